This design comes from an exercise in tuning for small area and a short achievable clock period on the open sky130 flow, not from production work.
Where RTL was checked, it was by simulation tests only, not by an equivalence proof against the original.
Runs are listed by start time; runs that overlapped did not see each other's results, and the first one shown may already differ from the original design.
Not every run is shown, and edits may drop behaviour that the tests do not exercise.
For runs 6 to 8, 10 and 17, only the layout was checked, not whether the RTL still works.

[constraint.sdc]
create_clock -name core_clock -period 5.0 [get_ports {clk_in}]
set_input_delay 1.0000 -clock core_clock [delete_from_list [all_inputs] [get_ports {clk_in}]]
set_output_delay 1.0000 -clock core_clock [all_outputs]
set_load 0.01 [all_outputs]
[run.sh]
#!/bin/bash
# synth_recipe.tcl (not shown) runs the flow's synth.tcl, then flattens the netlist and writes it again
# the make line also repeats each setting of config.mk as NAME=value (left out here)
make -C /OpenROAD-flow-scripts/flow DESIGN_CONFIG=/design/flow/config.mk WORK_HOME=/design/flow/orfs CLKGATE_MAP_FILE= SYNTH_SCRIPT=/design/flow/synth_recipe.tcl finish
[design.v]
module fifo_queue
#(
        parameter QUEUE_SIZE = 16,
        parameter QUEUE_PTR_WIDTH_IN_BITS = 4,
        parameter SINGLE_ENTRY_WIDTH_IN_BITS = 32,
        parameter STORAGE_TYPE = "LUTRAM"
)
(  
        input                                                                   reset_in,
        input                                                                   clk_in,
        output                                                                  is_empty_out,
        output                                                                  is_full_out,
        input           [SINGLE_ENTRY_WIDTH_IN_BITS - 1 : 0]                    request_in,
        input                                                                   request_valid_in,
        output  reg                                                             issue_ack_out,
        output  reg     [SINGLE_ENTRY_WIDTH_IN_BITS - 1 : 0]                    request_out,
        output  reg                                                             request_valid_out,
        input                                                                   issue_ack_in,
        output          [SINGLE_ENTRY_WIDTH_IN_BITS * QUEUE_SIZE - 1 : 0]       fifo_entry_packed_out,
        output          [QUEUE_SIZE - 1 : 0]                                    fifo_entry_valid_packed_out
);
wire [SINGLE_ENTRY_WIDTH_IN_BITS  - 1 : 0] fifo_entry_packed [QUEUE_SIZE - 1 : 0];
wire [QUEUE_SIZE                  - 1 : 0] fifo_entry_valid_packed;
genvar gen;
for(gen = 0; gen < QUEUE_SIZE; gen = gen + 1)
begin
        assign fifo_entry_packed_out[(gen+1) * SINGLE_ENTRY_WIDTH_IN_BITS - 1 : gen * SINGLE_ENTRY_WIDTH_IN_BITS] = fifo_entry_packed[gen];
end
assign fifo_entry_valid_packed_out = fifo_entry_valid_packed;
reg  [QUEUE_PTR_WIDTH_IN_BITS     - 1 : 0] write_ptr;
reg  [QUEUE_PTR_WIDTH_IN_BITS     - 1 : 0] read_ptr;
assign is_full_out  = &fifo_entry_valid_packed;
assign is_empty_out = &(~fifo_entry_valid_packed);
always@(posedge clk_in, posedge reset_in)
begin
        if(reset_in)
        begin
                write_ptr     <= {(QUEUE_PTR_WIDTH_IN_BITS){1'b0}};
                issue_ack_out <= 1'b0;
                read_ptr      <= {(QUEUE_PTR_WIDTH_IN_BITS){1'b0}};
                request_out   <= {(SINGLE_ENTRY_WIDTH_IN_BITS){1'b0}};
                request_valid_out <= 1'b0;
        end
        else
        begin
                if((~is_full_out | (issue_ack_in & is_full_out)) & request_valid_in)
                begin
                        write_ptr     <= write_ptr == {(QUEUE_PTR_WIDTH_IN_BITS){1'b1}} ? {(QUEUE_PTR_WIDTH_IN_BITS){1'b0}} : write_ptr + 1'b1;
                        issue_ack_out <= 1'b1;
                end
                else 
                begin
                        write_ptr     <= write_ptr;
                        issue_ack_out <= 1'b0;
                end
                if(issue_ack_in & fifo_entry_valid_packed[read_ptr])
                begin
                        read_ptr    <= read_ptr == {(QUEUE_PTR_WIDTH_IN_BITS){1'b1}} ? {(QUEUE_PTR_WIDTH_IN_BITS){1'b0}} : read_ptr + 1'b1;
                        request_out <= fifo_entry_packed[read_ptr];
                        request_valid_out <= 1'b1;
                end
                else if(fifo_entry_valid_packed[read_ptr])
                begin
                        read_ptr    <= read_ptr;
                        request_out <= fifo_entry_packed[read_ptr];   
                        request_valid_out <= 1'b1;    
                end
                else
                begin
                        read_ptr    <= read_ptr;
                        request_out <= {(SINGLE_ENTRY_WIDTH_IN_BITS){1'b0}};
                        request_valid_out <= 1'b0;
                end
        end
end
generate
if(STORAGE_TYPE == "LUTRAM")
        for(gen = 0; gen < QUEUE_SIZE; gen = gen + 1)
        begin
                reg [SINGLE_ENTRY_WIDTH_IN_BITS  - 1 : 0] entry;
                reg                                       entry_valid;
                assign fifo_entry_packed[gen]        =    entry;
                assign fifo_entry_valid_packed[gen]  =    entry_valid;
                wire write_qualified = (~is_full_out | (issue_ack_in & is_full_out)) & request_valid_in & gen == write_ptr;
                wire read_qualified  = ~is_empty_out & issue_ack_in & entry_valid & gen == read_ptr;
                always @(posedge clk_in, posedge reset_in)
                begin
                        if (reset_in)
                        begin
                                entry       <= {(SINGLE_ENTRY_WIDTH_IN_BITS){1'b0}};
                                entry_valid <= 1'b0;
                        end
                        else
                        begin
                                if(write_qualified & read_qualified)
                                begin
                                        entry       <= request_in;
                                        entry_valid <= 1'b1;
                                end
                                else
                                begin
                                        if(read_qualified)
                                        begin
                                                entry       <= {(SINGLE_ENTRY_WIDTH_IN_BITS){1'b0}};
                                                entry_valid <= 1'b0;
                                        end
                                        else if(write_qualified)
                                        begin
                                                entry       <= request_in;
                                                entry_valid <= 1'b1;
                                        end
                                        else
                                        begin
                                                entry       <= entry;
                                                entry_valid <= entry_valid;   
                                        end
                                end
                        end
                end
        end
endgenerate
endmodule
[config.mk]
export PLATFORM = sky130hd
export DESIGN_NAME = fifo_queue
export DESIGN_NICKNAME = fifo_queue
export VERILOG_FILES = /design/flow/design.v
export SDC_FILE = /design/flow/constraint.sdc
export NUM_CORES = 4
export LEC_CHECK = 0
export CAP_MARGIN = 20
export CORE_MARGIN = 2
export CORE_UTILIZATION = 40
export SLEW_MARGIN = 20
==> impl_metrics.json, run 1 <==
{
  "hold_viol": 0,
  "period_needed_ps": 3920,
  "synthSimpleGateAreaFrac": 0.149,
  "r2r-start": "read_ptr[0]",
  "cts_max_level": 2,
  "drcViolationCount": 0,
  "worstPathRequired_ps": 5570,
  "holdPathStages": 2,
  "setup_tns_ps": 0,
  "synth.distinct_cells": 67,
  "r2r_cells": 6,
  "fmax_ghz": 0.255,
  "final_cell_mix": "clkdlybuf4s50_1, dfrtp_1, o21ai_0",
  "setup.worst_path.end_class": "flip-flop",
  "maxSlewViolCount": 0,
  "regArea_um2": 14300,
  "clock-sinks": 570,
  "synthXorXnorAreaFrac": 0.000337,
  "tritoncts": "done",
  "synth_top_family_by_area": "compound AO/OA/AOI/OAI gates",
  "r2r_end": "request_out[24]",
  "tightestPinTransition_ps": 1050,
  "finalCritPeriodShare": 0.784,
  "synth.area.mux_share": 0.0206,
  "synth_seq_cells": 570,
  "reg2reg_slack_ps": 1080,
  "synth_warnings": 1,
  "syn2layout_area_growth_pct": 32.8,
  "rsz0062_at_grt": "no",
  "n_fill_cell": 5649,
  "dp_cells": 3941,
  "min_from": "genblk2.genblk1[6].entry[18]",
  "status": "no timing/DRC/antenna violations",
  "cts_resized": 0,
  "grt_max_degree": 116,
  "fin_skew_ps": 25.5,
  "hpwl_um": 90400,
  "grt_pass1_wl_um": 188000,
  "detail-route-antenna-nets": 0,
  "synth_compound_area_frac": 0.208,
  "met2_usage": 0.595,
  "criticalPathCategory": "flip-flop to flip-flop",
  "clkLatencyLatePin_ps": 650,
  "antenna_found_initial": 2,
  "drt_wl_total_um": 133000,
  "final_common_cell": "clkdlybuf4s50_1",
  "fp.dieW_um": 259,
  "synthCells": 2710,
  "fin_nets": 3193,
  "post_cts_buffers": 0,
  "synth_ff_type": "dfrtp_1",
  "initial_core_util": 0.404,
  "synth-async-reset-ratio": 1.00,
  "crit_arrival_ps": 4500,
  "syn_area_um2": 26000,
  "first_pass_iters": 9,
  "multi_input_area_um2": 10300,
  "synthAdderAreaFrac": 0.00385,
  "die-area_um2": 67000,
  "drtIter0Drc": 4196,
  "die_y_um": 259,
  "setup_viol": 0,
  "setup_ws_ps": 1080,
  "cts_root_buf": "clkbuf_16",
  "avgSynthCellArea_um2": 9.59,
  "place_congestion": 0.917,
  "drv_cap": 0,
  "worstPathMaxFanout": 60,
  "hp-class": "flip-flop to flip-flop",
  "grtUsageTotal": 0.389,
  "hold_ws_ps": 530,
  "synth_nets": 2754,
  "maxSlewHeadroom": 0.297,
  "cts_hold_buf": 0,
  "synth_edf_count": 0,
  "vias": 26308,
  "via_per_inst": 6.49,
  "wl_per_cell_um": 32.9,
  "start_kind": "flip-flop",
  "cts.path.max_buffers": 3,
  "use_met1": 0.484,
  "numPortBuffers": 599,
  "rows": 93,
  "use_met3": 0.118,
  "preCtsSetupSlack_ps": 1110,
  "grt_pass1_vias": 24848,
  "cts_buffers": 60,
  "overflow": 0,
  "instances_no_fill": 4053,
  "core_area_um2": 64300,
  "top_usage_layer": "met2",
  "clkTransAtPathRegs_ps": 60,
  "io_pins": 600,
  "yosysSeqAreaShare": 0.549,
  "layout-drive-gt1-share": 0.0789,
  "worstHoldEndpoint": "genblk2.genblk1[6].entry[18]"
}
## routing by layer
| layer | up-vias | wire length [um] |
|---|---|---|
| met1 | 12960 | 47500 |
| li1 | 10666 | - |
| met5 | - | 0 |
| met3 | 496 | 16700 |
| met4 | 0 | 9410 |
| met2 | 2186 | 59800 |
## worst max-delay path by stage
stage	cells past startpoint	to	slack, ps	from
6_report	6	request_out[24]	1080	read_ptr[0]
3_3_place_gp	6	genblk2.genblk1[10].entry[15]	900	read_ptr[0]
5_1_grt	6	genblk2.genblk1[2].entry[18]	950	read_ptr[0]
3_5_place_dp	6	genblk2.genblk1[2].entry[2]	1110	read_ptr[0]
4_1_cts	6	genblk2.genblk1[2].entry[2]	1090	read_ptr[0]
2_1_floorplan	1	genblk2.genblk1[0].entry[0]	-3760	reset_in
## worst max-delay path, stage by stage (launching register included)
cell and delay, ps:
dfrtp_1 840, ha_4 540, buf_4 750, nor2b_1 860, a32oi_1 150, a31oi_1 470, o21a_1 180
## cell families after synthesis
family | Yosys count
AOI/OAI and AO/OA | 868
xor gates and xnor gates | 1
adders and majority gates | 8
buffers and inverters | 348
DFF | 570
muxes | 44
and+or+nand+nor | 871
## registers in the layout, summed over array words and instances, names as in the netlist
name	count
genblk2.genblk1.entry	512
issue_ack_out	1
request_out	32
read_ptr	4
genblk2.genblk1.entry_valid	16
write_ptr	4
request_valid_out	1
## synthesized netlist by cell type, types with 33 or more instances
cell | number | area share
nor2_1 | 37 | 0.0053
o21ai_0 | 513 | 0.099
a22oi_1 | 62 | 0.018
dfrtp_1 | 570 | 0.55
inv_1 | 41 | 0.0059
clkbuf_1 | 117 | 0.017
nand2_1 | 397 | 0.057
a21oi_1 | 43 | 0.0083
a221oi_1 | 37 | 0.012
a222oi_1 | 48 | 0.018
buf_6 | 33 | 0.014
buf_2 | 100 | 0.019
nand3_1 | 378 | 0.073
## layout make-up
class                           count  area share
Sequential cell                   570       0.413
Multi-Input combinational cell   1792       0.297
Timing Repair Buffer              683       0.196
Clock buffer                       92      0.0519
Tap cell                          855      0.0310
Clock inverter                     15     0.00602
Inverter                           42     0.00467
Antenna cell                        4    0.000290
## per-stage QoR
stage                     utilization  cell area [um2]
after global placement          0.505            32500
after CTS                       0.536            34500
after global routing            0.536            34500
final                           0.537            34500
after detailed placement        0.505            32500
after floorplan                     -            26000
Power of run 1 is not shown: the default activity estimate is doubtful for this run.
==> run 2, diff against run 1 <==
==> design.v (replaced) <==
module fifo_queue
#(
        parameter QUEUE_SIZE = 16,
        parameter QUEUE_PTR_WIDTH_IN_BITS = 4,
        parameter SINGLE_ENTRY_WIDTH_IN_BITS = 32,
        parameter STORAGE_TYPE = "LUTRAM"
)
(
        input                                                                   reset_in,
        input                                                                   clk_in,
        output                                                                  is_empty_out,
        output                                                                  is_full_out,
        input           [SINGLE_ENTRY_WIDTH_IN_BITS - 1 : 0]                    request_in,
        input                                                                   request_valid_in,
        output  reg                                                             issue_ack_out,
        output  reg     [SINGLE_ENTRY_WIDTH_IN_BITS - 1 : 0]                    request_out,
        output  reg                                                             request_valid_out,
        input                                                                   issue_ack_in,
        output          [SINGLE_ENTRY_WIDTH_IN_BITS * QUEUE_SIZE - 1 : 0]       fifo_entry_packed_out,
        output          [QUEUE_SIZE - 1 : 0]                                    fifo_entry_valid_packed_out
);
localparam W = SINGLE_ENTRY_WIDTH_IN_BITS;
localparam N = QUEUE_SIZE;
reg  [QUEUE_PTR_WIDTH_IN_BITS - 1 : 0] write_ptr;
reg  [QUEUE_PTR_WIDTH_IN_BITS - 1 : 0] read_ptr;
reg                                    full_r;
reg                                    empty_r;
reg  [N - 1 : 0]                       valid_r;
reg  [W * N - 1 : 0]                   data_r;
assign is_full_out                 = full_r;
assign is_empty_out                = empty_r;
assign fifo_entry_valid_packed_out = valid_r;
assign fifo_entry_packed_out       = data_r;
wire write = request_valid_in & (~full_r | issue_ack_in);
wire read  = issue_ack_in & ~empty_r;
wire [N - 1 : 0] write_sel = {{(N - 1){1'b0}}, 1'b1} << write_ptr;
wire [N - 1 : 0] read_sel  = {{(N - 1){1'b0}}, 1'b1} << read_ptr;
wire after_read_valid  = valid_r[read_ptr + 1'b1];
wire after_write_valid = valid_r[write_ptr + 1'b1];
reg  [W - 1 : 0] head;
integer k;
always @(*)
begin
        head = {W{1'b0}};
        for (k = 0; k < N; k = k + 1)
                head = head | (data_r[k * W +: W] & {W{read_sel[k]}});
end
always @(posedge clk_in, posedge reset_in)
begin
        if (reset_in)
        begin
                write_ptr         <= {(QUEUE_PTR_WIDTH_IN_BITS){1'b0}};
                read_ptr          <= {(QUEUE_PTR_WIDTH_IN_BITS){1'b0}};
                issue_ack_out     <= 1'b0;
                request_out       <= {W{1'b0}};
                request_valid_out <= 1'b0;
                full_r            <= 1'b0;
                empty_r           <= 1'b1;
        end
        else
        begin
                write_ptr         <= write_ptr + write;
                read_ptr          <= read_ptr + read;
                issue_ack_out     <= write;
                request_out       <= head;
                request_valid_out <= ~empty_r;
                full_r            <= full_r ? (~issue_ack_in | request_valid_in)
                                            : (request_valid_in & ~read & after_write_valid);
                empty_r           <= ~full_r & ~request_valid_in & (empty_r | (issue_ack_in & ~after_read_valid));
        end
end
genvar gen;
generate
        for (gen = 0; gen < N; gen = gen + 1)
        begin : slot
                wire we   = write & write_sel[gen];
                wire rd   = read  & read_sel[gen];
                wire keep = ~(we | rd);
                always @(posedge clk_in, posedge reset_in)
                begin
                        if (reset_in)
                        begin
                                data_r[gen * W +: W] <= {W{1'b0}};
                                valid_r[gen]         <= 1'b0;
                        end
                        else
                        begin
                                data_r[gen * W +: W] <= (request_in & {W{we}}) | (data_r[gen * W +: W] & {W{keep}});
                                valid_r[gen]         <= we | (valid_r[gen] & ~rd);
                        end
                end
        end
endgenerate
endmodule
==> run 2 against run 1 <==
Against the previous run:
- still clean
- flip-flop and latch count rose by 2
- cell count fell by 21%
- global-route usage up 0.27 points
- synthesized area down 5.4%
- die area fell by 5.3%
- non-clock buffer count shrank 18
- highest routed layer is now met5
==> impl_metrics.json, run 2 <==
{
  "status": "no timing/DRC/antenna violations",
  "path_delay_family": "simple AND/OR/NAND/NOR gates",
  "maxSlewHeadroom": 0.207,
  "synth-async-reset-ratio": 1.00,
  "synth_compound_area_frac": 0.287,
  "worst-path-stages": 7,
  "drv_cap": 0,
  "synthAdderAreaFrac": 0.00814,
  "reg_top3": "data_r: 512 flops, request_out: 32 flops, valid_r: 16 flops",
  "fin_skew_ps": 21.0,
  "rsz0062_at_grt": "no",
  "syn2layout_area_growth_pct": 36.0,
  "setup_viol": 0,
  "cts.path.max_buffers": 3,
  "io_pins": 600,
  "worstPathMaxFanout": 34,
  "reg2reg_slack_ps": 1510,
  "final_cell_mix": "clkdlybuf4s50_1, dfrtp_1, a22o_1",
  "worstPathRequired_ps": 5570,
  "detail-route-antenna-nets": 0,
  "r2r_end": "data_r[281]",
  "via_per_inst": 6.91,
  "fp.dieW_um": 252,
  "path_buf_inv": 3,
  "synth_seq_cells": 572,
  "drcViolationCount": 0,
  "grt_max_degree": 126,
  "synthTopCellsByCount": "dfrtp_1, a22o_1, clkbuf_1",
  "layout-drive-gt1-share": 0.106,
  "final_common_cell": "clkdlybuf4s50_1",
  "slowest_delay_ps": 860,
  "numPortBuffers": 599,
  "crit_arrival_ps": 4260,
  "grt_pass1_vias": 22054,
  "syn_area_um2": 24600,
  "r2r-start": "read_ptr[0]",
  "tightestPinTransition_ps": 1190,
  "worstPathCellList": "clkdlybuf4s50_1 > nor2b_2 > nor3_4 > buf_4 > nor2b_4 > buf_4 > a22o_1",
  "hpwl_um": 80900,
  "maxSlewViolCount": 0,
  "min_from": "empty_r",
  "n_fill_cell": 5121,
  "tritoncts": "done",
  "yosys.area.top_type": "dfrtp_1",
  "regMostFlops": "data_r",
  "wl_per_cell_um": 39.2,
  "synth_top_area_share": 0.581,
  "post_cts_buffers": 0,
  "overflow": 0,
  "hp-class": "flip-flop to flip-flop",
  "setup_tns_ps": 0,
  "finalCritPeriodShare": 0.738,
  "setup_ws_ps": 1310,
  "initial_core_util": 0.406,
  "clkLatencyLatePin_ps": 650,
  "yosysMostFrequentCell": "dfrtp_1",
  "vias": 22278,
  "synth_edf_count": 0,
  "synthXorXnorAreaFrac": 0.00178,
  "multi_input_area_um2": 9400,
  "place_congestion": 0.924,
  "grtUsageTotal": 0.392,
  "fin_nets": 2443,
  "synth_warnings": 1,
  "synth_nets": 1976,
  "criticalPathCategory": "input port to flip-flop",
  "start_kind": "input port",
  "core_area_um2": 60600,
  "holdPathStages": 1,
  "cts_resized": 0,
  "yosysSeqAreaShare": 0.582,
  "fmax_ghz": 0.271,
  "period_needed_ps": 3690,
  "setup.worst_path.end_class": "flip-flop",
  "regArea_um2": 14300,
  "first_pass_iters": 7,
  "preCtsSetupSlack_ps": 726,
  "worstHoldEndpoint": "request_valid_out",
  "synth_ff_type": "dfrtp_1",
  "cts_root_buf": "clkbuf_16",
  "rows": 90,
  "grt_pass1_wl_um": 177000,
  "r2r_cells": 8,
  "avgSynthCellArea_um2": 12.8,
  "synth.distinct_cells": 67,
  "synthSimpleGateAreaFrac": 0.0372,
  "crit_path_frequent_cell": "buf_4",
  "die-area_um2": 63500,
  "cts_buffers": 60,
  "ys_top_cells_by_area": "dfrtp_1, a22o_1, a22oi_1",
  "antenna_found_initial": 3,
  "clock-sinks": 572,
  "drtIter0Drc": 2883,
  "clkTransAtPathRegs_ps": 60,
  "hold_viol": 0,
  "synth_top_family_by_area": "compound AO/OA/AOI/OAI gates",
  "synth.area.mux_share": 0.0367,
  "cts_hold_buf": 0,
  "synthCells": 1924,
  "die_y_um": 252,
  "largest_reg_flops": 512,
  "drt_wl_total_um": 126000,
  "cts_max_level": 2,
  "critical-path-slowest-cell": "nor2b_2"
}
-- run 2: worst max path at each step --
stage / from / end / slack [ps]
finish: issue_ack_in / data_r[281] / 1310
detailed placement: issue_ack_in / data_r[284] / 730
global placement: issue_ack_in / data_r[278] / 810
global route: issue_ack_in / data_r[377] / 1260
CTS: issue_ack_in / data_r[281] / 1400
floorplan: reset_in / data_r[0] / -3790
-- run 2: per-layer routing --
| layer | track usage | wire length [um] | vias to the layer above |
|---|---|---|---|
| met5 | 0 | 32 | - |
| met4 | 0.191 | 6730 | 6 |
| met3 | 0.125 | 16100 | 399 |
| met2 | 0.605 | 57500 | 1907 |
| met1 | 0.500 | 45800 | 11472 |
| li1 | - | - | 8494 |
-- run 2: metrics by stage --
| stage | hold slack, ps | cell area [um2] | cells | utilization |
|---|---|---|---|---|
| final | 464 | 33400 | 3222 | 0.552 |
| after global routing | 484 | 33400 | 3221 | 0.552 |
| after CTS | 465 | 33400 | 3221 | 0.552 |
| after detailed placement | 451 | 31400 | 3111 | 0.518 |
| after global placement | 443 | 31300 | 3109 | 0.517 |
| after floorplan | 450 | 24600 | 1924 | - |
-- run 2: final cells by class --
type,count,area share
sequential,572,0.428
inverter,11,0.00135
clock buffer,91,0.0544
multi-input combinational,1081,0.281
timing repair buffer,665,0.199
antenna,1,0.0000748
tap,782,0.0293
clock inverter,19,0.00666
-- run 2: worst reg2reg max path: cells and delay by family, from the launching register on --
family	cells	cell delay [ps]
DFF	1	490
AOI/OAI and AO/OA	1	240
buffers and inverters	3	1030
and+or+nand+nor	3	810
adders and majority gates	1	820
-- run 2: logic make-up (layout without fill, tap and decap cells) --
group | after synthesis | count (layout)
multiplexers | 67 | 67
XOR/XNOR | 5 | 5
AO/OA/AOI/OAI | 838 | 838
other | 0 | 1
flip-flops | 572 | 572
adder cells (fa/ha/maj) | 16 | 16
buffers and inverters | 271 | 786
AND/OR/NAND/NOR | 155 | 155
Power of run 2 is not shown: the default activity estimate is doubtful for this run.
==> run 3, diff against run 2 <==
--- a/config.mk
+++ b/config.mk
@@ -10,2 +10,3 @@
 export CORE_UTILIZATION = 40
+export SETUP_SLACK_MARGIN = 3.0
 export SLEW_MARGIN = 20
==> run 3 against run 2 <==
Against the previous run:
- cell area increased by 27%
- die area unchanged
- maximum frequency increased by 53%
- core utilization increased by 15 points
- clock skew decreased by 2.7 ps
- flip-flop and latch count unchanged
- still clean
- first-iteration DRC count increased by 84%
- cell count increased by 28%
==> impl_metrics.json, run 3 <==
{
  "fin_nets": 3330,
  "antenna_found_initial": 10,
  "reg_top3": "data_r: 512 flops, request_out: 32 flops, valid_r: 16 flops",
  "synth_seq_cells": 572,
  "yosys.area.top_type": "dfrtp_1",
  "cts_buffers": 60,
  "synthCells": 1924,
  "hpwl_um": 82500,
  "worstPathCellList": "inv_4 > ha_4 > buf_12 > buf_6 > nor2b_4 > buf_4 > nand3_2 > nor2b_4 > buf_12 > a22o_1",
  "period_needed_ps": 2410,
  "grtUsageTotal": 0.469,
  "regArea_um2": 14500,
  "ys_top_cells_by_area": "dfrtp_1, a22o_1, a22oi_1",
  "detail-route-antenna-nets": 0,
  "drcViolationCount": 0,
  "critical-path-slowest-cell": "dfrtp_2",
  "status": "no timing/DRC/antenna violations",
  "via_per_inst": 7.04,
  "avgSynthCellArea_um2": 12.8,
  "yosysMostFrequentCell": "dfrtp_1",
  "synthTopCellsByCount": "dfrtp_1, a22o_1, clkbuf_1",
  "synth_ff_type": "dfrtp_1",
  "regMostFlops": "data_r",
  "first_pass_iters": 7,
  "synth_warnings": 1,
  "slowest_delay_ps": 500,
  "clock-sinks": 572,
  "die_y_um": 252,
  "maxSlewViolCount": 0,
  "final_cell_mix": "buf_4, a22o_1, dfrtp_1",
  "grt_pass1_wl_um": 209000,
  "rsz0062_at_grt": "yes",
  "start_kind": "flip-flop",
  "worstPathRequired_ps": 5540,
  "setup_ws_ps": 2590,
  "drv_cap": 0,
  "path_buf_inv": 5,
  "tightestPinTransition_ps": 1060,
  "vias": 28975,
  "worstPathMaxFanout": 17,
  "n_fill_cell": 4141,
  "synth.distinct_cells": 67,
  "drt_wl_total_um": 167000,
  "cts_max_level": 2,
  "drtIter0Drc": 5304,
  "preCtsSetupSlack_ps": 1370,
  "synth-async-reset-ratio": 1.00,
  "hp-class": "flip-flop to flip-flop",
  "setup.worst_path.end_class": "flip-flop",
  "initial_core_util": 0.406,
  "setup_viol": 0,
  "tritoncts": "done",
  "fin_skew_ps": 18.3,
  "fmax_ghz": 0.414,
  "finalCritPeriodShare": 0.483,
  "layout-drive-gt1-share": 0.578,
  "final_common_cell": "buf_4",
  "numPortBuffers": 599,
  "grt_pass1_vias": 26642,
  "place_congestion": 0.905,
  "synth_nets": 1976,
  "syn_area_um2": 24600,
  "crit_arrival_ps": 2950,
  "synth_top_area_share": 0.581,
  "die-area_um2": 63500,
  "yosysSeqAreaShare": 0.582,
  "fp.dieW_um": 252,
  "reg2reg_slack_ps": 2590,
  "grt_max_degree": 112,
  "largest_reg_flops": 512,
  "clkLatencyLatePin_ps": 670,
  "wl_per_cell_um": 40.7,
  "maxSlewHeadroom": 0.291,
  "cts.path.max_buffers": 3,
  "hold_viol": 0,
  "criticalPathCategory": "flip-flop to flip-flop",
  "cts_hold_buf": 0,
  "clkTransAtPathRegs_ps": 80,
  "synth_edf_count": 0,
  "core_area_um2": 60600,
  "path_delay_family": "buffers and inverters",
  "cts_root_buf": "clkbuf_16",
  "syn2layout_area_growth_pct": 72.4,
  "rows": 90,
  "multi_input_area_um2": 10000,
  "io_pins": 600,
  "overflow": 0
}
==> run 3: cell types whose count changed in the layout (fill, tap and decap cells not counted), sizes merged, moves of 5 or more <==
cell / delta
bufbuf: +5
clkbuf: +14
buf: +1419
diode: +6
clkdlybuf4s50: -566
bufinv: +7
==> run 3: worst reg2reg max path, stage by stage, from the launching register on <==
cell and delay [ps]:
dfrtp_2 500, inv_4 140, ha_4 230, buf_12 130, buf_6 100, nor2b_4 340, buf_4 190, nand3_2 80
nor2b_4 160, buf_12 190, a22o_1 220
==> run 3: through the flow <==
step                utilization  std cells  TNS (ps)  hold WS (ps)  area, um2
floorplan                     -       1924  -2166130           450      25000
global placement          0.518       3104         0           460      31400
detailed placement        0.519       3106         0           464      31400
CTS                       0.649       3911         0           533      39300
global route              0.700       4110         0           561      42400
finish                    0.700       4117         0           543      42400
==> run 3: metal layers <==
layer | up-vias | share of wire | track usage
li1 | 10301 | - | -
met1 | 14041 | 0.32 | 0.562
met2 | 3462 | 0.40 | 0.670
met4 | 10 | 0.11 | 0.350
met5 | - | 0.00042 | 0
met3 | 1161 | 0.17 | 0.200
==> run 3: area by class of cell <==
class,count,area share
multi-input combinational,1085,0.236
timing repair inverter,2,0.000383
clock inverter,30,0.0106
timing repair buffer,1546,0.344
clock buffer,82,0.0419
sequential,572,0.341
inverter,11,0.00189
antenna,7,0.000413
tap,782,0.0231
==> run 3: what timing repair did <==
action,in CTS,in global routing
gates resized for setup,2912,232
buffers inserted,670,175
setup endpoints to repair,1437,1077
pin swaps,69,88
gates cloned,23,24
==> run 3: path summary, 6_finish.rpt <==
path / to / startpoint / cells past startpoint
setup / recovery: data_r[257] / read_ptr[0] / 10
hold / removal: data_r[384] / data_r[384] / 1
setup reg to reg: data_r[257] / read_ptr[0] / 10
hold reg to reg: data_r[384] / data_r[384] / 1
max in group asynchronous: data_r[184] / reset_in / 4
min in group asynchronous: data_r[295] / reset_in / 3
==> run 3: logic make-up (layout without fill, tap and decap cells) <==
| family | after synthesis | in the layout | synth area share |
|---|---|---|---|
| AOI/OAI and AO/OA | 838 | 839 | 0.287 |
| xor gates and xnor gates | 5 | 5 | 0.00178 |
| other | 0 | 7 | 0 |
| and+or+nand+nor | 155 | 158 | 0.0372 |
| muxes | 67 | 67 | 0.0367 |
| buffers and inverters | 271 | 1671 | 0.0476 |
| adders and majority gates | 16 | 16 | 0.00814 |
| DFF | 572 | 572 | 0.582 |
Power of run 3 is not shown: the default activity estimate is doubtful for this run.
==> run 4, diff against run 3 <==
--- a/config.mk
+++ b/config.mk
@@ -10,3 +10,3 @@
 export CORE_UTILIZATION = 40
-export SETUP_SLACK_MARGIN = 3.0
+export SETUP_SLACK_MARGIN = 2.5
 export SLEW_MARGIN = 20
==> run 4 against run 3 <==
Against the previous run:
- still clean on timing, DRC and antenna
- critical path depth down 4
- flip-flop and latch count stayed put
- register-to-register slack worse by 60 ps
- hold slack lost 89 ps
- clock skew increased by 0.50 ps
- routed wire length is 21% lower
- via count down 20%
==> impl_metrics.json, run 4 <==
{
  "grt_max_degree": 133,
  "antenna_found_initial": 5,
  "drv_cap": 0,
  "r2r_cells": 8,
  "reg2reg_slack_ps": 2530,
  "final_cell_mix": "dlygate4sd2_1, a22o_1, dfrtp_1",
  "maxSlewViolCount": 0,
  "hold_viol": 0,
  "synth_ff_type": "dfrtp_1",
  "ys_top_cells_by_area": "dfrtp_1, a22o_1, a22oi_1",
  "drtIter0Drc": 3313,
  "holdPathStages": 1,
  "critical-path-slowest-cell": "and4b_4",
  "overflow": 0,
  "die-area_um2": 63500,
  "reg_top3": "data_r: 512 flops, request_out: 32 flops, valid_r: 16 flops",
  "final_common_cell": "dlygate4sd2_1",
  "finalCritPeriodShare": 0.500,
  "hpwl_um": 80000,
  "via_per_inst": 6.89,
  "period_needed_ps": 2500,
  "synthTopCellsByCount": "dfrtp_1, a22o_1, clkbuf_1",
  "synth_edf_count": 0,
  "synthCells": 1924,
  "clock-sinks": 572,
  "worstPathCellList": "clkdlybuf4s50_1 > nor2b_4 > and4b_4 > nor2b_4 > buf_4 > a22o_1",
  "syn2layout_area_growth_pct": 39.9,
  "grt_pass1_vias": 23022,
  "slowest_delay_ps": 800,
  "cts_root_buf": "clkbuf_16",
  "yosysMostFrequentCell": "dfrtp_1",
  "regMostFlops": "data_r",
  "vias": 23324,
  "worstHoldEndpoint": "request_valid_out",
  "hp-class": "flip-flop to flip-flop",
  "drt_wl_total_um": 133000,
  "syn_area_um2": 24600,
  "maxSlewHeadroom": 0.387,
  "final_core_util": 0.568,
  "numPortBuffers": 599,
  "place_congestion": 0.928,
  "clkTransAtPathRegs_ps": 60,
  "fin_skew_ps": 18.8,
  "fin_nets": 2610,
  "rows": 90,
  "synth_top_area_share": 0.581,
  "setup_viol": 0,
  "fmax_ghz": 0.400,
  "cts.path.max_buffers": 3,
  "yosysSeqAreaShare": 0.582,
  "crit_arrival_ps": 3020,
  "drcViolationCount": 0,
  "layout-drive-gt1-share": 0.192,
  "start_kind": "input port",
  "r2r_end": "data_r[273]",
  "grt_pass1_wl_um": 184000,
  "setup.worst_path.end_class": "flip-flop",
  "yosys.area.top_type": "dfrtp_1",
  "cts_max_level": 2,
  "synth_nets": 1976,
  "synth_seq_cells": 572,
  "grtUsageTotal": 0.412,
  "die_y_um": 252,
  "criticalPathCategory": "input port to flip-flop",
  "synth_warnings": 1,
  "worstPathMaxFanout": 35,
  "avgSynthCellArea_um2": 12.8,
  "cts_buffers": 60,
  "initial_core_util": 0.406,
  "r2r-start": "read_ptr[0]",
  "worstPathRequired_ps": 5520,
  "crit_path_frequent_cell": "nor2b_4",
  "detail-route-antenna-nets": 0,
  "fp.dieW_um": 252,
  "rsz0062_at_grt": "yes",
  "min_from": "empty_r",
  "clkLatencyLatePin_ps": 640,
  "hold_ws_ps": 453,
  "status": "no timing/DRC/antenna violations",
  "io_pins": 600,
  "largest_reg_flops": 512,
  "synth.distinct_cells": 67,
  "first_pass_iters": 6,
  "wl_per_cell_um": 39.3,
  "tightestPinTransition_ps": 916,
  "core_area_um2": 60600,
  "synth-async-reset-ratio": 1.00,
  "tritoncts": "done"
}
-- run 4: cell types whose count changed in the layout (fill, tap and decap cells not counted), sizes merged, moves of 3 or more --
cell / before / now
diode: 7 / 4
clkinv: 15 / 10
buf: 1485 / 231
bufbuf: 5 / 0
bufinv: 11 / 0
clkbuf: 105 / 92
dlygate4sd2: 0 / 563
-- run 4: cell families (layout without fill, tap and decap cells) --
group | after synthesis | count (layout) | share of synthesized area
other cells | 0 | 4 | 0
flops | 572 | 572 | 0.582
buf+inv | 271 | 945 | 0.0476
mux | 67 | 67 | 0.0367
xor+xnor | 5 | 5 | 0.00178
compound gates | 838 | 838 | 0.287
fa+ha+maj | 16 | 16 | 0.00814
simple gates | 155 | 157 | 0.0372
-- run 4: critical path: cells and delay by family --
family / cells / cell delay [ps]
compound gates: 1 / 190
buf+inv: 2 / 780
simple gates: 3 / 1000
-- run 4: how the worst max path moves through the flow --
stage                 startpoint          end  slack, ps  cells after the start
finish              issue_ack_in  data_r[376]       2500                      6
global route        issue_ack_in  data_r[378]       2490                      6
CTS                 issue_ack_in  data_r[342]       2500                      6
detailed placement  issue_ack_in  data_r[357]       1040                      5
global placement    issue_ack_in  data_r[268]       1010                      6
floorplan               reset_in    data_r[0]      -3790                      1
-- run 4: routing by layer --
layer	vias to the layer above	track usage	part of all wire
li1	8827	-	-
met1	11936	0.517	0.35
met2	2109	0.631	0.45
met3	450	0.127	0.13
met4	2	0.240	0.065
met5	-	0	0.000083
-- run 4: cell type report --
cell class                      instances  area (um2)
Fill cell                            5279       26200
Clock buffer                           92        1830
Inverter                               11        55.1
Antenna cell                            4        10.0
Tap cell                              782         978
Timing Repair Buffer                  830        7540
Multi-Input combinational cell       1083        9500
Sequential cell                       572       14400
Clock inverter                         12        80.1
-- run 4: metrics by stage --
step / instance area [um2] / TNS, ps / std cells / setup WS (ps)
2_1_floorplan: 24600 / -2166130 / 1924 / -3790
3_3_place_gp: 31400 / 0 / 3114 / 1010
3_5_place_dp: 31400 / 0 / 3115 / 1040
4_1_cts: 34200 / 0 / 3371 / 2500
5_1_grt: 34400 / 0 / 3382 / 2490
6_report: 34400 / 0 / 3386 / 2500
-- run 4: repair_timing --
item | 4_1_cts | 5_1_grt
pin swaps | 4 | 3
setup buffers | 150 | 11
cloned | 2 | 0
hold buffers | 0 | 0
setup endpoints to repair | 1107 | 240
resized for setup | 671 | 21
Power of run 4 is not shown: the default activity estimate is doubtful for this run.
==> run 5, diff against run 4 <==
--- a/design.v
+++ b/design.v
@@ -23,8 +23,8 @@
 localparam N = QUEUE_SIZE;
-reg  [QUEUE_PTR_WIDTH_IN_BITS - 1 : 0] write_ptr;
-reg  [QUEUE_PTR_WIDTH_IN_BITS - 1 : 0] read_ptr;
-reg                                    full_r;
-reg                                    empty_r;
-reg  [N - 1 : 0]                       valid_r;
-reg  [W * N - 1 : 0]                   data_r;
+reg  [N - 1 : 0]     write_sel;
+reg  [N - 1 : 0]     read_sel;
+reg                  full_r;
+reg                  empty_r;
+reg  [N - 1 : 0]     valid_r;
+reg  [W * N - 1 : 0] data_r;
 assign is_full_out                 = full_r;
@@ -35,6 +35,5 @@
 wire read  = issue_ack_in & ~empty_r;
-wire [N - 1 : 0] write_sel = {{(N - 1){1'b0}}, 1'b1} << write_ptr;
-wire [N - 1 : 0] read_sel  = {{(N - 1){1'b0}}, 1'b1} << read_ptr;
-wire after_read_valid  = valid_r[read_ptr + 1'b1];
-wire after_write_valid = valid_r[write_ptr + 1'b1];
+wire [N - 1 : 0] valid_next_slot = {valid_r[0], valid_r[N - 1 : 1]};
+wire after_read_valid  = |(read_sel  & valid_next_slot);
+wire after_write_valid = |(write_sel & valid_next_slot);
 reg  [W - 1 : 0] head;
@@ -51,4 +50,4 @@
         begin
-                write_ptr         <= {(QUEUE_PTR_WIDTH_IN_BITS){1'b0}};
-                read_ptr          <= {(QUEUE_PTR_WIDTH_IN_BITS){1'b0}};
+                write_sel         <= {{(N - 1){1'b0}}, 1'b1};
+                read_sel          <= {{(N - 1){1'b0}}, 1'b1};
                 issue_ack_out     <= 1'b0;
@@ -61,4 +60,6 @@
         begin
-                write_ptr         <= write_ptr + write;
-                read_ptr          <= read_ptr + read;
+                if (write)
+                        write_sel <= {write_sel[N - 2 : 0], write_sel[N - 1]};
+                if (read)
+                        read_sel  <= {read_sel[N - 2 : 0], read_sel[N - 1]};
                 issue_ack_out     <= write;
==> flow/run.sh (new file) <==
#!/bin/bash
export BUFFER_PORTS_ARGS="-buffer_cell sky130_fd_sc_hd__buf_1"
export SETUP_MOVE_SEQUENCE="unbuffer,sizeup,swap"
bash standard.sh > standard.log 2>&1
==> standard.sh (new file) <==
#!/bin/bash
# synth_recipe.tcl (not shown) runs the flow's synth.tcl, then flattens the netlist and writes it again
# the make line also repeats each setting of config.mk as NAME=value (left out here)
make -C /OpenROAD-flow-scripts/flow DESIGN_CONFIG=/design/flow/config.mk WORK_HOME=/design/flow/orfs CLKGATE_MAP_FILE= SYNTH_SCRIPT=/design/flow/synth_recipe.tcl "${@:-finish}"
--- a/config.mk
+++ b/config.mk
@@ -10,3 +10,3 @@
 export CORE_UTILIZATION = 40
-export SETUP_SLACK_MARGIN = 2.5
+export SETUP_SLACK_MARGIN = 2.8
 export SLEW_MARGIN = 20
removed: run.sh
==> run 5 against run 4 <==
Against the previous run:
- maximum frequency grew 8.1%
- register-to-register slack gained 200 ps
- setup slack gained 190 ps
- routed wire length shrank 15%
- die area shrank 1.7%
- first-iteration DRC count shrank 9.6%
==> impl_metrics.json, run 5 <==
{
  "avgSynthCellArea_um2": 13.5,
  "hold_viol": 0,
  "clock-sinks": 596,
  "synth_top_area_share": 0.614,
  "criticalPathCategory": "input port to flip-flop",
  "synth_edf_count": 0,
  "synth_warnings": 1,
  "initial_core_util": 0.403,
  "drt_wl_total_um": 114000,
  "maxSlewViolCount": 0,
  "layout-drive-gt1-share": 0.275,
  "critical-path-slowest-cell": "nor2_4",
  "synth_seq_cells": 596,
  "reg_top3": "data_r: 512 flops, request_out: 32 flops",
  "tritoncts": "done",
  "hp-class": "flip-flop to flip-flop",
  "synth-async-reset-ratio": 1.00,
  "via_per_inst": 6.98,
  "overflow": 0,
  "worstPathMaxFanout": 20,
  "yosysSeqAreaShare": 0.617,
  "antenna_found_initial": 2,
  "cts_buffers": 66,
  "numPortBuffers": 599,
  "syn2layout_area_growth_pct": 24.5,
  "yosysMostFrequentCell": "a22o_1",
  "reg2reg_slack_ps": 2730,
  "cts_max_level": 3,
  "status": "no timing/DRC/antenna violations",
  "fmax_ghz": 0.432,
  "crit_arrival_ps": 2790,
  "cts.path.max_buffers": 3,
  "synth_nets": 1827,
  "synthCells": 1791,
  "die-area_um2": 62400,
  "first_pass_iters": 9,
  "core_area_um2": 60000,
  "drtIter0Drc": 2995,
  "syn_area_um2": 24200,
  "finalCritPeriodShare": 0.463,
  "hpwl_um": 69400,
  "path_buf_inv": 4,
  "final_cell_mix": "a22o_1, dfrtp_1, buf_2",
  "grtUsageTotal": 0.356,
  "rsz0062_at_grt": "yes",
  "setup_viol": 0,
  "detail-route-antenna-nets": 0,
  "slowest_delay_ps": 570,
  "n_fill_cell": 5314,
  "largest_reg_flops": 512,
  "synth_ff_type": "dfrtp_1",
  "vias": 21615,
  "clkLatencyLatePin_ps": 610,
  "synthTopCellsByCount": "a22o_1, dfrtp_1, a221oi_1",
  "wl_per_cell_um": 36.7,
  "regMostFlops": "data_r",
  "tightestPinTransition_ps": 1110,
  "period_needed_ps": 2310,
  "path_delay_family": "compound AO/OA/AOI/OAI gates",
  "fin_skew_ps": 23.7,
  "post_cts_buffers": 0,
  "place_congestion": 0.911,
  "synth.distinct_cells": 27,
  "start_kind": "input port",
  "io_pins": 600,
  "final_common_cell": "a22o_1",
  "worstPathCellList": "buf_6 > buf_12 > inv_8 > nor2_4 > a21oi_4 > buf_12 > a22o_1",
  "drv_cap": 0,
  "final_core_util": 0.501,
  "cts_root_buf": "clkbuf_16",
  "fin_nets": 2307,
  "die_y_um": 250,
  "drcViolationCount": 0,
  "ys_top_cells_by_area": "dfrtp_1, a22o_1, a221oi_1",
  "yosys.area.top_type": "dfrtp_1",
  "maxSlewHeadroom": 0.262,
  "crit_path_frequent_cell": "buf_12",
  "rows": 90,
  "grt_pass1_wl_um": 160000,
  "grt_pass1_vias": 21080,
  "clkTransAtPathRegs_ps": 60,
  "setup.worst_path.end_class": "flip-flop",
  "fp.dieW_um": 250,
  "grt_max_degree": 118,
  "worstPathRequired_ps": 5470
}
run 5: changes by cell type in the layout (fill, tap and decap cells not counted), sizes merged, moves of 27 or more:
| cell | delta |
|---|---|
| clkbuf | +82 |
| nand3 | -27 |
| dlygate4sd2 | -563 |
| a222oi | -27 |
| clkdlybuf4s50 | -34 |
| mux2 | -34 |
| buf | +352 |
| a22oi | -59 |
| nand4 | +32 |
| a221oi | +85 |
| a22o | +97 |
run 5: final cells by class:
class,count,area [um2],share of cell area
sequential,596,15000,0.499
clock inverter,14,130,0.00433
multi-input combinational,940,8000,0.266
timing repair buffer,662,4010,0.133
antenna,2,5.00,0.000166
tap,782,978,0.0325
clock buffer,95,1930,0.0643
inverter,5,32.5,0.00108
run 5: worst paths after layout:
| check | startpoint | cells after the start | endpoint |
|---|---|---|---|
| worst min register to register | data_r[163] | 1 | data_r[163] |
| max in group asynchronous | reset_in | 4 | data_r[303] |
| worst min-delay path | data_r[163] | 1 | data_r[163] |
| worst max-delay path | issue_ack_in | 7 | data_r[301] |
| min in group asynchronous | reset_in | 2 | data_r[450] |
| worst max register to register | read_sel[2] | 4 | data_r[82] |
run 5: routing by layer:
metal  vias to the layer above  GRT usage  routed length [um]
met5                         -          0                   0
met4                         0      0.186                6050
met3                       422     0.0938               13100
met2                      2020      0.546               52100
met1                     11099      0.464               42200
li1                       8074          -                   -
run 5: per-stage QoR:
stage / setup TNS [ps] / hold WS (ps) / worst slack, ps / instances / area (um2)
after floorplan: -2451540 / 468 / -4120 / 1791 / 24200
after global placement: 0 / 486 / 1530 / 2983 / 26700
after detailed placement: 0 / 498 / 1520 / 2983 / 26700
after CTS: 0 / 515 / 2590 / 3092 / 29700
after global routing: 0 / 533 / 2650 / 3095 / 30100
final: 0 / 522 / 2690 / 3096 / 30100
run 5: kinds of logic after synthesis:
family	Yosys count	synth area share
buf+inv	255	0.0550
simple gates	88	0.0177
flops	596	0.617
compound gates	852	0.310
run 5: repair_timing:
action,in CTS,in global routing
setup endpoints to repair,833,641
resized for setup,446,157
endpoints found under the hold margin,0,0
hold buffers,0,0
pin swaps,20,12
run 5: worst reg2reg max path, cell delays in order (launching register included):
cell and delay [ps]:
dfrtp_2 760, buf_4 570, a21oi_4 310, buf_12 290, a22o_1 220
Power of run 5 is not shown: the default activity estimate is doubtful for this run.
==> run 6, diff against run 5 <==
--- a/design.v
+++ b/design.v
@@ -23,4 +23,4 @@
 localparam N = QUEUE_SIZE;
-reg  [N - 1 : 0]     write_sel;
-reg  [N - 1 : 0]     read_sel;
+reg  [N - 1 : 0]     wr_nf;
+reg  [N - 1 : 0]     rd_ne;
 reg                  full_r;
@@ -35,5 +35,12 @@
 wire read  = issue_ack_in & ~empty_r;
+wire [N - 1 : 0] write_sel = wr_nf | (rd_ne & {N{full_r}});
+wire [N - 1 : 0] read_sel  = rd_ne | (wr_nf & {N{empty_r}});
 wire [N - 1 : 0] valid_next_slot = {valid_r[0], valid_r[N - 1 : 1]};
-wire after_read_valid  = |(read_sel  & valid_next_slot);
-wire after_write_valid = |(write_sel & valid_next_slot);
+wire after_read_valid  = |(rd_ne & valid_next_slot);
+wire after_write_valid = |(wr_nf & valid_next_slot);
+wire full_next  = full_r ? (~issue_ack_in | request_valid_in)
+                         : (request_valid_in & ~read & after_write_valid);
+wire empty_next = ~full_r & ~request_valid_in & (empty_r | (issue_ack_in & ~after_read_valid));
+wire [N - 1 : 0] write_sel_next = write ? {write_sel[N - 2 : 0], write_sel[N - 1]} : write_sel;
+wire [N - 1 : 0] read_sel_next  = read  ? {read_sel[N - 2 : 0],  read_sel[N - 1]}  : read_sel;
 reg  [W - 1 : 0] head;
@@ -44,3 +51,3 @@
         for (k = 0; k < N; k = k + 1)
-                head = head | (data_r[k * W +: W] & {W{read_sel[k]}});
+                head = head | (data_r[k * W +: W] & {W{rd_ne[k]}});
 end
@@ -50,4 +57,4 @@
         begin
-                write_sel         <= {{(N - 1){1'b0}}, 1'b1};
-                read_sel          <= {{(N - 1){1'b0}}, 1'b1};
+                wr_nf             <= {{(N - 1){1'b0}}, 1'b1};
+                rd_ne             <= {N{1'b0}};
                 issue_ack_out     <= 1'b0;
@@ -60,6 +67,4 @@
         begin
-                if (write)
-                        write_sel <= {write_sel[N - 2 : 0], write_sel[N - 1]};
-                if (read)
-                        read_sel  <= {read_sel[N - 2 : 0], read_sel[N - 1]};
+                wr_nf             <= write_sel_next & {N{~full_next}};
+                rd_ne             <= read_sel_next  & {N{~empty_next}};
                 issue_ack_out     <= write;
@@ -67,7 +72,7 @@
                 request_valid_out <= ~empty_r;
-                full_r            <= full_r ? (~issue_ack_in | request_valid_in)
-                                            : (request_valid_in & ~read & after_write_valid);
-                empty_r           <= ~full_r & ~request_valid_in & (empty_r | (issue_ack_in & ~after_read_valid));
+                full_r            <= full_next;
+                empty_r           <= empty_next;
         end
 end
+wire write_full = request_valid_in & issue_ack_in & full_r;
 genvar gen;
@@ -76,5 +81,4 @@
         begin : slot
-                wire we   = write & write_sel[gen];
-                wire rd   = read  & read_sel[gen];
-                wire keep = ~(we | rd);
+                wire we   = (request_valid_in & wr_nf[gen]) | (write_full & rd_ne[gen]);
+                wire keep = ~((request_valid_in & wr_nf[gen]) | (issue_ack_in & rd_ne[gen]));
                 always @(posedge clk_in, posedge reset_in)
@@ -89,3 +93,3 @@
                                 data_r[gen * W +: W] <= (request_in & {W{we}}) | (data_r[gen * W +: W] & {W{keep}});
-                                valid_r[gen]         <= we | (valid_r[gen] & ~rd);
+                                valid_r[gen]         <= we | (valid_r[gen] & keep);
                         end
==> run 6 against run 5 <==
Against the previous run:
- via count increased by 1.9%
- maximum frequency decreased by 9.5%
- die area increased by 0.46%
- synthesized cell count increased by 5.1%
- synthesized area increased by 0.46%
- critical endpoint is now is_empty_out
==> impl_metrics.json, run 6 <==
{
  "criticalPathCategory": "flip-flop to output pin",
  "synth_compound_area_frac": 0.317,
  "grt_pass1_vias": 21477,
  "cts_buffers": 61,
  "antenna_found_initial": 2,
  "clkTransAtPathRegs_ps": 60,
  "worstPathMaxFanout": 21,
  "fp.dieW_um": 250,
  "place_congestion": 0.901,
  "synthSimpleGateAreaFrac": 0.0230,
  "reg_top3": "data_r: 512 flops, request_out: 32 flops",
  "synth_edf_count": 0,
  "worstPathCellList": "buf_6",
  "drv_cap": 0,
  "tightestPinTransition_ps": 1070,
  "layout-drive-gt1-share": 0.337,
  "path_buf_inv": 1,
  "slowest_delay_ps": 760,
  "drcViolationCount": 0,
  "yosysSeqAreaShare": 0.614,
  "final_cell_mix": "a22o_1, dfrtp_1, buf_2",
  "worstPathRequired_ps": 4000,
  "synth_top_family_by_area": "compound AO/OA/AOI/OAI gates",
  "first_pass_iters": 6,
  "rsz0062_at_grt": "yes",
  "drtIter0Drc": 2826,
  "regMostFlops": "data_r",
  "avgSynthCellArea_um2": 12.9,
  "initial_core_util": 0.404,
  "core_area_um2": 60100,
  "r2r_end": "rd_ne[13]",
  "hp-class": "flip-flop to flip-flop",
  "overflow": 0,
  "antennaDiodeCount": 0,
  "synth_seq_cells": 596,
  "synth_nets": 1918,
  "crit_arrival_ps": 1560,
  "n_fill_cell": 5216,
  "synth.distinct_cells": 29,
  "clkLatencyLatePin_ps": 640,
  "drt_wl_total_um": 117000,
  "setup_ws_ps": 2440,
  "tritoncts": "done",
  "grt_max_degree": 145,
  "via_per_inst": 6.89,
  "maxSlewViolCount": 0,
  "hold_viol": 0,
  "cp-startpoint": "empty_r",
  "clock-sinks": 596,
  "setup_viol": 0,
  "maxSlewHeadroom": 0.285,
  "fin_nets": 2404,
  "r2r_cells": 6,
  "synthAdderAreaFrac": 0,
  "vias": 22016,
  "fmax_ghz": 0.391,
  "largest_reg_flops": 512,
  "start_kind": "flip-flop",
  "cts_max_level": 2,
  "final_common_cell": "a22o_1",
  "synthXorXnorAreaFrac": 0,
  "critical-path-slowest-cell": "dfstp_4",
  "endpoint": "is_empty_out",
  "instances_no_fill": 3197,
  "yosys.area.top_type": "dfrtp_1",
  "setup.worst_path.end_class": "output pin",
  "ys_top_cells_by_area": "dfrtp_1, a22o_1, a221oi_1",
  "synthCells": 1882,
  "die-area_um2": 62700,
  "r2r-start": "rd_ne[10]",
  "die_y_um": 250,
  "numPortBuffers": 599,
  "reg2reg_slack_ps": 2650,
  "status": "no timing/DRC/antenna violations",
  "grtUsageTotal": 0.361,
  "dp_cells": 3087,
  "path_delay_family": "flip-flops",
  "synth-async-reset-ratio": 1.00,
  "syn_area_um2": 24300,
  "synth_ff_type": "dfrtp_1",
  "grt_pass1_wl_um": 163000,
  "synth.area.mux_share": 0,
  "synth_warnings": 1,
  "hpwl_um": 71500,
  "fin_skew_ps": 19.3,
  "post_cts_buffers": 0,
  "synth_top_area_share": 0.612,
  "wl_per_cell_um": 36.5,
  "preCtsSetupSlack_ps": 1590,
  "worst-path-stages": 1,
  "syn2layout_area_growth_pct": 29.1,
  "cts.path.max_buffers": 3,
  "synthTopCellsByCount": "a22o_1, dfrtp_1, a221oi_1",
  "rows": 90,
  "period_needed_ps": 2560,
  "io_pins": 600,
  "cts_root_buf": "clkbuf_16",
  "yosysMostFrequentCell": "a22o_1",
  "finalCritPeriodShare": 0.511,
  "detail-route-antenna-nets": 0
}
run 6: layout make-up:
type	count	area, um2	area share
sequential	596	15000	0.479
tap	782	978	0.0312
clock inverter	18	226	0.00722
multi-input combinational	1022	8400	0.268
inverter	21	82.6	0.00263
timing repair buffer	666	4810	0.153
clock buffer	92	1820	0.0582
run 6: worst min path at each step:
stage / endpoint / start / slack [ps] / cells after the start
finish: data_r[101] / data_r[101] / 530 / 1
global route: data_r[141] / data_r[141] / 550 / 1
CTS: data_r[398] / data_r[398] / 540 / 1
detailed placement: data_r[186] / data_r[186] / 510 / 1
global placement: data_r[432] / data_r[432] / 520 / 1
floorplan: valid_r[15] / valid_r[15] / 560 / 1
run 6: layer usage:
layer  GRT usage  wire length (um)  up-vias
li1            -                 -     8438
met1       0.474             44600    11227
met2       0.548             52500     1915
met3       0.101             13000      434
met4       0.185              6510        2
met5           0                 9        -
run 6: repair_timing:
| item | in CTS | in global routing |
|---|---|---|
| pin swaps | 20 | 7 |
| resized for setup | 672 | 218 |
| setup endpoints to repair | 1043 | 666 |
| cloned | 0 | 0 |
| hold buffers | 0 | 0 |
run 6: kinds of logic after synthesis:
kind of cell | count (synthesis)
AOI/OAI and AO/OA | 917
DFF | 596
buffers and inverters | 264
and+or+nand+nor | 105
run 6: per-stage QoR:
| stage | setup TNS [ps] | cell area (um2) | hold slack (ps) | util |
|---|---|---|---|---|
| after floorplan | -2454310 | 24300 | 556 | - |
| after global placement | 0 | 27100 | 517 | 0.451 |
| after detailed placement | 0 | 27400 | 514 | 0.455 |
| after CTS | 0 | 30800 | 540 | 0.512 |
| after global routing | 0 | 31300 | 552 | 0.521 |
| final | 0 | 31300 | 533 | 0.521 |
Power of run 6 is not shown: the default activity estimate is doubtful for this run.
==> run 7, diff against run 6 <==
--- a/design.v
+++ b/design.v
@@ -23,6 +23,8 @@
 localparam N = QUEUE_SIZE;
-reg  [N - 1 : 0]     wr_nf;
-reg  [N - 1 : 0]     rd_ne;
+reg  [N - 1 : 0]     write_sel;
+reg  [N - 1 : 0]     read_sel;
 reg                  full_r;
 reg                  empty_r;
+reg                  not_full_r;
+reg                  not_empty_r;
 reg  [N - 1 : 0]     valid_r;
@@ -33,14 +35,10 @@
 assign fifo_entry_packed_out       = data_r;
-wire write = request_valid_in & (~full_r | issue_ack_in);
-wire read  = issue_ack_in & ~empty_r;
-wire [N - 1 : 0] write_sel = wr_nf | (rd_ne & {N{full_r}});
-wire [N - 1 : 0] read_sel  = rd_ne | (wr_nf & {N{empty_r}});
 wire [N - 1 : 0] valid_next_slot = {valid_r[0], valid_r[N - 1 : 1]};
-wire after_read_valid  = |(rd_ne & valid_next_slot);
-wire after_write_valid = |(wr_nf & valid_next_slot);
-wire full_next  = full_r ? (~issue_ack_in | request_valid_in)
-                         : (request_valid_in & ~read & after_write_valid);
-wire empty_next = ~full_r & ~request_valid_in & (empty_r | (issue_ack_in & ~after_read_valid));
-wire [N - 1 : 0] write_sel_next = write ? {write_sel[N - 2 : 0], write_sel[N - 1]} : write_sel;
-wire [N - 1 : 0] read_sel_next  = read  ? {read_sel[N - 2 : 0],  read_sel[N - 1]}  : read_sel;
+wire after_read_valid  = |(read_sel  & valid_next_slot);
+wire after_write_valid = |(write_sel & valid_next_slot);
+wire write = request_valid_in & (not_full_r | issue_ack_in);
+wire read  = issue_ack_in & not_empty_r;
+wire full_next  = not_full_r ? (request_valid_in & ~read & after_write_valid)
+                             : (~issue_ack_in | request_valid_in);
+wire empty_next = not_full_r & ~request_valid_in & (~not_empty_r | (issue_ack_in & ~after_read_valid));
 reg  [W - 1 : 0] head;
@@ -51,3 +49,3 @@
         for (k = 0; k < N; k = k + 1)
-                head = head | (data_r[k * W +: W] & {W{rd_ne[k]}});
+                head = head | (data_r[k * W +: W] & {W{read_sel[k]}});
 end
@@ -57,4 +55,4 @@
         begin
-                wr_nf             <= {{(N - 1){1'b0}}, 1'b1};
-                rd_ne             <= {N{1'b0}};
+                write_sel         <= {{(N - 1){1'b0}}, 1'b1};
+                read_sel          <= {{(N - 1){1'b0}}, 1'b1};
                 issue_ack_out     <= 1'b0;
@@ -64,2 +62,4 @@
                 empty_r           <= 1'b1;
+                not_full_r        <= 1'b1;
+                not_empty_r       <= 1'b0;
         end
@@ -67,12 +67,15 @@
         begin
-                wr_nf             <= write_sel_next & {N{~full_next}};
-                rd_ne             <= read_sel_next  & {N{~empty_next}};
+                if (write)
+                        write_sel <= {write_sel[N - 2 : 0], write_sel[N - 1]};
+                if (read)
+                        read_sel  <= {read_sel[N - 2 : 0], read_sel[N - 1]};
                 issue_ack_out     <= write;
                 request_out       <= head;
-                request_valid_out <= ~empty_r;
+                request_valid_out <= not_empty_r;
                 full_r            <= full_next;
                 empty_r           <= empty_next;
+                not_full_r        <= ~full_next;
+                not_empty_r       <= ~empty_next;
         end
 end
-wire write_full = request_valid_in & issue_ack_in & full_r;
 genvar gen;
@@ -81,4 +84,5 @@
         begin : slot
-                wire we   = (request_valid_in & wr_nf[gen]) | (write_full & rd_ne[gen]);
-                wire keep = ~((request_valid_in & wr_nf[gen]) | (issue_ack_in & rd_ne[gen]));
+                wire we   = write & write_sel[gen];
+                wire rd   = read  & read_sel[gen];
+                wire keep = ~(we | rd);
                 always @(posedge clk_in, posedge reset_in)
@@ -93,3 +97,3 @@
                                 data_r[gen * W +: W] <= (request_in & {W{we}}) | (data_r[gen * W +: W] & {W{keep}});
-                                valid_r[gen]         <= we | (valid_r[gen] & keep);
+                                valid_r[gen]         <= we | (valid_r[gen] & ~rd);
                         end
==> run 7 against run 6 <==
Against the previous run:
- via count fell by 0.64%
- hold slack lost 110 ps
- critical path depth rose by 7
- synthesized cell count decreased by 4.9%
- cell count shrank 2.8%
- cell area shrank 0.97%
- critical endpoint is now data_r[370]
==> impl_metrics.json, run 7 <==
{
  "status": "no timing/DRC/antenna violations",
  "synthTopCellsByCount": "a22o_1, dfrtp_1, a221oi_1",
  "clkTransAtPathRegs_ps": 60,
  "setup_viol": 0,
  "ys_top_cells_by_area": "dfrtp_1, a22o_1, a221oi_1",
  "preCtsSetupSlack_ps": 1390,
  "synth_seq_cells": 598,
  "rows": 90,
  "overflow": 0,
  "setup_ws_ps": 2210,
  "final_common_cell": "a22o_1",
  "syn_area_um2": 24200,
  "regMostFlops": "data_r",
  "die-area_um2": 62400,
  "yosysSeqAreaShare": 0.619,
  "fin_nets": 2307,
  "largest_reg_flops": 512,
  "synthCells": 1790,
  "hp-class": "input port to asynchronous set/reset pin",
  "cts_root_buf": "clkbuf_16",
  "io_pins": 600,
  "finalCritPeriodShare": 0.558,
  "hold_viol": 0,
  "synth.distinct_cells": 28,
  "detail-route-antenna-nets": 0,
  "antenna_found_initial": 1,
  "dp_cells": 2983,
  "reg_top3": "data_r: 512 flops, request_out: 32 flops",
  "core_area_um2": 60000,
  "worstPathRequired_ps": 5540,
  "wl_per_cell_um": 37.9,
  "grt_pass1_vias": 21290,
  "vias": 21874,
  "die_y_um": 250,
  "final_core_util": 0.517,
  "final_cell_mix": "a22o_1, dfrtp_1, buf_2",
  "drtIter0Drc": 3278,
  "yosysMostFrequentCell": "a22o_1",
  "synth_ff_type": "dfrtp_1",
  "first_pass_iters": 6,
  "place_congestion": 0.937,
  "cts_max_level": 3,
  "period_needed_ps": 2790,
  "start_kind": "input port",
  "cts.path.max_buffers": 3,
  "syn2layout_area_growth_pct": 28.4,
  "drt_wl_total_um": 118000,
  "cts_buffers": 67,
  "initial_core_util": 0.403,
  "hpwl_um": 72400,
  "via_per_inst": 7.04,
  "synth_nets": 1826,
  "r2r_cells": 7,
  "crit_arrival_ps": 3330,
  "yosys.area.top_type": "dfrtp_1",
  "synth_warnings": 1,
  "n_fill_cell": 5139,
  "regArea_um2": 15100,
  "instances_no_fill": 3106,
  "cp-startpoint": "issue_ack_in",
  "numPortBuffers": 599,
  "fmax_ghz": 0.358,
  "worstPathMaxFanout": 35,
  "criticalPathCategory": "input port to flip-flop",
  "reg2reg_slack_ps": 2290,
  "setup.worst_path.end_class": "flip-flop",
  "avgSynthCellArea_um2": 13.5,
  "drv_cap": 0,
  "clock-sinks": 598,
  "maxSlewViolCount": 0,
  "cts_hold_buf": 0,
  "multi_input_area_um2": 7980,
  "rsz0062_at_grt": "yes",
  "fp.dieW_um": 250,
  "grtUsageTotal": 0.367,
  "tritoncts": "done",
  "r2r-start": "not_full_r",
  "synth_top_area_share": 0.615,
  "tightestPinTransition_ps": 1140,
  "fin_skew_ps": 33.5,
  "grt_max_degree": 148,
  "drcViolationCount": 0,
  "grt_pass1_wl_um": 164000,
  "layout-drive-gt1-share": 0.332,
  "clkLatencyLatePin_ps": 630,
  "synth_edf_count": 0,
  "synth-async-reset-ratio": 1.00,
  "maxSlewHeadroom": 0.240
}
## run 7: changes by cell type in the layout (fill, tap and decap cells not counted), moves of 17 or more
| cell | before | now |
|---|---|---|
| buf_1 | 64 | 147 |
| buf_2 | 267 | 208 |
| dfrtp_2 | 61 | 111 |
| o21ai_0 | 48 | 0 |
| dfrtp_1 | 525 | 483 |
| clkbuf_2 | 119 | 84 |
| nand2_1 | 19 | 52 |
| a21oi_1 | 33 | 2 |
| inv_1 | 20 | 0 |
| nor2_4 | 17 | 0 |
## run 7: cell families after synthesis
family                 synth area share
AOI/OAI and AO/OA                 0.304
and+or+nand+nor                  0.0229
buffers and inverters            0.0539
DFF                               0.619
## run 7: routing by layer
| metal | track usage | wire [um] | share of wire | vias to the layer above |
|---|---|---|---|---|
| li1 | - | - | - | 8071 |
| met1 | 0.473 | 43300 | 0.37 | 11204 |
| met2 | 0.548 | 52300 | 0.44 | 2094 |
| met3 | 0.122 | 15100 | 0.13 | 503 |
| met4 | 0.196 | 6950 | 0.059 | 2 |
| met5 | 0.00386 | 36 | 0.00031 | - |
## run 7: final timing paths
path / endpoint
hold / removal: data_r[258]
hold reg to reg: request_valid_out
min in group core_clock: request_valid_out
max in group asynchronous: data_r[467]
setup reg to reg: data_r[370]
setup / recovery: data_r[370]
## run 7: layout make-up
| cell class | count | share of cell area |
|---|---|---|
| Inverter | 2 | 0.000443 |
| Clock buffer | 99 | 0.0651 |
| Antenna cell | 1 | 0.0000806 |
| Multi-Input combinational cell | 943 | 0.257 |
| Timing Repair Buffer | 659 | 0.152 |
| Clock inverter | 22 | 0.00754 |
| Tap cell | 782 | 0.0315 |
| Sequential cell | 598 | 0.487 |
## run 7: repair_timing
action                                  4_1_cts  5_1_grt
endpoints found under the setup margin      899      902
pin swaps                                    87       28
setup buffers                                 0        0
resized for setup                           613      201
## run 7: metrics by stage
step | setup TNS, ps | hold WS [ps] | area [um2]
final | 0 | 421 | 31000
after global routing | 0 | 450 | 31000
after detailed placement | 0 | 428 | 27000
after floorplan | -2473710 | 387 | 24200
after CTS | 0 | 443 | 30500
after global placement | 0 | 408 | 26600
## run 7: critical path: stages
cell and delay [ps]:
buf_8 110, o21ai_4 420, inv_4 170, and2_4 410
a21oi_4 620, buf_16 240, buf_16 180, a22o_1 150
Power of run 7 is not shown: the default activity estimate is doubtful for this run.
==> run 8, diff against run 7 <==
--- a/flow/run.sh
+++ b/flow/run.sh
@@ -3,2 +3,3 @@
 export SETUP_MOVE_SEQUENCE="unbuffer,sizeup,swap"
+export PRE_RESIZE_TCL="$PWD/flow/pre_resize.tcl"
 bash standard.sh > standard.log 2>&1
==> flow/pre_resize.tcl (new file) <==
# buffer high-fanout nets by gain before the standard repair_design
estimate_parasitics -placement
repair_design -buffer_gain 4.0 -verbose
==> run 8 against run 7 <==
Against the previous run:
- the run now fails in 3_4_place_resized
- synthesized area is the same
- synthesized cell count is the same
==> impl_metrics.json, run 8 <==
{
  "status": "stopped before the end",
  "stop_stage": "3_4_place_resized",
  "stop_error": "[ERROR EST-0104] inconsistent parasitics state",
  "synthCells": 1790,
  "synth-async-reset-ratio": 1.00,
  "synthTopCellsByCount": "a22o_1, dfrtp_1, a221oi_1",
  "place_congestion": 0.937,
  "synth_edf_count": 0,
  "synth.distinct_cells": 28,
  "syn_area_um2": 24200,
  "initial_core_util": 0.403,
  "synth_seq_cells": 598,
  "ys_top_cells_by_area": "dfrtp_1, a22o_1, a221oi_1",
  "yosysSeqAreaShare": 0.619,
  "synth_nets": 1826,
  "synth_warnings": 1,
  "die_y_um": 250,
  "rows": 90,
  "synth_ff_type": "dfrtp_1",
  "io_pins": 600,
  "yosys.area.top_type": "dfrtp_1",
  "fp.dieW_um": 250,
  "synth_top_area_share": 0.615,
  "numPortBuffers": 599,
  "avgSynthCellArea_um2": 13.5,
  "yosysMostFrequentCell": "a22o_1"
}
==> run 8: worst min path at each step <==
stage                      endpoint  depth (start not counted)        start  slack (ps)
floorplan         request_valid_out                          0  not_empty_r         390
global placement  request_valid_out                          0  not_empty_r         410
==> run 8: cell families after synthesis <==
kind of cell    count (synthesis)  synth area share
simple gates                  106            0.0229
flops                         598             0.619
compound gates                837             0.304
buf+inv                       249            0.0539
==> run 8: metrics by stage <==
step / setup slack [ps] / hold slack, ps / TNS, ps / instances / cell area [um2]
2_1_floorplan: -4150 / 387 / -2473710 / 1790 / 24200
3_3_place_gp: 1100 / 408 / 0 / 2970 / 26600
==> run 9, diff against run 8 <==
--- a/design.v
+++ b/design.v
@@ -27,4 +27,2 @@
 reg                  empty_r;
-reg                  not_full_r;
-reg                  not_empty_r;
 reg  [N - 1 : 0]     valid_r;
@@ -35,2 +33,4 @@
 assign fifo_entry_packed_out       = data_r;
+wire write = request_valid_in & (~full_r | issue_ack_in);
+wire read  = issue_ack_in & ~empty_r;
 wire [N - 1 : 0] valid_next_slot = {valid_r[0], valid_r[N - 1 : 1]};
@@ -38,7 +38,2 @@
 wire after_write_valid = |(write_sel & valid_next_slot);
-wire write = request_valid_in & (not_full_r | issue_ack_in);
-wire read  = issue_ack_in & not_empty_r;
-wire full_next  = not_full_r ? (request_valid_in & ~read & after_write_valid)
-                             : (~issue_ack_in | request_valid_in);
-wire empty_next = not_full_r & ~request_valid_in & (~not_empty_r | (issue_ack_in & ~after_read_valid));
 reg  [W - 1 : 0] head;
@@ -62,4 +57,2 @@
                 empty_r           <= 1'b1;
-                not_full_r        <= 1'b1;
-                not_empty_r       <= 1'b0;
         end
@@ -73,7 +66,6 @@
                 request_out       <= head;
-                request_valid_out <= not_empty_r;
-                full_r            <= full_next;
-                empty_r           <= empty_next;
-                not_full_r        <= ~full_next;
-                not_empty_r       <= ~empty_next;
+                request_valid_out <= ~empty_r;
+                full_r            <= full_r ? (~issue_ack_in | request_valid_in)
+                                            : (request_valid_in & ~read & after_write_valid);
+                empty_r           <= ~full_r & ~request_valid_in & (empty_r | (issue_ack_in & ~after_read_valid));
         end
==> flow/run.sh (replaced) <==
#!/bin/bash
export BUFFER_PORTS_ARGS="-buffer_cell sky130_fd_sc_hd__buf_1"
export SETUP_MOVE_SEQUENCE="unbuffer,sizeup,swap"
bash standard.sh > standard.log 2>&1
--- a/config.mk
+++ b/config.mk
@@ -7,2 +7,3 @@
 export LEC_CHECK = 0
+export ABC_CLOCK_PERIOD_IN_PS = 1500
 export CAP_MARGIN = 20
removed: flow/pre_resize.tcl
==> run 9 against run 8 <==
Against the previous run:
- now clean on timing, DRC and antenna
- synthesized cell count barely moved
- synthesized area barely moved
==> impl_metrics.json, run 9 <==
{
  "reg_top3": "data_r: 512 flops, request_out: 32 flops",
  "cts_buffers": 66,
  "initial_core_util": 0.403,
  "ys_top_cells_by_area": "dfrtp_1, a22o_1, a221oi_1",
  "start_kind": "input port",
  "detail-route-antenna-nets": 0,
  "status": "no timing/DRC/antenna violations",
  "criticalPathCategory": "input port to flip-flop",
  "final_common_cell": "a22o_1",
  "maxSlewViolCount": 0,
  "instances_no_fill": 3096,
  "maxSlewHeadroom": 0.262,
  "drcViolationCount": 0,
  "synth_nets": 1827,
  "place_congestion": 0.911,
  "final_cell_mix": "a22o_1, dfrtp_1, buf_2",
  "cts_max_level": 3,
  "synth_ff_type": "dfrtp_1",
  "drtIter0Drc": 2995,
  "tightestPinTransition_ps": 1110,
  "clock-sinks": 596,
  "clkTransAtPathRegs_ps": 60,
  "syn2layout_area_growth_pct": 24.5,
  "synth_top_area_share": 0.614,
  "dp_cells": 2983,
  "tritoncts": "done",
  "syn_area_um2": 24200,
  "synth_warnings": 1,
  "setup_viol": 0,
  "grt_pass1_vias": 21080,
  "fin_skew_ps": 23.7,
  "synth_seq_cells": 596,
  "yosysSeqAreaShare": 0.617,
  "cts.path.max_buffers": 3,
  "synth_edf_count": 0,
  "clkLatencyLatePin_ps": 610,
  "fmax_ghz": 0.432,
  "hp-class": "flip-flop to flip-flop",
  "layout-drive-gt1-share": 0.275,
  "final_core_util": 0.501,
  "fin_nets": 2307,
  "hold_viol": 0,
  "core_area_um2": 60000,
  "post_cts_buffers": 0,
  "grt_max_degree": 118,
  "synthTopCellsByCount": "a22o_1, dfrtp_1, a221oi_1",
  "via_per_inst": 6.98,
  "first_pass_iters": 9,
  "rows": 90,
  "synth-async-reset-ratio": 1.00,
  "cts_root_buf": "clkbuf_16",
  "io_pins": 600,
  "numPortBuffers": 599,
  "largest_reg_flops": 512,
  "fp.dieW_um": 250,
  "grtUsageTotal": 0.356,
  "period_needed_ps": 2310,
  "vias": 21615,
  "crit_arrival_ps": 2790,
  "worstPathMaxFanout": 20,
  "drv_cap": 0,
  "die-area_um2": 62400,
  "grt_pass1_wl_um": 160000,
  "setup.worst_path.end_class": "flip-flop",
  "worstPathRequired_ps": 5470,
  "finalCritPeriodShare": 0.463,
  "die_y_um": 250,
  "drt_wl_total_um": 114000,
  "avgSynthCellArea_um2": 13.5,
  "overflow": 0,
  "regMostFlops": "data_r",
  "antenna_found_initial": 2,
  "n_fill_cell": 5314,
  "hpwl_um": 69400,
  "cts_hold_buf": 0,
  "yosysMostFrequentCell": "a22o_1",
  "synthCells": 1791,
  "synth.distinct_cells": 27,
  "yosys.area.top_type": "dfrtp_1",
  "wl_per_cell_um": 36.7,
  "rsz0062_at_grt": "yes"
}
run 9: what timing repair did:
action / 4_1_cts / 5_1_grt
setup endpoints to repair: 833 / 641
gates cloned: 0 / 0
gates resized for setup: 446 / 157
pin swaps: 20 / 12
run 9: cell type report:
cell class | instances | area (um2) | share of cell area
repair buffers | 662 | 4010 | 0.133
well taps | 782 | 978 | 0.0325
flip-flops and latches | 596 | 15000 | 0.499
clock inverters | 14 | 130 | 0.00433
inverters | 5 | 32.5 | 0.00108
multi-input cells | 940 | 8000 | 0.266
clock buffers | 95 | 1930 | 0.0643
diodes | 2 | 5.00 | 0.000166
run 9: logic make-up (layout without fill, tap and decap cells):
| family | after synthesis | count (layout) | share of synthesized area |
|---|---|---|---|
| compound gates | 852 | 852 | 0.310 |
| buf+inv | 255 | 776 | 0.0550 |
| flops | 596 | 596 | 0.617 |
| other cells | 0 | 2 | 0 |
| simple gates | 88 | 88 | 0.0177 |
run 9: worst paths after layout:
check | end | slack (ps) | cells after the start | start
min in group asynchronous | data_r[450] | 580 | 2 | reset_in
worst max register to register | data_r[82] | 2730 | 4 | read_sel[2]
worst min register to register | data_r[163] | 520 | 1 | data_r[163]
worst min-delay path | data_r[163] | 520 | 1 | data_r[163]
max in group asynchronous | data_r[303] | 3200 | 4 | reset_in
worst max-delay path | data_r[301] | 2690 | 7 | issue_ack_in
run 9: worst max-delay path: stages:
cell,delay [ps]
buf_6,80
buf_12,160
inv_8,40
nor2_4,570
a21oi_4,420
buf_12,300
a22o_1,180
run 9: routing by layer:
layer | GRT usage | part of all wire | routed length (um) | vias up
met3 | 0.0938 | 0.12 | 13100 | 422
li1 | - | - | - | 8074
met4 | 0.186 | 0.053 | 6050 | 0
met2 | 0.546 | 0.46 | 52100 | 2020
met5 | 0 | 0 | 0 | -
met1 | 0.464 | 0.37 | 42200 | 11099
run 9: per-stage QoR:
stage | setup WS (ps) | hold slack (ps) | cell area (um2) | setup TNS (ps)
3_3_place_gp | 1530 | 486 | 26700 | 0
6_report | 2690 | 522 | 30100 | 0
5_1_grt | 2650 | 533 | 30100 | 0
4_1_cts | 2590 | 515 | 29700 | 0
2_1_floorplan | -4120 | 468 | 24200 | -2451540
3_5_place_dp | 1520 | 498 | 26700 | 0
Power of run 9 is not shown: the default activity estimate is doubtful for this run.
==> run 10, diff against run 9 <==
--- a/design.v
+++ b/design.v
@@ -24,5 +24,7 @@
 reg  [N - 1 : 0]     write_sel;
-reg  [N - 1 : 0]     read_sel;
+reg  [N - 1 : 0]     head_sel;
 reg                  full_r;
 reg                  empty_r;
+reg                  not_full_r;
+reg                  not_empty_r;
 reg  [N - 1 : 0]     valid_r;
@@ -33,7 +35,13 @@
 assign fifo_entry_packed_out       = data_r;
-wire write = request_valid_in & (~full_r | issue_ack_in);
-wire read  = issue_ack_in & ~empty_r;
+wire write = request_valid_in & (not_full_r | issue_ack_in);
+wire read  = issue_ack_in & not_empty_r;
 wire [N - 1 : 0] valid_next_slot = {valid_r[0], valid_r[N - 1 : 1]};
-wire after_read_valid  = |(read_sel  & valid_next_slot);
+wire after_read_valid  = |(head_sel  & valid_next_slot);
 wire after_write_valid = |(write_sel & valid_next_slot);
+wire full_next  = not_full_r ? (request_valid_in & ~read & after_write_valid)
+                             : (~issue_ack_in | request_valid_in);
+wire empty_next = not_full_r & ~request_valid_in & (~not_empty_r | (issue_ack_in & ~after_read_valid));
+wire [N - 1 : 0] read_sel       = head_sel | (write_sel & {N{~not_empty_r}});
+wire [N - 1 : 0] write_sel_next = write ? {write_sel[N - 2 : 0], write_sel[N - 1]} : write_sel;
+wire [N - 1 : 0] read_sel_next  = read  ? {read_sel[N - 2 : 0],  read_sel[N - 1]}  : read_sel;
 reg  [W - 1 : 0] head;
@@ -44,3 +52,3 @@
         for (k = 0; k < N; k = k + 1)
-                head = head | (data_r[k * W +: W] & {W{read_sel[k]}});
+                head = head | (data_r[k * W +: W] & {W{head_sel[k]}});
 end
@@ -51,3 +59,3 @@
                 write_sel         <= {{(N - 1){1'b0}}, 1'b1};
-                read_sel          <= {{(N - 1){1'b0}}, 1'b1};
+                head_sel          <= {N{1'b0}};
                 issue_ack_out     <= 1'b0;
@@ -57,2 +65,4 @@
                 empty_r           <= 1'b1;
+                not_full_r        <= 1'b1;
+                not_empty_r       <= 1'b0;
         end
@@ -60,12 +70,11 @@
         begin
-                if (write)
-                        write_sel <= {write_sel[N - 2 : 0], write_sel[N - 1]};
-                if (read)
-                        read_sel  <= {read_sel[N - 2 : 0], read_sel[N - 1]};
+                write_sel         <= write_sel_next;
+                head_sel          <= read_sel_next & {N{~empty_next}};
                 issue_ack_out     <= write;
                 request_out       <= head;
-                request_valid_out <= ~empty_r;
-                full_r            <= full_r ? (~issue_ack_in | request_valid_in)
-                                            : (request_valid_in & ~read & after_write_valid);
-                empty_r           <= ~full_r & ~request_valid_in & (empty_r | (issue_ack_in & ~after_read_valid));
+                request_valid_out <= not_empty_r;
+                full_r            <= full_next;
+                empty_r           <= empty_next;
+                not_full_r        <= ~full_next;
+                not_empty_r       <= ~empty_next;
         end
@@ -77,4 +86,3 @@
                 wire we   = write & write_sel[gen];
-                wire rd   = read  & read_sel[gen];
-                wire keep = ~(we | rd);
+                wire keep = ~(issue_ack_in & head_sel[gen]);
                 always @(posedge clk_in, posedge reset_in)
@@ -89,3 +97,3 @@
                                 data_r[gen * W +: W] <= (request_in & {W{we}}) | (data_r[gen * W +: W] & {W{keep}});
-                                valid_r[gen]         <= we | (valid_r[gen] & ~rd);
+                                valid_r[gen]         <= we | (valid_r[gen] & keep);
                         end
--- a/config.mk
+++ b/config.mk
@@ -7,3 +7,2 @@
 export LEC_CHECK = 0
-export ABC_CLOCK_PERIOD_IN_PS = 1500
 export CAP_MARGIN = 20
==> run 10 against run 9 <==
Against the previous run:
- still clean on timing, DRC and antenna
- global-route usage increased by 1.3 points
- maximum frequency down 6.1%
- clock skew is 9.0 ps higher
- via count grew 0.18%
- routed wire length up 4.2%
- register-to-register slack got worse by 190 ps
- non-clock buffer count fell by 22
- first-iteration DRC count shrank 6.3%
- synthesized cell count increased by 1.1%
- flip-flop and latch count grew 2
- core utilization up 1.1 points
- die area about the same
- critical path type is now flip-flop to flip-flop
- largest cell class unchanged
==> impl_metrics.json, run 10 <==
{
  "status": "no timing/DRC/antenna violations",
  "worstPathMaxFanout": 21,
  "syn_area_um2": 24200,
  "vias": 21654,
  "initial_core_util": 0.403,
  "yosysMostFrequentCell": "a22o_1",
  "syn2layout_area_growth_pct": 27.1,
  "maxSlewHeadroom": 0.276,
  "overflow": 0,
  "cts_buffers": 67,
  "criticalPathCategory": "flip-flop to flip-flop",
  "layout-drive-gt1-share": 0.328,
  "synth_nets": 1847,
  "rsz0062_at_grt": "yes",
  "r2r-start": "head_sel[6]",
  "rows": 90,
  "final_common_cell": "a22o_1",
  "hpwl_um": 70700,
  "post_cts_buffers": 0,
  "drv_cap": 0,
  "detail-route-antenna-nets": 0,
  "path_buf_inv": 1,
  "n_fill_cell": 5284,
  "setup_viol": 0,
  "period_needed_ps": 2460,
  "multi_input_area_um2": 8030,
  "met2_usage": 0.541,
  "regArea_um2": 15100,
  "largest_reg_flops": 512,
  "reg_top3": "data_r: 512 flops, request_out: 32 flops",
  "synth-async-reset-ratio": 1.00,
  "io_pins": 600,
  "synth_ff_type": "dfrtp_1",
  "hp-class": "input port to asynchronous set/reset pin",
  "drtIter0Drc": 2807,
  "die_y_um": 250,
  "tritoncts": "done",
  "wl_per_cell_um": 38.2,
  "maxSlewViolCount": 0,
  "worst-path-stages": 5,
  "crit_arrival_ps": 2930,
  "grt_pass1_vias": 21281,
  "final_core_util": 0.512,
  "final_cell_mix": "a22o_1, dfrtp_1, buf_2",
  "die-area_um2": 62400,
  "clkTransAtPathRegs_ps": 70,
  "cts_max_level": 3,
  "cts.path.max_buffers": 3,
  "fp.dieW_um": 250,
  "top_usage_layer": "met2",
  "worstPathRequired_ps": 5460,
  "fin_nets": 2306,
  "fin_skew_ps": 32.7,
  "grt_max_degree": 129,
  "synthTopCellsByCount": "a22o_1, dfrtp_1, a221oi_1",
  "avgSynthCellArea_um2": 13.3,
  "antenna_found_initial": 0,
  "yosysSeqAreaShare": 0.619,
  "hold_viol": 0,
  "place_area_um2": 26600,
  "yosys.area.top_type": "dfrtp_1",
  "r2r_cells": 5,
  "synth.distinct_cells": 31,
  "reg2reg_slack_ps": 2540,
  "worstPathCellList": "buf_6 > nand2_1 > nand4_1 > o31ai_4 > nor2_1",
  "first_pass_iters": 9,
  "finalCritPeriodShare": 0.493,
  "cp-startpoint": "head_sel[6]",
  "use_met1": 0.480,
  "setup.worst_path.end_class": "flip-flop",
  "critical-path-slowest-cell": "o31ai_4",
  "endpoint": "head_sel[6]",
  "cts_root_buf": "clkbuf_16",
  "numPortBuffers": 599,
  "grt_pass1_wl_um": 165000,
  "synth_warnings": 1,
  "drcViolationCount": 0,
  "ys_top_cells_by_area": "dfrtp_1, a22o_1, a221oi_1",
  "drt_wl_total_um": 118000,
  "path_delay_family": "compound AO/OA/AOI/OAI gates",
  "use_met3": 0.133,
  "fmax_ghz": 0.406,
  "r2r_end": "head_sel[6]",
  "dp_cells": 2983,
  "clkLatencyLatePin_ps": 640,
  "place_congestion": 0.940,
  "start_kind": "flip-flop",
  "synth_top_area_share": 0.616,
  "instances_no_fill": 3098,
  "synth_edf_count": 0,
  "grtUsageTotal": 0.369,
  "slowest_delay_ps": 940,
  "via_per_inst": 6.99,
  "core_area_um2": 60000,
  "synthCells": 1811,
  "synth_seq_cells": 598,
  "tightestPinTransition_ps": 1090,
  "regMostFlops": "data_r",
  "clock-sinks": 598,
  "final_area_um2": 30700
}
[run 10: cell types whose count changed after synthesis, sizes merged, moves of 2 or more]
cell,delta
nor2,+47
a22oi,-2
buf,-14
nand2,-32
a21oi,-16
and2,+16
clkbuf,+14
o22ai,+17
o211a,-16
dfrtp,+2
[run 10: final cells by class]
| cell class | count | share of cell area |
|---|---|---|
| sequential | 598 | 0.490 |
| multi-input combinational | 958 | 0.261 |
| timing repair buffer | 640 | 0.143 |
| clock buffer | 98 | 0.0636 |
| tap | 782 | 0.0318 |
| clock inverter | 16 | 0.00863 |
| inverter | 5 | 0.000896 |
| antenna | 1 | 0.0000814 |
[run 10: per-layer routing]
metal	vias to the layer above	part of all wire
met4	0	0.055
met2	1914	0.44
li1	8084	-
met5	-	0
met1	11176	0.38
met3	480	0.13
[run 10: worst register-to-register path: cells and delay by family (launching register included)]
| family | cells | cell delay [ps] |
|---|---|---|
| compound gates | 1 | 940 |
| flops | 1 | 690 |
| simple gates | 3 | 370 |
| buf+inv | 1 | 310 |
[run 10: cells by family (layout without fill, tap and decap cells)]
family	Yosys count	count (layout)	share of synthesized area
AOI/OAI and AO/OA	837	837	0.301
buffers and inverters	255	759	0.0549
DFF	598	598	0.619
other	0	1	0
and+or+nand+nor	121	121	0.0253
[run 10: metrics by stage]
step                worst slack [ps]   TNS, ps  hold WS, ps
floorplan                      -4150  -2476490          365
global placement                1700         0          515
detailed placement              1610         0          515
CTS                             2570         0          528
global route                    2450         0          549
finish                          2540         0          532
[run 10: what timing repair did]
action / 4_1_cts / 5_1_grt
pin swaps: 16 / 11
gates resized for setup: 616 / 252
hold buffers: 0 / 0
endpoints found under the setup margin: 950 / 732
[run 10: how the worst min path moves through the flow]
stage                start                end  slack, ps  cells past startpoint
3_3_place_gp   data_r[288]        data_r[288]        520                      1
6_report          reset_in        head_sel[3]        530                      2
5_1_grt        data_r[237]        data_r[237]        550                      1
4_1_cts           reset_in        head_sel[3]        530                      2
2_1_floorplan  not_empty_r  request_valid_out        360                      0
3_5_place_dp   data_r[246]        data_r[246]        520                      1
Power of run 10 is not shown: the default activity estimate is doubtful for this run.
==> run 11, diff against run 10 <==
--- a/design.v
+++ b/design.v
@@ -24,3 +24,3 @@
 reg  [N - 1 : 0]     write_sel;
-reg  [N - 1 : 0]     head_sel;
+reg  [N - 1 : 0]     read_sel;
 reg                  full_r;
@@ -38,3 +38,3 @@
 wire [N - 1 : 0] valid_next_slot = {valid_r[0], valid_r[N - 1 : 1]};
-wire after_read_valid  = |(head_sel  & valid_next_slot);
+wire after_read_valid  = |(read_sel  & valid_next_slot);
 wire after_write_valid = |(write_sel & valid_next_slot);
@@ -43,3 +43,2 @@
 wire empty_next = not_full_r & ~request_valid_in & (~not_empty_r | (issue_ack_in & ~after_read_valid));
-wire [N - 1 : 0] read_sel       = head_sel | (write_sel & {N{~not_empty_r}});
 wire [N - 1 : 0] write_sel_next = write ? {write_sel[N - 2 : 0], write_sel[N - 1]} : write_sel;
@@ -52,3 +51,3 @@
         for (k = 0; k < N; k = k + 1)
-                head = head | (data_r[k * W +: W] & {W{head_sel[k]}});
+                head = head | (data_r[k * W +: W] & {W{read_sel[k]}});
 end
@@ -59,3 +58,3 @@
                 write_sel         <= {{(N - 1){1'b0}}, 1'b1};
-                head_sel          <= {N{1'b0}};
+                read_sel          <= {{(N - 1){1'b0}}, 1'b1};
                 issue_ack_out     <= 1'b0;
@@ -71,3 +70,3 @@
                 write_sel         <= write_sel_next;
-                head_sel          <= read_sel_next & {N{~empty_next}};
+                read_sel          <= read_sel_next;
                 issue_ack_out     <= write;
@@ -86,3 +85,3 @@
                 wire we   = write & write_sel[gen];
-                wire keep = ~(issue_ack_in & head_sel[gen]);
+                wire keep = ~(issue_ack_in & (read_sel[gen] & not_empty_r));
                 always @(posedge clk_in, posedge reset_in)
==> flow/run.sh (replaced) <==
#!/bin/bash
export BUFFER_PORTS_ARGS="-buffer_cell sky130_fd_sc_hd__buf_1"
bash standard.sh MATCH_CELL_FOOTPRINT=0 finish > standard.log 2>&1
--- a/config.mk
+++ b/config.mk
@@ -12 +12,2 @@
 export SLEW_MARGIN = 20
+export TNS_END_PERCENT = 5
==> run 11 against run 10 <==
Against the previous run:
- synthesized cell count decreased by 2.2%
- core utilization fell by 3.0 points
- setup slack improved by 44 ps
- hold slack worse by 47 ps
- via count decreased by 2.6%
- cell area is 7.3% lower
- count of clock-buffer cells in the layout down 2
- maximum frequency rose by 1.8%
- register-to-register slack better by 150 ps
- synthesized area decreased by 0.90%
- highest routed layer is now met5
==> impl_metrics.json, run 11 <==
{
  "cts_root_buf": "clkbuf_16",
  "finalCritPeriodShare": 0.484,
  "criticalPathCategory": "input port to flip-flop",
  "min_from": "not_empty_r",
  "holdPathStages": 0,
  "synthCells": 1772,
  "period_needed_ps": 2420,
  "grt_max_degree": 150,
  "via_per_inst": 6.88,
  "grt_pass1_vias": 20473,
  "clock-sinks": 598,
  "cts.path.max_buffers": 3,
  "maxSlewViolCount": 0,
  "worstPathMaxFanout": 26,
  "fp.dieW_um": 249,
  "worstPathRequired_ps": 5510,
  "synth_top_area_share": 0.621,
  "rows": 89,
  "clkLatencyLatePin_ps": 650,
  "synth_seq_cells": 598,
  "clkTransAtPathRegs_ps": 60,
  "tritoncts": "done",
  "r2r-start": "read_sel[2]",
  "initial_core_util": 0.405,
  "final_cell_mix": "a22o_1, buf_1, dfrtp_1",
  "cp-startpoint": "issue_ack_in",
  "vias": 21083,
  "crit_arrival_ps": 2930,
  "avgSynthCellArea_um2": 13.5,
  "drtIter0Drc": 2577,
  "ys_top_cells_by_area": "dfrtp_1, a22o_1, a221oi_1",
  "fmax_ghz": 0.413,
  "hold_viol": 0,
  "die-area_um2": 61900,
  "setup_viol": 0,
  "core_area_um2": 59100,
  "die_y_um": 249,
  "cts_buffers": 61,
  "maxSlewHeadroom": 0.308,
  "syn_area_um2": 24000,
  "layout-drive-gt1-share": 0.0882,
  "place_area_um2": 26400,
  "r2r_cells": 3,
  "grt_pass1_wl_um": 159000,
  "drcViolationCount": 0,
  "start_kind": "input port",
  "overflow": 0,
  "wl_per_cell_um": 37.1,
  "final_core_util": 0.482,
  "synth_warnings": 1,
  "drv_cap": 0,
  "synth_nets": 1808,
  "rsz0062_at_grt": "yes",
  "yosysMostFrequentCell": "a22o_1",
  "dp_cells": 2948,
  "largest_reg_flops": 512,
  "hpwl_um": 67800,
  "synth-async-reset-ratio": 1.00,
  "yosys.area.top_type": "dfrtp_1",
  "yosysSeqAreaShare": 0.625,
  "fin_skew_ps": 26.7,
  "place_congestion": 0.901,
  "regMostFlops": "data_r",
  "first_pass_iters": 28,
  "cts_max_level": 2,
  "final_common_cell": "a22o_1",
  "detail-route-antenna-nets": 0,
  "synthTopCellsByCount": "a22o_1, dfrtp_1, a221oi_1",
  "grtUsageTotal": 0.356,
  "syn2layout_area_growth_pct": 18.9,
  "instances_no_fill": 3064,
  "status": "no timing/DRC/antenna violations",
  "tightestPinTransition_ps": 1040,
  "io_pins": 600,
  "synth_ff_type": "dfrtp_1",
  "setup.worst_path.end_class": "flip-flop",
  "reg_top3": "data_r: 512 flops, request_out: 32 flops",
  "numPortBuffers": 599,
  "drt_wl_total_um": 114000,
  "synth.distinct_cells": 26,
  "antenna_found_initial": 3,
  "fin_nets": 2276,
  "synth_edf_count": 0,
  "final_area_um2": 28500,
  "hp-class": "flip-flop to flip-flop"
}
## run 11: cell types whose count changed in the layout (fill, tap and decap cells not counted), moves of 14 or more
cell | before | now
buf_1 | 99 | 598
buf_2 | 200 | 0
buf_4 | 26 | 40
buf_6 | 168 | 6
clkbuf_2 | 133 | 1
dfrtp_1 | 529 | 579
dfrtp_2 | 62 | 15
nand2_1 | 3 | 36
nor2_1 | 40 | 2
o22ai_1 | 17 | 0
## run 11: cell families (layout without fill, tap and decap cells)
group	after synthesis	after routing	share of synthesized area
AO/OA/AOI/OAI	821	821	0.299
flip-flops	598	598	0.625
buffers and inverters	247	765	0.0533
AND/OR/NAND/NOR	106	106	0.0231
other	0	1	0
## run 11: final cells by class
cell class,instances,area (um2)
fillers,5403,30600
diodes,1,2.50
flip-flops and latches,598,15000
clock inverters,17,146
clock buffers,96,1840
multi-input cells,927,7820
repair buffers,650,2720
well taps,773,967
inverters,2,11.3
## run 11: timing repair
item | in CTS | in global routing
pin swaps | 1 | 0
gates resized for setup | 18 | 4
hold buffers | 0 | 0
setup endpoints to repair | 934 | 993
buffers inserted | 0 | 2
gates cloned | 0 | 0
## run 11: final timing paths
| path | slack [ps] | endpoint |
|---|---|---|
| hold reg to reg | 490 | request_valid_out |
| setup reg to reg | 2690 | data_r[72] |
| min in group asynchronous | 500 | request_out[11] |
| hold / removal | 490 | request_valid_out |
| setup / recovery | 2580 | data_r[101] |
| max in group asynchronous | 3080 | data_r[234] |
## run 11: per-layer routing
layer | track usage | vias up | part of all wire
met4 | 0.176 | 2 | 0.058
met2 | 0.527 | 1727 | 0.44
met3 | 0.0990 | 437 | 0.11
met1 | 0.482 | 10957 | 0.39
met5 | 0 | - | 0.000088
li1 | - | 7960 | -
## run 11: metrics by stage
step                hold WS (ps)  setup slack, ps  TNS (ps)
global route                 487             2570         0
finish                       485             2580         0
detailed placement           449             1750         0
CTS                          470             2610         0
global placement             454             1630         0
floorplan                    387            -4150  -2473710
## run 11: worst max-delay path: stages
cell and delay (ps):
buf_1 270, and2_2 330, buf_6 280, nand2_2 290
buf_4 410, a22o_1 300
Power of run 11 is not shown: the default activity estimate is doubtful for this run.
==> run 12, diff against run 11 <==
==> flow/run.sh (replaced) <==
#!/bin/bash
export BUFFER_PORTS_ARGS="-buffer_cell sky130_fd_sc_hd__buf_1"
export SETUP_MOVE_SEQUENCE="unbuffer,sizeup,swap"
bash standard.sh MATCH_CELL_FOOTPRINT=0 finish > standard.log 2>&1
--- a/config.mk
+++ b/config.mk
@@ -12,2 +12 @@
 export SLEW_MARGIN = 20
-export TNS_END_PERCENT = 5
==> run 12 against run 11 <==
Against the previous run:
- cell area up 6.1%
- die area unchanged
- setup slack better by 140 ps
- largest cell class unchanged
- highest routed layer is now met4
==> impl_metrics.json, run 12 <==
{
  "clkTransAtPathRegs_ps": 60,
  "cts_buffers": 61,
  "first_pass_iters": 26,
  "drv_cap": 0,
  "syn2layout_area_growth_pct": 26.2,
  "worstPathCellList": "buf_2",
  "post_cts_buffers": 0,
  "initial_core_util": 0.405,
  "grt_pass1_wl_um": 159000,
  "fin_skew_ps": 24.0,
  "hp-class": "input port to asynchronous set/reset pin",
  "tightestPinTransition_ps": 986,
  "crit_arrival_ps": 1280,
  "hpwl_um": 67800,
  "cts_max_level": 2,
  "worstPathMaxFanout": 3,
  "synthCells": 1772,
  "drtIter0Drc": 2741,
  "n_fill_cell": 5227,
  "drt_wl_total_um": 114000,
  "avgSynthCellArea_um2": 13.5,
  "status": "no timing/DRC/antenna violations",
  "synth_top_area_share": 0.621,
  "yosysMostFrequentCell": "a22o_1",
  "tritoncts": "done",
  "yosysSeqAreaShare": 0.625,
  "overflow": 0,
  "hold_viol": 0,
  "fin_nets": 2274,
  "drcViolationCount": 0,
  "vias": 21083,
  "regMostFlops": "data_r",
  "start_kind": "flip-flop",
  "synthTopCellsByCount": "a22o_1, dfrtp_1, a221oi_1",
  "rows": 89,
  "finalCritPeriodShare": 0.456,
  "final_core_util": 0.511,
  "place_area_um2": 26400,
  "clkLatencyLatePin_ps": 650,
  "critical-path-slowest-cell": "dfrtp_1",
  "syn_area_um2": 24000,
  "rsz0062_at_grt": "yes",
  "setup_ws_ps": 2720,
  "cts.path.max_buffers": 3,
  "grtUsageTotal": 0.357,
  "final_common_cell": "a22o_1",
  "synth_seq_cells": 598,
  "final_area_um2": 30200,
  "synth_ff_type": "dfrtp_1",
  "detail-route-antenna-nets": 0,
  "setup_viol": 0,
  "path_buf_inv": 1,
  "fp.dieW_um": 249,
  "numPortBuffers": 599,
  "reg_top3": "data_r: 512 flops, request_out: 32 flops",
  "preCtsSetupSlack_ps": 1750,
  "clock-sinks": 598,
  "antenna_found_initial": 2,
  "fmax_ghz": 0.439,
  "die-area_um2": 61900,
  "ys_top_cells_by_area": "dfrtp_1, a22o_1, a221oi_1",
  "maxSlewViolCount": 0,
  "layout-drive-gt1-share": 0.333,
  "synth_warnings": 1,
  "via_per_inst": 6.89,
  "criticalPathCategory": "flip-flop to output pin",
  "wl_per_cell_um": 37.2,
  "io_pins": 600,
  "setup.worst_path.end_class": "output pin",
  "yosys.area.top_type": "dfrtp_1",
  "final_cell_mix": "a22o_1, dfrtp_1, clkbuf_2",
  "synth-async-reset-ratio": 1.00,
  "synth.distinct_cells": 26,
  "cts_root_buf": "clkbuf_16",
  "synth_nets": 1808,
  "path_delay_family": "flip-flops",
  "die_y_um": 249,
  "largest_reg_flops": 512,
  "grt_pass1_vias": 20648,
  "synth_edf_count": 0,
  "place_congestion": 0.901,
  "period_needed_ps": 2280,
  "worstPathRequired_ps": 4000,
  "maxSlewHeadroom": 0.343,
  "slowest_delay_ps": 450,
  "core_area_um2": 59100,
  "grt_max_degree": 150,
  "hold_ws_ps": 489
}
-- run 12: through the flow --
| step | std cells | TNS [ps] |
|---|---|---|
| after floorplan | 1772 | -2473710 |
| after global placement | 2948 | 0 |
| after detailed placement | 2948 | 0 |
| after CTS | 3061 | 0 |
| after global routing | 3062 | 0 |
| final | 3062 | 0 |
-- run 12: per-layer routing --
metal,routed length [um],up-vias,global-route usage
met2,50800,1723,0.535
met3,12900,418,0.105
met1,44100,10989,0.478
met5,0,-,0
met4,6000,0,0.166
li1,-,7953,-
-- run 12: cells by family (layout without fill, tap and decap cells) --
group	Yosys count	count (layout)	share of synthesized area
simple gates	106	106	0.0231
flops	598	598	0.625
other cells	0	1	0
buf+inv	247	763	0.0533
compound gates	821	821	0.299
-- run 12: area by class of cell --
class / instances / area, um2 / area share
tap: 773 / 967 / 0.0320
sequential: 598 / 15100 / 0.498
clock buffer: 96 / 1840 / 0.0609
multi-input combinational: 927 / 7870 / 0.260
clock inverter: 17 / 146 / 0.00484
antenna: 1 / 2.50 / 0.0000828
timing repair buffer: 648 / 4340 / 0.143
inverter: 2 / 13.8 / 0.000455
-- run 12: what timing repair did --
action	CTS	global route
hold buffers	0	0
endpoints found under the hold margin	0	0
resized for setup	879	154
setup endpoints to repair	934	856
pin swaps	1	4
-- run 12: path summary, 6_finish.rpt --
kind	startpoint	endpoint	slack, ps	cells past startpoint
max	data_r[376]	fifo_entry_packed_out[376]	2720	1
min	reset_in	request_out[11]	490	2
max reg2reg	read_sel[2]	request_out[30]	2910	4
min reg2reg	not_empty_r	request_valid_out	490	0
max in group asynchronous	reset_in	data_r[321]	3180	3
min in group core_clock	not_empty_r	request_valid_out	490	0
Power of run 12 is not shown: the default activity estimate is doubtful for this run.
==> run 13, diff against run 12 <==
==> flow/run.sh (replaced) <==
#!/bin/bash
export BUFFER_PORTS_ARGS="-buffer_cell sky130_fd_sc_hd__buf_1"
export SETUP_MOVE_SEQUENCE="unbuffer,sizeup,swap"
bash standard.sh > standard.log 2>&1
==> run 13 against run 12 <==
Against the previous run:
- still clean on timing, DRC and antenna
- flip-flop and latch count unchanged
- global-route usage is essentially flat
- hold slack worse by 25 ps
- register-to-register slack worse by 30 ps
- synthesized area unchanged
- core utilization grew 0.074 points
- cell count about the same
- first-iteration DRC count decreased by 1.2%
- sequential share of layout area is 0.089 points lower
- maximum frequency is 0.44% lower
- setup slack got worse by 10 ps
==> impl_metrics.json, run 13 <==
{
  "slowest_delay_ps": 460,
  "core_area_um2": 59100,
  "cts_root_buf": "clkbuf_16",
  "drv_cap": 0,
  "setup.worst_path.end_class": "output pin",
  "fmax_ghz": 0.437,
  "worstPathMaxFanout": 3,
  "final_cell_mix": "a22o_1, dfrtp_1, buf_2",
  "cts_buffers": 61,
  "start_kind": "flip-flop",
  "antenna_found_initial": 1,
  "setup_viol": 0,
  "antennaDiodeCount": 0,
  "synthTopCellsByCount": "a22o_1, dfrtp_1, a221oi_1",
  "first_pass_iters": 29,
  "worstPathRequired_ps": 4000,
  "largest_reg_flops": 512,
  "critical-path-slowest-cell": "dfrtp_1",
  "vias": 21158,
  "path_buf_inv": 1,
  "maxSlewViolCount": 0,
  "hold_viol": 0,
  "io_pins": 600,
  "syn2layout_area_growth_pct": 26.4,
  "initial_core_util": 0.405,
  "synth_top_area_share": 0.621,
  "path_delay_family": "flip-flops",
  "place_area_um2": 26400,
  "fin_skew_ps": 27.6,
  "hold_ws_ps": 464,
  "grt_pass1_vias": 20612,
  "syn_area_um2": 24000,
  "drt_wl_total_um": 114000,
  "yosysSeqAreaShare": 0.625,
  "rows": 89,
  "met2_usage": 0.538,
  "fp.dieW_um": 249,
  "fin_nets": 2274,
  "tightestPinTransition_ps": 1000,
  "dp_cells": 2948,
  "clkLatencyLatePin_ps": 650,
  "layout-drive-gt1-share": 0.331,
  "regMostFlops": "data_r",
  "finalCritPeriodShare": 0.458,
  "grt_max_degree": 150,
  "synth_seq_cells": 598,
  "use_met3": 0.101,
  "wl_per_cell_um": 37.3,
  "crit_arrival_ps": 1290,
  "top_usage_layer": "met2",
  "yosysMostFrequentCell": "a22o_1",
  "tritoncts": "done",
  "detail-route-antenna-nets": 0,
  "yosys.area.top_type": "dfrtp_1",
  "synth-async-reset-ratio": 1.00,
  "instances_no_fill": 3061,
  "period_needed_ps": 2290,
  "clock-sinks": 598,
  "n_fill_cell": 5205,
  "overflow": 0,
  "cts.path.max_buffers": 3,
  "reg_top3": "data_r: 512 flops, request_out: 32 flops",
  "avgSynthCellArea_um2": 13.5,
  "final_area_um2": 30300,
  "maxSlewHeadroom": 0.331,
  "clkTransAtPathRegs_ps": 60,
  "drtIter0Drc": 2707,
  "cts_max_level": 2,
  "die-area_um2": 61900,
  "ys_top_cells_by_area": "dfrtp_1, a22o_1, a221oi_1",
  "synth_edf_count": 0,
  "worstPathCellList": "buf_2",
  "numPortBuffers": 599,
  "post_cts_buffers": 0,
  "place_congestion": 0.901,
  "hp-class": "input port to asynchronous set/reset pin",
  "die_y_um": 249,
  "use_met1": 0.480,
  "synth_nets": 1808,
  "synth_ff_type": "dfrtp_1",
  "status": "no timing/DRC/antenna violations",
  "criticalPathCategory": "flip-flop to output pin",
  "final_core_util": 0.512,
  "drcViolationCount": 0,
  "final_common_cell": "a22o_1",
  "grt_pass1_wl_um": 160000,
  "cts_hold_buf": 0,
  "rsz0062_at_grt": "yes",
  "grtUsageTotal": 0.357,
  "synthCells": 1772,
  "synth_warnings": 1,
  "synth.distinct_cells": 26,
  "hpwl_um": 67800,
  "via_per_inst": 6.91
}
run 13: cell type report:
type                       count  area [um2]  share of cell area
sequential                   598       15000               0.497
multi-input combinational    927        7870               0.260
timing repair buffer         648        4390               0.145
clock buffer                  96        1840              0.0608
tap                          773         967              0.0320
clock inverter                17         146             0.00484
inverter                       2        13.8            0.000455
run 13: final timing paths:
check	start	end	slack, ps	cells after the start
worst max-delay path	data_r[376]	fifo_entry_packed_out[376]	2710	1
worst min-delay path	reset_in	request_out[11]	460	2
min in group core_clock	not_empty_r	request_valid_out	490	0
max in group asynchronous	reset_in	data_r[234]	3040	3
worst max register to register	read_sel[13]	data_r[438]	2880	4
worst min register to register	not_empty_r	request_valid_out	490	0
run 13: timing repair:
item	4_1_cts	5_1_grt
gates resized for setup	667	185
hold endpoints to repair	0	0
pin swaps	1	4
gates cloned	0	0
setup endpoints to repair	934	856
run 13: logic make-up after synthesis:
group                  synth area share
DFF                               0.625
AOI/OAI and AO/OA                 0.299
buffers and inverters            0.0533
and+or+nand+nor                  0.0231
run 13: metal layers:
metal,vias up,wire length (um)
met5,-,0
met4,0,6180
met3,447,12800
met2,1742,51000
met1,11013,44200
li1,7956,-
run 13: per-stage QoR:
stage / setup WS [ps] / setup TNS, ps
floorplan: -4150 / -2473710
global route: 2720 / 0
CTS: 2720 / 0
global placement: 1630 / 0
finish: 2710 / 0
detailed placement: 1750 / 0
Power of run 13 is not shown: the default activity estimate is doubtful for this run.
==> run 14, diff against run 13 <==
==> flow/run.sh (replaced) <==
#!/bin/bash
export BUFFER_PORTS_ARGS="-outputs -buffer_cell sky130_fd_sc_hd__buf_1"
export PRE_RESIZE_TCL="$PWD/flow/ports.tcl"
export SETUP_MOVE_SEQUENCE="unbuffer,sizeup,swap"
bash standard.sh > standard.log 2>&1
==> flow/ports.tcl (new file) <==
# every input port gets a buffer too, as in the standard flow
buffer_ports -inputs -buffer_cell sky130_fd_sc_hd__buf_4
==> run 14 against run 13 <==
Against the previous run:
- cell count barely moved
- synthesized cell count did not move
- routed wire length fell by 1.8%
- setup slack improved by 42 ps
==> impl_metrics.json, run 14 <==
{
  "crit_arrival_ps": 2720,
  "tightestPinTransition_ps": 843,
  "antenna_found_initial": 0,
  "slowest_delay_ps": 530,
  "yosysSeqAreaShare": 0.625,
  "min_from": "not_empty_r",
  "worstPathRequired_ps": 5470,
  "fin_nets": 2277,
  "die_y_um": 249,
  "wl_per_cell_um": 36.6,
  "synth_warnings": 1,
  "synth.area.mux_share": 0,
  "avgSynthCellArea_um2": 13.5,
  "fin_skew_ps": 25.4,
  "critical-path-slowest-cell": "and2_4",
  "final_cell_mix": "a22o_1, dfrtp_1, buf_2",
  "cts_hold_buf": 0,
  "place_congestion": 0.914,
  "met2_usage": 0.516,
  "clock-sinks": 598,
  "first_pass_iters": 27,
  "io_pins": 600,
  "antennaDiodeCount": 0,
  "rsz0062_at_grt": "yes",
  "synthCells": 1772,
  "cts.path.max_buffers": 3,
  "synthXorXnorAreaFrac": 0,
  "start_kind": "input port",
  "grt_pass1_wl_um": 157000,
  "clkTransAtPathRegs_ps": 60,
  "hpwl_um": 67800,
  "cts_root_buf": "clkbuf_16",
  "core_area_um2": 59100,
  "drtIter0Drc": 2768,
  "worstPathMaxFanout": 19,
  "rows": 89,
  "grtUsageTotal": 0.352,
  "die-area_um2": 61900,
  "use_met1": 0.482,
  "detail-route-antenna-nets": 0,
  "final_common_cell": "a22o_1",
  "grt_pass1_vias": 20257,
  "n_fill_cell": 5145,
  "yosysMostFrequentCell": "a22o_1",
  "drv_cap": 0,
  "period_needed_ps": 2250,
  "use_met3": 0.108,
  "synth_compound_area_frac": 0.299,
  "finalCritPeriodShare": 0.449,
  "regMostFlops": "data_r",
  "layout-drive-gt1-share": 0.297,
  "synthTopCellsByCount": "a22o_1, dfrtp_1, a221oi_1",
  "syn2layout_area_growth_pct": 25.5,
  "fp.dieW_um": 249,
  "r2r_cells": 4,
  "overflow": 0,
  "cts_max_level": 3,
  "hold_viol": 0,
  "hp-class": "flip-flop to flip-flop",
  "post_cts_buffers": 0,
  "drcViolationCount": 0,
  "synth_seq_cells": 598,
  "setup.worst_path.end_class": "flip-flop",
  "r2r_end": "data_r[327]",
  "grt_max_degree": 124,
  "reg_top3": "data_r: 512 flops, request_out: 32 flops",
  "reg2reg_slack_ps": 2850,
  "setup_viol": 0,
  "synthSimpleGateAreaFrac": 0.0231,
  "top_usage_layer": "met2",
  "largest_reg_flops": 512,
  "synth_top_family_by_area": "compound AO/OA/AOI/OAI gates",
  "criticalPathCategory": "input port to flip-flop",
  "drt_wl_total_um": 112000,
  "cts_buffers": 67,
  "synth_edf_count": 0,
  "ys_top_cells_by_area": "dfrtp_1, a22o_1, a221oi_1",
  "crit_path_frequent_cell": "buf_4",
  "r2r-start": "not_empty_r",
  "synth.distinct_cells": 26,
  "hold_ws_ps": 475,
  "clkLatencyLatePin_ps": 600,
  "numPortBuffers": 564,
  "synth_nets": 1808,
  "vias": 21151,
  "synth_top_area_share": 0.621,
  "worstPathCellList": "buf_4 > and2_4 > nand2_4 > buf_4 > a22o_1",
  "yosys.area.top_type": "dfrtp_1",
  "maxSlewViolCount": 0,
  "via_per_inst": 6.90,
  "fmax_ghz": 0.445,
  "syn_area_um2": 24000,
  "synth_ff_type": "dfrtp_1",
  "endpoint": "data_r[327]",
  "cp-startpoint": "issue_ack_in",
  "status": "no timing/DRC/antenna violations",
  "initial_core_util": 0.405,
  "maxSlewHeadroom": 0.437,
  "synthAdderAreaFrac": 0,
  "synth-async-reset-ratio": 1.00,
  "tritoncts": "done"
}
[run 14: cell counts after synthesis]
No cell type changed its count.
[run 14: worst min path at each step]
| stage | depth (start not counted) | slack (ps) | end |
|---|---|---|---|
| after floorplan | 0 | 390 | request_valid_out |
| after global placement | 0 | 440 | request_valid_out |
| after detailed placement | 0 | 430 | request_valid_out |
| after CTS | 0 | 460 | request_valid_out |
| after global routing | 0 | 480 | request_valid_out |
| final | 0 | 470 | request_valid_out |
[run 14: worst max-delay path: cells and delay by family]
kind / cells / cell delay, ps
compound gates: 1 / 290
buf+inv: 2 / 490
simple gates: 2 / 870
[run 14: layout make-up]
type	instances	area (um2)	share of cell area
sequential	598	15000	0.500
multi-input combinational	927	7860	0.262
timing repair buffer	645	3970	0.132
clock buffer	98	1950	0.0650
tap	773	967	0.0322
clock inverter	21	256	0.00854
inverter	2	13.8	0.000458
[run 14: kinds of logic after synthesis]
family                 after synthesis
AOI/OAI and AO/OA                  821
buffers and inverters              247
DFF                                598
and+or+nand+nor                    106
[run 14: per-stage QoR]
step / setup TNS, ps / cells / setup WS (ps) / utilization / area [um2]
after floorplan: -2473710 / 1772 / -4150 / - / 24000
after global placement: 0 / 2909 / 1520 / 0.444 / 26200
after detailed placement: 0 / 2945 / 1330 / 0.449 / 26500
after CTS: 0 / 3064 / 2730 / 0.497 / 29400
after global routing: 0 / 3064 / 2740 / 0.508 / 30100
final: 0 / 3064 / 2750 / 0.508 / 30100
[run 14: repair_timing]
action | CTS | global route
setup endpoints to repair | 823 | 514
hold endpoints to repair | 0 | 0
cloned | 0 | 0
pin swaps | 1 | 2
gates resized for setup | 367 | 269
[run 14: routing by layer]
layer,vias up,part of all wire
met3,413,0.12
met1,10875,0.39
met5,-,0.00037
met4,2,0.052
li1,7977,-
met2,1884,0.44
Power of run 14 is not shown: the default activity estimate is doubtful for this run.
==> run 15, diff against run 14 <==
==> flow/run.sh (replaced) <==
#!/bin/bash
export BUFFER_PORTS_ARGS="-buffer_cell sky130_fd_sc_hd__buf_1"
export SETUP_MOVE_SEQUENCE="unbuffer,sizeup,swap"
bash standard.sh MATCH_CELL_FOOTPRINT=0 finish > standard.log 2>&1
--- a/config.mk
+++ b/config.mk
@@ -10,3 +10,3 @@
 export CORE_UTILIZATION = 40
-export SETUP_SLACK_MARGIN = 2.8
+export SETUP_SLACK_MARGIN = 3.0
 export SLEW_MARGIN = 20
removed: flow/ports.tcl
==> run 15 against run 14 <==
Against the previous run:
- non-clock buffer count decreased by 4
- highest routed layer is now met4
- largest cell class unchanged
- still clean on timing, DRC and antenna
- via count increased by 0.33%
- maximum frequency increased by 0.31%
- first-iteration DRC count decreased by 1.3%
- critical path type is now flip-flop to output pin
- routed wire length increased by 2.0%
==> impl_metrics.json, run 15 <==
{
  "worstPathRequired_ps": 4000,
  "final_core_util": 0.520,
  "synth_edf_count": 0,
  "maxSlewViolCount": 0,
  "synthCells": 1772,
  "post_cts_buffers": 0,
  "drtIter0Drc": 2732,
  "antenna_found_initial": 2,
  "cts_root_buf": "clkbuf_16",
  "drt_wl_total_um": 114000,
  "first_pass_iters": 27,
  "grt_pass1_wl_um": 160000,
  "synthTopCellsByCount": "a22o_1, dfrtp_1, a221oi_1",
  "fp.dieW_um": 249,
  "fin_skew_ps": 35.0,
  "worstPathCellList": "buf_2",
  "final_common_cell": "a22o_1",
  "rows": 89,
  "crit_arrival_ps": 1240,
  "worstPathMaxFanout": 3,
  "syn_area_um2": 24000,
  "period_needed_ps": 2240,
  "ys_top_cells_by_area": "dfrtp_1, a22o_1, a221oi_1",
  "detail-route-antenna-nets": 0,
  "slowest_delay_ps": 450,
  "core_area_um2": 59100,
  "clkLatencyLatePin_ps": 620,
  "grt_max_degree": 172,
  "grt_pass1_vias": 20597,
  "cts_hold_buf": 0,
  "overflow": 0,
  "drv_cap": 0,
  "io_pins": 600,
  "grtUsageTotal": 0.360,
  "cts_buffers": 67,
  "maxSlewHeadroom": 0.327,
  "fmax_ghz": 0.446,
  "synth_ff_type": "dfrtp_1",
  "fin_nets": 2273,
  "clock-sinks": 598,
  "largest_reg_flops": 512,
  "clkTransAtPathRegs_ps": 60,
  "synth.distinct_cells": 26,
  "final_cell_mix": "a22o_1, dfrtp_1, clkbuf_2",
  "die-area_um2": 61900,
  "hpwl_um": 69100,
  "avgSynthCellArea_um2": 13.5,
  "die_y_um": 249,
  "yosys.area.top_type": "dfrtp_1",
  "tritoncts": "done",
  "hold_viol": 0,
  "synth_top_area_share": 0.621,
  "criticalPathCategory": "flip-flop to output pin",
  "setup.worst_path.end_class": "output pin",
  "regMostFlops": "data_r",
  "initial_core_util": 0.405,
  "yosysSeqAreaShare": 0.625,
  "path_delay_family": "flip-flops",
  "tightestPinTransition_ps": 1010,
  "layout-drive-gt1-share": 0.354,
  "cts_max_level": 3,
  "synth-async-reset-ratio": 1.00,
  "start_kind": "flip-flop",
  "setup_viol": 0,
  "synth_nets": 1808,
  "reg_top3": "data_r: 512 flops, request_out: 32 flops",
  "cts.path.max_buffers": 3,
  "wl_per_cell_um": 37.3,
  "setup_tns_ps": 0,
  "numPortBuffers": 599,
  "finalCritPeriodShare": 0.448,
  "hp-class": "flip-flop to flip-flop",
  "critical-path-slowest-cell": "dfrtp_1",
  "place_congestion": 0.941,
  "syn2layout_area_growth_pct": 28.4,
  "yosysMostFrequentCell": "a22o_1",
  "rsz0062_at_grt": "yes",
  "synth_seq_cells": 598,
  "via_per_inst": 6.93,
  "drcViolationCount": 0,
  "path_buf_inv": 1,
  "synth_warnings": 1,
  "status": "no timing/DRC/antenna violations",
  "vias": 21220
}
run 15: changes by cell type in the layout (fill, tap and decap cells not counted), moves of 6 or more:
cell      delta
nand2_4     -13
clkbuf_2   +230
buf_6       +60
buf_4       -47
buf_1      -125
buf_16       +6
dfrtp_1      -7
nand2_8     +11
buf_2      -135
run 15: cell type report:
class                      count  area [um2]
antenna                        1        2.50
clock buffer                  98        1940
clock inverter                22         231
fill                        5143       28400
inverter                       2        16.3
multi-input combinational    927        7970
sequential                   598       15100
tap                          773         967
timing repair buffer         641        4580
run 15: through the flow:
step / hold slack [ps] / cells / area (um2) / setup WS [ps]
after floorplan: 387 / 1772 / 24100 / -4150
after global placement: 427 / 2941 / 26300 / 1390
after detailed placement: 427 / 2941 / 26300 / 1290
after CTS: 459 / 3061 / 30300 / 2750
after global routing: 468 / 3062 / 30800 / 2740
final: 452 / 3062 / 30800 / 2760
run 15: logic make-up (layout without fill, tap and decap cells):
group | Yosys count | in the layout | synth area share
compound gates | 821 | 821 | 0.299
simple gates | 106 | 106 | 0.0231
flops | 598 | 598 | 0.625
buf+inv | 247 | 763 | 0.0533
other cells | 0 | 1 | 0
run 15: worst reg2reg max path, stage by stage, from the launching register on:
cell,delay (ps)
dfstp_2,600
o21ai_4,190
inv_6,200
and2_4,750
a22o_1,280
run 15: final timing paths:
kind,from,endpoint,slack (ps),cells past startpoint
worst max-delay path,data_r[344],fifo_entry_packed_out[344],2760,1
worst min-delay path,not_empty_r,request_valid_out,450,0
worst max register to register,not_full_r,data_r[272],2910,4
worst min register to register,not_empty_r,request_valid_out,450,0
max in group asynchronous,reset_in,data_r[310],3180,3
min in group asynchronous,reset_in,read_sel[5],500,2
run 15: timing repair:
item | CTS | global route
gates cloned | 0 | 0
resized for setup | 1012 | 177
endpoints found under the setup margin | 1128 | 1291
pin swaps | 5 | 149
run 15: per-layer routing:
layer / routed length [um] / part of all wire / track usage
met1: 43600 / 0.38 / 0.478
met3: 14200 / 0.12 / 0.113
met2: 49400 / 0.43 / 0.526
met5: 0 / 0 / 0
met4: 7200 / 0.063 / 0.193
Power of run 15 is not shown: the default activity estimate is doubtful for this run.
==> run 16, diff against run 15 <==
--- a/config.mk
+++ b/config.mk
@@ -7,2 +7,3 @@
 export LEC_CHECK = 0
+export ABC_AREA = 1
 export CAP_MARGIN = 20
@@ -10,3 +11,3 @@
 export CORE_UTILIZATION = 40
-export SETUP_SLACK_MARGIN = 3.0
+export SETUP_SLACK_MARGIN = 2.8
 export SLEW_MARGIN = 20
==> run 16 against run 15 <==
Against the previous run:
- core utilization down 2.4 points
- critical path type is now input port to flip-flop
- synthesized cell count rose by 55%
- setup slack got worse by 210 ps
- sequential share of layout area up 0.48 points
- register-to-register slack got worse by 280 ps
- critical endpoint is now data_r[112]
- flip-flop and latch count stayed put
- via count up 12%
- first-iteration DRC count is 2.5% higher
- maximum frequency fell by 8.4%
- still clean
- die area grew 2.9%
==> impl_metrics.json, run 16 <==
{
  "cts.path.max_buffers": 3,
  "vias": 23860,
  "hpwl_um": 70300,
  "grt_pass1_vias": 22289,
  "via_per_inst": 5.82,
  "core_area_um2": 61400,
  "final_common_cell": "nand2_1",
  "synth-async-reset-ratio": 1.00,
  "tightestPinTransition_ps": 1010,
  "fmax_ghz": 0.409,
  "critical-path-slowest-cell": "nand2_2",
  "fp.dieW_um": 252,
  "antennaDiodeCount": 0,
  "slowest_delay_ps": 730,
  "finalCritPeriodShare": 0.489,
  "synth_top_area_share": 0.603,
  "antenna_found_initial": 2,
  "worstPathRequired_ps": 5480,
  "crit_arrival_ps": 2930,
  "wl_per_cell_um": 28.0,
  "grtUsageTotal": 0.354,
  "overflow": 0,
  "tritoncts": "done",
  "cts_buffers": 66,
  "worstPathCellList": "buf_1 > o21a_4 > nand2_2 > o21ai_0",
  "setup.worst_path.end_class": "flip-flop",
  "path_delay_family": "compound AO/OA/AOI/OAI gates",
  "period_needed_ps": 2450,
  "syn_area_um2": 24700,
  "r2r-start": "read_sel[7]",
  "reg2reg_slack_ps": 2630,
  "layout-drive-gt1-share": 0.186,
  "hp-class": "input port to asynchronous set/reset pin",
  "synth_nets": 2787,
  "hold_viol": 0,
  "yosysSeqAreaShare": 0.607,
  "preCtsSetupSlack_ps": 1890,
  "cts_hold_buf": 0,
  "synth_warnings": 1,
  "fin_nets": 3296,
  "die-area_um2": 63700,
  "regMostFlops": "data_r",
  "setup_viol": 0,
  "clkLatencyLatePin_ps": 610,
  "numPortBuffers": 599,
  "use_met1": 0.458,
  "rsz0062_at_grt": "yes",
  "grt_max_degree": 115,
  "cts_root_buf": "clkbuf_16",
  "start_kind": "input port",
  "yosys.area.top_type": "dfrtp_1",
  "drv_cap": 0,
  "synth_ff_type": "dfrtp_1",
  "place_congestion": 0.879,
  "ys_top_cells_by_area": "dfrtp_1, nand2_1, o21ai_0",
  "io_pins": 600,
  "worstPathMaxFanout": 34,
  "final_cell_mix": "nand2_1, dfrtp_1, o21ai_0",
  "yosysMostFrequentCell": "nand2_1",
  "rows": 91,
  "drcViolationCount": 0,
  "use_met3": 0.0917,
  "path_buf_inv": 1,
  "synthCells": 2751,
  "syn2layout_area_growth_pct": 23.4,
  "avgSynthCellArea_um2": 8.97,
  "synth_edf_count": 0,
  "r2r_end": "data_r[242]",
  "top_usage_layer": "met2",
  "clock-sinks": 598,
  "clkTransAtPathRegs_ps": 60,
  "met2_usage": 0.559,
  "die_y_um": 252,
  "detail-route-antenna-nets": 0,
  "synth_seq_cells": 598,
  "setup_tns_ps": 0,
  "synth.distinct_cells": 28,
  "setup_ws_ps": 2550,
  "largest_reg_flops": 512,
  "cts_max_level": 3,
  "maxSlewViolCount": 0,
  "initial_core_util": 0.402,
  "first_pass_iters": 6,
  "r2r_cells": 5,
  "synthTopCellsByCount": "nand2_1, dfrtp_1, o21ai_0",
  "drt_wl_total_um": 115000,
  "drtIter0Drc": 2800,
  "cp-startpoint": "issue_ack_in",
  "maxSlewHeadroom": 0.322,
  "fin_skew_ps": 27.4,
  "criticalPathCategory": "input port to flip-flop",
  "grt_pass1_wl_um": 161000,
  "reg_top3": "data_r: 512 flops, request_out: 32 flops",
  "status": "no timing/DRC/antenna violations"
}
run 16: cell count changes in the layout (fill, tap and decap cells not counted), moves of 17 or more:
cell / previous run / this run
o21ai_1: 0 / 93
nand2_1: 36 / 1040
clkbuf_2: 353 / 265
nand4_1: 32 / 106
a221oi_1: 130 / 2
o22ai_1: 0 / 53
o21ai_0: 0 / 416
inv_1: 0 / 102
nor2_1: 2 / 67
and2_4: 17 / 0
buf_6: 166 / 83
buf_1: 36 / 216
a22o_1: 646 / 6
a21o_1: 32 / 0
run 16: how the worst max path moves through the flow:
stage,depth (start not counted),end,slack [ps]
floorplan,1,data_r[0],-4150
global placement,4,data_r[6],1980
detailed placement,4,data_r[13],1890
CTS,4,data_r[447],2580
global route,4,data_r[118],2450
finish,4,data_r[112],2550
run 16: repair_timing:
item	4_1_cts	5_1_grt
resized for setup	478	201
setup endpoints to repair	584	582
pin swaps	1	0
hold endpoints to repair	0	0
buffers inserted	0	0
run 16: kinds of logic (layout without fill, tap and decap cells):
| family | after synthesis | in the layout | share of synthesized area |
|---|---|---|---|
| buffers and inverters | 309 | 867 | 0.0621 |
| flip-flops | 598 | 598 | 0.607 |
| AO/OA/AOI/OAI | 587 | 587 | 0.124 |
| AND/OR/NAND/NOR | 1257 | 1257 | 0.207 |
run 16: final cells by class:
cell class,instances,area [um2]
Clock inverter,12,124
Sequential cell,598,15000
Fill cell,5955,30900
Timing Repair Buffer,629,3540
Clock buffer,105,2070
Multi-Input combinational cell,1844,8200
Inverter,121,487
Tap cell,790,988
run 16: through the flow:
step / area [um2] / hold WS, ps / util / instances
5_1_grt: 30500 / 425 / 0.496 / 4099
4_1_cts: 30100 / 392 / 0.490 / 4099
6_report: 30500 / 417 / 0.496 / 4099
3_3_place_gp: 27100 / 464 / 0.442 / 3981
3_5_place_dp: 27200 / 455 / 0.442 / 3982
2_1_floorplan: 24700 / 439 / - / 2751
run 16: routing by layer:
metal  share of wire  routed length, um
met1            0.38              43400
met3            0.11              12900
met5               0                  0
met2            0.46              53300
met4           0.046               5290
run 16: worst reg2reg max path, stage by stage, from the launching register on:
cell and delay (ps):
dfrtp_4 930, clkinvlp_4 470, nor2_4 350, inv_8 200, nand2_1 150, o21ai_0 100
Power of run 16 is not shown: the default activity estimate is doubtful for this run.
==> run 17, diff against run 16 <==
--- a/design.v
+++ b/design.v
@@ -23,4 +23,4 @@
 localparam N = QUEUE_SIZE;
-reg  [N - 1 : 0]     write_sel;
-reg  [N - 1 : 0]     read_sel;
+reg  [QUEUE_PTR_WIDTH_IN_BITS - 1 : 0] write_ptr;
+reg  [QUEUE_PTR_WIDTH_IN_BITS - 1 : 0] read_ptr;
 reg                  full_r;
@@ -35,2 +35,4 @@
 assign fifo_entry_packed_out       = data_r;
+wire [N - 1 : 0] write_sel = {{(N - 1){1'b0}}, 1'b1} << write_ptr;
+wire [N - 1 : 0] read_sel  = {{(N - 1){1'b0}}, 1'b1} << read_ptr;
 wire write = request_valid_in & (not_full_r | issue_ack_in);
@@ -43,4 +45,2 @@
 wire empty_next = not_full_r & ~request_valid_in & (~not_empty_r | (issue_ack_in & ~after_read_valid));
-wire [N - 1 : 0] write_sel_next = write ? {write_sel[N - 2 : 0], write_sel[N - 1]} : write_sel;
-wire [N - 1 : 0] read_sel_next  = read  ? {read_sel[N - 2 : 0],  read_sel[N - 1]}  : read_sel;
 reg  [W - 1 : 0] head;
@@ -57,4 +57,4 @@
         begin
-                write_sel         <= {{(N - 1){1'b0}}, 1'b1};
-                read_sel          <= {{(N - 1){1'b0}}, 1'b1};
+                write_ptr         <= {(QUEUE_PTR_WIDTH_IN_BITS){1'b0}};
+                read_ptr          <= {(QUEUE_PTR_WIDTH_IN_BITS){1'b0}};
                 issue_ack_out     <= 1'b0;
@@ -69,4 +69,4 @@
         begin
-                write_sel         <= write_sel_next;
-                read_sel          <= read_sel_next;
+                write_ptr         <= write_ptr + write;
+                read_ptr          <= read_ptr + read;
                 issue_ack_out     <= write;
--- a/config.mk
+++ b/config.mk
@@ -7,3 +7,2 @@
 export LEC_CHECK = 0
-export ABC_AREA = 1
 export CAP_MARGIN = 20
==> run 17 against run 16 <==
Against the previous run:
- cell count decreased by 19%
- synthesized area increased by 0.20%
- first-iteration DRC count increased by 16%
- critical path depth increased by 2
- routed wire length increased by 18%
- clock skew increased by 3.1 ps
- still clean on timing, DRC and antenna
- synthesized cell count decreased by 29%
- highest routed layer is now met5
- flip-flop and latch count decreased by 24
- cell area increased by 10%
- global-route usage increased by 6.2 points
==> impl_metrics.json, run 17 <==
{
  "critical-path-slowest-cell": "dfrtp_4",
  "final_common_cell": "a22o_1",
  "yosysSeqAreaShare": 0.581,
  "synth_edf_count": 0,
  "vias": 23114,
  "synthTopCellsByCount": "dfrtp_1, a22o_1, clkbuf_1",
  "status": "no timing/DRC/antenna violations",
  "synth-async-reset-ratio": 1.00,
  "io_pins": 600,
  "tightestPinTransition_ps": 1180,
  "layout-drive-gt1-share": 0.410,
  "largest_reg_flops": 512,
  "hold_ws_ps": 532,
  "crit_path_frequent_cell": "buf_16",
  "tritoncts": "done",
  "avgSynthCellArea_um2": 12.6,
  "via_per_inst": 7.00,
  "syn2layout_area_growth_pct": 36.0,
  "grt_pass1_wl_um": 185000,
  "grtUsageTotal": 0.416,
  "fp.dieW_um": 253,
  "crit_arrival_ps": 3360,
  "slowest_delay_ps": 740,
  "finalCritPeriodShare": 0.564,
  "clkLatencyLatePin_ps": 660,
  "yosysMostFrequentCell": "dfrtp_1",
  "fin_skew_ps": 30.5,
  "cts.path.max_buffers": 3,
  "synthCells": 1959,
  "place_congestion": 0.968,
  "ys_top_cells_by_area": "dfrtp_1, a22o_1, mux2i_1",
  "first_pass_iters": 6,
  "yosys.area.top_type": "dfrtp_1",
  "grt_pass1_vias": 22658,
  "overflow": 0,
  "grt_max_degree": 126,
  "worstPathMaxFanout": 43,
  "initial_core_util": 0.403,
  "criticalPathCategory": "flip-flop to flip-flop",
  "regMostFlops": "data_r",
  "synth_seq_cells": 574,
  "hp-class": "flip-flop to flip-flop",
  "maxSlewViolCount": 0,
  "cts_buffers": 61,
  "drv_cap": 0,
  "rows": 91,
  "core_area_um2": 61400,
  "worstPathRequired_ps": 5540,
  "drt_wl_total_um": 136000,
  "die-area_um2": 63800,
  "maxSlewHeadroom": 0.215,
  "clkTransAtPathRegs_ps": 60,
  "fin_nets": 2497,
  "die_y_um": 253,
  "period_needed_ps": 2820,
  "wl_per_cell_um": 41.1,
  "clock-sinks": 574,
  "synth.distinct_cells": 71,
  "synth_warnings": 1,
  "cts_root_buf": "clkbuf_16",
  "detail-route-antenna-nets": 0,
  "rsz0062_at_grt": "yes",
  "fmax_ghz": 0.354,
  "drtIter0Drc": 3254,
  "start_kind": "flip-flop",
  "setup.worst_path.end_class": "flip-flop",
  "synth_nets": 1999,
  "hpwl_um": 92400,
  "drcViolationCount": 0,
  "hold_viol": 0,
  "numPortBuffers": 599,
  "post_cts_buffers": 0,
  "final_cell_mix": "a22o_1, dfrtp_1, buf_6",
  "setup_viol": 0,
  "cts_max_level": 2,
  "syn_area_um2": 24700,
  "synth_top_area_share": 0.579,
  "synth_ff_type": "dfrtp_1",
  "antenna_found_initial": 2,
  "worstPathCellList": "nor2_4 > and2_4 > nand2_8 > buf_16 > buf_16 > a22o_1",
  "reg_top3": "data_r: 512 flops, request_out: 32 flops, valid_r: 16 flops"
}
==> run 17: per-layer routing <==
| metal | routed length, um | part of all wire | vias up | global-route usage |
|---|---|---|---|---|
| met5 | 27 | 0.00020 | - | 0 |
| met4 | 9810 | 0.072 | 4 | 0.250 |
| met3 | 16700 | 0.12 | 492 | 0.118 |
| met2 | 60400 | 0.45 | 2078 | 0.630 |
| met1 | 48700 | 0.36 | 11877 | 0.530 |
| li1 | - | - | 8663 | - |
==> run 17: critical path: cells and delay by family, from the launching register on <==
family / cells / cell delay [ps]
buffers and inverters: 2 / 390
AO/OA/AOI/OAI: 1 / 220
AND/OR/NAND/NOR: 3 / 1350
flip-flops: 1 / 740
==> run 17: per-stage QoR <==
stage           util  setup WS, ps  area (um2)  instances  setup TNS (ps)
6_report       0.548          2180       33600       3301               0
5_1_grt        0.547          2210       33600       3297               0
4_1_cts        0.534          2300       32700       3296               0
3_5_place_dp   0.452          1630       27700       3183               0
3_3_place_gp   0.451          1490       27700       3181               0
2_1_floorplan      -         -3820       24700       1959        -2187090
==> run 17: cell type report <==
type | count | area [um2]
clock buffer | 89 | 1870
inverter | 7 | 33.8
multi-input combinational | 1143 | 9990
tap | 790 | 988
timing repair buffer | 670 | 5790
sequential | 574 | 14600
clock inverter | 24 | 353
fill | 5278 | 27800
antenna | 4 | 10.0
==> run 17: path summary, 6_finish.rpt <==
check                       startpoint           to  slack [ps]  depth (start not counted)
setup / recovery           read_ptr[0]  data_r[284]        2180                          6
hold / removal               data_r[5]    data_r[5]         530                          1
setup reg to reg           read_ptr[0]  data_r[284]        2180                          6
hold reg to reg              data_r[5]    data_r[5]         530                          1
max in group asynchronous     reset_in  data_r[326]        3130                          3
min in group asynchronous     reset_in   valid_r[4]         570                          2
==> run 17: cell families (layout without fill, tap and decap cells) <==
| logic type | Yosys count | count (layout) | synth area share |
|---|---|---|---|
| xor gates and xnor gates | 4 | 4 | 0.00142 |
| AOI/OAI and AO/OA | 816 | 816 | 0.275 |
| DFF | 574 | 574 | 0.581 |
| other | 0 | 4 | 0 |
| buffers and inverters | 242 | 790 | 0.0449 |
| and+or+nand+nor | 205 | 205 | 0.0421 |
| muxes | 114 | 114 | 0.0531 |
| adders and majority gates | 4 | 4 | 0.00202 |
==> run 17: repair_timing <==
action	CTS	global route
cloned	0	0
pin swaps	216	101
hold buffers	0	0
setup endpoints to repair	1042	1080
resized for setup	1298	339
Power of run 17 is not shown: the default activity estimate is doubtful for this run.
==> run 18, diff against run 17 <==
--- a/design.v
+++ b/design.v
@@ -23,4 +23,4 @@
 localparam N = QUEUE_SIZE;
-reg  [QUEUE_PTR_WIDTH_IN_BITS - 1 : 0] write_ptr;
-reg  [QUEUE_PTR_WIDTH_IN_BITS - 1 : 0] read_ptr;
+reg  [N - 1 : 0]     write_sel;
+reg  [N - 1 : 0]     read_sel;
 reg                  full_r;
@@ -35,4 +35,2 @@
 assign fifo_entry_packed_out       = data_r;
-wire [N - 1 : 0] write_sel = {{(N - 1){1'b0}}, 1'b1} << write_ptr;
-wire [N - 1 : 0] read_sel  = {{(N - 1){1'b0}}, 1'b1} << read_ptr;
 wire write = request_valid_in & (not_full_r | issue_ack_in);
@@ -45,2 +43,4 @@
 wire empty_next = not_full_r & ~request_valid_in & (~not_empty_r | (issue_ack_in & ~after_read_valid));
+wire [N - 1 : 0] write_sel_next = write ? {write_sel[N - 2 : 0], write_sel[N - 1]} : write_sel;
+wire [N - 1 : 0] read_sel_next  = read  ? {read_sel[N - 2 : 0],  read_sel[N - 1]}  : read_sel;
 reg  [W - 1 : 0] head;
@@ -57,4 +57,4 @@
         begin
-                write_ptr         <= {(QUEUE_PTR_WIDTH_IN_BITS){1'b0}};
-                read_ptr          <= {(QUEUE_PTR_WIDTH_IN_BITS){1'b0}};
+                write_sel         <= {{(N - 1){1'b0}}, 1'b1};
+                read_sel          <= {{(N - 1){1'b0}}, 1'b1};
                 issue_ack_out     <= 1'b0;
@@ -69,4 +69,4 @@
         begin
-                write_ptr         <= write_ptr + write;
-                read_ptr          <= read_ptr + read;
+                write_sel         <= write_sel_next;
+                read_sel          <= read_sel_next;
                 issue_ack_out     <= write;
--- a/config.mk
+++ b/config.mk
@@ -10,2 +10,4 @@
 export CORE_UTILIZATION = 40
+export CTS_CLUSTER_DIAMETER = 100
+export CTS_CLUSTER_SIZE = 24
 export SETUP_SLACK_MARGIN = 2.8
==> run 18 against run 17 <==
Against the previous run:
- die area down 3.0%
- synthesized area down 3.1%
- first-iteration DRC count down 16%
- via count down 10%
- cell count down 9.3%
- non-clock buffer count down 22
- core utilization down 5.7 points
- maximum frequency up 25%
- count of clock-buffer cells in the layout down 48
- critical path type is now flip-flop to output pin
==> impl_metrics.json, run 18 <==
{
  "dp_cells": 2948,
  "grtUsageTotal": 0.353,
  "fp.dieW_um": 249,
  "grt_pass1_vias": 20369,
  "synth_seq_cells": 598,
  "tightestPinTransition_ps": 953,
  "largest_reg_flops": 512,
  "final_core_util": 0.491,
  "cts_buffers": 29,
  "grt_pass1_wl_um": 158000,
  "antenna_found_initial": 3,
  "hold_viol": 0,
  "syn2layout_area_growth_pct": 21.2,
  "yosys.area.top_type": "dfrtp_1",
  "synth_warnings": 1,
  "setup.worst_path.end_class": "output pin",
  "numPortBuffers": 599,
  "drv_cap": 0,
  "drt_wl_total_um": 113000,
  "critical-path-slowest-cell": "dfrtp_1",
  "reg_top3": "data_r: 512 flops, request_out: 32 flops",
  "final_cell_mix": "a22o_1, dfrtp_1, clkbuf_2",
  "synth_edf_count": 0,
  "io_pins": 600,
  "die-area_um2": 61900,
  "cts_root_buf": "clkbuf_16",
  "path_delay_family": "flip-flops",
  "hpwl_um": 67800,
  "regMostFlops": "data_r",
  "worstPathMaxFanout": 3,
  "tritoncts": "done",
  "crit_arrival_ps": 1260,
  "drcViolationCount": 0,
  "regArea_um2": 15100,
  "detail-route-antenna-nets": 0,
  "finalCritPeriodShare": 0.452,
  "rsz0062_at_grt": "yes",
  "synth.distinct_cells": 26,
  "cts_max_level": 1,
  "syn_area_um2": 24000,
  "vias": 20769,
  "wl_per_cell_um": 37.7,
  "maxSlewHeadroom": 0.365,
  "rows": 89,
  "ys_top_cells_by_area": "dfrtp_1, a22o_1, a221oi_1",
  "clock-sinks": 598,
  "die_y_um": 249,
  "synth_top_area_share": 0.621,
  "criticalPathCategory": "flip-flop to output pin",
  "n_fill_cell": 5333,
  "hold_ws_ps": 483,
  "start_kind": "flip-flop",
  "slowest_delay_ps": 460,
  "yosysSeqAreaShare": 0.625,
  "status": "no timing/DRC/antenna violations",
  "synth_nets": 1808,
  "layout-drive-gt1-share": 0.316,
  "worstPathCellList": "buf_2",
  "synthTopCellsByCount": "a22o_1, dfrtp_1, a221oi_1",
  "avgSynthCellArea_um2": 13.5,
  "synth-async-reset-ratio": 1.00,
  "clkTransAtPathRegs_ps": 100,
  "clkLatencyLatePin_ps": 620,
  "hp-class": "input port to asynchronous set/reset pin",
  "grt_max_degree": 150,
  "multi_input_area_um2": 7880,
  "fin_nets": 2242,
  "final_common_cell": "a22o_1",
  "core_area_um2": 59100,
  "fmax_ghz": 0.443,
  "yosysMostFrequentCell": "a22o_1",
  "maxSlewViolCount": 0,
  "post_cts_buffers": 0,
  "overflow": 0,
  "synthCells": 1772,
  "instances_no_fill": 2993,
  "synth_ff_type": "dfrtp_1",
  "cts.path.max_buffers": 3,
  "worstPathRequired_ps": 4000,
  "setup_viol": 0,
  "first_pass_iters": 30,
  "period_needed_ps": 2260,
  "initial_core_util": 0.405,
  "path_buf_inv": 1,
  "via_per_inst": 6.94,
  "fin_skew_ps": 17.7,
  "place_congestion": 0.901,
  "drtIter0Drc": 2736
}
## run 18: cell types whose count changed in the layout (fill, tap and decap cells not counted), sizes merged, moves of 20 or more
cell | previous run | this run
mux2 | 34 | 0
o21ai | 24 | 1
nand3 | 20 | 0
a221oi | 12 | 134
a22o | 566 | 646
mux2i | 70 | 0
a22oi | 49 | 1
nor2 | 47 | 2
buf | 453 | 307
dfrtp | 572 | 594
o22ai | 25 | 0
a21oi | 33 | 2
clkbuf | 306 | 382
nand4 | 2 | 32
## run 18: cell families (layout without fill, tap and decap cells)
family / after synthesis / in the layout / share of synthesized area
buf+inv: 247 / 693 / 0.0533
simple gates: 106 / 106 / 0.0231
other cells: 0 / 2 / 0
flops: 598 / 598 / 0.625
compound gates: 821 / 821 / 0.299
## run 18: cell type report
class	instances	area share
Sequential cell	598	0.519
Multi-Input combinational cell	927	0.272
Timing Repair Buffer	648	0.148
Tap cell	773	0.0333
Clock buffer	41	0.0269
Clock inverter	2	0.000948
Inverter	2	0.000474
Antenna cell	2	0.000172
## run 18: repair_timing
action                                  CTS  global route
pin swaps                                 1             1
hold buffers                              0             0
gates resized for setup                 834           183
endpoints found under the setup margin  920           877
## run 18: metal layers
layer | routed length, um | up-vias | global-route usage
met5 | 0 | - | 0
met4 | 6060 | 0 | 0.152
met3 | 12600 | 404 | 0.100
met2 | 50200 | 1704 | 0.534
met1 | 43900 | 10805 | 0.476
li1 | - | 7856 | -
## run 18: final timing paths
check,startpoint,endpoint,slack [ps],depth (start not counted)
max in group asynchronous,reset_in,data_r[321],3220,3
min in group core_clock,not_empty_r,request_valid_out,500,0
min reg2reg,not_empty_r,request_valid_out,500,0
min,reset_in,request_out[11],480,2
max,data_r[376],fifo_entry_packed_out[376],2740,1
max reg2reg,read_sel[2],request_out[30],2850,4
## run 18: metrics by stage
step                setup slack, ps  setup TNS, ps  cell area (um2)
floorplan                     -4150       -2473710            24000
global placement               1630              0            26400
detailed placement             1750              0            26400
CTS                            2700              0            28600
global route                   2720              0            29000
finish                         2740              0            29000
Power of run 18 is not shown: the default activity estimate is doubtful for this run.
==> run 19, diff against run 18 <==
--- a/config.mk
+++ b/config.mk
@@ -10,4 +10,4 @@
 export CORE_UTILIZATION = 40
-export CTS_CLUSTER_DIAMETER = 100
-export CTS_CLUSTER_SIZE = 24
+export CTS_CLUSTER_DIAMETER = 90
+export CTS_CLUSTER_SIZE = 20
 export SETUP_SLACK_MARGIN = 2.8
==> run 19 against run 18 <==
Against the previous run:
- hold slack improved by 7.4 ps
- count of clock-buffer cells in the layout rose by 11
- register-to-register slack improved by 50 ps
- routed wire length rose by 0.48%
- via count rose by 0.44%
- largest cell class unchanged
- cell area fell by 2.1%
- critical endpoint is now fifo_entry_valid_packed_out[9]
- sequential share of layout area rose by 1.1 points
- maximum frequency rose by 1.0%
- synthesized cell count did not move
- cell count rose by 0.47%
- clock skew rose by 28 ps
- non-clock buffer count did not move
==> impl_metrics.json, run 19 <==
{
  "status": "no timing/DRC/antenna violations",
  "place_congestion": 0.901,
  "maxSlewHeadroom": 0.365,
  "setup_ws_ps": 2760,
  "synth.distinct_cells": 26,
  "r2r_cells": 4,
  "die-area_um2": 61900,
  "slowest_delay_ps": 480,
  "grt_pass1_vias": 20256,
  "drv_cap": 0,
  "clkLatencyLatePin_ps": 600,
  "via_per_inst": 6.94,
  "r2r_end": "request_out[30]",
  "ys_top_cells_by_area": "dfrtp_1, a22o_1, a221oi_1",
  "fp.dieW_um": 249,
  "vias": 20861,
  "path_delay_family": "flip-flops",
  "wl_per_cell_um": 37.7,
  "rsz0062_at_grt": "yes",
  "worst-path-stages": 1,
  "synth-async-reset-ratio": 1.00,
  "synth_seq_cells": 598,
  "fmax_ghz": 0.447,
  "yosysSeqAreaShare": 0.625,
  "drcViolationCount": 0,
  "io_pins": 600,
  "n_fill_cell": 5379,
  "endpoint": "fifo_entry_valid_packed_out[9]",
  "synth_nets": 1808,
  "regMostFlops": "data_r",
  "overflow": 0,
  "setup.worst_path.end_class": "output pin",
  "clock-sinks": 598,
  "drtIter0Drc": 2901,
  "cp-startpoint": "valid_r[9]",
  "syn_area_um2": 24000,
  "cts_root_buf": "clkbuf_16",
  "dp_cells": 2948,
  "layout-drive-gt1-share": 0.210,
  "yosysMostFrequentCell": "a22o_1",
  "place_area_um2": 26400,
  "setup_viol": 0,
  "fin_skew_ps": 45.4,
  "synth_warnings": 1,
  "reg_top3": "data_r: 512 flops, request_out: 32 flops",
  "cts_hold_buf": 0,
  "hpwl_um": 67800,
  "first_pass_iters": 28,
  "worstPathCellList": "buf_6",
  "final_cell_mix": "a22o_1, dfrtp_1, buf_1",
  "start_kind": "flip-flop",
  "final_area_um2": 28400,
  "initial_core_util": 0.405,
  "hold_viol": 0,
  "numPortBuffers": 599,
  "instances_no_fill": 3007,
  "path_buf_inv": 1,
  "worstPathRequired_ps": 4000,
  "cts_buffers": 37,
  "synthCells": 1772,
  "avgSynthCellArea_um2": 13.5,
  "syn2layout_area_growth_pct": 18.6,
  "maxSlewViolCount": 0,
  "largest_reg_flops": 512,
  "preCtsSetupSlack_ps": 1750,
  "rows": 89,
  "die_y_um": 249,
  "worstPathMaxFanout": 4,
  "yosys.area.top_type": "dfrtp_1",
  "cts.path.max_buffers": 3,
  "r2r-start": "read_sel[2]",
  "synthTopCellsByCount": "a22o_1, dfrtp_1, a221oi_1",
  "antenna_found_initial": 3,
  "hp-class": "flip-flop to flip-flop",
  "tightestPinTransition_ps": 953,
  "period_needed_ps": 2240,
  "crit_arrival_ps": 1240,
  "cts_max_level": 2,
  "core_area_um2": 59100,
  "reg2reg_slack_ps": 2900,
  "drt_wl_total_um": 113000,
  "critical-path-slowest-cell": "dfrtp_2",
  "finalCritPeriodShare": 0.447,
  "clkTransAtPathRegs_ps": 100,
  "criticalPathCategory": "flip-flop to output pin",
  "synth_top_area_share": 0.621,
  "final_common_cell": "a22o_1",
  "grtUsageTotal": 0.355,
  "detail-route-antenna-nets": 0,
  "grt_pass1_wl_um": 158000,
  "fin_nets": 2250,
  "tritoncts": "done",
  "hold_ws_ps": 490,
  "synth_edf_count": 0,
  "grt_max_degree": 150,
  "synth_ff_type": "dfrtp_1"
}
run 19: changes by cell type in the layout (fill, tap and decap cells not counted), sizes merged:
cell    before  now
buf        307  456
clkbuf     382  244
clkinv       0    1
inv          3    5
run 19: timing repair:
item                                    in CTS  in global routing
endpoints found under the setup margin     719                611
resized for setup                          338                185
pin swaps                                    1                  3
setup buffers                                0                  0
run 19: worst min-delay path by stage:
| stage | cells after the start | slack, ps | endpoint | startpoint |
|---|---|---|---|---|
| 5_1_grt | 0 | 500 | request_valid_out | not_empty_r |
| 4_1_cts | 0 | 470 | request_valid_out | not_empty_r |
| 3_5_place_dp | 0 | 450 | request_valid_out | not_empty_r |
| 2_1_floorplan | 0 | 390 | request_valid_out | not_empty_r |
| 3_3_place_gp | 0 | 450 | request_valid_out | not_empty_r |
| 6_report | 0 | 490 | request_valid_out | not_empty_r |
run 19: cell families after synthesis:
family | synth area share
AO/OA/AOI/OAI | 0.299
buffers and inverters | 0.0533
flip-flops | 0.625
AND/OR/NAND/NOR | 0.0231
run 19: layer usage:
layer / part of all wire / GRT usage / vias to the layer above
li1: - / - / 7887
met1: 0.39 / 0.483 / 10864
met2: 0.44 / 0.530 / 1753
met3: 0.11 / 0.0967 / 357
met4: 0.052 / 0.166 / 0
met5: 0 / 0 / -
run 19: layout make-up:
| type | instances | area, um2 | share of cell area |
|---|---|---|---|
| Antenna cell | 2 | 5.00 | 0.000176 |
| Clock buffer | 52 | 1030 | 0.0364 |
| Clock inverter | 5 | 56.3 | 0.00198 |
| Inverter | 2 | 16.3 | 0.000573 |
| Multi-Input combinational cell | 927 | 7890 | 0.278 |
| Sequential cell | 598 | 15000 | 0.530 |
| Tap cell | 773 | 967 | 0.0340 |
| Timing Repair Buffer | 648 | 3390 | 0.119 |
run 19: stage by stage:
step | util | TNS, ps
final | 0.480 | 0
after global routing | 0.480 | 0
after CTS | 0.476 | 0
after detailed placement | 0.447 | 0
after global placement | 0.446 | 0
after floorplan | - | -2473710
Power of run 19 is not shown: the default activity estimate is doubtful for this run.
==> run 20, diff against run 19 <==
--- a/config.mk
+++ b/config.mk
@@ -12,3 +12,3 @@
 export CTS_CLUSTER_SIZE = 20
-export SETUP_SLACK_MARGIN = 2.8
+export SETUP_SLACK_MARGIN = 3.0
 export SLEW_MARGIN = 20
==> run 20 against run 19 <==
Against the previous run:
- global-route usage rose by 0.12 points
- clock skew fell by 7.4 ps
- synthesized cell count did not move
- maximum frequency rose by 0.28%
- flip-flop and latch count did not move
- critical path depth did not move
- count of clock-buffer cells in the layout rose by 2
- setup slack improved by 6.2 ps
- sequential share of layout area fell by 2.3 points
- cell count fell by 0.23%
==> impl_metrics.json, run 20 <==
{
  "status": "no timing/DRC/antenna violations",
  "grt_max_degree": 172,
  "start_kind": "flip-flop",
  "synth_top_family_by_area": "compound AO/OA/AOI/OAI gates",
  "die-area_um2": 61900,
  "synth_seq_cells": 598,
  "final_cell_mix": "a22o_1, dfrtp_1, clkbuf_2",
  "grt_pass1_vias": 20300,
  "n_fill_cell": 5257,
  "syn_area_um2": 24000,
  "place_congestion": 0.941,
  "worstPathRequired_ps": 4000,
  "io_pins": 600,
  "synth_edf_count": 0,
  "finalCritPeriodShare": 0.446,
  "final_area_um2": 29700,
  "syn2layout_area_growth_pct": 24.0,
  "via_per_inst": 6.93,
  "setup_viol": 0,
  "largest_reg_flops": 512,
  "first_pass_iters": 26,
  "r2r-start": "not_full_r",
  "cts_hold_buf": 0,
  "yosys.area.top_type": "dfrtp_1",
  "synthCells": 1772,
  "hp-class": "flip-flop to flip-flop",
  "synthSimpleGateAreaFrac": 0.0231,
  "criticalPathCategory": "flip-flop to output pin",
  "die_y_um": 249,
  "cts.path.max_buffers": 3,
  "path_buf_inv": 1,
  "antenna_found_initial": 2,
  "synth_nets": 1808,
  "slowest_delay_ps": 460,
  "detail-route-antenna-nets": 0,
  "yosysMostFrequentCell": "a22o_1",
  "synth_compound_area_frac": 0.299,
  "holdPathStages": 0,
  "tightestPinTransition_ps": 986,
  "core_area_um2": 59100,
  "hold_viol": 0,
  "critical-path-slowest-cell": "dfrtp_1",
  "cts_root_buf": "clkbuf_16",
  "clkTransAtPathRegs_ps": 90,
  "rows": 89,
  "cts_buffers": 36,
  "synth-async-reset-ratio": 1.00,
  "drv_cap": 0,
  "synthTopCellsByCount": "a22o_1, dfrtp_1, a221oi_1",
  "initial_core_util": 0.405,
  "setup.worst_path.end_class": "output pin",
  "drt_wl_total_um": 114000,
  "clkLatencyLatePin_ps": 600,
  "drtIter0Drc": 2875,
  "avgSynthCellArea_um2": 13.5,
  "regMostFlops": "data_r",
  "worstHoldEndpoint": "request_valid_out",
  "worstPathCellList": "clkbuf_2",
  "synth.distinct_cells": 26,
  "rsz0062_at_grt": "yes",
  "fin_skew_ps": 38.0,
  "maxSlewViolCount": 0,
  "reg2reg_slack_ps": 2920,
  "synth_top_area_share": 0.621,
  "maxSlewHeadroom": 0.343,
  "crit_arrival_ps": 1230,
  "r2r_end": "data_r[461]",
  "ys_top_cells_by_area": "dfrtp_1, a22o_1, a221oi_1",
  "fp.dieW_um": 249,
  "vias": 20784,
  "tritoncts": "done",
  "min_from": "not_empty_r",
  "grtUsageTotal": 0.356,
  "fin_nets": 2242,
  "hpwl_um": 69100,
  "clock-sinks": 598,
  "regArea_um2": 15100,
  "synthXorXnorAreaFrac": 0,
  "numPortBuffers": 599,
  "grt_pass1_wl_um": 159000,
  "cts_max_level": 2,
  "wl_per_cell_um": 37.8,
  "period_needed_ps": 2230,
  "worstPathMaxFanout": 3,
  "reg_top3": "data_r: 512 flops, request_out: 32 flops",
  "drcViolationCount": 0,
  "setup_ws_ps": 2770,
  "synthAdderAreaFrac": 0,
  "layout-drive-gt1-share": 0.338,
  "final_common_cell": "a22o_1",
  "preCtsSetupSlack_ps": 1290,
  "fmax_ghz": 0.448,
  "multi_input_area_um2": 7980,
  "place_area_um2": 26300,
  "yosysSeqAreaShare": 0.625,
  "synth_ff_type": "dfrtp_1",
  "post_cts_buffers": 0,
  "path_delay_family": "flip-flops",
  "r2r_cells": 4,
  "synth.area.mux_share": 0,
  "synth_warnings": 1,
  "overflow": 0
}
==> run 20: cell counts after synthesis <==
Identical to the previous run, type by type.
==> run 20: cells by family (layout without fill, tap and decap cells) <==
group / count (synthesis) / in the layout
AOI/OAI and AO/OA: 821 / 821
DFF: 598 / 598
buffers and inverters: 247 / 701
and+or+nand+nor: 106 / 106
other: 0 / 1
==> run 20: area by class of cell <==
class                           instances  area share
Inverter                                2    0.000548
Clock inverter                          4     0.00135
Multi-Input combinational cell        927       0.269
Sequential cell                       598       0.507
Antenna cell                            1   0.0000842
Timing Repair Buffer                  641       0.157
Tap cell                              773      0.0326
Clock buffer                           54      0.0333
==> run 20: metal layers <==
layer  share of wire  global-route usage
met5               0                   0
met4           0.059               0.175
met3            0.12               0.101
met2            0.44               0.529
met1            0.38               0.481
==> run 20: how the worst max path moves through the flow <==
stage / start / to / cells past startpoint
global placement: issue_ack_in / data_r[85] / 4
floorplan: reset_in / data_r[0] / 1
global route: data_r[349] / fifo_entry_packed_out[349] / 1
CTS: data_r[152] / fifo_entry_packed_out[152] / 1
detailed placement: issue_ack_in / data_r[202] / 4
finish: data_r[347] / fifo_entry_packed_out[347] / 1
==> run 20: repair_timing <==
action                     4_1_cts  5_1_grt
setup endpoints to repair     1129     1331
resized for setup             1046      164
pin swaps                       36      289
==> run 20: per-stage QoR <==
| step | cells | TNS, ps | hold WS (ps) | utilization |
|---|---|---|---|---|
| floorplan | 1772 | -2473710 | 387 | - |
| global placement | 2941 | 0 | 427 | 0.445 |
| detailed placement | 2941 | 0 | 427 | 0.445 |
| CTS | 2999 | 0 | 463 | 0.496 |
| global route | 3000 | 0 | 477 | 0.502 |
| finish | 3000 | 0 | 471 | 0.502 |
Power of run 20 is not shown: the default activity estimate is doubtful for this run.
==> run 21, diff against run 20 <==
--- a/config.mk
+++ b/config.mk
@@ -9,6 +9,6 @@
 export CORE_MARGIN = 2
-export CORE_UTILIZATION = 40
+export CORE_UTILIZATION = 50
 export CTS_CLUSTER_DIAMETER = 90
 export CTS_CLUSTER_SIZE = 20
-export SETUP_SLACK_MARGIN = 3.0
+export SETUP_SLACK_MARGIN = 2.8
 export SLEW_MARGIN = 20
==> run 21 against run 20 <==
Against the previous run:
- still clean
- clock skew is 25 ps lower
- non-clock buffer count is 5 higher
- synthesized cell count is the same
- critical path type is now input port to flip-flop
==> impl_metrics.json, run 21 <==
{
  "fp.dieW_um": 223,
  "synth_warnings": 1,
  "reg2reg_slack_ps": 2860,
  "slowest_delay_ps": 460,
  "worstPathRequired_ps": 5460,
  "hold_viol": 0,
  "criticalPathCategory": "input port to flip-flop",
  "top_layer_used": "met4",
  "fin_skew_ps": 13.3,
  "synthCells": 1772,
  "drt_wl_total_um": 107000,
  "clkTransAtPathRegs_ps": 90,
  "n_fill_cell": 4036,
  "cts_buffers": 35,
  "setup.worst_path.end_class": "flip-flop",
  "status": "no timing/DRC/antenna violations",
  "synth-async-reset-ratio": 1.00,
  "period_needed_ps": 2270,
  "cts.path.max_buffers": 3,
  "drcViolationCount": 0,
  "crit_path_frequent_cell": "buf_12",
  "final_common_cell": "a22o_1",
  "worstHoldEndpoint": "request_valid_out",
  "largest_reg_flops": 512,
  "via_per_inst": 7.26,
  "holdPathStages": 0,
  "avgSynthCellArea_um2": 13.5,
  "synth_seq_cells": 598,
  "regArea_um2": 15000,
  "syn2layout_area_growth_pct": 16.4,
  "critical-path-slowest-cell": "o21ai_4",
  "first_pass_iters": 5,
  "tritoncts": "done",
  "core_area_um2": 47500,
  "rows": 80,
  "synth_ff_type": "dfrtp_1",
  "r2r_end": "data_r[0]",
  "wl_per_cell_um": 37.8,
  "maxSlewViolCount": 0,
  "io_pins": 600,
  "multi_input_area_um2": 7840,
  "worstPathCellList": "buf_12 > o21ai_4 > clkinv_4 > and2_4 > buf_12 > a22o_1",
  "clkLatencyLatePin_ps": 580,
  "cts_root_buf": "clkbuf_16",
  "worstPathMaxFanout": 23,
  "die-area_um2": 49700,
  "synth_top_area_share": 0.621,
  "place_congestion": 0.864,
  "wirelength_met1_um": 40100,
  "synthTopCellsByCount": "a22o_1, dfrtp_1, a221oi_1",
  "crit_arrival_ps": 2730,
  "start_kind": "input port",
  "drv_cap": 0,
  "antenna_found_initial": 1,
  "yosysMostFrequentCell": "a22o_1",
  "yosysSeqAreaShare": 0.625,
  "rsz0062_at_grt": "yes",
  "path_buf_inv": 3,
  "r2r_cells": 5,
  "fmax_ghz": 0.441,
  "finalCritPeriodShare": 0.454,
  "regMostFlops": "data_r",
  "preCtsSetupSlack_ps": 1190,
  "hold_ws_ps": 486,
  "syn_area_um2": 24000,
  "cts_max_level": 2,
  "ys_top_cells_by_area": "dfrtp_1, a22o_1, a221oi_1",
  "fin_nets": 2246,
  "die_y_um": 223,
  "yosys.area.top_type": "dfrtp_1",
  "hp-class": "flip-flop to flip-flop",
  "drtIter0Drc": 2779,
  "layout-drive-gt1-share": 0.178,
  "grt_max_degree": 127,
  "grtUsageTotal": 0.425,
  "maxSlewHeadroom": 0.391,
  "setup_ws_ps": 2730,
  "numPortBuffers": 599,
  "min_from": "not_empty_r",
  "grt_pass1_wl_um": 150000,
  "synth_edf_count": 0,
  "reg_top3": "data_r: 512 flops, request_out: 32 flops",
  "hpwl_um": 63100,
  "synth.distinct_cells": 26,
  "tightestPinTransition_ps": 914,
  "routed-wl-met2_um": 48700,
  "synth_nets": 1808,
  "setup_viol": 0,
  "overflow": 0,
  "vias": 20588,
  "initial_core_util": 0.504,
  "final_cell_mix": "a22o_1, dfrtp_1, buf_1",
  "path_delay_family": "compound AO/OA/AOI/OAI gates",
  "route.met3.wl_um": 12400,
  "r2r-start": "not_full_r",
  "clock-sinks": 598,
  "grt_pass1_vias": 19516,
  "detail-route-antenna-nets": 0
}
## run 21: cell counts after synthesis
No cell type changed its count.
## run 21: worst max path at each step
stage                      start     endpoint  slack (ps)  cells after the start
global placement    issue_ack_in  data_r[106]        1300                      4
global route        issue_ack_in    data_r[1]        2740                      6
detailed placement  issue_ack_in   data_r[20]        1190                      5
floorplan               reset_in    data_r[0]       -4150                      1
finish              issue_ack_in    data_r[0]        2730                      6
CTS                 issue_ack_in  data_r[332]        2570                      4
## run 21: repair_timing
| action | 4_1_cts | 5_1_grt |
|---|---|---|
| hold buffers | 0 | 0 |
| pin swaps | 5 | 5 |
| setup buffers | 0 | 0 |
| gates resized for setup | 233 | 186 |
| setup endpoints to repair | 704 | 563 |
## run 21: logic make-up (layout without fill, tap and decap cells)
group / after synthesis / in the layout / synth area share
flip-flops: 598 / 598 / 0.625
AND/OR/NAND/NOR: 106 / 106 / 0.0231
AO/OA/AOI/OAI: 821 / 821 / 0.299
buffers and inverters: 247 / 695 / 0.0533
other: 0 / 1 / 0
## run 21: layout make-up
class                           instances  share of cell area
Tap cell                              615              0.0276
Sequential cell                       598               0.539
Multi-Input combinational cell        927               0.281
Timing Repair Buffer                  646               0.117
Antenna cell                            1           0.0000898
Clock buffer                           47              0.0346
Inverter                                2            0.000584
## run 21: layer usage
metal | track usage | vias up
li1 | - | 7838
met1 | 0.568 | 10724
met2 | 0.640 | 1679
met3 | 0.118 | 347
met4 | 0.213 | 0
met5 | 0 | -
## run 21: stage by stage
| stage | util | instances | cell area [um2] | setup TNS [ps] |
|---|---|---|---|---|
| after detailed placement | 0.551 | 2788 | 26200 | 0 |
| after global routing | 0.586 | 2836 | 27900 | 0 |
| final | 0.586 | 2836 | 27900 | 0 |
| after global placement | 0.551 | 2788 | 26200 | 0 |
| after floorplan | - | 1772 | 24000 | -2473710 |
| after CTS | 0.579 | 2835 | 27500 | 0 |
Power of run 21 is not shown: the default activity estimate is doubtful for this run.
==> run 22, diff against run 21 <==
--- a/config.mk
+++ b/config.mk
@@ -9,5 +9,5 @@
 export CORE_MARGIN = 2
-export CORE_UTILIZATION = 50
-export CTS_CLUSTER_DIAMETER = 90
-export CTS_CLUSTER_SIZE = 20
+export CORE_UTILIZATION = 40
+export CTS_CLUSTER_DIAMETER = 80
+export CTS_CLUSTER_SIZE = 16
 export SETUP_SLACK_MARGIN = 2.8
==> run 22 against run 21 <==
Against the previous run:
- still clean on timing, DRC and antenna
- cell area increased by 4.0%
- flip-flop and latch count unchanged
- setup slack improved by 39 ps
- hold slack improved by 12 ps
- register-to-register slack got worse by 30 ps
==> impl_metrics.json, run 22 <==
{
  "setup_viol": 0,
  "worstPathMaxFanout": 1,
  "fmax_ghz": 0.448,
  "status": "no timing/DRC/antenna violations",
  "hold_viol": 0,
  "setup.worst_path.end_class": "output pin",
  "tightestPinTransition_ps": 977,
  "maxSlewViolCount": 0,
  "path_delay_family": "flip-flops",
  "synth_nets": 1808,
  "grt_pass1_vias": 20458,
  "hold_ws_ps": 498,
  "syn_area_um2": 24000,
  "hpwl_um": 67800,
  "criticalPathCategory": "flip-flop to output pin",
  "largest_reg_flops": 512,
  "yosysMostFrequentCell": "a22o_1",
  "post_cts_buffers": 0,
  "yosysSeqAreaShare": 0.625,
  "hp-class": "flip-flop to flip-flop",
  "setup_ws_ps": 2770,
  "io_pins": 600,
  "drcViolationCount": 0,
  "final_common_cell": "a22o_1",
  "cts_root_buf": "clkbuf_16",
  "numPortBuffers": 599,
  "synth_top_area_share": 0.621,
  "wl_per_cell_um": 37.6,
  "layout-drive-gt1-share": 0.267,
  "synthCells": 1772,
  "grt_pass1_wl_um": 159000,
  "initial_core_util": 0.405,
  "cts_max_level": 2,
  "slowest_delay_ps": 530,
  "syn2layout_area_growth_pct": 21.0,
  "core_area_um2": 59100,
  "worstPathCellList": "buf_6",
  "overflow": 0,
  "first_pass_iters": 27,
  "rows": 89,
  "rsz0062_at_grt": "yes",
  "regMostFlops": "data_r",
  "die-area_um2": 61900,
  "final_core_util": 0.490,
  "drv_cap": 0,
  "die_y_um": 249,
  "synth_seq_cells": 598,
  "fp.dieW_um": 249,
  "avgSynthCellArea_um2": 13.5,
  "final_area_um2": 29000,
  "grtUsageTotal": 0.357,
  "preCtsSetupSlack_ps": 1750,
  "clock-sinks": 598,
  "vias": 20854,
  "fin_nets": 2258,
  "detail-route-antenna-nets": 0,
  "worstPathRequired_ps": 4000,
  "antenna_found_initial": 3,
  "synth_edf_count": 0,
  "period_needed_ps": 2230,
  "start_kind": "flip-flop",
  "clkLatencyLatePin_ps": 600,
  "drtIter0Drc": 2628,
  "critical-path-slowest-cell": "dfstp_2",
  "synth.distinct_cells": 26,
  "place_area_um2": 26400,
  "synth_warnings": 1,
  "synth_ff_type": "dfrtp_1",
  "finalCritPeriodShare": 0.446,
  "grt_max_degree": 150,
  "maxSlewHeadroom": 0.348,
  "synth-async-reset-ratio": 1.00,
  "ys_top_cells_by_area": "dfrtp_1, a22o_1, a221oi_1",
  "final_cell_mix": "a22o_1, dfrtp_1, clkbuf_2",
  "cts_buffers": 45,
  "clkTransAtPathRegs_ps": 80,
  "synthTopCellsByCount": "a22o_1, dfrtp_1, a221oi_1",
  "reg_top3": "data_r: 512 flops, request_out: 32 flops",
  "cts_hold_buf": 0,
  "place_congestion": 0.901,
  "yosys.area.top_type": "dfrtp_1",
  "tritoncts": "done",
  "drt_wl_total_um": 113000,
  "fin_skew_ps": 32.7,
  "via_per_inst": 6.91,
  "cts.path.max_buffers": 3,
  "path_buf_inv": 1,
  "crit_arrival_ps": 1230
}
[run 22: changes by cell type in the layout (fill, tap and decap cells not counted), moves of 9 or more]
cell / previous run / this run
buf_2: 21 / 34
dfrtp_2: 54 / 63
buf_6: 32 / 97
clkbuf_2: 165 / 277
dfrtp_1: 540 / 530
buf_1: 381 / 206
clkbuf_16: 37 / 47
[run 22: final cells by class]
class | instances | area, um2
well taps | 773 | 967
flip-flops and latches | 598 | 15100
clock buffers | 64 | 1250
diodes | 2 | 5.00
multi-input cells | 927 | 7860
fillers | 5328 | 30100
clock inverters | 6 | 85.1
inverters | 2 | 13.8
repair buffers | 648 | 3750
[run 22: logic make-up (layout without fill, tap and decap cells)]
group                  after synthesis  after routing  share of synthesized area
AOI/OAI and AO/OA                  821            821                      0.299
buffers and inverters              247            720                     0.0533
DFF                                598            598                      0.625
other                                0              2                          0
and+or+nand+nor                    106            106                     0.0231
[run 22: what timing repair did]
item / 4_1_cts / 5_1_grt
setup endpoints to repair: 807 / 702
hold endpoints to repair: 0 / 0
gates resized for setup: 529 / 205
pin swaps: 1 / 3
[run 22: path summary, 6_finish.rpt]
kind	start	to	slack [ps]	cells after the start
max	empty_r	is_empty_out	2770	1
min	not_empty_r	request_valid_out	500	0
max reg2reg	read_sel[6]	data_r[208]	2830	2
min reg2reg	not_empty_r	request_valid_out	500	0
max in group asynchronous	reset_in	data_r[321]	3160	3
min in group asynchronous	reset_in	read_sel[14]	530	2
[run 22: per-layer routing]
| layer | wire [um] | part of all wire | track usage |
|---|---|---|---|
| met5 | 0 | 0 | 0 |
| met2 | 50000 | 0.44 | 0.531 |
| met4 | 6310 | 0.056 | 0.169 |
| met3 | 12900 | 0.11 | 0.106 |
| met1 | 44200 | 0.39 | 0.479 |
[run 22: per-stage QoR]
step,cells,TNS [ps]
after detailed placement,2948,0
after CTS,3018,0
after floorplan,1772,-2473710
final,3020,0
after global placement,2948,0
after global routing,3019,0
[run 22: worst register-to-register path, stage by stage, from the launching register on]
cell and delay, ps:
dfrtp_2 930, nand2_4 660, a22o_1 450
Power of run 22 is not shown: the default activity estimate is doubtful for this run.

==> afterwards: timing with drivers on the ports <==
Ports are ideal in the flow. The routed layouts listed here were re-timed in OpenROAD.
Step 1 (the two cells are an assumption about what drives the block):
set clk [get_ports {clk_in}]
set_driving_cell -lib_cell sky130_fd_sc_hd__clkbuf_16 $clk
set_driving_cell -lib_cell sky130_fd_sc_hd__buf_2 [delete_from_list [all_inputs] $clk]
Step 2, shift: input delay + t, output delay - t, t = (earliest + latest rising clock arrival at the registers) / 2. This alone moves slack from input paths to output paths.
a / b / c = no drivers / after step 1 / after step 2; a / b = the first two.
run	shift t [ns]	setup WS [ns]	worst register clock-pin slew, ns	cell pins on the clock port's net
run 1	0.694	1.078 / 1.078 / 1.078	0.07 / 0.07	1
run 2	0.699	1.308 / 1.350 / 0.651	0.07 / 0.07	1
run 3	0.729	2.587 / 2.567 / 2.316	0.08 / 0.08	1
run 4	0.696	2.499 / 2.469 / 1.838	0.07 / 0.07	1
run 5	0.651	2.686 / 2.647 / 2.052	0.06 / 0.06	1
run 6	0.694	2.444 / 2.383 / 2.031	0.07 / 0.07	1
run 7	0.672	2.208 / 2.218 / 1.546	0.06 / 0.06	1
run 9	0.651	2.686 / 2.647 / 2.052	0.06 / 0.06	1
run 10	0.688	2.536 / 2.536 / 1.990	0.07 / 0.07	1
run 11	0.699	2.579 / 2.586 / 1.905	0.07 / 0.07	1
run 12	0.699	2.720 / 2.656 / 2.139	0.07 / 0.07	1
run 13	0.700	2.710 / 2.644 / 2.136	0.07 / 0.07	1
run 14	0.657	2.753 / 2.704 / 2.131	0.07 / 0.07	1
run 15	0.667	2.760 / 2.695 / 2.229	0.06 / 0.06	1
run 16	0.657	2.553 / 2.584 / 1.927	0.07 / 0.07	1
run 17	0.706	2.179 / 2.179 / 1.944	0.07 / 0.07	1
run 18	0.676	2.741 / 2.675 / 2.180	0.11 / 0.11	1
run 19	0.645	2.764 / 2.699 / 2.209	0.10 / 0.10	1
run 20	0.645	2.770 / 2.705 / 2.216	0.09 / 0.09	1
run 21	0.635	2.730 / 2.709 / 2.100	0.09 / 0.09	1
run 22	0.651	2.770 / 2.706 / 2.209	0.08 / 0.08	1
After both steps every run listed still meets setup and hold. For run 11, which loses most, drivers alone change the setup slack by +0.007 ns; drivers and shift together by -0.674 ns.
